This is an optimization exercise on Yosys and OpenROAD, whose aim is small area, not a production implementation. At most, simulation tests tie the RTL to the original design; equivalence was not proved. Order is by start time. A run may have started before the one above it ended, and the first run may already hold edits. Some runs may be left out. An edit can pass the tests and still lose a function that they never use. Function not checked in runs 8 and 12: the RTL went through the layout flow alone. Power is estimated from default activity; no workload was simulated. No driver is modelled on the clock port, so clocking that relies on it looks cheaper here than on a real chip.

$ cat flow/config.mk
export PLATFORM = sky130hd
export DESIGN_NAME = fifo
export DESIGN_NICKNAME = fifo
export VERILOG_FILES = /design/flow/design.v
export SDC_FILE = /design/flow/constraint.sdc
export NUM_CORES = 4
export LEC_CHECK = 0
export CAP_MARGIN = 20
export CORE_MARGIN = 2
export CORE_UTILIZATION = 50
export PLACE_DENSITY = 0.6
export SLEW_MARGIN = 20
$ cat flow/constraint.sdc
create_clock -name core_clock -period 7.0 [get_ports {clk_i}]
set_input_delay 1.4000 -clock core_clock [delete_from_list [all_inputs] [get_ports {clk_i}]]
set_output_delay 1.4000 -clock core_clock [all_outputs]
set_load 0.01 [all_outputs]
$ cat flow/design.v
module fifo #(
    parameter XLEN = 32,
    parameter FIFO_SIZE = 32
) (
    input                           clk_i,
    input                           rst_ni,
    input                           flush_en_i,
    input                           push_en_i,
    input           [XLEN-1:0]      data_i,
    input                           pop_en_i,
    output  logic   [XLEN-1:0]      data_o,
    output  logic                   full_o,
    output  logic                   empty_o
);
    logic [1:0][15:0] fifo_buffer_q[FIFO_SIZE];
    logic [1:0] valid_q[FIFO_SIZE];
    logic [1:0][15:0] fifo_buffer_d[FIFO_SIZE];
    logic [1:0] valid_d[FIFO_SIZE];
    logic [XLEN-1:0] data_q;
    logic [XLEN-1:0] data_d;
    logic [$clog2(FIFO_SIZE)-1:0] write_ptr;
    logic [$clog2(FIFO_SIZE)-1:0] read_ptr;
    always_ff @(posedge clk_i or negedge rst_ni) begin
        if (~rst_ni) begin
            write_ptr <= '0;
        end else begin
            if (flush_en_i) begin
                write_ptr <= '0;
            end else begin
                case ({push_en_i, pop_en_i})
                    2'b01: begin
                        write_ptr <= write_ptr;
                    end
                    2'b10: begin
                        if (!full_o) begin
                            if (write_ptr == FIFO_SIZE - 1) begin
                                write_ptr <= '0;  
                            end else begin
                                write_ptr <= write_ptr + 1;
                            end
                        end
                    end
                    2'b11: begin
                        if (!empty_o) begin
                            if (write_ptr == FIFO_SIZE - 1) begin
                                write_ptr <= '0;  
                            end else begin
                                write_ptr <= write_ptr + 1;
                            end
                        end
                    end
                    default: begin
                        write_ptr <= write_ptr;
                    end
                endcase
            end
        end
    end
    always_ff @(posedge clk_i or negedge rst_ni) begin
        if (~rst_ni) begin
            read_ptr <= '0;
        end else begin
            if (flush_en_i) begin
                read_ptr <= '0;
            end else begin
                case ({push_en_i, pop_en_i})
                    2'b01, 2'b11: begin
                        if (!empty_o) begin
                            if (read_ptr == FIFO_SIZE - 1) begin
                                read_ptr <= '0;  
                            end else begin
                                read_ptr <= read_ptr + 1;
                            end
                        end
                    end
                    2'b10: begin
                        read_ptr <= read_ptr;
                    end
                    default: begin
                        read_ptr <= read_ptr;
                    end
                endcase
            end
        end
    end
    always_ff @(posedge clk_i or negedge rst_ni) begin
        if (~rst_ni) begin
            for (int i = 0; i < FIFO_SIZE; i++) begin
                fifo_buffer_q[i] <= '0;
                valid_q[i] <= '0;
            end
        end else begin
            if (flush_en_i) begin
                for (int i = 0; i < FIFO_SIZE; i++) begin
                    fifo_buffer_q[i] <= '0;
                    valid_q[i] <= '0;
                end
            end else begin
                for (int i = 0; i < FIFO_SIZE; i++) begin
                    fifo_buffer_q[i] <= fifo_buffer_d[i];
                    valid_q[i] <= valid_d[i];
                end
            end
        end
    end
    always @(*) begin
        data_d = '0;  
        for (int i = 0; i < FIFO_SIZE; i++) begin
            fifo_buffer_d[i] = fifo_buffer_q[i];
            valid_d[i] = valid_q[i];
        end
        if (flush_en_i) begin
            for (int i = 0; i < FIFO_SIZE; i++) begin
                fifo_buffer_d[i] = '0;
                valid_d[i] = '0;
            end
        end else begin
            case ({push_en_i, pop_en_i})
                2'b01: begin
                    if (!empty_o) begin
                        data_d = {fifo_buffer_q[read_ptr][1], fifo_buffer_q[read_ptr][0]};
                        valid_d[read_ptr][1] = '0;
                        valid_d[read_ptr][0] = '0;
                    end
                end
                2'b10: begin
                    if (!full_o) begin
                        fifo_buffer_d[write_ptr][1] = data_i[XLEN-1:16];
                        fifo_buffer_d[write_ptr][0] = data_i[15:0];
                        valid_d[write_ptr][1] = 1'b1;
                        valid_d[write_ptr][0] = 1'b1;
                    end
                end
                2'b11: begin
                    if (empty_o) begin
                        data_d = data_i;  
                    end else begin
                        data_d = {fifo_buffer_q[read_ptr][1], fifo_buffer_q[read_ptr][0]};
                        valid_d[read_ptr][1] = '0;
                        valid_d[read_ptr][0] = '0;
                        fifo_buffer_d[write_ptr][1] = data_i[XLEN-1:16];
                        fifo_buffer_d[write_ptr][0] = data_i[15:0];
                        valid_d[write_ptr][1] = 1'b1;
                        valid_d[write_ptr][0] = 1'b1;
                    end
                end
                default: begin
                    for (int i = 0; i < FIFO_SIZE; i++) begin
                        fifo_buffer_d[i] = fifo_buffer_q[i];
                        valid_d[i] = valid_q[i];
                    end
                end
            endcase
        end
    end
    always_ff @(posedge clk_i or negedge rst_ni) begin
        if (~rst_ni) begin
            data_q <= '0;
        end else begin
            data_q <= data_d;
        end
    end
    assign data_o = data_q;
    assign full_o = (valid_q[write_ptr] != 2'b00);  
    assign empty_o = (valid_q[read_ptr] == 2'b00);  
endmodule
$ cat flow/run.sh
#!/bin/bash
# synth_recipe.tcl (not shown) runs the flow's synth.tcl, then flattens the netlist and writes it again
# the make line also repeats each setting of config.mk as NAME=value (left out here)
make -C /OpenROAD-flow-scripts/flow DESIGN_CONFIG=/design/flow/config.mk WORK_HOME=/design/flow/orfs CLKGATE_MAP_FILE= SYNTH_SCRIPT=/design/flow/synth_recipe.tcl finish
==> out/summary.json, run 1 <==
{
  "grt_pass1_wl_mm": 328,
  "cts.hold.buffers_added": 0,
  "std_cell_rows": 115,
  "final_period_minus_worst_setup_slack_ns": 6.17,
  "drc": 0,
  "run_status": "timing/DRC/antenna clean",
  "area_delta_synth_final_pct": 13.2,
  "synthesis.instances": 4078,
  "grt_pass1_vias": 41900,
  "die_width_um": 320,
  "htreeDepth": 3,
  "initial_utilization_pct": 50.5,
  "post_syn_area_um2": 49800,
  "clock_sink_count": 1130,
  "ys_seq_elements": 1130,
  "skew_ns": 0.0416,
  "cts_tree": "yes",
  "antenna_found_initial": 4,
  "setup-tns-final_ns": 0,
  "drt_first_iter_violations": 6982,
  "num_io_pins": 71,
  "synth_largest_area_cell": "dfrtp_1",
  "largest_net_degree_at_the_start_of_global_routing": 201,
  "m1WireLength_mm": 86.7,
  "design.final.nets": 3973,
  "min_period_over_period_pct": 88.2,
  "fin_cells": 5313,
  "max-slew-margin-rel_pct": 17.7,
  "gp_routability_congestion": 0.927,
  "synth_top_cells_by_area": "dfrtp_1 (57%), a22o_1 (22%), a221oi_1 (3.9%)",
  "synth_top_cell_area_share_pct": 56.8,
  "hold_depth": 1,
  "post_cts_resized": 0,
  "slew_violations": 0,
  "tightest_slew_ns": 1.23,
  "syn-num-nets": 4130,
  "buffer_ports.inserted": 70,
  "postRouteAntennaNets": 0,
  "synth_cell_types": 89,
  "static-leakage-power_nw": 25.6,
  "worst_hold_start": "valid_q[28][1]",
  "peak_clock_frequency_supported_by_timing_ghz": 0.162,
  "ctsLongestPathBuffers": 3,
  "via_count": 42900,
  "grtUsageTotal_pct": 45.2,
  "die-height_um": 320,
  "critical_path.max_fanout": 20,
  "finalSetupViolCount": 0,
  "fraction_of_the_yosys_area_taken_by_sequential_cells_pct": 56.8,
  "detail_route.wirelength_mm": 233,
  "die_area_um2": 102000,
  "cts_made_buffers": 117,
  "routed_wire_length_per_instance_um": 43.9,
  "hold_class": "flip-flop to flip-flop",
  "clock_transition_at_the_registers_of_the_reported_paths_ns": 0.06,
  "rr_worst_depth": 13,
  "dp_hpwl_mm": 123,
  "core_area_um2": 98600,
  "count_of_flip_flops_with_a_built_in_enable_after_synthesis": 0,
  "highest_layer": "met5",
  "worstSetupPathType": "flip-flop to output port",
  "min_to": "valid_q[28][1]",
  "proportion_of_layout_cells_with_a_drive_suffix_above_1_pct": 13.3,
  "async_reset_ff_share_pct": 100,
  "drt_pre_antenna_iters": 9,
  "max_capacitance_violation_count": 0,
  "postCtsSetupRepairBufs": 0,
  "timing.reg2reg.setup_slack_ns": 0.98,
  "met2RoutedLength_mm": 95.9,
  "worstReg2RegEnd": "fifo_buffer_q[30][30]",
  "synthesis.area_per_instance_um2": 12.2,
  "timing.critical_path.required_ns": 5.60,
  "dr_wl_met3_mm": 33.8,
  "critPathLaunchType": "flip-flop",
  "setup_repair_after_global_routing_missed_its_margin": "false",
  "root_cell_of_the_clock_tree": "clkbuf_16",
  "gr_overflow_total": 0,
  "routed_via_density": 8.07,
  "rr_startpoint": "write_ptr[0]",
  "fin_hold_ws_ns": 0.484,
  "most_instantiated_flip_flop_cell_in_the_synthesis_netlist": "dfrtp_1",
  "dpl.cell_count": 5087,
  "finalHoldViolCount": 0,
  "critical_path_arrival_ns": 4.77,
  "insertion_delay_ns": 0.76,
  "kind_of_end_point_of_the_critical_path": "output port",
  "yosysWarningCount": 5,
  "power_density_nw_per_um2": 411,
  "vdd_ir_drop_max_v": 0.000312
}
cell families after synthesis:
family / Yosys count / synth area share [%]
AO/OA/AOI/OAI: 1856 / 32.0
adder cells (fa/ha/maj): 15 / 0.377
buffers and inverters: 562 / 5.10
flip-flops: 1130 / 56.8
multiplexers: 15 / 0.337
AND/OR/NAND/NOR: 500 / 5.45
placed cells by master (no fill, tap or decap), types with 68 or more instances in the layout:
cell type,count
nand2_1,112
buf_4,158
dfrtp_1,1127
nand4_1,68
clkdlybuf4s50_1,68
o21ai_0,91
clkbuf_16,118
a221oi_1,224
nor2_1,78
a22o_1,1250
area by class of cell:
type | count | area, um^2
diodes | 2 | 5.00
clock buffers | 158 | 3400
clock inverters | 64 | 835
fillers | 7983 | 42200
inverters | 29 | 111
multi-input cells | 2386 | 19600
flip-flops and latches | 1130 | 28300
well taps | 1287 | 1610
repair buffers | 257 | 2530
how the worst max path moves through the flow:
stage | end | startpoint
3_3_place_gp | fifo_buffer_q[12][6] | write_ptr[0]
5_1_grt | full_o | write_ptr[0]
4_1_cts | empty_o | read_ptr[0]
2_1_floorplan | empty_o | read_ptr[0]
6_report | empty_o | read_ptr[0]
3_5_place_dp | fifo_buffer_q[30][20] | write_ptr[0]
critical path: stages (launching register included):
cell             delay [ns]
dfrtp_1                0.44
ha_1                   0.52
and3_1                 0.36
ha_2                   0.49
o21ai_0                0.34
o211a_1                0.24
o2111ai_1              0.11
or4_4                  0.61
o2bb2ai_2              0.30
clkdlybuf4s50_1        0.60
synth_stat cells, types with 11 or more instances:
library cell	count
dfrtp_1	1130
nand4_1	68
a221oi_1	224
nand2_1	112
nor2b_1	13
and2_0	33
a211o_1	32
a32o_1	38
clkbuf_1	296
buf_2	127
nor2_1	102
nand3_1	21
buf_1	41
buf_4	66
o21ai_0	92
a21oi_4	21
a222oi_1	32
inv_1	27
and3_1	11
a21oi_1	47
nor3_1	34
nand2b_1	11
a22o_1	1250
ha_1	15
metrics by stage:
stage	util, %	power, W	setup WS, ns	cell area, um^2
3_3_place_gp	52.7	0.0156	1.21	51900
6_report	57.2	0.0232	0.828	56400
3_5_place_dp	52.8	0.0159	1.21	52100
4_1_cts	57.1	0.0226	0.961	56300
5_1_grt	57.2	0.0234	0.781	56400
2_1_floorplan	-	0.0118	2.92	49800
where the power goes:
part           total (W)  switching [W]  internal (W)
clock network    0.00686        0.00286       0.00400
logic            0.00791        0.00595       0.00196
registers        0.00838       0.000758       0.00762
state kept, by name (all words and copies together) (netlist names):
signal,flops
fifo_buffer_q,1024
read_ptr,5
write_ptr,5
data_q,32
valid_q,64
metal layers:
layer,global-route usage (%),vias to the layer above
met2,62.9,3878
met4,26.4,8
met3,17.3,1025
met1,59.9,22100
li1,-,15900
met5,1.89,-
==> run 2: changes to the inputs <==
==> flow/design.v (replaced) <==
module fifo #(
    parameter XLEN = 32,
    parameter FIFO_SIZE = 32
) (
    input                           clk_i,
    input                           rst_ni,
    input                           flush_en_i,
    input                           push_en_i,
    input           [XLEN-1:0]      data_i,
    input                           pop_en_i,
    output  logic   [XLEN-1:0]      data_o,
    output  logic                   full_o,
    output  logic                   empty_o
);
    localparam AW = $clog2(FIFO_SIZE);
    logic [XLEN-1:0] mem_q [FIFO_SIZE];
    logic [AW:0] wptr_q, rptr_q;
    logic [XLEN-1:0] data_q;
    logic ptr_eq;
    assign ptr_eq  = (wptr_q[AW-1:0] == rptr_q[AW-1:0]);
    assign empty_o = ptr_eq & (wptr_q[AW] == rptr_q[AW]);
    assign full_o  = ptr_eq & (wptr_q[AW] != rptr_q[AW]);
    logic do_pop, do_push, fwd;
    assign do_pop  = ~flush_en_i & pop_en_i & ~empty_o;
    assign do_push = ~flush_en_i & push_en_i & (pop_en_i ? ~empty_o : ~full_o);
    assign fwd     = ~flush_en_i & push_en_i & pop_en_i & empty_o;
    always_ff @(posedge clk_i or negedge rst_ni) begin
        if (~rst_ni) begin
            wptr_q <= '0;
            rptr_q <= '0;
        end else if (flush_en_i) begin
            wptr_q <= '0;
            rptr_q <= '0;
        end else begin
            if (do_push) wptr_q <= wptr_q + 1'b1;
            if (do_pop)  rptr_q <= rptr_q + 1'b1;
        end
    end
    always_ff @(posedge clk_i) begin
        for (int i = 0; i < FIFO_SIZE; i++) begin
            if (do_push && (wptr_q[AW-1:0] == i)) mem_q[i] <= data_i;
        end
    end
    logic [FIFO_SIZE:0] rsel;
    always_comb begin
        for (int i = 0; i < FIFO_SIZE; i++) rsel[i] = do_pop && (rptr_q[AW-1:0] == i);
        rsel[FIFO_SIZE] = fwd;
    end
    logic [XLEN-1:0] data_d;
    for (genvar b = 0; b < XLEN; b++) begin : g_rd
        logic [FIFO_SIZE:0] col;
        logic [10:0] grp_n;
        for (genvar i = 0; i < FIFO_SIZE; i++) begin : g_col
            assign col[i] = mem_q[i][b];
        end
        assign col[FIFO_SIZE] = data_i[b];
        for (genvar k = 0; k < 11; k++) begin : g_grp
            fifo_aoi222 u_aoi (
                .a1(rsel[3*k]),   .a2(col[3*k]),
                .b1(rsel[3*k+1]), .b2(col[3*k+1]),
                .c1(rsel[3*k+2]), .c2(col[3*k+2]),
                .y(grp_n[k])
            );
        end
        logic [2:0] part;
        fifo_nand4 u_n0 (.a(grp_n[0]), .b(grp_n[1]), .c(grp_n[2]),  .d(grp_n[3]), .y(part[0]));
        fifo_nand4 u_n1 (.a(grp_n[4]), .b(grp_n[5]), .c(grp_n[6]),  .d(grp_n[7]), .y(part[1]));
        fifo_nand3 u_n2 (.a(grp_n[8]), .b(grp_n[9]), .c(grp_n[10]), .y(part[2]));
        fifo_or3   u_or (.a(part[0]), .b(part[1]), .c(part[2]), .y(data_d[b]));
    end
    always_ff @(posedge clk_i or negedge rst_ni) begin
        if (~rst_ni) data_q <= '0;
        else         data_q <= data_d;
    end
    assign data_o = data_q;
endmodule
module fifo_aoi222 (
    input  logic a1, a2, b1, b2, c1, c2,
    output logic y
);
    assign y = ~((a1 & a2) | (b1 & b2) | (c1 & c2));
endmodule
module fifo_nand4 (
    input  logic a, b, c, d,
    output logic y
);
    assign y = ~(a & b & c & d);
endmodule
module fifo_nand3 (
    input  logic a, b, c,
    output logic y
);
    assign y = ~(a & b & c);
endmodule
module fifo_or3 (
    input  logic a, b, c,
    output logic y
);
    assign y = a | b | c;
endmodule
--- a/flow/config.mk
+++ b/flow/config.mk
@@ -7,6 +7,8 @@
 export LEC_CHECK = 0
 export CAP_MARGIN = 20
 export CORE_MARGIN = 2
-export CORE_UTILIZATION = 50
-export PLACE_DENSITY = 0.6
+export CORE_UTILIZATION = 60
+export PLACE_DENSITY = 0.7
 export SLEW_MARGIN = 20
+export SYNTH_HIERARCHICAL = 1
+export SYNTH_MINIMUM_KEEP_SIZE = 0
==> out/summary.json, run 2 <==
{
  "largest_net_degree_at_the_start_of_global_routing": {"value": 45, "change": "-78%"},
  "root_cell_of_the_clock_tree": "clkbuf_16",
  "critical_path.max_fanout": {"value": 32, "change": "+60%"},
  "detail_route.wirelength": {"value": 94.8, "unit": "mm", "change": "-59%"},
  "finalHoldViolCount": {"value": 0, "change": "unchanged"},
  "area_delta_synth_final_pct": 16.2,
  "ctsLongestPathBuffers": {"value": 3, "change": "unchanged"},
  "synth_largest_area_cell": "edfxtp_1",
  "antenna_found_initial": {"value": 2, "change": "-2"},
  "skew": {"value": 0.0280, "unit": "ns", "change": "-0.0136 ns"},
  "kind_of_end_point_of_the_critical_path": "flip-flop",
  "routed_via_density": {"value": 7.27, "change": "-9.9%"},
  "max_capacitance_violation_count": {"value": 0, "change": "unchanged"},
  "gr_overflow_total": {"value": 0, "change": "unchanged"},
  "regMostFlops": "mem_q",
  "htreeDepth": {"value": 3, "change": "unchanged"},
  "proportion_of_layout_cells_with_a_drive_suffix_above_1": {"value": 15.5, "unit": "%", "change": "+2.2 points"},
  "rr_startpoint": "rptr_q[2]",
  "final_period_minus_worst_setup_slack": {"value": 4.40, "unit": "ns", "change": "-1.77 ns"},
  "grt_pass1_vias": {"value": 20400, "change": "-51%"},
  "fraction_of_the_yosys_area_taken_by_sequential_cells": {"value": 85.6, "unit": "%", "change": "+29 points"},
  "cts.hold.buffers_added": {"value": 0, "change": "unchanged"},
  "clock_sink_count": {"value": 1068, "change": "-5.5%"},
  "die_width": {"value": 253, "unit": "um", "change": "-21%"},
  "worstSetupPathType": "input port to flip-flop",
  "syn-num-nets": {"value": 1781, "change": "-57%"},
  "fill_cells": {"value": 3701, "change": "-54%"},
  "most_instantiated_flip_flop_cell_in_the_synthesis_netlist": "edfxtp_1",
  "setup_repair_after_global_routing_missed_its_margin": "false",
  "die-height": {"value": 253, "unit": "um", "change": "-21%"},
  "finalSetupViolCount": {"value": 0, "change": "unchanged"},
  "buffer_ports.inserted": {"value": 70, "change": "unchanged"},
  "async_reset_ff_share": {"value": 4.12, "unit": "%", "change": "-96 points"},
  "mostFrequentLayoutCells": "edfxtp_1 (1024), a222oi_1 (352), clkbuf_16 (104)",
  "power_density": {"value": 308, "unit": "nW/um^2", "change": "-25%"},
  "routed_wire_length_per_instance": {"value": 33.2, "unit": "um", "change": "-24%"},
  "synth_top_cell_area_share": {"value": 82.6, "unit": "%", "change": "+26 points"},
  "timing.critical_path.from": "pop_en_i",
  "synthesis.area_per_instance": {"value": 21.5, "unit": "um^2", "change": "+76%"},
  "synth_cell_types": {"value": 39, "change": "-56%"},
  "final_critical_path_setup_slack": {"value": 2.60, "unit": "ns", "change": "+1.77 ns"},
  "tightest_slew": {"value": 1.15, "unit": "ns", "change": "-0.0839 ns"},
  "clock_transition_at_the_registers_of_the_reported_paths": {"value": 0.06, "unit": "ns", "change": "about the same"},
  "largest_register_ffs": {"value": 1024, "change": "unchanged"},
  "detailedPlace.worstSlack": {"value": 1.95, "unit": "ns", "change": "+0.738 ns"},
  "finalPower": {"value": 0.0133, "unit": "W", "change": "-43%"},
  "top_count_cell_post_synth": "edfxtp_1",
  "critPathLaunchType": "input port",
  "cts_made_buffers": {"value": 100, "change": "-15%"},
  "most_common_cell_after_layout_fill_and_taps_aside": "edfxtp_1",
  "slew_violations": {"value": 0, "change": "unchanged"},
  "min_period_over_period": {"value": 62.9, "unit": "%", "change": "-25 points"},
  "hold_class": "flip-flop to flip-flop",
  "gp_routability_congestion": {"value": 0.905, "change": "-2.4%"},
  "drc": {"value": 0, "change": "unchanged"},
  "peak_clock_frequency_supported_by_timing": {"value": 0.227, "unit": "GHz", "change": "+40%"},
  "grtUsageTotal": {"value": 29.9, "unit": "%", "change": "-15 points"},
  "design.final.nets": {"value": 2029, "change": "-49%"},
  "num_io_pins": {"value": 71, "change": "unchanged"},
  "number_of_inserted_diodes": {"value": 0, "change": "-2"},
  "synth_top_cells_by_area": "edfxtp_1 (83%), a222oi_1 (9.5%), dfrtp_1 (3.0%)",
  "post_syn_area": {"value": 37200, "unit": "um^2", "change": "-25%"},
  "postRouteAntennaNets": {"value": 0, "change": "unchanged"},
  "synthesis.instances": {"value": 1732, "change": "-58%"},
  "count_of_flip_flops_with_a_built_in_enable_after_synthesis": {"value": 1024, "change": "+1024"},
  "critical_path_arrival": {"value": 4.92, "unit": "ns", "change": "+0.15 ns"},
  "setup-tns-final": {"value": 0, "unit": "ns", "change": "unchanged"},
  "die_area": {"value": 64000, "unit": "um^2", "change": "-37%"},
  "timing.critical_path.required": {"value": 7.52, "unit": "ns", "change": "+1.92 ns"},
  "post_cts_resized": {"value": 0, "change": "unchanged"},
  "std_cell_rows": {"value": 91, "change": "-21%"},
  "drt_first_iter_violations": {"value": 4272, "change": "-39%"},
  "vdd_ir_drop_max": {"value": 0.000293, "unit": "V", "change": "-6.0%"},
  "drt_pre_antenna_iters": {"value": 8, "change": "-1"},
  "postCtsSetupRepairBufs": {"value": 0, "change": "unchanged"},
  "insertion_delay": {"value": 0.66, "unit": "ns", "change": "-0.10 ns"},
  "final-seq-area": {"value": 31900, "unit": "um^2", "change": "+13%"},
  "core_area": {"value": 61500, "unit": "um^2", "change": "-38%"},
  "fin_hold_ws": {"value": 0.563, "unit": "ns", "change": "+0.0784 ns"},
  "reg.largest.list": "mem_q: 1024 flops, data_q: 32 flops",
  "initial_utilization": {"value": 60.5, "unit": "%", "change": "+10 points"},
  "static-leakage-power": {"value": 13.7, "unit": "nW", "change": "-46%"},
  "worst_hold_start": "mem_q[28][13]",
  "multi_input_area": {"value": 5620, "unit": "um^2", "change": "-71%"},
  "grt_pass1_wl": {"value": 137, "unit": "mm", "change": "-58%"},
  "ys_seq_elements": {"value": 1068, "change": "-5.5%"},
  "max-slew-margin-rel": {"value": 23.3, "unit": "%", "change": "+5.6 points"},
  "yosysWarningCount": {"value": 8, "change": "+3"},
  "dp_hpwl": {"value": 51.1, "unit": "mm", "change": "-59%"},
  "run_status": "timing/DRC/antenna clean",
  "cts_tree": "yes",
  "via_count": {"value": 20800, "change": "-52%"},
  "netlist_top_cells_count": "edfxtp_1 (1024), a222oi_1 (352), nand4_1 (65), dfrtp_1 (44), or3_1 (35)"
}
run 2: critical path, stage by stage:
cell and delay [ns]:
clkdlybuf4s50_1 0.49, a21bo_1 0.38, or2_2 0.83, nor3_2 0.11, buf_4 0.34, a222oi_1 0.47, nand4_1 0.40, or3_1 0.47
run 2: Yosys stat by module, one instance, submodules excluded:
module | cell area (um^2) | flip-flops and latches
fifo_or3 | 6.26 | 0
fifo | 32900 | 1068
fifo_nand4 | 6.26 | 0
fifo_nand3 | 5.00 | 0
fifo_aoi222 | 10.0 | 0
run 2: logic make-up after synthesis:
logic type	count (synthesis)	synth area share (%)
buf+inv	28	0.373
mux	2	0.0538
simple gates	245	3.61
fa+ha+maj	12	0.403
xor+xnor	11	0.279
flops	1068	85.6
compound gates	366	9.70
run 2: cell type report:
cell class                      instances  area share (%)
Clock buffer                          129            6.37
Clock inverter                         59            1.37
Inverter                               10          0.0868
Multi-Input combinational cell        636            13.0
Sequential cell                      1068            73.7
Tap cell                              790            2.29
Timing Repair Buffer                  164            3.23
run 2: power by group:
group | internal, W | total, W | switching (W)
Clock | 0.00319 | 0.00545 | 0.00226
Sequential | 0.00710 | 0.00717 | 0.0000690
Combinational | 0.000235 | 0.000686 | 0.000451
Total | 0.0105 | 0.0133 | 0.00278
run 2: through the flow:
stage,utilization (%),cell area [um^2],cells
floorplan,-,37200,1732
global placement,64.9,39900,2668
detailed placement,64.9,39900,2668
CTS,70.3,43200,2856
global route,70.3,43200,2856
finish,70.3,43200,2856
run 2: layer usage:
metal | part of all wire [%] | vias to the layer above | wire [um] | track usage, %
met5 | 0.025 | - | 24 | 0
met4 | 4.1 | 4 | 3900 | 12.9
met3 | 12 | 200 | 11200 | 5.23
met2 | 48 | 1497 | 45300 | 47.2
met1 | 36 | 10500 | 34500 | 42.0
li1 | - | 8524 | - | -
run 2: path summary, 6_finish.rpt:
kind,slack [ns],to,depth (start not counted)
worst max-delay path,2.60,data_q[25],8
worst min-delay path,0.56,data_q[13],3
worst max register to register,2.72,data_q[25],9
worst min register to register,0.56,data_q[13],3
max in group asynchronous,5.50,data_q[6],2
min in group asynchronous,0.92,wptr_q[2],2
==> run 3: changes to the inputs <==
--- a/flow/config.mk
+++ b/flow/config.mk
@@ -7,8 +7,10 @@
 export LEC_CHECK = 0
 export CAP_MARGIN = 20
 export CORE_MARGIN = 2
-export CORE_UTILIZATION = 60
-export PLACE_DENSITY = 0.7
+export CORE_UTILIZATION = 72
+export CTS_CLUSTER_DIAMETER = 100
+export CTS_CLUSTER_SIZE = 25
+export PLACE_DENSITY = 0.8
 export SLEW_MARGIN = 20
 export SYNTH_HIERARCHICAL = 1
 export SYNTH_MINIMUM_KEEP_SIZE = 0
==> out/summary.json, run 3 <==
{
  "die_area": {"value": 53500, "unit": "um^2", "change": "-16%"},
  "regMostFlops": "mem_q",
  "root_cell_of_the_clock_tree": "clkbuf_16",
  "synth_top_cells_by_area": "edfxtp_1 (83%), a222oi_1 (9.5%), dfrtp_1 (3.0%)",
  "routed_wire_length_per_instance": {"value": 36.4, "unit": "um", "change": "+9.5%"},
  "synth_cell_types": {"value": 39, "change": "unchanged"},
  "buffer_ports.inserted": {"value": 70, "change": "unchanged"},
  "hold_class": "flip-flop to flip-flop",
  "detail_route.wirelength": {"value": 96.3, "unit": "mm", "change": "+1.6%"},
  "design.final.nets": {"value": 1981, "change": "-2.4%"},
  "core_area": {"value": 51200, "unit": "um^2", "change": "-17%"},
  "max-slew-margin-rel": {"value": 21.5, "unit": "%", "change": "-1.8 points"},
  "most_instantiated_flip_flop_cell_in_the_synthesis_netlist": "edfxtp_1",
  "count_of_flip_flops_with_a_built_in_enable_after_synthesis": {"value": 1024, "change": "unchanged"},
  "final_period_minus_worst_setup_slack": {"value": 4.91, "unit": "ns", "change": "+0.510 ns"},
  "min_period_over_period": {"value": 70.1, "unit": "%", "change": "+7.3 points"},
  "timing.critical_path.from": "flush_en_i",
  "fill_cells": {"value": 2375, "change": "-36%"},
  "setup-tns-final": {"value": 0, "unit": "ns", "change": "unchanged"},
  "syn-num-nets": {"value": 1781, "change": "unchanged"},
  "vdd_ir_drop_max": {"value": 0.000198, "unit": "V", "change": "-32%"},
  "critical-path-max-stage-delay": {"value": 1.18, "unit": "ns", "change": "+0.35 ns"},
  "grt_pass1_vias": {"value": 20900, "change": "+2.4%"},
  "critical_path.max_fanout": {"value": 32, "change": "unchanged"},
  "postCtsSetupRepairBufs": {"value": 0, "change": "unchanged"},
  "largest_family_of_logic_cells_by_synthesized_area": "compound AO/OA/AOI/OAI gates",
  "yosys-mux-area-fraction": {"value": 0.0538, "unit": "%", "change": "unchanged"},
  "timing.critical_path.required": {"value": 7.54, "unit": "ns", "change": "+0.02 ns"},
  "static-leakage-power": {"value": 12.9, "unit": "nW", "change": "-6.4%"},
  "gp_routability_congestion": {"value": 0.902, "change": "-0.38%"},
  "design_area": {"value": 41500, "unit": "um^2", "change": "-4.1%"},
  "cp_top_family": "simple AND/OR/NAND/NOR gates",
  "antenna_found_initial": {"value": 1, "change": "-1"},
  "worst-path-stages": {"value": 6, "change": "-2"},
  "via_count": {"value": 21200, "change": "+2.1%"},
  "critical_path_arrival": {"value": 5.45, "unit": "ns", "change": "+0.53 ns"},
  "worstPathCellList": "clkdlybuf4s50_1, or2_2, nor2_4, a222oi_1, nand4_1, or3_1",
  "post_cts_resized": {"value": 0, "change": "unchanged"},
  "synthesis.area_per_instance": {"value": 21.5, "unit": "um^2", "change": "unchanged"},
  "drt_pre_antenna_iters": {"value": 12, "change": "+4"},
  "most_common_cell_after_layout_fill_and_taps_aside": "edfxtp_1",
  "detailedPlace.worstSlack": {"value": 1.53, "unit": "ns", "change": "-0.421 ns"},
  "netlist_top_cells_count": "edfxtp_1 (1024), a222oi_1 (352), nand4_1 (65), dfrtp_1 (44), or3_1 (35)",
  "area_delta_synth_final_pct": 11.4,
  "async_reset_ff_share": {"value": 4.12, "unit": "%", "change": "unchanged"},
  "die_width": {"value": 231, "unit": "um", "change": "-8.6%"},
  "largest_net_degree_at_the_start_of_global_routing": {"value": 45, "change": "unchanged"},
  "number_of_inserted_diodes": {"value": 0, "change": "unchanged"},
  "cts_made_buffers": {"value": 48, "change": "-52%"},
  "synth_top_cell_area_share": {"value": 82.6, "unit": "%", "change": "unchanged"},
  "crit_path_end": "data_q[26]",
  "fraction_of_the_yosys_area_taken_by_sequential_cells": {"value": 85.6, "unit": "%", "change": "unchanged"},
  "synth-simple-area-share": {"value": 3.61, "unit": "%", "change": "unchanged"},
  "synth_largest_area_cell": "edfxtp_1",
  "final_critical_path_setup_slack": {"value": 2.09, "unit": "ns", "change": "-0.510 ns"},
  "postRouteAntennaNets": {"value": 0, "change": "unchanged"},
  "proportion_of_layout_cells_with_a_drive_suffix_above_1": {"value": 11.3, "unit": "%", "change": "-4.2 points"},
  "rr_worst_depth": {"value": 8, "change": "-1"},
  "skew": {"value": 0.0260, "unit": "ns", "change": "-0.00202 ns"},
  "routed_via_density": {"value": 8.00, "change": "+10%"},
  "largest_register_ffs": {"value": 1024, "change": "unchanged"},
  "synth_adder_area_share": {"value": 0.403, "unit": "%", "change": "unchanged"},
  "finalSetupViolCount": {"value": 0, "change": "unchanged"},
  "synth-xor-area-share": {"value": 0.279, "unit": "%", "change": "unchanged"},
  "mostFrequentLayoutCells": "edfxtp_1 (1024), a222oi_1 (352), buf_4 (82)",
  "dp_hpwl": {"value": 53.8, "unit": "mm", "change": "+5.4%"},
  "cts_tree": "yes",
  "gr_overflow_total": {"value": 0, "change": "unchanged"},
  "post_syn_area": {"value": 37200, "unit": "um^2", "change": "unchanged"},
  "run_status": "timing/DRC/antenna clean",
  "path_buf_inv": {"value": 1, "change": "-1"},
  "cts.hold.buffers_added": {"value": 0, "change": "unchanged"},
  "std_cell_rows": {"value": 83, "change": "-8.8%"},
  "slew_violations": {"value": 0, "change": "unchanged"},
  "num_io_pins": {"value": 71, "change": "unchanged"},
  "clock_transition_at_the_registers_of_the_reported_paths": {"value": 0.11, "unit": "ns", "change": "+0.05 ns"},
  "ys_seq_elements": {"value": 1068, "change": "unchanged"},
  "initial_utilization": {"value": 72.7, "unit": "%", "change": "+12 points"},
  "synth_compound_gate_area_share": {"value": 9.70, "unit": "%", "change": "unchanged"},
  "drc": {"value": 0, "change": "unchanged"},
  "finalHoldViolCount": {"value": 0, "change": "unchanged"},
  "kind_of_end_point_of_the_critical_path": "flip-flop",
  "grt_pass1_wl": {"value": 138, "unit": "mm", "change": "+0.65%"},
  "htreeDepth": {"value": 2, "change": "-1"},
  "tightest_slew": {"value": 1.17, "unit": "ns", "change": "+0.0264 ns"},
  "ctsLongestPathBuffers": {"value": 3, "change": "unchanged"},
  "clock_sink_count": {"value": 1068, "change": "unchanged"},
  "crit_path_top_delay_cell": "clkdlybuf4s50_1",
  "reg.largest.list": "mem_q: 1024 flops, data_q: 32 flops",
  "worstSetupPathType": "input port to flip-flop",
  "insertion_delay": {"value": 0.64, "unit": "ns", "change": "-0.02 ns"},
  "worstReg2RegEnd": "data_q[26]",
  "synthesis.instances": {"value": 1732, "change": "unchanged"},
  "timing.reg2reg.setup_slack": {"value": 2.70, "unit": "ns", "change": "-0.02 ns"},
  "die-height": {"value": 231, "unit": "um", "change": "-8.6%"},
  "detailed_place.area": {"value": 39900, "unit": "um^2", "change": "unchanged"},
  "drt_first_iter_violations": {"value": 5211, "change": "+22%"},
  "rr_startpoint": "rptr_q[2]",
  "critPathLaunchType": "input port",
  "yosysWarningCount": {"value": 8, "change": "unchanged"},
  "max_capacitance_violation_count": {"value": 0, "change": "unchanged"},
  "top_count_cell_post_synth": "edfxtp_1",
  "peak_clock_frequency_supported_by_timing": {"value": 0.204, "unit": "GHz", "change": "-10%"},
  "setup_repair_after_global_routing_missed_its_margin": "false",
  "grtUsageTotal": {"value": 36.3, "unit": "%", "change": "+6.4 points"},
  "power_density": {"value": 266, "unit": "nW/um^2", "change": "-13%"}
}
[run 3: layout make-up]
class                   count  area (um^2)  area share, %
repair buffers            168         1720           4.16
well taps                 680          851           2.05
inverters                  10         37.5         0.0905
clock buffers              84         1360           3.27
flip-flops and latches   1068        31900           76.8
multi-input cells         636         5610           13.5
clock inverters             3         26.3         0.0634
[run 3: per-module statistics from Yosys (local to each module, per instance)]
| module | cell area, um^2 | cells inside |
|---|---|---|
| fifo_nand3 | 5.00 | 1 |
| fifo_or3 | 6.26 | 1 |
| fifo | 32900 | 1252 |
| fifo_nand4 | 6.26 | 1 |
| fifo_aoi222 | 10.0 | 1 |
[run 3: where the power goes]
group | total [W] | leakage [nW] | switching [W] | internal, W
registers | 0.00716 | 9.81 | 0.0000732 | 0.00709
clock network | 0.00318 | 0.659 | 0.00184 | 0.00134
logic | 0.000696 | 2.40 | 0.000455 | 0.000242
total | 0.0110 | 12.9 | 0.00237 | 0.00867
[run 3: routing by layer]
layer  wire, um  track usage [%]  vias to the layer above
met5          7                0                        -
met4       5030             18.2                        2
met3      13900             6.71                      285
met2      47300             58.2                     2075
met1      30100             49.1                    10500
li1           -                -                     8366
[run 3: cells by family after synthesis]
kind of cell             count (synthesis)
AO/OA/AOI/OAI                          366
XOR/XNOR                                11
adder cells (fa/ha/maj)                 12
buffers and inverters                   28
flip-flops                            1068
multiplexers                             2
AND/OR/NAND/NOR                        245
[run 3: worst register-to-register path: stages (launching register included)]
cell and delay, ns:
dfrtp_1 0.54, xor2_1 0.24, nor3b_1 0.34, a21bo_1 0.33, or2_2 0.82, nor2_4 0.41
a222oi_1 0.60, nand4_1 0.45, or3_1 0.48
[run 3: worst min-delay path by stage]
stage | startpoint | to | slack (ns) | cells after the start
2_1_floorplan | mem_q[28][0] | data_q[0] | 0.52 | 3
3_3_place_gp | mem_q[28][21] | data_q[21] | 0.53 | 3
3_5_place_dp | mem_q[28][25] | data_q[25] | 0.55 | 3
4_1_cts | mem_q[28][25] | data_q[25] | 0.57 | 3
5_1_grt | mem_q[25][12] | data_q[12] | 0.62 | 3
6_report | mem_q[4][26] | data_q[26] | 0.57 | 3
[run 3: per-stage QoR]
step	hold WS [ns]	total power, W	cells	utilization (%)
floorplan	0.523	0.00753	1732	-
global placement	0.531	0.00794	2546	77.5
detailed placement	0.551	0.00797	2555	77.9
CTS	0.573	0.0110	2642	80.6
global route	0.616	0.0113	2649	81.0
finish	0.566	0.0110	2649	81.0
==> run 4: changes to the inputs <==
--- a/flow/config.mk
+++ b/flow/config.mk
@@ -7,10 +7,10 @@
 export LEC_CHECK = 0
 export CAP_MARGIN = 20
 export CORE_MARGIN = 2
-export CORE_UTILIZATION = 72
+export CORE_UTILIZATION = 60
 export CTS_CLUSTER_DIAMETER = 100
 export CTS_CLUSTER_SIZE = 25
-export PLACE_DENSITY = 0.8
+export PLACE_DENSITY = 0.7
 export SLEW_MARGIN = 20
 export SYNTH_HIERARCHICAL = 1
 export SYNTH_MINIMUM_KEEP_SIZE = 0
==> out/summary.json, run 4 <==
{
  "setup_repair_after_global_routing_missed_its_margin": "false",
  "syn-num-nets": {"value": 1781, "change": "unchanged"},
  "async_reset_ff_share": {"value": 4.12, "unit": "%", "change": "unchanged"},
  "synthesis.area_per_instance": {"value": 21.5, "unit": "um^2", "change": "unchanged"},
  "postRouteAntennaNets": {"value": 0, "change": "unchanged"},
  "proportion_of_layout_cells_with_a_drive_suffix_above_1": {"value": 11.2, "unit": "%", "change": "-0.15 points"},
  "peak_clock_frequency_supported_by_timing": {"value": 0.224, "unit": "GHz", "change": "+10%"},
  "drt_first_iter_violations": {"value": 4075, "change": "-22%"},
  "drc": {"value": 0, "change": "unchanged"},
  "setup-tns-final": {"value": 0, "unit": "ns", "change": "unchanged"},
  "final_period_minus_worst_setup_slack": {"value": 4.46, "unit": "ns", "change": "-0.447 ns"},
  "kind_of_end_point_of_the_critical_path": "flip-flop",
  "timing.critical_path.required": {"value": 7.51, "unit": "ns", "change": "-0.03 ns"},
  "htreeDepth": {"value": 2, "change": "unchanged"},
  "synth_largest_area_cell": "edfxtp_1",
  "cts_made_buffers": {"value": 48, "change": "unchanged"},
  "critPathLaunchType": "input port",
  "largest_net_degree_at_the_start_of_global_routing": {"value": 45, "change": "unchanged"},
  "yosysWarningCount": {"value": 8, "change": "unchanged"},
  "initial_utilization": {"value": 60.5, "unit": "%", "change": "-12 points"},
  "detailedPlace.worstSlack": {"value": 1.95, "unit": "ns", "change": "+0.421 ns"},
  "skew": {"value": 0.0158, "unit": "ns", "change": "-0.0102 ns"},
  "routed_wire_length_per_instance": {"value": 33.5, "unit": "um", "change": "-7.9%"},
  "design_area": {"value": 41300, "unit": "um^2", "change": "-0.37%"},
  "buffer_ports.inserted": {"value": 70, "change": "unchanged"},
  "clock_transition_at_the_registers_of_the_reported_paths": {"value": 0.09, "unit": "ns", "change": "-0.02 ns"},
  "num_io_pins": {"value": 71, "change": "unchanged"},
  "max_capacitance_violation_count": {"value": 0, "change": "unchanged"},
  "critical_path_arrival": {"value": 4.97, "unit": "ns", "change": "-0.48 ns"},
  "post_cts_resized": {"value": 0, "change": "unchanged"},
  "synth_top_cells_by_area": "edfxtp_1 (83%), a222oi_1 (9.5%), dfrtp_1 (3.0%)",
  "fraction_of_the_yosys_area_taken_by_sequential_cells": {"value": 85.6, "unit": "%", "change": "unchanged"},
  "final_critical_path_setup_slack": {"value": 2.54, "unit": "ns", "change": "+0.447 ns"},
  "grt_pass1_vias": {"value": 19700, "change": "-5.8%"},
  "via_count": {"value": 20300, "change": "-4.2%"},
  "drt_pre_antenna_iters": {"value": 7, "change": "-5"},
  "power_density": {"value": 267, "unit": "nW/um^2", "change": "+0.17%"},
  "detail_route.wirelength": {"value": 92.4, "unit": "mm", "change": "-4.1%"},
  "crit_path_top_delay_cell": "or2_2",
  "clock_sink_count": {"value": 1068, "change": "unchanged"},
  "reg.largest.list": "mem_q: 1024 flops, data_q: 32 flops",
  "finish.utilization": {"value": 67.2, "unit": "%", "change": "-14 points"},
  "largest_register_ffs": {"value": 1024, "change": "unchanged"},
  "gr_overflow_total": {"value": 0, "change": "unchanged"},
  "area_delta_synth_final_pct": 11.0,
  "synth_cell_types": {"value": 39, "change": "unchanged"},
  "count_of_flip_flops_with_a_built_in_enable_after_synthesis": {"value": 1024, "change": "unchanged"},
  "slew_violations": {"value": 0, "change": "unchanged"},
  "netlist_top_cells_count": "edfxtp_1 (1024), a222oi_1 (352), nand4_1 (65), dfrtp_1 (44), or3_1 (35)",
  "tightest_slew": {"value": 1.21, "unit": "ns", "change": "+0.0327 ns"},
  "finalHoldViolCount": {"value": 0, "change": "unchanged"},
  "routed_via_density": {"value": 7.36, "change": "-8.1%"},
  "ctsLongestPathBuffers": {"value": 3, "change": "unchanged"},
  "cp_top_family": "simple AND/OR/NAND/NOR gates",
  "design.final.nets": {"value": 1978, "change": "-0.15%"},
  "die_area": {"value": 64000, "unit": "um^2", "change": "+20%"},
  "critical-path-max-stage-delay": {"value": 0.83, "unit": "ns", "change": "-0.35 ns"},
  "worstPathCellList": "clkdlybuf4s50_1, a21bo_1, or2_2, nor3_2, buf_4, a222oi_1, nand4_1, or3_1",
  "most_instantiated_flip_flop_cell_in_the_synthesis_netlist": "edfxtp_1",
  "vdd_ir_drop_max": {"value": 0.000201, "unit": "V", "change": "+1.1%"},
  "regMostFlops": "mem_q",
  "mostFrequentLayoutCells": "edfxtp_1 (1024), a222oi_1 (352), buf_4 (94)",
  "min_period_over_period": {"value": 63.8, "unit": "%", "change": "-6.4 points"},
  "timing.reg2reg.setup_slack": {"value": 2.69, "unit": "ns", "change": "about the same"},
  "antenna_found_initial": {"value": 0, "change": "-1"},
  "max-slew-margin-rel": {"value": 19.4, "unit": "%", "change": "-2.1 points"},
  "hold_class": "flip-flop to flip-flop",
  "synthesis.instances": {"value": 1732, "change": "unchanged"},
  "critical_path.max_fanout": {"value": 32, "change": "unchanged"},
  "detailed_place.area": {"value": 39900, "unit": "um^2", "change": "unchanged"},
  "std_cell_rows": {"value": 91, "change": "+9.6%"},
  "grt_pass1_wl": {"value": 134, "unit": "mm", "change": "-3.3%"},
  "grtUsageTotal": {"value": 29.1, "unit": "%", "change": "-7.2 points"},
  "path_buf_inv": {"value": 2, "change": "+1"},
  "gp_routability_congestion": {"value": 0.905, "change": "+0.38%"},
  "fill_cells": {"value": 3961, "change": "+67%"},
  "die-height": {"value": 253, "unit": "um", "change": "+9.4%"},
  "insertion_delay": {"value": 0.63, "unit": "ns", "change": "about the same"},
  "post_syn_area": {"value": 37200, "unit": "um^2", "change": "unchanged"},
  "postCtsSetupRepairBufs": {"value": 0, "change": "unchanged"},
  "top_count_cell_post_synth": "edfxtp_1",
  "worstSetupPathType": "input port to flip-flop",
  "ys_seq_elements": {"value": 1068, "change": "unchanged"},
  "synth_top_cell_area_share": {"value": 82.6, "unit": "%", "change": "unchanged"},
  "die_width": {"value": 253, "unit": "um", "change": "+9.4%"},
  "core_area": {"value": 61500, "unit": "um^2", "change": "+20%"},
  "cts.hold.buffers_added": {"value": 0, "change": "unchanged"},
  "finalSetupViolCount": {"value": 0, "change": "unchanged"},
  "dp_hpwl": {"value": 51.1, "unit": "mm", "change": "-5.1%"},
  "run_status": "timing/DRC/antenna clean",
  "root_cell_of_the_clock_tree": "clkbuf_16",
  "most_common_cell_after_layout_fill_and_taps_aside": "edfxtp_1",
  "cts_tree": "yes",
  "static-leakage-power": {"value": 12.8, "unit": "nW", "change": "-0.79%"}
}
run 4: cell counts after synthesis:
Identical to the previous run, type by type.
run 4: cell type report:
cell class / instances / area [um^2] / share of cell area, %
diodes: 1 / 2.50 / 0.00606
clock buffers: 87 / 1370 / 3.31
clock inverters: 3 / 25.0 / 0.0606
inverters: 10 / 37.5 / 0.0909
multi-input cells: 636 / 5620 / 13.6
flip-flops and latches: 1068 / 31900 / 77.1
well taps: 790 / 988 / 2.39
repair buffers: 165 / 1420 / 3.43
run 4: logic make-up after synthesis:
| logic type | count (synthesis) | synth area share (%) |
|---|---|---|
| AND/OR/NAND/NOR | 245 | 3.61 |
| adder cells (fa/ha/maj) | 12 | 0.403 |
| flip-flops | 1068 | 85.6 |
| XOR/XNOR | 11 | 0.279 |
| buffers and inverters | 28 | 0.373 |
| AO/OA/AOI/OAI | 366 | 9.70 |
| multiplexers | 2 | 0.0538 |
run 4: worst register-to-register path, cell delays in order, from the launching register on:
cell and delay, ns:
dfrtp_1 0.55, xor2_1 0.24, nor3b_1 0.38, a21bo_1 0.33, or2_2 0.83, nor3_2 0.11, buf_4 0.35, a222oi_1 0.50
nand4_1 0.41, or3_1 0.50
run 4: final timing paths:
kind                            depth (start not counted)          start          to
worst max register to register                          9      rptr_q[2]   data_q[9]
worst max-delay path                                    8       pop_en_i   data_q[9]
max in group asynchronous                               2         rst_ni  data_q[19]
min in group asynchronous                               2         rst_ni   wptr_q[2]
worst min-delay path                                    3  mem_q[28][13]  data_q[13]
worst min register to register                          3  mem_q[28][13]  data_q[13]
run 4: routing by layer:
layer / routed length (um) / up-vias / GRT usage (%)
met5: 0 / - / 0
met4: 3390 / 0 / 10.3
met3: 11500 / 153 / 4.77
met2: 44200 / 1508 / 46.4
met1: 33300 / 10300 / 41.5
li1: - / 8356 / -
run 4: stage by stage:
stage	cells	hold WS (ns)	total power, W
floorplan	1732	0.523	0.00753
global placement	2668	0.548	0.00795
detailed placement	2668	0.551	0.00798
CTS	2758	0.565	0.0110
global route	2759	0.617	0.0113
finish	2760	0.566	0.0110
run 4: where the power goes:
part           switching (W)  internal, W
sequential         0.0000674      0.00709
clock                0.00183      0.00134
combinational       0.000449     0.000235
total                0.00235      0.00867
run 4: modules after synthesis (local to each module, per instance):
module	area [um^2]	flops+latches	copies in the design	cells inside
fifo_nand3	5.00	0	32	1
fifo	32900	1068	1	1252
fifo_aoi222	10.0	0	352	1
fifo_nand4	6.26	0	64	1
fifo_or3	6.26	0	32	1
==> run 5: changes to the inputs <==
==> flow/flow/run.sh (new file) <==
#!/bin/bash
set -e
export BUFFER_PORTS_ARGS="-buffer_cell sky130_fd_sc_hd__buf_1"
export CTS_ARGS="-sink_clustering_enable -repair_clock_nets -sink_clustering_size 25 -sink_clustering_max_diameter 100 -dont_use_dummy_load"
bash standard.sh > flow.log 2>&1
==> flow/standard.sh (new file) <==
#!/bin/bash
# synth_recipe.tcl (not shown) runs the flow's synth.tcl, then flattens the netlist and writes it again
# the make line also repeats each setting of config.mk as NAME=value (left out here)
make -C /OpenROAD-flow-scripts/flow DESIGN_CONFIG=/design/flow/config.mk WORK_HOME=/design/flow/orfs CLKGATE_MAP_FILE= SYNTH_SCRIPT=/design/flow/synth_recipe.tcl "${@:-finish}"
--- a/flow/config.mk
+++ b/flow/config.mk
@@ -5,12 +5,12 @@
 export SDC_FILE = /design/flow/constraint.sdc
 export NUM_CORES = 4
 export LEC_CHECK = 0
-export CAP_MARGIN = 20
+export CAP_MARGIN = 5
 export CORE_MARGIN = 2
 export CORE_UTILIZATION = 60
 export CTS_CLUSTER_DIAMETER = 100
 export CTS_CLUSTER_SIZE = 25
 export PLACE_DENSITY = 0.7
-export SLEW_MARGIN = 20
+export SLEW_MARGIN = 5
 export SYNTH_HIERARCHICAL = 1
 export SYNTH_MINIMUM_KEEP_SIZE = 0
removed: flow/run.sh
==> out/summary.json, run 5 <==
{
  "largest_register_ffs": {"value": 1024, "change": "unchanged"},
  "peak_clock_frequency_supported_by_timing": {"value": 0.236, "unit": "GHz", "change": "+5.2%"},
  "ctsLongestPathBuffers": {"value": 3, "change": "unchanged"},
  "antenna_found_initial": {"value": 1, "change": "+1"},
  "ys_seq_elements": {"value": 1068, "change": "unchanged"},
  "tightest_slew": {"value": 1.27, "unit": "ns", "change": "+0.0615 ns"},
  "worstSetupPathType": "flip-flop to flip-flop",
  "kind_of_end_point_of_the_critical_path": "flip-flop",
  "grt_pass1_vias": {"value": 18800, "change": "-4.8%"},
  "yosysWarningCount": {"value": 8, "change": "unchanged"},
  "clock_sink_count": {"value": 1068, "change": "unchanged"},
  "detail_route.wirelength": {"value": 91.9, "unit": "mm", "change": "-0.56%"},
  "finalHoldViolCount": {"value": 0, "change": "unchanged"},
  "power_density": {"value": 266, "unit": "nW/um^2", "change": "-0.36%"},
  "most_common_cell_after_layout_fill_and_taps_aside": "edfxtp_1",
  "setup_repair_after_global_routing_missed_its_margin": "false",
  "count_of_flip_flops_with_a_built_in_enable_after_synthesis": {"value": 1024, "change": "unchanged"},
  "postRouteAntennaNets": {"value": 0, "change": "unchanged"},
  "clock_transition_at_the_registers_of_the_reported_paths": {"value": 0.10, "unit": "ns", "change": "about the same"},
  "htreeDepth": {"value": 2, "change": "unchanged"},
  "worstReg2RegEnd": "data_q[18]",
  "netlist_top_cells_count": "edfxtp_1 (1024), a222oi_1 (352), nand4_1 (65), dfrtp_1 (44), or3_1 (35)",
  "hold_class": "flip-flop to flip-flop",
  "finalSetupViolCount": {"value": 0, "change": "unchanged"},
  "slew_violations": {"value": 0, "change": "unchanged"},
  "core_area": {"value": 61500, "unit": "um^2", "change": "unchanged"},
  "cts_made_buffers": {"value": 48, "change": "unchanged"},
  "proportion_of_layout_cells_with_a_drive_suffix_above_1": {"value": 10.5, "unit": "%", "change": "-0.71 points"},
  "regMostFlops": "mem_q",
  "max_capacitance_violation_count": {"value": 0, "change": "unchanged"},
  "final_critical_path_setup_slack": {"value": 2.76, "unit": "ns", "change": "+0.221 ns"},
  "mostFrequentLayoutCells": "edfxtp_1 (1024), a222oi_1 (352), buf_4 (80)",
  "die_width": {"value": 253, "unit": "um", "change": "unchanged"},
  "post_cts_resized": {"value": 0, "change": "unchanged"},
  "die-height": {"value": 253, "unit": "um", "change": "unchanged"},
  "largest_net_degree_at_the_start_of_global_routing": {"value": 45, "change": "unchanged"},
  "drc": {"value": 0, "change": "unchanged"},
  "fraction_of_the_yosys_area_taken_by_sequential_cells": {"value": 85.6, "unit": "%", "change": "unchanged"},
  "fin_hold_ws": {"value": 0.573, "unit": "ns", "change": "+0.00704 ns"},
  "die_area": {"value": 64000, "unit": "um^2", "change": "unchanged"},
  "critical_path.max_fanout": {"value": 32, "change": "unchanged"},
  "rr_worst_depth": {"value": 9, "change": "unchanged"},
  "grt_pass1_wl": {"value": 133, "unit": "mm", "change": "-0.57%"},
  "design.final.nets": {"value": 1963, "change": "-0.76%"},
  "min_to": "data_q[12]",
  "synth_cell_types": {"value": 39, "change": "unchanged"},
  "routed_via_density": {"value": 7.42, "change": "+0.87%"},
  "synth_top_cell_area_share": {"value": 82.6, "unit": "%", "change": "unchanged"},
  "std_cell_rows": {"value": 91, "change": "unchanged"},
  "gp_routability_congestion": {"value": 0.867, "change": "-4.2%"},
  "dp_hpwl": {"value": 51.8, "unit": "mm", "change": "+1.4%"},
  "synthesis.instances": {"value": 1732, "change": "unchanged"},
  "cts.hold.buffers_added": {"value": 0, "change": "unchanged"},
  "final_period_minus_worst_setup_slack": {"value": 4.24, "unit": "ns", "change": "-0.221 ns"},
  "routed_wire_length_per_instance": {"value": 34.0, "unit": "um", "change": "+1.5%"},
  "top_count_cell_post_synth": "edfxtp_1",
  "grtUsageTotal": {"value": 29.0, "unit": "%", "change": "-0.098 points"},
  "min_period_over_period": {"value": 60.6, "unit": "%", "change": "-3.2 points"},
  "buffer_ports.inserted": {"value": 70, "change": "unchanged"},
  "run_status": "timing/DRC/antenna clean",
  "static-leakage-power": {"value": 12.4, "unit": "nW", "change": "-2.6%"},
  "critPathLaunchType": "flip-flop",
  "insertion_delay": {"value": 0.64, "unit": "ns", "change": "about the same"},
  "synth_largest_area_cell": "edfxtp_1",
  "post_syn_area": {"value": 37200, "unit": "um^2", "change": "unchanged"},
  "timing.critical_path.required": {"value": 7.49, "unit": "ns", "change": "-0.02 ns"},
  "timing.reg2reg.setup_slack": {"value": 2.76, "unit": "ns", "change": "+0.07 ns"},
  "drt_pre_antenna_iters": {"value": 9, "change": "+2"},
  "skew": {"value": 0.0403, "unit": "ns", "change": "+0.0245 ns"},
  "synth_top_cells_by_area": "edfxtp_1 (83%), a222oi_1 (9.5%), dfrtp_1 (3.0%)",
  "root_cell_of_the_clock_tree": "clkbuf_16",
  "detailedPlace.worstSlack": {"value": 2.39, "unit": "ns", "change": "+0.434 ns"},
  "gr_overflow_total": {"value": 0, "change": "unchanged"},
  "synthesis.area_per_instance": {"value": 21.5, "unit": "um^2", "change": "unchanged"},
  "async_reset_ff_share": {"value": 4.12, "unit": "%", "change": "unchanged"},
  "cts_tree": "yes",
  "via_count": {"value": 20100, "change": "-1.2%"},
  "rr_startpoint": "rptr_q[2]",
  "timing.critical_path.from": "rptr_q[2]",
  "initial_utilization": {"value": 60.5, "unit": "%", "change": "unchanged"},
  "reg.largest.list": "mem_q: 1024 flops, data_q: 32 flops",
  "postCtsSetupRepairBufs": {"value": 0, "change": "unchanged"},
  "num_io_pins": {"value": 71, "change": "unchanged"},
  "setup-tns-final": {"value": 0, "unit": "ns", "change": "unchanged"},
  "max-slew-margin-rel": {"value": 15.3, "unit": "%", "change": "-4.1 points"},
  "worst_hold_start": "mem_q[31][12]",
  "hold_depth": {"value": 3, "change": "unchanged"},
  "area_delta_synth_final_pct": 8.98,
  "critical_path_arrival": {"value": 4.74, "unit": "ns", "change": "-0.23 ns"},
  "syn-num-nets": {"value": 1781, "change": "unchanged"},
  "most_instantiated_flip_flop_cell_in_the_synthesis_netlist": "edfxtp_1",
  "drt_first_iter_violations": {"value": 4234, "change": "+3.9%"},
  "vdd_ir_drop_max": {"value": 0.000190, "unit": "V", "change": "-5.4%"}
}
-- run 5: cell count changes in the layout (fill, tap and decap cells not counted), sizes merged --
cell	delta
clkdlybuf4s50	-68
buf	+52
clkbuf	-38
inv	-2
clkinvlp	-1
-- run 5: routing by layer --
| layer | track usage [%] | wire length [um] | up-vias | share of wire (%) |
|---|---|---|---|---|
| met1 | 43.3 | 35100 | 10200 | 38 |
| met4 | 7.39 | 2440 | 0 | 2.7 |
| met3 | 3.96 | 10400 | 114 | 11 |
| li1 | - | - | 8279 | - |
| met2 | 46.1 | 43900 | 1420 | 48 |
| met5 | 0 | 0 | - | 0 |
-- run 5: worst max-delay path, stage by stage (launching register included) --
cell and delay (ns):
dfrtp_1 0.53, xor2_1 0.23, nor3b_1 0.37, a21bo_1 0.28, or2_2 0.81, nor3_2 0.10
buf_4 0.31, a222oi_1 0.58, nand4_1 0.37, or3_1 0.48
-- run 5: cell type report --
| class | count | area, um^2 |
|---|---|---|
| inverters | 10 | 37.5 |
| diodes | 1 | 2.50 |
| multi-input cells | 636 | 5610 |
| flip-flops and latches | 1068 | 31900 |
| fillers | 3945 | 20900 |
| well taps | 790 | 988 |
| repair buffers | 150 | 865 |
| clock buffers | 48 | 1200 |
-- run 5: cells by family after synthesis --
family                   after synthesis  share of synthesized area, %
AO/OA/AOI/OAI                        366                          9.70
XOR/XNOR                              11                         0.279
adder cells (fa/ha/maj)               12                         0.403
buffers and inverters                 28                         0.373
flip-flops                          1068                          85.6
multiplexers                           2                        0.0538
AND/OR/NAND/NOR                      245                          3.61
-- run 5: worst max path at each step --
| stage | endpoint | slack, ns |
|---|---|---|
| CTS | data_q[30] | 2.83 |
| detailed placement | data_q[18] | 2.39 |
| floorplan | mem_q[13][0] | 1.31 |
| global route | data_q[18] | 2.54 |
| global placement | data_q[30] | 2.45 |
| finish | data_q[18] | 2.76 |
-- run 5: modules after synthesis (local to each module, per instance) --
module,cells,copies in the design,flops+latches
fifo,1252,1,1068
fifo_nand3,1,32,0
fifo_nand4,1,64,0
fifo_or3,1,32,0
fifo_aoi222,1,352,0
-- run 5: where the power goes --
part           total [W]  switching [W]  internal [W]  leakage [nW]
clock network    0.00300        0.00177       0.00123         0.592
registers        0.00716      0.0000753       0.00709          9.81
logic           0.000612       0.000454      0.000158          2.04
-- run 5: through the flow --
| stage | util [%] | power (W) | area, um^2 | cells |
|---|---|---|---|---|
| finish | 66.0 | 0.0108 | 40600 | 2703 |
| global route | 66.0 | 0.0110 | 40600 | 2702 |
| CTS | 66.0 | 0.0108 | 40600 | 2702 |
| detailed placement | 64.0 | 0.00792 | 39400 | 2654 |
| global placement | 64.0 | 0.00790 | 39400 | 2654 |
| floorplan | - | 0.00753 | 37200 | 1732 |
==> run 6: changes to the inputs <==
--- a/flow/design.v
+++ b/flow/design.v
@@ -36,15 +36,29 @@
             if (do_pop)  rptr_q <= rptr_q + 1'b1;
         end
     end
+    logic [3:0] wlo_n, rlo_n;
+    logic [7:0] whi_n, rhi_n;
+    always_comb begin
+        for (int j = 0; j < 4; j++) begin
+            wlo_n[j] = ~(do_push && (wptr_q[1:0] == j));
+            rlo_n[j] = ~(do_pop  && (rptr_q[1:0] == j));
+        end
+        for (int k = 0; k < 8; k++) begin
+            whi_n[k] = ~(wptr_q[AW-1:2] == k);
+            rhi_n[k] = ~(rptr_q[AW-1:2] == k);
+        end
+    end
+    logic [FIFO_SIZE-1:0] wsel;
+    logic [FIFO_SIZE:0] rsel;
+    for (genvar i = 0; i < FIFO_SIZE; i++) begin : g_dec
+        fifo_nor2 u_wdec (.a(wlo_n[i%4]), .b(whi_n[i/4]), .y(wsel[i]));
+        fifo_nor2 u_rdec (.a(rlo_n[i%4]), .b(rhi_n[i/4]), .y(rsel[i]));
+    end
+    assign rsel[FIFO_SIZE] = fwd;
     always_ff @(posedge clk_i) begin
         for (int i = 0; i < FIFO_SIZE; i++) begin
-            if (do_push && (wptr_q[AW-1:0] == i)) mem_q[i] <= data_i;
+            if (wsel[i]) mem_q[i] <= data_i;
         end
-    end
-    logic [FIFO_SIZE:0] rsel;
-    always_comb begin
-        for (int i = 0; i < FIFO_SIZE; i++) rsel[i] = do_pop && (rptr_q[AW-1:0] == i);
-        rsel[FIFO_SIZE] = fwd;
     end
     logic [XLEN-1:0] data_d;
     for (genvar b = 0; b < XLEN; b++) begin : g_rd
@@ -98,3 +112,9 @@
 );
     assign y = a | b | c;
 endmodule
+module fifo_nor2 (
+    input  logic a, b,
+    output logic y
+);
+    assign y = ~(a | b);
+endmodule
==> out/summary.json, run 6 <==
{
  "critical-path-max-stage-delay": {"value": 0.79, "unit": "ns", "change": "-0.02 ns"},
  "die_width": {"value": 253, "unit": "um", "change": "-0.11%"},
  "async_reset_ff_share": {"value": 4.12, "unit": "%", "change": "unchanged"},
  "fraction_of_the_yosys_area_taken_by_sequential_cells": {"value": 85.8, "unit": "%", "change": "+0.19 points"},
  "timing.critical_path.from": "rptr_q[3]",
  "skew": {"value": 0.0333, "unit": "ns", "change": "-0.00702 ns"},
  "drt_first_iter_violations": {"value": 4931, "change": "+16%"},
  "min_period_over_period": {"value": 64.9, "unit": "%", "change": "+4.3 points"},
  "detail_route.wirelength": {"value": 102, "unit": "mm", "change": "+11%"},
  "via_count": {"value": 20600, "change": "+2.7%"},
  "max_capacitance_violation_count": {"value": 0, "change": "unchanged"},
  "yosysWarningCount": {"value": 8, "change": "unchanged"},
  "std_cell_rows": {"value": 91, "change": "unchanged"},
  "finalHoldViolCount": {"value": 0, "change": "unchanged"},
  "largest_register_ffs": {"value": 1024, "change": "unchanged"},
  "dpl.cell_count": {"value": 2617, "change": "-1.4%"},
  "dp_hpwl": {"value": 63.6, "unit": "mm", "change": "+23%"},
  "design_area": {"value": 40300, "unit": "um^2", "change": "-0.52%"},
  "reg.largest.list": "mem_q: 1024 flops, data_q: 32 flops",
  "fin_hold_ws": {"value": 0.592, "unit": "ns", "change": "+0.0188 ns"},
  "rr_startpoint": "rptr_q[3]",
  "static-leakage-power": {"value": 12.3, "unit": "nW", "change": "-1.2%"},
  "fin_cells": {"value": 2669, "change": "-1.3%"},
  "max-slew-margin-rel": {"value": 24.3, "unit": "%", "change": "+9.1 points"},
  "initial_utilization": {"value": 60.4, "unit": "%", "change": "-0.14 points"},
  "routed_via_density": {"value": 7.72, "change": "+4.1%"},
  "timing.reg2reg.setup_slack": {"value": 2.46, "unit": "ns", "change": "-0.30 ns"},
  "regMostFlops": "mem_q",
  "cts.hold.buffers_added": {"value": 0, "change": "unchanged"},
  "finalSetupViolCount": {"value": 0, "change": "unchanged"},
  "synthesis.instances": {"value": 1717, "change": "-0.87%"},
  "num_io_pins": {"value": 71, "change": "unchanged"},
  "root_cell_of_the_clock_tree": "clkbuf_16",
  "slew_violations": {"value": 0, "change": "unchanged"},
  "drt_pre_antenna_iters": {"value": 10, "change": "+1"},
  "gp_routability_congestion": {"value": 0.899, "change": "+3.7%"},
  "critical_path_arrival": {"value": 5.05, "unit": "ns", "change": "+0.31 ns"},
  "design.final.nets": {"value": 1922, "change": "-2.1%"},
  "peak_clock_frequency_supported_by_timing": {"value": 0.220, "unit": "GHz", "change": "-6.6%"},
  "gr_overflow_total": {"value": 0, "change": "unchanged"},
  "postCtsSetupRepairBufs": {"value": 0, "change": "unchanged"},
  "post_cts_resized": {"value": 0, "change": "unchanged"},
  "cts_made_buffers": {"value": 48, "change": "unchanged"},
  "ctsLongestPathBuffers": {"value": 3, "change": "unchanged"},
  "routed_wire_length_per_instance": {"value": 38.2, "unit": "um", "change": "+12%"},
  "final_period_minus_worst_setup_slack": {"value": 4.54, "unit": "ns", "change": "+0.302 ns"},
  "critical_path.max_fanout": {"value": 32, "change": "unchanged"},
  "synth_largest_area_cell": "edfxtp_1",
  "synth_top_cells_by_area": "edfxtp_1 (83%), a222oi_1 (9.5%), dfrtp_1 (3.0%)",
  "mostFrequentLayoutCells": "edfxtp_1 (1024), a222oi_1 (352), nand4_1 (68)",
  "post_syn_area": {"value": 37100, "unit": "um^2", "change": "-0.23%"},
  "netlist_top_cells_count": "edfxtp_1 (1024), a222oi_1 (352), nor2_1 (79), nand4_1 (68), dfrtp_1 (44)",
  "grtUsageTotal": {"value": 32.0, "unit": "%", "change": "+3.0 points"},
  "setup-tns-final": {"value": 0, "unit": "ns", "change": "unchanged"},
  "die_area": {"value": 63900, "unit": "um^2", "change": "-0.22%"},
  "worst_hold_start": "mem_q[16][13]",
  "top_count_cell_post_synth": "edfxtp_1",
  "timing.critical_path.required": {"value": 7.51, "unit": "ns", "change": "+0.02 ns"},
  "tightest_slew": {"value": 1.13, "unit": "ns", "change": "-0.136 ns"},
  "clock_sink_count": {"value": 1068, "change": "unchanged"},
  "synth_cell_types": {"value": 32, "change": "-18%"},
  "setup_repair_after_global_routing_missed_its_margin": "false",
  "detailed_place.area": {"value": 39100, "unit": "um^2", "change": "-0.56%"},
  "power_density": {"value": 267, "unit": "nW/um^2", "change": "+0.49%"},
  "synthesis.area_per_instance": {"value": 21.6, "unit": "um^2", "change": "+0.65%"},
  "vdd_ir_drop_max": {"value": 0.000258, "unit": "V", "change": "+36%"},
  "worstPathCellList": "xor2_1, nor3_1, a21boi_2, nor2b_1, nand2_1, nor2_4, a222oi_1, nand4_1, or3_1",
  "antenna_found_initial": {"value": 12, "change": "+11"},
  "buffer_ports.inserted": {"value": 70, "change": "unchanged"},
  "htreeDepth": {"value": 2, "change": "unchanged"},
  "critPathLaunchType": "flip-flop",
  "core_area": {"value": 61500, "unit": "um^2", "change": "unchanged"},
  "count_of_flip_flops_with_a_built_in_enable_after_synthesis": {"value": 1024, "change": "unchanged"},
  "area_delta_synth_final_pct": 8.65,
  "synth_top_cell_area_share": {"value": 82.8, "unit": "%", "change": "+0.19 points"},
  "largest_net_degree_at_the_start_of_global_routing": {"value": 45, "change": "unchanged"},
  "cts_tree": "yes",
  "finalPower": {"value": 0.0108, "unit": "W", "change": "about the same"},
  "ys_seq_elements": {"value": 1068, "change": "unchanged"},
  "drc": {"value": 0, "change": "unchanged"},
  "die-height": {"value": 253, "unit": "um", "change": "-0.11%"},
  "hold_class": "flip-flop to flip-flop",
  "crit_path_top_delay_cell": "a222oi_1",
  "worstSetupPathType": "flip-flop to flip-flop",
  "insertion_delay": {"value": 0.63, "unit": "ns", "change": "about the same"},
  "most_instantiated_flip_flop_cell_in_the_synthesis_netlist": "edfxtp_1",
  "proportion_of_layout_cells_with_a_drive_suffix_above_1": {"value": 9.44, "unit": "%", "change": "-1.0 points"},
  "grt_pass1_wl": {"value": 141, "unit": "mm", "change": "+6.3%"},
  "most_common_cell_after_layout_fill_and_taps_aside": "edfxtp_1",
  "syn-num-nets": {"value": 1762, "change": "-1.1%"},
  "run_status": "timing/DRC/antenna clean",
  "postRouteAntennaNets": {"value": 0, "change": "unchanged"},
  "grt_pass1_vias": {"value": 18800, "change": "+0.17%"},
  "kind_of_end_point_of_the_critical_path": "flip-flop",
  "clock_transition_at_the_registers_of_the_reported_paths": {"value": 0.09, "unit": "ns", "change": "about the same"}
}
run 6: cell count changes in the layout (fill, tap and decap cells not counted), moves of 7 or more:
cell	before	now
buf_4	80	48
nand2_1	20	12
nor2_1	8	15
nor2_2	1	11
nor2_4	25	53
nor3_2	31	1
run 6: critical path, delay by kind of cell, from the launching register on:
family	cells	cell delay, ns
compound gates	2	0.97
flops	1	0.65
simple gates	6	2.60
xor+xnor	1	0.20
run 6: Yosys stat by module (local to each module, per instance):
| module | cells inside | times used | flops+latches | cell area [um^2] |
|---|---|---|---|---|
| fifo_nand4 | 1 | 64 | 0 | 6.26 |
| fifo_or3 | 1 | 32 | 0 | 6.26 |
| fifo_nor2 | 1 | 64 | 0 | 3.75 |
| fifo_aoi222 | 1 | 352 | 0 | 10.0 |
| fifo_nand3 | 1 | 32 | 0 | 5.00 |
| fifo | 1173 | 1 | 1068 | 32600 |
run 6: final timing paths:
check,cells after the start,to
worst min-delay path,3,data_q[13]
worst max register to register,9,data_q[12]
min in group asynchronous,2,data_q[30]
worst min register to register,3,data_q[13]
worst max-delay path,9,data_q[12]
max in group asynchronous,2,data_q[29]
run 6: report_power, final:
group          internal [W]  leakage [nW]  switching [W]
sequential          0.00708          9.81       0.000106
combinational      0.000139          1.88       0.000441
clock               0.00123         0.592        0.00177
run 6: metrics by stage:
step / setup slack [ns] / util, %
2_1_floorplan: 2.87 / -
3_3_place_gp: 2.24 / 63.7
3_5_place_dp: 2.24 / 63.7
4_1_cts: 2.56 / 65.6
5_1_grt: 2.21 / 65.6
6_report: 2.46 / 65.6
run 6: area by class of cell:
class / count / area (um^2)
sequential: 1068 / 31900
fill: 3939 / 21100
multi-input combinational: 637 / 5650
clock buffer: 48 / 1200
tap: 790 / 988
timing repair buffer: 118 / 627
inverter: 4 / 15.0
antenna: 4 / 10.0
run 6: kinds of logic after synthesis:
family	count (synthesis)	share of synthesized area (%)
AND/OR/NAND/NOR	252	3.65
flip-flops	1068	85.8
multiplexers	6	0.195
AO/OA/AOI/OAI	358	9.60
adder cells (fa/ha/maj)	8	0.270
buffers and inverters	12	0.145
XOR/XNOR	13	0.364
run 6: metal layers:
| layer | global-route usage [%] | vias to the layer above | share of wire, % |
|---|---|---|---|
| met2 | 44.5 | 1780 | 43 |
| met4 | 8.20 | 6 | 3.1 |
| met5 | 0 | - | 0.037 |
| li1 | - | 8165 | - |
| met3 | 10.3 | 155 | 17 |
| met1 | 49.6 | 10500 | 37 |
==> run 7: changes to the inputs <==
==> flow/flow/run.sh (replaced) <==
#!/bin/bash
set -e
export BUFFER_PORTS_ARGS="-buffer_cell sky130_fd_sc_hd__buf_1"
export CTS_ARGS="-sink_clustering_enable -repair_clock_nets -sink_clustering_size 29 -sink_clustering_max_diameter 100 -dont_use_dummy_load"
bash standard.sh > flow.log 2>&1
==> out/summary.json, run 7 <==
{
  "run_status": "timing/DRC/antenna clean",
  "worstPathCellList": "xor2_1, nor3_1, a21boi_2, nor2b_1, nand2_1, nor2_4, a222oi_1, nand4_1, or3_1",
  "cts_made_buffers": {"value": 42, "change": "-13%"},
  "drc": {"value": 0, "change": "unchanged"},
  "worst-path-stages": {"value": 9, "change": "unchanged"},
  "routed_wire_length_per_instance": {"value": 38.4, "unit": "um", "change": "+0.42%"},
  "dp_hpwl": {"value": 63.6, "unit": "mm", "change": "unchanged"},
  "std_cell_rows": {"value": 91, "change": "unchanged"},
  "synth_largest_area_cell": "edfxtp_1",
  "post_cts_resized": {"value": 0, "change": "unchanged"},
  "drt_pre_antenna_iters": {"value": 13, "change": "+3"},
  "antenna_found_initial": {"value": 10, "change": "-2"},
  "core_area": {"value": 61500, "unit": "um^2", "change": "unchanged"},
  "initial_utilization": {"value": 60.4, "unit": "%", "change": "unchanged"},
  "via_count": {"value": 20700, "change": "+0.19%"},
  "setup_repair_after_global_routing_missed_its_margin": "false",
  "hold_depth": {"value": 3, "change": "unchanged"},
  "synth-xor-area-share": {"value": 0.364, "unit": "%", "change": "unchanged"},
  "drt_first_iter_violations": {"value": 5119, "change": "+3.8%"},
  "static-leakage-power": {"value": 12.2, "unit": "nW", "change": "-0.60%"},
  "fin_hold_ws": {"value": 0.598, "unit": "ns", "change": "+0.00663 ns"},
  "netlist_top_cells_count": "edfxtp_1 (1024), a222oi_1 (352), nor2_1 (79), nand4_1 (68), dfrtp_1 (44)",
  "gr_overflow_total": {"value": 0, "change": "unchanged"},
  "power_density": {"value": 264, "unit": "nW/um^2", "change": "-1.3%"},
  "ctsLongestPathBuffers": {"value": 3, "change": "unchanged"},
  "path_buf_inv": {"value": 0, "change": "unchanged"},
  "insertion_delay": {"value": 0.62, "unit": "ns", "change": "about the same"},
  "area_delta_synth_final_pct": 8.24,
  "critPathLaunchType": "flip-flop",
  "critical_path_arrival": {"value": 5.16, "unit": "ns", "change": "+0.11 ns"},
  "vdd_ir_drop_max": {"value": 0.000216, "unit": "V", "change": "-16%"},
  "root_cell_of_the_clock_tree": "clkbuf_16",
  "finalSetupViolCount": {"value": 0, "change": "unchanged"},
  "routed_via_density": {"value": 7.76, "change": "+0.46%"},
  "most_instantiated_flip_flop_cell_in_the_synthesis_netlist": "edfxtp_1",
  "slew_violations": {"value": 0, "change": "unchanged"},
  "postCtsSetupRepairBufs": {"value": 0, "change": "unchanged"},
  "worstSetupPathType": "flip-flop to flip-flop",
  "synth_cell_types": {"value": 32, "change": "unchanged"},
  "yosys-mux-area-fraction": {"value": 0.195, "unit": "%", "change": "unchanged"},
  "skew": {"value": 0.0208, "unit": "ns", "change": "-0.0125 ns"},
  "die_width": {"value": 253, "unit": "um", "change": "unchanged"},
  "top_count_cell_post_synth": "edfxtp_1",
  "finalHoldViolCount": {"value": 0, "change": "unchanged"},
  "kind_of_end_point_of_the_critical_path": "flip-flop",
  "finalPower": {"value": 0.0106, "unit": "W", "change": "-1.6%"},
  "max-slew-margin-rel": {"value": 21.9, "unit": "%", "change": "-2.5 points"},
  "largest_net_degree_at_the_start_of_global_routing": {"value": 45, "change": "unchanged"},
  "setup-tns-final": {"value": 0, "unit": "ns", "change": "unchanged"},
  "timing.critical_path.required": {"value": 7.50, "unit": "ns", "change": "about the same"},
  "peak_clock_frequency_supported_by_timing": {"value": 0.215, "unit": "GHz", "change": "-2.4%"},
  "grt_pass1_vias": {"value": 18700, "change": "-0.72%"},
  "grt_pass1_wl": {"value": 141, "unit": "mm", "change": "+0.21%"},
  "detail_route.wirelength": {"value": 102, "unit": "mm", "change": "+0.16%"},
  "design.final.nets": {"value": 1916, "change": "-0.31%"},
  "hold_class": "flip-flop to flip-flop",
  "tightest_slew": {"value": 1.17, "unit": "ns", "change": "+0.0396 ns"},
  "num_io_pins": {"value": 71, "change": "unchanged"},
  "htreeDepth": {"value": 2, "change": "unchanged"},
  "async_reset_ff_share": {"value": 4.12, "unit": "%", "change": "unchanged"},
  "largest_family_of_logic_cells_by_synthesized_area": "compound AO/OA/AOI/OAI gates",
  "largest_register_ffs": {"value": 1024, "change": "unchanged"},
  "crit_path_top_delay_cell": "a222oi_1",
  "cts_tree": "yes",
  "post_syn_area": {"value": 37100, "unit": "um^2", "change": "unchanged"},
  "die_area": {"value": 63900, "unit": "um^2", "change": "unchanged"},
  "max_capacitance_violation_count": {"value": 0, "change": "unchanged"},
  "die-height": {"value": 253, "unit": "um", "change": "unchanged"},
  "cp_top_family": "simple AND/OR/NAND/NOR gates",
  "synth_top_cells_by_area": "edfxtp_1 (83%), a222oi_1 (9.5%), dfrtp_1 (3.0%)",
  "mostFrequentLayoutCells": "edfxtp_1 (1024), a222oi_1 (352), nand4_1 (68)",
  "proportion_of_layout_cells_with_a_drive_suffix_above_1": {"value": 9.15, "unit": "%", "change": "-0.29 points"},
  "synth_top_cell_area_share": {"value": 82.8, "unit": "%", "change": "unchanged"},
  "synth-simple-area-share": {"value": 3.65, "unit": "%", "change": "unchanged"},
  "synth_adder_area_share": {"value": 0.270, "unit": "%", "change": "unchanged"},
  "final_period_minus_worst_setup_slack": {"value": 4.66, "unit": "ns", "change": "+0.112 ns"},
  "synthesis.area_per_instance": {"value": 21.6, "unit": "um^2", "change": "unchanged"},
  "ys_seq_elements": {"value": 1068, "change": "unchanged"},
  "critical_path.max_fanout": {"value": 32, "change": "unchanged"},
  "rr_worst_depth": {"value": 9, "change": "unchanged"},
  "clock_transition_at_the_registers_of_the_reported_paths": {"value": 0.11, "unit": "ns", "change": "+0.02 ns"},
  "min_period_over_period": {"value": 66.5, "unit": "%", "change": "+1.6 points"},
  "yosysWarningCount": {"value": 8, "change": "unchanged"},
  "syn-num-nets": {"value": 1762, "change": "unchanged"},
  "buffer_ports.inserted": {"value": 70, "change": "unchanged"},
  "clock_sink_count": {"value": 1068, "change": "unchanged"},
  "fraction_of_the_yosys_area_taken_by_sequential_cells": {"value": 85.8, "unit": "%", "change": "unchanged"},
  "count_of_flip_flops_with_a_built_in_enable_after_synthesis": {"value": 1024, "change": "unchanged"},
  "reg.largest.list": "mem_q: 1024 flops, data_q: 32 flops",
  "regMostFlops": "mem_q",
  "grtUsageTotal": {"value": 32.1, "unit": "%", "change": "+0.057 points"},
  "gp_routability_congestion": {"value": 0.899, "change": "unchanged"},
  "cts.hold.buffers_added": {"value": 0, "change": "unchanged"},
  "synthesis.instances": {"value": 1717, "change": "unchanged"},
  "synth_compound_gate_area_share": {"value": 9.60, "unit": "%", "change": "unchanged"},
  "critical-path-max-stage-delay": {"value": 0.75, "unit": "ns", "change": "-0.04 ns"},
  "postRouteAntennaNets": {"value": 0, "change": "unchanged"},
  "most_common_cell_after_layout_fill_and_taps_aside": "edfxtp_1"
}
[run 7: cell types whose count changed in the layout (fill, tap and decap cells not counted), sizes merged]
cell	change
clkbuf	-6
diode	-1
[run 7: where the power goes]
group | internal, W | switching [W]
clock | 0.00109 | 0.00174
combinational | 0.000140 | 0.000442
sequential | 0.00708 | 0.000106
total | 0.00831 | 0.00229
[run 7: routing by layer]
layer	vias up	GRT usage, %	share of wire (%)
li1	8155	-	-
met4	6	7.76	2.8
met1	10600	50.6	37
met3	129	9.10	17
met5	-	0	0.031
met2	1769	44.8	43
[run 7: final timing paths]
| kind | from | to | slack, ns |
|---|---|---|---|
| setup / recovery | rptr_q[3] | data_q[8] | 2.34 |
| hold / removal | mem_q[16][13] | data_q[13] | 0.60 |
| setup reg to reg | rptr_q[3] | data_q[8] | 2.34 |
| hold reg to reg | mem_q[16][13] | data_q[13] | 0.60 |
| max in group asynchronous | rst_ni | data_q[2] | 5.56 |
| min in group asynchronous | rst_ni | data_q[30] | 0.91 |
[run 7: worst reg2reg max path, cell delays in order (launching register included)]
cell,delay [ns]
dfrtp_1,0.66
xor2_1,0.20
nor3_1,0.45
a21boi_2,0.18
nor2b_1,0.21
nand2_1,0.65
nor2_4,0.32
a222oi_1,0.77
nand4_1,0.60
or3_1,0.52
[run 7: through the flow]
step / cell area [um^2] / worst slack, ns / instances / util [%]
6_report: 40200 / 2.34 / 2662 / 65.4
5_1_grt: 40200 / 2.24 / 2659 / 65.4
4_1_cts: 40200 / 2.57 / 2659 / 65.4
3_5_place_dp: 39100 / 2.24 / 2617 / 63.7
3_3_place_gp: 39100 / 2.24 / 2617 / 63.7
2_1_floorplan: 37100 / 2.87 / 1717 / -
[run 7: layout make-up]
cell class                 count  area (um^2)
inverter                       4         15.0
multi-input combinational    637         5650
clock buffer                  42         1050
fill                        3957        21300
tap                          790          988
timing repair buffer         118          627
antenna                        3         7.51
sequential                  1068        31900
[run 7: cell families (layout without fill, tap and decap cells)]
logic type | count (synthesis) | count (layout)
flops | 1068 | 1068
compound gates | 358 | 358
simple gates | 252 | 252
xor+xnor | 13 | 13
buf+inv | 12 | 164
fa+ha+maj | 8 | 8
mux | 6 | 6
other cells | 0 | 3
[run 7: modules after synthesis (local to each module, per instance)]
module	cells inside	cell area, um^2
fifo	1173	32600
fifo_aoi222	1	10.0
fifo_nand3	1	5.00
fifo_nand4	1	6.26
fifo_nor2	1	3.75
fifo_or3	1	6.26
==> run 8: changes to the inputs <==
==> flow/design.v (replaced) <==
module fifo #(
    parameter XLEN = 32,
    parameter FIFO_SIZE = 32
) (
    input                           clk_i,
    input                           rst_ni,
    input                           flush_en_i,
    input                           push_en_i,
    input           [XLEN-1:0]      data_i,
    input                           pop_en_i,
    output  logic   [XLEN-1:0]      data_o,
    output  logic                   full_o,
    output  logic                   empty_o
);
    localparam AW = 5;
    logic [XLEN-1:0] mem_q [32];
    logic [AW:0] wptr_q, rptr_q;
    logic [AW:0] wptr_d, rptr_d;
    logic [XLEN-1:0] data_q;
    logic [AW-1:0] ptr_same;
    for (genvar i = 0; i < AW; i++) begin : g_cmp
        fifo_xnor2 u_x (.a(wptr_q[i]), .b(rptr_q[i]), .y(ptr_same[i]));
    end
    logic eq_a_n, eq_b_n, eq5, wrap_diff;
    fifo_nand3 u_eqa (.a(ptr_same[0]), .b(ptr_same[1]), .c(ptr_same[2]), .y(eq_a_n));
    fifo_nand2 u_eqb (.a(ptr_same[3]), .b(ptr_same[4]), .y(eq_b_n));
    fifo_nor2  u_eq  (.a(eq_a_n), .b(eq_b_n), .y(eq5));
    fifo_xor2  u_wd  (.a(wptr_q[AW]), .b(rptr_q[AW]), .y(wrap_diff));
    fifo_nor3  u_emp (.a(eq_a_n), .b(eq_b_n), .c(wrap_diff), .y(empty_o));
    fifo_and2  u_ful (.a(wrap_diff), .b(eq5), .y(full_o));
    logic nflush, pop_nf_n, push_nf, room_n, do_pop, do_push, fwd;
    fifo_inv   u_nf   (.a(flush_en_i), .y(nflush));
    fifo_nand2 u_pnf  (.a(pop_en_i), .b(nflush), .y(pop_nf_n));
    fifo_nor2  u_dpop (.a(empty_o), .b(pop_nf_n), .y(do_pop));         
    fifo_and2  u_unf  (.a(push_en_i), .b(nflush), .y(push_nf));        
    fifo_and3  u_fwd  (.a(push_nf), .b(pop_en_i), .c(empty_o), .y(fwd));
    fifo_mux2i u_room (.a0(full_o), .a1(empty_o), .s(pop_en_i), .y(room_n));  
    fifo_and2  u_dpsh (.a(push_nf), .b(room_n), .y(do_push));
    logic [AW:0] wcarry, rcarry, wsum, rsum;
    assign wcarry[0] = do_push;
    assign rcarry[0] = do_pop;
    for (genvar i = 0; i < AW; i++) begin : g_inc
        fifo_ha u_wha (.a(wptr_q[i]), .b(wcarry[i]), .s(wsum[i]), .c(wcarry[i+1]));
        fifo_ha u_rha (.a(rptr_q[i]), .b(rcarry[i]), .s(rsum[i]), .c(rcarry[i+1]));
    end
    fifo_xor2 u_wtop (.a(wptr_q[AW]), .b(wcarry[AW]), .y(wsum[AW]));
    fifo_xor2 u_rtop (.a(rptr_q[AW]), .b(rcarry[AW]), .y(rsum[AW]));
    for (genvar i = 0; i <= AW; i++) begin : g_clr
        fifo_and2 u_wclr (.a(wsum[i]), .b(nflush), .y(wptr_d[i]));
        fifo_and2 u_rclr (.a(rsum[i]), .b(nflush), .y(rptr_d[i]));
    end
    always_ff @(posedge clk_i or negedge rst_ni) begin
        if (~rst_ni) begin
            wptr_q <= '0;
            rptr_q <= '0;
        end else begin
            wptr_q <= wptr_d;
            rptr_q <= rptr_d;
        end
    end
    logic [AW-1:0] wptr_n, rptr_n;
    for (genvar i = 0; i < AW; i++) begin : g_inv
        fifo_inv u_wi (.a(wptr_q[i]), .y(wptr_n[i]));
        fifo_inv u_ri (.a(rptr_q[i]), .y(rptr_n[i]));
    end
    logic [3:0] wlo_n, rlo_n;
    logic [7:0] whi_n, rhi_n;
    for (genvar j = 0; j < 4; j++) begin : g_lo
        fifo_nand3 u_w (.a(do_push),
                        .b(j[0] ? wptr_q[0] : wptr_n[0]),
                        .c(j[1] ? wptr_q[1] : wptr_n[1]), .y(wlo_n[j]));
        fifo_nand3 u_r (.a(do_pop),
                        .b(j[0] ? rptr_q[0] : rptr_n[0]),
                        .c(j[1] ? rptr_q[1] : rptr_n[1]), .y(rlo_n[j]));
    end
    for (genvar k = 0; k < 8; k++) begin : g_hi
        fifo_nand3 u_w (.a(k[0] ? wptr_q[2] : wptr_n[2]),
                        .b(k[1] ? wptr_q[3] : wptr_n[3]),
                        .c(k[2] ? wptr_q[4] : wptr_n[4]), .y(whi_n[k]));
        fifo_nand3 u_r (.a(k[0] ? rptr_q[2] : rptr_n[2]),
                        .b(k[1] ? rptr_q[3] : rptr_n[3]),
                        .c(k[2] ? rptr_q[4] : rptr_n[4]), .y(rhi_n[k]));
    end
    logic [31:0] wsel;
    logic [32:0] rsel;
    for (genvar i = 0; i < 32; i++) begin : g_dec
        fifo_nor2 u_wdec (.a(wlo_n[i%4]), .b(whi_n[i/4]), .y(wsel[i]));
        fifo_nor2 u_rdec (.a(rlo_n[i%4]), .b(rhi_n[i/4]), .y(rsel[i]));
    end
    assign rsel[32] = fwd;
    always_ff @(posedge clk_i) begin
        for (int i = 0; i < 32; i++) begin
            if (wsel[i]) mem_q[i] <= data_i;
        end
    end
    logic [XLEN-1:0] data_d;
    for (genvar b = 0; b < XLEN; b++) begin : g_rd
        logic [32:0] col;
        logic [10:0] grp_n;
        for (genvar i = 0; i < 32; i++) begin : g_col
            assign col[i] = mem_q[i][b];
        end
        assign col[32] = data_i[b];
        for (genvar k = 0; k < 11; k++) begin : g_grp
            fifo_aoi222 u_aoi (
                .a1(rsel[3*k]),   .a2(col[3*k]),
                .b1(rsel[3*k+1]), .b2(col[3*k+1]),
                .c1(rsel[3*k+2]), .c2(col[3*k+2]),
                .y(grp_n[k])
            );
        end
        logic [2:0] part;
        fifo_nand4 u_n0 (.a(grp_n[0]), .b(grp_n[1]), .c(grp_n[2]),  .d(grp_n[3]), .y(part[0]));
        fifo_nand4 u_n1 (.a(grp_n[4]), .b(grp_n[5]), .c(grp_n[6]),  .d(grp_n[7]), .y(part[1]));
        fifo_nand3 u_n2 (.a(grp_n[8]), .b(grp_n[9]), .c(grp_n[10]), .y(part[2]));
        fifo_or3   u_or (.a(part[0]), .b(part[1]), .c(part[2]), .y(data_d[b]));
    end
    always_ff @(posedge clk_i or negedge rst_ni) begin
        if (~rst_ni) data_q <= '0;
        else         data_q <= data_d;
    end
    assign data_o = data_q;
endmodule
module fifo_inv (input logic a, output logic y);
    assign y = ~a;
endmodule
module fifo_and2 (input logic a, b, output logic y);
    assign y = a & b;
endmodule
module fifo_and3 (input logic a, b, c, output logic y);
    assign y = a & b & c;
endmodule
module fifo_nand2 (input logic a, b, output logic y);
    assign y = ~(a & b);
endmodule
module fifo_nand3 (input logic a, b, c, output logic y);
    assign y = ~(a & b & c);
endmodule
module fifo_nand4 (input logic a, b, c, d, output logic y);
    assign y = ~(a & b & c & d);
endmodule
module fifo_nor2 (input logic a, b, output logic y);
    assign y = ~(a | b);
endmodule
module fifo_nor3 (input logic a, b, c, output logic y);
    assign y = ~(a | b | c);
endmodule
module fifo_or3 (input logic a, b, c, output logic y);
    assign y = a | b | c;
endmodule
module fifo_xor2 (input logic a, b, output logic y);
    assign y = a ^ b;
endmodule
module fifo_xnor2 (input logic a, b, output logic y);
    assign y = ~(a ^ b);
endmodule
module fifo_mux2i (input logic a0, a1, s, output logic y);
    assign y = ~(s ? a1 : a0);
endmodule
module fifo_ha (input logic a, b, output logic s, c);
    assign s = a ^ b;
    assign c = a & b;
endmodule
module fifo_aoi222 (
    input  logic a1, a2, b1, b2, c1, c2,
    output logic y
);
    assign y = ~((a1 & a2) | (b1 & b2) | (c1 & c2));
endmodule
==> out/summary.json, run 8 <==
{
  "kind_of_end_point_of_the_critical_path": "flip-flop",
  "gr_overflow_total": {"value": 0, "change": "unchanged"},
  "worst_hold_start": "mem_q[25][7]",
  "gp_routability_congestion": {"value": 0.905, "change": "+0.60%"},
  "largest_register_ffs": {"value": 1024, "change": "unchanged"},
  "buffer_ports.inserted": {"value": 70, "change": "unchanged"},
  "most_common_cell_after_layout_fill_and_taps_aside": "edfxtp_1",
  "skew": {"value": 0.0392, "unit": "ns", "change": "+0.0184 ns"},
  "critPathLaunchType": "input port",
  "cts.hold.buffers_added": {"value": 0, "change": "unchanged"},
  "mostFrequentLayoutCells": "edfxtp_1 (1024), a222oi_1 (352), buf_4 (84)",
  "drt_pre_antenna_iters": {"value": 9, "change": "-4"},
  "die_area": {"value": 63500, "unit": "um^2", "change": "-0.70%"},
  "max_capacitance_violation_count": {"value": 0, "change": "unchanged"},
  "timing.critical_path.required": {"value": 7.53, "unit": "ns", "change": "+0.03 ns"},
  "die-height": {"value": 252, "unit": "um", "change": "-0.35%"},
  "regMostFlops": "mem_q",
  "syn-num-nets": {"value": 1735, "change": "-1.5%"},
  "most_instantiated_flip_flop_cell_in_the_synthesis_netlist": "edfxtp_1",
  "htreeDepth": {"value": 2, "change": "unchanged"},
  "fraction_of_the_yosys_area_taken_by_sequential_cells": {"value": 86.4, "unit": "%", "change": "+0.61 points"},
  "setup_repair_after_global_routing_missed_its_margin": "false",
  "crit_path_top_delay_cell": "nor2_4",
  "yosysWarningCount": {"value": 8, "change": "unchanged"},
  "root_cell_of_the_clock_tree": "clkbuf_16",
  "proportion_of_layout_cells_with_a_drive_suffix_above_1": {"value": 10.2, "unit": "%", "change": "+1.0 points"},
  "p_int": {"value": 0.00814, "unit": "W", "change": "-2.0%"},
  "cts_tree": "yes",
  "tightest_slew": {"value": 1.27, "unit": "ns", "change": "+0.0970 ns"},
  "cts_made_buffers": {"value": 42, "change": "unchanged"},
  "final_period_minus_worst_setup_slack": {"value": 4.26, "unit": "ns", "change": "-0.391 ns"},
  "count_of_flip_flops_with_a_built_in_enable_after_synthesis": {"value": 1024, "change": "unchanged"},
  "power_frac_seq": {"value": 70.0, "unit": "%", "change": "+2.2 points"},
  "switching_share": {"value": 18.9, "unit": "%", "change": "-2.7 points"},
  "power_density": {"value": 250, "unit": "nW/um^2", "change": "-5.3%"},
  "worstPathCellList": "buf_1, inv_1, nand2_1, nor2_1, nand3_1, nor2_4, a222oi_1, nand4_1, or3_1",
  "clock_network_fraction_of_design_power": {"value": 28.0, "unit": "%", "change": "+1.3 points"},
  "postRouteAntennaNets": {"value": 0, "change": "unchanged"},
  "grtUsageTotal": {"value": 28.8, "unit": "%", "change": "-3.3 points"},
  "max-slew-margin-rel": {"value": 15.2, "unit": "%", "change": "-6.7 points"},
  "routed_via_density": {"value": 7.43, "change": "-4.3%"},
  "reg.largest.list": "mem_q: 1024 flops, data_q: 32 flops",
  "ctsLongestPathBuffers": {"value": 3, "change": "unchanged"},
  "routed_wire_length_per_instance": {"value": 34.2, "unit": "um", "change": "-11%"},
  "worstSetupPathType": "input port to flip-flop",
  "antenna_found_initial": {"value": 0, "change": "-10"},
  "largest_net_degree_at_the_start_of_global_routing": {"value": 45, "change": "unchanged"},
  "min_to": "data_q[7]",
  "via_count": {"value": 19800, "change": "-4.1%"},
  "ys_seq_elements": {"value": 1068, "change": "unchanged"},
  "insertion_delay": {"value": 0.62, "unit": "ns", "change": "about the same"},
  "met2RoutedLength": {"value": 43.2, "unit": "mm", "change": "-1.3%"},
  "drc": {"value": 0, "change": "unchanged"},
  "post_cts_resized": {"value": 0, "change": "unchanged"},
  "dp_hpwl": {"value": 50.8, "unit": "mm", "change": "-20%"},
  "dr_wl_met3": {"value": 10.9, "unit": "mm", "change": "-39%"},
  "synth_largest_area_cell": "edfxtp_1",
  "setup-tns-final": {"value": 0, "unit": "ns", "change": "unchanged"},
  "die_width": {"value": 252, "unit": "um", "change": "-0.35%"},
  "num_io_pins": {"value": 71, "change": "unchanged"},
  "m1WireLength": {"value": 33.4, "unit": "mm", "change": "-11%"},
  "net-switching-power": {"value": 0.00190, "unit": "W", "change": "-17%"},
  "std_cell_rows": {"value": 90, "change": "-1.1%"},
  "top_count_cell_post_synth": "edfxtp_1",
  "clock_transition_at_the_registers_of_the_reported_paths": {"value": 0.10, "unit": "ns", "change": "about the same"},
  "critical-path-max-stage-delay": {"value": 1.17, "unit": "ns", "change": "+0.42 ns"},
  "slew_violations": {"value": 0, "change": "unchanged"},
  "hold_class": "flip-flop to flip-flop",
  "synthesis.area_per_instance": {"value": 21.8, "unit": "um^2", "change": "+1.0%"},
  "fill_cells": {"value": 3938, "change": "-0.48%"},
  "postCtsSetupRepairBufs": {"value": 0, "change": "unchanged"},
  "timing.reg2reg.setup_slack": {"value": 3.12, "unit": "ns", "change": "+0.78 ns"},
  "drt_first_iter_violations": {"value": 4104, "change": "-20%"},
  "cp_top_family": "simple AND/OR/NAND/NOR gates",
  "static-leakage-power": {"value": 12.4, "unit": "nW", "change": "+1.3%"},
  "finalHoldViolCount": {"value": 0, "change": "unchanged"},
  "critical_path.max_fanout": {"value": 32, "change": "unchanged"},
  "async_reset_ff_share": {"value": 4.12, "unit": "%", "change": "unchanged"},
  "rr_startpoint": "wptr_q[2]",
  "run_status": "timing/DRC/antenna clean",
  "critical_path_arrival": {"value": 4.80, "unit": "ns", "change": "-0.36 ns"},
  "synth_cell_types": {"value": 16, "change": "-50%"},
  "grt_pass1_vias": {"value": 18800, "change": "+0.40%"},
  "synth_top_cell_area_share": {"value": 83.4, "unit": "%", "change": "+0.59 points"},
  "rr_worst_depth": {"value": 9, "change": "unchanged"},
  "min_period_over_period": {"value": 60.9, "unit": "%", "change": "-5.6 points"},
  "area_delta_synth_final_pct": 9.08,
  "clock_sink_count": {"value": 1068, "change": "unchanged"},
  "post_syn_area": {"value": 36900, "unit": "um^2", "change": "-0.70%"},
  "hold_depth": {"value": 3, "change": "unchanged"},
  "peak_clock_frequency_supported_by_timing": {"value": 0.234, "unit": "GHz", "change": "+9.2%"},
  "synthesis.instances": {"value": 1688, "change": "-1.7%"},
  "core_area": {"value": 60600, "unit": "um^2", "change": "-1.5%"},
  "fin_hold_ws": {"value": 0.566, "unit": "ns", "change": "-0.0320 ns"},
  "grt_pass1_wl": {"value": 130, "unit": "mm", "change": "-8.1%"},
  "highest_layer": "met4",
  "vdd_ir_drop_max": {"value": 0.000280, "unit": "V", "change": "+30%"},
  "synth_top_cells_by_area": "edfxtp_1 (83%), a222oi_1 (9.6%), dfrtp_1 (3.0%)",
  "p_comb_share": {"value": 2.0, "unit": "%", "change": "-3.5 points"},
  "netlist_top_cells_count": "edfxtp_1 (1024), a222oi_1 (352), nor2_1 (66), nand4_1 (64), nand3_1 (57)",
  "finalSetupViolCount": {"value": 0, "change": "unchanged"},
  "design.final.nets": {"value": 1933, "change": "+0.89%"},
  "initial_utilization": {"value": 60.9, "unit": "%", "change": "+0.47 points"},
  "detail_route.wirelength": {"value": 91.2, "unit": "mm", "change": "-11%"},
  "worstReg2RegEnd": "data_q[3]",
  "path_buf_inv": {"value": 2, "change": "+2"}
}
==> run 8: cell types whose count changed after synthesis, moves of 4 or more <==
cell      change
nor2b_1       -6
nand3_1      +22
inv_1         +7
nand3b_1      -6
nand2_1      -10
nor2_1       -13
and2_1       +14
nand4_1       -4
or3b_2        -4
a21oi_1       -4
clkbuf_1      -6
==> run 8: per-stage QoR <==
stage	util, %	instance area [um^2]	instances	setup slack [ns]	total power, W
2_1_floorplan	-	36900	1688	3.07	0.00721
3_3_place_gp	64.6	39200	2624	2.32	0.00736
3_5_place_dp	64.6	39200	2624	2.26	0.00737
4_1_cts	66.4	40200	2666	2.92	0.0101
5_1_grt	66.4	40200	2666	2.68	0.0103
6_report	66.4	40200	2667	2.74	0.0100
==> run 8: layout make-up <==
cell class	count	area, um^2	share of cell area (%)
repair buffers	154	895	2.22
inverters	11	41.3	0.103
multi-input cells	609	5400	13.4
well taps	782	978	2.43
clock buffers	42	1050	2.61
flip-flops and latches	1068	31900	79.2
diodes	1	2.50	0.00622
==> run 8: tightest hold or removal path, delay by kind of cell, from the launching register on <==
family	cells	cell delay (ns)
flip-flops	1	0.33
AO/OA/AOI/OAI	1	0.06
AND/OR/NAND/NOR	2	0.16
==> run 8: kinds of logic (layout without fill, tap and decap cells) <==
family / Yosys count / count (layout) / synth area share, %
flops: 1068 / 1068 / 86.4
compound gates: 352 / 352 / 9.56
simple gates: 238 / 238 / 3.39
buf+inv: 11 / 207 / 0.112
fa+ha+maj: 10 / 10 / 0.339
xor+xnor: 8 / 8 / 0.190
mux: 1 / 1 / 0.0271
other cells: 0 / 1 / 0
==> run 8: worst max-delay path by stage <==
stage | from | endpoint | slack [ns] | depth (start not counted)
2_1_floorplan | flush_en_i | mem_q[11][0] | 3.07 | 5
5_1_grt | flush_en_i | data_q[3] | 2.68 | 9
4_1_cts | flush_en_i | data_q[28] | 2.92 | 9
3_5_place_dp | flush_en_i | data_q[28] | 2.26 | 9
3_3_place_gp | flush_en_i | data_q[16] | 2.32 | 9
6_report | flush_en_i | data_q[3] | 2.74 | 9
==> run 8: per-layer routing <==
layer / vias up / global-route usage [%]
met5: - / 0
met4: 0 / 11.3
met3: 144 / 4.57
met2: 1384 / 45.4
met1: 10100 / 41.1
li1: 8145 / -
==> run 8: per-module statistics from Yosys (local to each module, per instance) <==
module	cell area (um^2)	flip-flops and latches	times used	cells
fifo_and2	6.26	0	15	1
fifo_and3	6.26	0	1	1
fifo_ha	12.5	0	10	1
fifo_xor2	8.76	0	3	1
fifo_or3	6.26	0	32	1
fifo_inv	3.75	0	11	1
fifo_mux2i	10.0	0	1	1
fifo_xnor2	8.76	0	5	1
fifo	31900	1068	1	1068
fifo_nand4	6.26	0	64	1
fifo_nor2	3.75	0	66	1
fifo_aoi222	10.0	0	352	1
fifo_nand3	5.00	0	57	1
fifo_nor3	10.0	0	1	1
fifo_nand2	3.75	0	2	1
==> run 8: power by group through the flow <==
stage	clock network [W]	logic [W]	registers, W
final	0.00281	0.000200	0.00703
after detailed placement	0	0.000200	0.00717
after global routing	0.00303	0.000215	0.00703
after CTS	0.00284	0.000200	0.00702
after global placement	0	0.000190	0.00717
after floorplan	0	0.0000375	0.00717
==> run 9: changes to the inputs <==
--- a/flow/design.v
+++ b/flow/design.v
@@ -63,29 +63,29 @@
         fifo_inv u_wi (.a(wptr_q[i]), .y(wptr_n[i]));
         fifo_inv u_ri (.a(rptr_q[i]), .y(rptr_n[i]));
     end
-    logic [3:0] wlo_n, rlo_n;
-    logic [7:0] whi_n, rhi_n;
+    logic [3:0] wlo, rlo;
+    logic [7:0] whi, rhi;
     for (genvar j = 0; j < 4; j++) begin : g_lo
-        fifo_nand3 u_w (.a(do_push),
-                        .b(j[0] ? wptr_q[0] : wptr_n[0]),
-                        .c(j[1] ? wptr_q[1] : wptr_n[1]), .y(wlo_n[j]));
-        fifo_nand3 u_r (.a(do_pop),
-                        .b(j[0] ? rptr_q[0] : rptr_n[0]),
-                        .c(j[1] ? rptr_q[1] : rptr_n[1]), .y(rlo_n[j]));
+        fifo_and3 u_w (.a(do_push),
+                       .b(j[0] ? wptr_q[0] : wptr_n[0]),
+                       .c(j[1] ? wptr_q[1] : wptr_n[1]), .y(wlo[j]));
+        fifo_and3 u_r (.a(do_pop),
+                       .b(j[0] ? rptr_q[0] : rptr_n[0]),
+                       .c(j[1] ? rptr_q[1] : rptr_n[1]), .y(rlo[j]));
     end
     for (genvar k = 0; k < 8; k++) begin : g_hi
-        fifo_nand3 u_w (.a(k[0] ? wptr_q[2] : wptr_n[2]),
-                        .b(k[1] ? wptr_q[3] : wptr_n[3]),
-                        .c(k[2] ? wptr_q[4] : wptr_n[4]), .y(whi_n[k]));
-        fifo_nand3 u_r (.a(k[0] ? rptr_q[2] : rptr_n[2]),
-                        .b(k[1] ? rptr_q[3] : rptr_n[3]),
-                        .c(k[2] ? rptr_q[4] : rptr_n[4]), .y(rhi_n[k]));
+        fifo_and3 u_w (.a(k[0] ? wptr_q[2] : wptr_n[2]),
+                       .b(k[1] ? wptr_q[3] : wptr_n[3]),
+                       .c(k[2] ? wptr_q[4] : wptr_n[4]), .y(whi[k]));
+        fifo_and3 u_r (.a(k[0] ? rptr_q[2] : rptr_n[2]),
+                       .b(k[1] ? rptr_q[3] : rptr_n[3]),
+                       .c(k[2] ? rptr_q[4] : rptr_n[4]), .y(rhi[k]));
     end
     logic [31:0] wsel;
     logic [32:0] rsel;
     for (genvar i = 0; i < 32; i++) begin : g_dec
-        fifo_nor2 u_wdec (.a(wlo_n[i%4]), .b(whi_n[i/4]), .y(wsel[i]));
-        fifo_nor2 u_rdec (.a(rlo_n[i%4]), .b(rhi_n[i/4]), .y(rsel[i]));
+        fifo_and2 u_wdec (.a(wlo[i%4]), .b(whi[i/4]), .y(wsel[i]));
+        fifo_and2 u_rdec (.a(rlo[i%4]), .b(rhi[i/4]), .y(rsel[i]));
     end
     assign rsel[32] = fwd;
     always_ff @(posedge clk_i) begin
==> out/summary.json, run 9 <==
{
  "rr_worst_depth": {"value": 10, "change": "+1"},
  "multi_input_area": {"value": 5210, "unit": "um^2", "change": "-3.5%"},
  "clock_transition_at_the_registers_of_the_reported_paths": {"value": 0.10, "unit": "ns", "change": "about the same"},
  "final-seq-area": {"value": 31900, "unit": "um^2", "change": "unchanged"},
  "antenna_found_initial": {"value": 2, "change": "+2"},
  "async_reset_ff_share": {"value": 4.12, "unit": "%", "change": "unchanged"},
  "postCtsSetupRepairBufs": {"value": 0, "change": "unchanged"},
  "met2_usage": {"value": 45.6, "unit": "%", "change": "+0.14 points"},
  "design_area": {"value": 39900, "unit": "um^2", "change": "-0.78%"},
  "syn-num-nets": {"value": 1735, "change": "unchanged"},
  "design.final.nets": {"value": 1915, "change": "-0.93%"},
  "setup-tns-final": {"value": 0, "unit": "ns", "change": "unchanged"},
  "routed_wire_length_per_instance": {"value": 33.2, "unit": "um", "change": "-2.9%"},
  "critPathLaunchType": "flip-flop",
  "post_cts_resized": {"value": 0, "change": "unchanged"},
  "timing.critical_path.from": "rptr_q[2]",
  "routed_via_density": {"value": 7.33, "change": "-1.3%"},
  "synth_top_cells_by_area": "edfxtp_1 (83%), a222oi_1 (9.5%), dfrtp_1 (3.0%)",
  "worstSetupPathType": "flip-flop to flip-flop",
  "synth_cell_types": {"value": 16, "change": "unchanged"},
  "synth_largest_area_cell": "edfxtp_1",
  "top_count_cell_post_synth": "edfxtp_1",
  "cts.hold.buffers_added": {"value": 0, "change": "unchanged"},
  "die-height": {"value": 253, "unit": "um", "change": "+0.25%"},
  "grt_pass1_wl": {"value": 128, "unit": "mm", "change": "-1.7%"},
  "grt_pass1_vias": {"value": 19200, "change": "+2.5%"},
  "finalPower": {"value": 0.0100, "unit": "W", "change": "-0.13%"},
  "worstReg2RegEnd": "data_q[5]",
  "num_io_pins": {"value": 71, "change": "unchanged"},
  "std_cell_rows": {"value": 91, "change": "+1.1%"},
  "power_density": {"value": 251, "unit": "nW/um^2", "change": "+0.66%"},
  "fill_cells": {"value": 4031, "change": "+2.4%"},
  "final_period_minus_worst_setup_slack": {"value": 3.55, "unit": "ns", "change": "-0.712 ns"},
  "detail_route.wirelength": {"value": 88.2, "unit": "mm", "change": "-3.3%"},
  "fin_cells": {"value": 2657, "change": "-0.37%"},
  "ys_seq_elements": {"value": 1068, "change": "unchanged"},
  "rr_startpoint": "rptr_q[2]",
  "synth_top_cell_area_share": {"value": 83.0, "unit": "%", "change": "-0.43 points"},
  "yosysWarningCount": {"value": 8, "change": "unchanged"},
  "root_cell_of_the_clock_tree": "clkbuf_16",
  "skew": {"value": 0.0215, "unit": "ns", "change": "-0.0177 ns"},
  "run_status": "timing/DRC/antenna clean",
  "drt_pre_antenna_iters": {"value": 12, "change": "+3"},
  "netlist_top_cells_count": "edfxtp_1 (1024), a222oi_1 (352), and2_1 (79), nand4_1 (64), dfrtp_1 (44)",
  "synthesis.area_per_instance": {"value": 22.0, "unit": "um^2", "change": "+0.52%"},
  "slew_violations": {"value": 0, "change": "unchanged"},
  "htreeDepth": {"value": 2, "change": "unchanged"},
  "drc": {"value": 0, "change": "unchanged"},
  "critical-path-max-stage-delay": {"value": 0.51, "unit": "ns", "change": "-0.66 ns"},
  "mostFrequentLayoutCells": "edfxtp_1 (1024), a222oi_1 (352), buf_1 (69)",
  "cts_made_buffers": {"value": 42, "change": "unchanged"},
  "path_buf_inv": {"value": 1, "change": "-1"},
  "finalSetupViolCount": {"value": 0, "change": "unchanged"},
  "grtUsageTotal": {"value": 27.9, "unit": "%", "change": "-0.89 points"},
  "ctsLongestPathBuffers": {"value": 3, "change": "unchanged"},
  "timing.reg2reg.setup_slack": {"value": 3.45, "unit": "ns", "change": "+0.33 ns"},
  "postRouteAntennaNets": {"value": 0, "change": "unchanged"},
  "dp_hpwl": {"value": 47.6, "unit": "mm", "change": "-6.4%"},
  "gr_overflow_total": {"value": 0, "change": "unchanged"},
  "synthesis.instances": {"value": 1688, "change": "unchanged"},
  "crit_path_top_delay_cell": "a222oi_1",
  "die_area": {"value": 63800, "unit": "um^2", "change": "+0.51%"},
  "critical_path.max_fanout": {"value": 32, "change": "unchanged"},
  "detailed_place.area": {"value": 38800, "unit": "um^2", "change": "-0.81%"},
  "insertion_delay": {"value": 0.61, "unit": "ns", "change": "about the same"},
  "regMostFlops": "mem_q",
  "hold_class": "flip-flop to flip-flop",
  "largest_net_degree_at_the_start_of_global_routing": {"value": 45, "change": "unchanged"},
  "vdd_ir_drop_max": {"value": 0.000202, "unit": "V", "change": "-28%"},
  "fraction_of_the_yosys_area_taken_by_sequential_cells": {"value": 85.9, "unit": "%", "change": "-0.44 points"},
  "peak_clock_frequency_supported_by_timing": {"value": 0.282, "unit": "GHz", "change": "+20%"},
  "area_delta_synth_final_pct": 7.67,
  "static-leakage-power": {"value": 12.5, "unit": "nW", "change": "+1.4%"},
  "via_count": {"value": 19500, "change": "-1.7%"},
  "max_capacitance_violation_count": {"value": 0, "change": "unchanged"},
  "crit_path_end": "data_q[5]",
  "gp_routability_congestion": {"value": 0.822, "change": "-9.2%"},
  "max-slew-margin-rel": {"value": 23.9, "unit": "%", "change": "+8.7 points"},
  "worstPathCellList": "xnor2_1, nand3_1, nor3_2, nor2_1, and3_1, and2_1, buf_4, a222oi_1, nand4_1, or3_1",
  "finalHoldViolCount": {"value": 0, "change": "unchanged"},
  "proportion_of_layout_cells_with_a_drive_suffix_above_1": {"value": 7.61, "unit": "%", "change": "-2.6 points"},
  "gr-usage-met3": {"value": 4.42, "unit": "%", "change": "-0.15 points"},
  "global_route.peak_usage_layer": "met2",
  "core_area": {"value": 61400, "unit": "um^2", "change": "+1.3%"},
  "most_common_cell_after_layout_fill_and_taps_aside": "edfxtp_1",
  "tightest_slew": {"value": 1.14, "unit": "ns", "change": "-0.127 ns"},
  "most_instantiated_flip_flop_cell_in_the_synthesis_netlist": "edfxtp_1",
  "cp_top_family": "simple AND/OR/NAND/NOR gates",
  "reg.largest.list": "mem_q: 1024 flops, data_q: 32 flops",
  "count_of_flip_flops_with_a_built_in_enable_after_synthesis": {"value": 1024, "change": "unchanged"},
  "timing.critical_path.required": {"value": 7.49, "unit": "ns", "change": "-0.04 ns"},
  "grt_use_met1": {"value": 39.5, "unit": "%", "change": "-1.7 points"},
  "clock_sink_count": {"value": 1068, "change": "unchanged"},
  "dpl.cell_count": {"value": 2614, "change": "-0.38%"},
  "cts_tree": "yes",
  "min_period_over_period": {"value": 50.7, "unit": "%", "change": "-10 points"},
  "initial_utilization": {"value": 60.4, "unit": "%", "change": "-0.47 points"},
  "kind_of_end_point_of_the_critical_path": "flip-flop",
  "buffer_ports.inserted": {"value": 70, "change": "unchanged"},
  "largest_register_ffs": {"value": 1024, "change": "unchanged"},
  "die_width": {"value": 253, "unit": "um", "change": "+0.25%"},
  "setup_repair_after_global_routing_missed_its_margin": "false",
  "finish.utilization": {"value": 65.0, "unit": "%", "change": "-1.4 points"},
  "critical_path_arrival": {"value": 4.04, "unit": "ns", "change": "-0.76 ns"},
  "worst-path-stages": {"value": 10, "change": "+1"},
  "post_syn_area": {"value": 37100, "unit": "um^2", "change": "+0.52%"},
  "drt_first_iter_violations": {"value": 4012, "change": "-2.2%"}
}
run 9: cell count changes after synthesis, sizes merged:
cell	previous run	this run
and2	15	79
nor2	66	2
and3	1	25
nand3	57	33
run 9: cells by family (layout without fill, tap and decap cells):
logic type                 count (synthesis)  in the layout  synth area share [%]
DFF                                     1068           1068                  85.9
AOI/OAI and AO/OA                        352            352                  9.51
and+or+nand+nor                          238            238                  3.89
buffers and inverters                     11            189                 0.111
adders and majority gates                 10             10                 0.338
xor gates and xnor gates                   8              8                 0.189
muxes                                      1              1                0.0270
other                                      0              1                     0
run 9: routing by layer:
layer,part of all wire [%],up-vias,wire [um]
met5,0.010,-,9
met4,3.0,2,2640
met3,11,136,9400
met2,49,1253,43200
met1,37,9986,32900
li1,-,8101,-
run 9: through the flow:
| step | hold WS, ns | setup slack (ns) |
|---|---|---|
| final | 0.556 | 3.45 |
| after detailed placement | 0.552 | 2.93 |
| after global routing | 0.575 | 3.25 |
| after CTS | 0.560 | 3.50 |
| after floorplan | 0.523 | 3.69 |
| after global placement | 0.545 | 3.01 |
run 9: final cells by class:
type / count / area share, %
clock buffers: 42 / 2.63
well taps: 790 / 2.48
multi-input cells: 609 / 13.1
inverters: 11 / 0.103
flip-flops and latches: 1068 / 79.8
repair buffers: 136 / 1.90
diodes: 1 / 0.00627
run 9: how the worst min path moves through the flow:
stage,start,endpoint,cells after the start
floorplan,mem_q[28][0],data_q[0],3
finish,mem_q[28][19],data_q[19],3
CTS,mem_q[28][19],data_q[19],3
detailed placement,mem_q[28][19],data_q[19],3
global route,mem_q[28][19],data_q[19],3
global placement,mem_q[28][18],data_q[18],3
run 9: power breakdown:
part	leakage, nW	internal [W]	switching [W]
clock	0.518	0.00109	0.00172
sequential	9.81	0.00701	0.0000123
combinational	2.21	0.0000419	0.000155
total	12.5	0.00814	0.00188
run 9: worst reg2reg max path, stage by stage (launching register included):
cell and delay [ns]:
dfrtp_1 0.48, xnor2_1 0.20, nand3_1 0.15, nor3_2 0.29, nor2_1 0.15, and3_1 0.29, and2_1 0.20, buf_4 0.29
a222oi_1 0.52, nand4_1 0.39, or3_1 0.47
run 9: per-module statistics from Yosys, one instance, submodules excluded:
module | flops+latches | times used | area, um^2
fifo | 1068 | 1 | 31900
fifo_and2 | 0 | 79 | 6.26
fifo_and3 | 0 | 25 | 6.26
fifo_aoi222 | 0 | 352 | 10.0
fifo_ha | 0 | 10 | 12.5
fifo_inv | 0 | 11 | 3.75
fifo_mux2i | 0 | 1 | 10.0
fifo_nand2 | 0 | 2 | 3.75
fifo_nand3 | 0 | 33 | 5.00
fifo_nand4 | 0 | 64 | 6.26
fifo_nor2 | 0 | 2 | 3.75
fifo_nor3 | 0 | 1 | 10.0
fifo_or3 | 0 | 32 | 6.26
fifo_xnor2 | 0 | 5 | 8.76
fifo_xor2 | 0 | 3 | 8.76
==> run 10: changes to the inputs <==
==> flow/flow/run.sh (replaced) <==
#!/bin/bash
set -e
here=$(pwd)
export BUFFER_PORTS_ARGS="-inputs -buffer_cell sky130_fd_sc_hd__buf_4"
export POST_GLOBAL_PLACE_TCL="$here/flow/post_global_place.tcl"
export CTS_ARGS="-sink_clustering_enable -repair_clock_nets -sink_clustering_size 17 -sink_clustering_max_diameter 100 -dont_use_dummy_load -buf_list sky130_fd_sc_hd__clkbuf_8"
bash standard.sh > flow.log 2>&1
==> flow/flow/post_global_place.tcl (new file) <==
# Output ports get their buffers here, after global placement, with the
# smallest buffer: they only drive the pin. The input ports are buffered
# before placement (BUFFER_PORTS_ARGS in run.sh).
buffer_ports -outputs -buffer_cell sky130_fd_sc_hd__buf_1
==> out/summary.json, run 10 <==
{
  "run_status": "timing/DRC/antenna clean",
  "die-height": {"value": 253, "unit": "um", "change": "unchanged"},
  "max_capacitance_violation_count": {"value": 0, "change": "unchanged"},
  "final-seq-area": {"value": 31900, "unit": "um^2", "change": "unchanged"},
  "most_instantiated_flip_flop_cell_in_the_synthesis_netlist": "edfxtp_1",
  "synth_top_cells_by_area": "edfxtp_1 (83%), a222oi_1 (9.5%), dfrtp_1 (3.0%)",
  "clock_sink_count": {"value": 1068, "change": "unchanged"},
  "detail_route.wirelength": {"value": 90.5, "unit": "mm", "change": "+2.6%"},
  "setup_repair_after_global_routing_missed_its_margin": "false",
  "post_syn_area": {"value": 37100, "unit": "um^2", "change": "unchanged"},
  "antenna_found_initial": {"value": 2, "change": "unchanged"},
  "synth_top_cell_area_share": {"value": 83.0, "unit": "%", "change": "unchanged"},
  "clock_transition_at_the_registers_of_the_reported_paths": {"value": 0.11, "unit": "ns", "change": "about the same"},
  "netlist_top_cells_count": "edfxtp_1 (1024), a222oi_1 (352), and2_1 (79), nand4_1 (64), dfrtp_1 (44)",
  "drt_pre_antenna_iters": {"value": 9, "change": "-3"},
  "via_count": {"value": 19700, "change": "+0.89%"},
  "fraction_of_the_yosys_area_taken_by_sequential_cells": {"value": 85.9, "unit": "%", "change": "unchanged"},
  "static-leakage-power": {"value": 12.5, "unit": "nW", "change": "-0.29%"},
  "routed_wire_length_per_instance": {"value": 34.1, "unit": "um", "change": "+2.7%"},
  "synth_cell_types": {"value": 16, "change": "unchanged"},
  "setup-tns-final": {"value": 0, "unit": "ns", "change": "unchanged"},
  "ys_seq_elements": {"value": 1068, "change": "unchanged"},
  "area_delta_synth_final_pct": 7.19,
  "initial_utilization": {"value": 60.4, "unit": "%", "change": "unchanged"},
  "most_common_cell_after_layout_fill_and_taps_aside": "edfxtp_1",
  "buffer_ports.inserted": {"value": 70, "change": "unchanged"},
  "die_area": {"value": 63800, "unit": "um^2", "change": "unchanged"},
  "routed_via_density": {"value": 7.40, "change": "+1.0%"},
  "post_cts_resized": {"value": 0, "change": "unchanged"},
  "fin_hold_ws": {"value": 0.560, "unit": "ns", "change": "+0.00386 ns"},
  "num_io_pins": {"value": 71, "change": "unchanged"},
  "critical_path_arrival": {"value": 4.08, "unit": "ns", "change": "+0.04 ns"},
  "worstReg2RegEnd": "data_q[17]",
  "mostFrequentLayoutCells": "edfxtp_1 (1024), a222oi_1 (352), clkbuf_8 (72)",
  "grt_pass1_wl": {"value": 130, "unit": "mm", "change": "+1.5%"},
  "ctsLongestPathBuffers": {"value": 3, "change": "unchanged"},
  "peak_clock_frequency_supported_by_timing": {"value": 0.284, "unit": "GHz", "change": "+0.85%"},
  "synthesis.area_per_instance": {"value": 22.0, "unit": "um^2", "change": "unchanged"},
  "cts_tree": "yes",
  "async_reset_ff_share": {"value": 4.12, "unit": "%", "change": "unchanged"},
  "critPathLaunchType": "flip-flop",
  "cts.hold.buffers_added": {"value": 0, "change": "unchanged"},
  "timing.reg2reg.setup_slack": {"value": 3.48, "unit": "ns", "change": "+0.03 ns"},
  "critical_path.max_fanout": {"value": 32, "change": "unchanged"},
  "gr_overflow_total": {"value": 0, "change": "unchanged"},
  "root_cell_of_the_clock_tree": "clkbuf_8",
  "core_area": {"value": 61400, "unit": "um^2", "change": "unchanged"},
  "proportion_of_layout_cells_with_a_drive_suffix_above_1": {"value": 9.34, "unit": "%", "change": "+1.7 points"},
  "final_period_minus_worst_setup_slack": {"value": 3.52, "unit": "ns", "change": "-0.0298 ns"},
  "htreeDepth": {"value": 3, "change": "+1"},
  "synth_largest_area_cell": "edfxtp_1",
  "rr_startpoint": "rptr_q[3]",
  "design.final.nets": {"value": 1911, "change": "-0.21%"},
  "finalHoldViolCount": {"value": 0, "change": "unchanged"},
  "reg.largest.list": "mem_q: 1024 flops, data_q: 32 flops",
  "largest_net_degree_at_the_start_of_global_routing": {"value": 45, "change": "unchanged"},
  "skew": {"value": 0.0311, "unit": "ns", "change": "+0.00967 ns"},
  "fill_cells": {"value": 3977, "change": "-1.3%"},
  "timing.critical_path.from": "rptr_q[3]",
  "worstSetupPathType": "flip-flop to flip-flop",
  "postRouteAntennaNets": {"value": 0, "change": "unchanged"},
  "grt_pass1_vias": {"value": 19100, "change": "-0.46%"},
  "postCtsSetupRepairBufs": {"value": 0, "change": "unchanged"},
  "largest_register_ffs": {"value": 1024, "change": "unchanged"},
  "tightest_slew": {"value": 1.15, "unit": "ns", "change": "+0.00366 ns"},
  "cts_made_buffers": {"value": 72, "change": "+71%"},
  "min_period_over_period": {"value": 50.3, "unit": "%", "change": "-0.43 points"},
  "timing.critical_path.required": {"value": 7.56, "unit": "ns", "change": "+0.07 ns"},
  "power_density": {"value": 249, "unit": "nW/um^2", "change": "-0.77%"},
  "multi_input_area": {"value": 5210, "unit": "um^2", "change": "about the same"},
  "top_count_cell_post_synth": "edfxtp_1",
  "max-slew-margin-rel": {"value": 23.6, "unit": "%", "change": "-0.24 points"},
  "drc": {"value": 0, "change": "unchanged"},
  "die_width": {"value": 253, "unit": "um", "change": "unchanged"},
  "insertion_delay": {"value": 0.69, "unit": "ns", "change": "+0.08 ns"},
  "vdd_ir_drop_max": {"value": 0.000142, "unit": "V", "change": "-30%"},
  "std_cell_rows": {"value": 91, "change": "unchanged"},
  "regMostFlops": "mem_q",
  "dp_hpwl": {"value": 48.0, "unit": "mm", "change": "+0.91%"},
  "slew_violations": {"value": 0, "change": "unchanged"},
  "drt_first_iter_violations": {"value": 3846, "change": "-4.1%"},
  "synthesis.instances": {"value": 1688, "change": "unchanged"},
  "yosysWarningCount": {"value": 8, "change": "unchanged"},
  "rr_worst_depth": {"value": 10, "change": "unchanged"},
  "finalSetupViolCount": {"value": 0, "change": "unchanged"},
  "grtUsageTotal": {"value": 28.5, "unit": "%", "change": "+0.66 points"},
  "hold_class": "flip-flop to flip-flop",
  "count_of_flip_flops_with_a_built_in_enable_after_synthesis": {"value": 1024, "change": "unchanged"},
  "kind_of_end_point_of_the_critical_path": "flip-flop",
  "crit_path_end": "data_q[17]",
  "syn-num-nets": {"value": 1735, "change": "unchanged"}
}
-- run 10: cell counts after synthesis --
Identical to the previous run, type by type.
-- run 10: report_power, final --
part           total, W  internal (W)  switching, W
Sequential      0.00703       0.00701     0.0000152
Combinational  0.000189     0.0000382      0.000151
Clock           0.00269      0.000930       0.00176
Total           0.00990       0.00798       0.00192
-- run 10: cell families (layout without fill, tap and decap cells) --
group,Yosys count,count (layout),share of synthesized area (%)
compound gates,352,352,9.51
xor+xnor,8,8,0.189
fa+ha+maj,10,10,0.338
buf+inv,11,185,0.111
flops,1068,1068,85.9
mux,1,1,0.0270
other cells,0,2,0
simple gates,238,238,3.89
-- run 10: worst max-delay path: stages, from the launching register on --
cell and delay, ns:
dfrtp_1 0.49, xnor2_1 0.20, nand2_1 0.10, nor3_2 0.29, nor2_1 0.15, and3_1 0.28, and2_1 0.19, buf_4 0.29
a222oi_1 0.56, nand4_1 0.38, or3_1 0.44
-- run 10: how the worst min path moves through the flow --
stage,from,endpoint,slack (ns),depth (start not counted)
floorplan,mem_q[28][0],data_q[0],0.52,3
global placement,mem_q[28][25],data_q[25],0.54,3
detailed placement,mem_q[28][31],data_q[31],0.54,3
CTS,mem_q[31][21],data_q[21],0.56,3
global route,mem_q[28][31],data_q[31],0.59,3
finish,mem_q[28][31],data_q[31],0.56,3
-- run 10: modules after synthesis, one instance, submodules excluded, a selection --
| module | cell area [um^2] | flops+latches | times used | cells |
|---|---|---|---|---|
| fifo_inv | 3.75 | 0 | 11 | 1 |
| fifo_xor2 | 8.76 | 0 | 3 | 1 |
| fifo_nand2 | 3.75 | 0 | 2 | 1 |
| fifo_nor3 | 10.0 | 0 | 1 | 1 |
| fifo_aoi222 | 10.0 | 0 | 352 | 1 |
| fifo_mux2i | 10.0 | 0 | 1 | 1 |
| fifo_xnor2 | 8.76 | 0 | 5 | 1 |
| fifo_or3 | 6.26 | 0 | 32 | 1 |
| fifo_and3 | 6.26 | 0 | 25 | 1 |
| fifo_nand3 | 5.00 | 0 | 33 | 1 |
| fifo_and2 | 6.26 | 0 | 79 | 1 |
| fifo_nand4 | 6.26 | 0 | 64 | 1 |
| fifo_ha | 12.5 | 0 | 10 | 1 |
-- run 10: routing by layer --
layer,wire [um],vias up,part of all wire [%],global-route usage [%]
met4,2740,0,3.0,9.65
met1,34000,10100,38,41.1
li1,-,8080,-,-
met2,43000,1332,48,45.0
met3,10700,141,12,4.96
met5,0,-,0,0
-- run 10: through the flow --
step	power, W	instance area (um^2)	util (%)	cells	setup slack, ns
final	0.00990	39700	64.7	2654	3.48
after global routing	0.0102	39700	64.7	2653	3.24
after CTS	0.00994	39700	64.7	2652	3.54
after detailed placement	0.00736	38700	63.1	2580	2.95
after global placement	0.00734	38600	62.9	2546	2.96
after floorplan	0.00721	37100	-	1688	3.69
-- run 10: cell type report --
cell class | count | share of cell area [%]
multi-input cells | 609 | 13.1
flip-flops and latches | 1068 | 80.2
clock buffers | 72 | 2.49
well taps | 790 | 2.49
inverters | 11 | 0.104
repair buffers | 102 | 1.61
diodes | 2 | 0.0126
==> run 11: changes to the inputs <==
--- a/flow/config.mk
+++ b/flow/config.mk
@@ -7,10 +7,10 @@
 export LEC_CHECK = 0
 export CAP_MARGIN = 5
 export CORE_MARGIN = 2
-export CORE_UTILIZATION = 60
+export CORE_UTILIZATION = 70
 export CTS_CLUSTER_DIAMETER = 100
 export CTS_CLUSTER_SIZE = 25
-export PLACE_DENSITY = 0.7
+export PLACE_DENSITY = 0.8
 export SLEW_MARGIN = 5
 export SYNTH_HIERARCHICAL = 1
 export SYNTH_MINIMUM_KEEP_SIZE = 0
==> out/summary.json, run 11 <==
{
  "largest_net_degree_at_the_start_of_global_routing": {"value": 45, "change": "unchanged"},
  "insertion_delay": {"value": 0.69, "unit": "ns", "change": "about the same"},
  "timing.critical_path.from": "rptr_q[4]",
  "gr_overflow_total": {"value": 0, "change": "unchanged"},
  "skew": {"value": 0.0442, "unit": "ns", "change": "+0.0131 ns"},
  "finalPower": {"value": 0.00987, "unit": "W", "change": "-0.35%"},
  "post_cts_resized": {"value": 0, "change": "unchanged"},
  "power_density": {"value": 249, "unit": "nW/um^2", "change": "about the same"},
  "peak_clock_frequency_supported_by_timing": {"value": 0.282, "unit": "GHz", "change": "-0.76%"},
  "ctsLongestPathBuffers": {"value": 3, "change": "unchanged"},
  "p_comb_share": {"value": 1.9, "unit": "%", "change": "about the same"},
  "design.final.nets": {"value": 1914, "change": "+0.16%"},
  "rr_startpoint": "rptr_q[4]",
  "min_period_over_period": {"value": 50.7, "unit": "%", "change": "+0.38 points"},
  "dp_hpwl": {"value": 48.2, "unit": "mm", "change": "+0.31%"},
  "yosysWarningCount": {"value": 8, "change": "unchanged"},
  "drc": {"value": 0, "change": "unchanged"},
  "regMostFlops": "mem_q",
  "worstSetupPathType": "flip-flop to flip-flop",
  "clock_transition_at_the_registers_of_the_reported_paths": {"value": 0.10, "unit": "ns", "change": "about the same"},
  "cts_made_buffers": {"value": 72, "change": "unchanged"},
  "drt_pre_antenna_iters": {"value": 8, "change": "-1"},
  "mostFrequentLayoutCells": "edfxtp_1 (1024), a222oi_1 (352), clkbuf_8 (72)",
  "die_width": {"value": 234, "unit": "um", "change": "-7.3%"},
  "postCtsSetupRepairBufs": {"value": 0, "change": "unchanged"},
  "buffer_ports.inserted": {"value": 70, "change": "unchanged"},
  "die-height": {"value": 234, "unit": "um", "change": "-7.3%"},
  "detail_route.wirelength": {"value": 88.6, "unit": "mm", "change": "-2.1%"},
  "critical_path.max_fanout": {"value": 32, "change": "unchanged"},
  "grtUsageTotal": {"value": 33.3, "unit": "%", "change": "+4.8 points"},
  "worst_hold_start": "mem_q[28][28]",
  "multi_input_area": {"value": 5210, "unit": "um^2", "change": "about the same"},
  "finalSetupViolCount": {"value": 0, "change": "unchanged"},
  "tightest_slew": {"value": 1.16, "unit": "ns", "change": "+0.0181 ns"},
  "async_reset_ff_share": {"value": 4.12, "unit": "%", "change": "unchanged"},
  "grt_pass1_wl": {"value": 128, "unit": "mm", "change": "-1.1%"},
  "static-leakage-power": {"value": 12.5, "unit": "nW", "change": "+0.13%"},
  "critical_path_arrival": {"value": 4.09, "unit": "ns", "change": "about the same"},
  "synth_cell_types": {"value": 16, "change": "unchanged"},
  "hold_class": "flip-flop to flip-flop",
  "via_count": {"value": 19900, "change": "+1.2%"},
  "power_frac_seq": {"value": 71.2, "unit": "%", "change": "+0.2 points"},
  "std_cell_rows": {"value": 84, "change": "-7.7%"},
  "final_period_minus_worst_setup_slack": {"value": 3.55, "unit": "ns", "change": "+0.0269 ns"},
  "cts_tree": "yes",
  "timing.critical_path.required": {"value": 7.54, "unit": "ns", "change": "-0.02 ns"},
  "fraction_of_the_yosys_area_taken_by_sequential_cells": {"value": 85.9, "unit": "%", "change": "unchanged"},
  "clock_sink_count": {"value": 1068, "change": "unchanged"},
  "top_count_cell_post_synth": "edfxtp_1",
  "most_instantiated_flip_flop_cell_in_the_synthesis_netlist": "edfxtp_1",
  "die_area": {"value": 54800, "unit": "um^2", "change": "-14%"},
  "synth_largest_area_cell": "edfxtp_1",
  "post_syn_area": {"value": 37100, "unit": "um^2", "change": "unchanged"},
  "setup_repair_after_global_routing_missed_its_margin": "false",
  "area_delta_synth_final_pct": 6.90,
  "routed_wire_length_per_instance": {"value": 34.7, "unit": "um", "change": "+1.7%"},
  "cts.hold.buffers_added": {"value": 0, "change": "unchanged"},
  "routed_via_density": {"value": 7.78, "change": "+5.1%"},
  "postRouteAntennaNets": {"value": 0, "change": "unchanged"},
  "num_io_pins": {"value": 71, "change": "unchanged"},
  "max_capacitance_violation_count": {"value": 0, "change": "unchanged"},
  "htreeDepth": {"value": 3, "change": "unchanged"},
  "net-switching-power": {"value": 0.00189, "unit": "W", "change": "-1.8%"},
  "proportion_of_layout_cells_with_a_drive_suffix_above_1": {"value": 9.44, "unit": "%", "change": "+0.092 points"},
  "final-seq-area": {"value": 31900, "unit": "um^2", "change": "unchanged"},
  "clock_network_fraction_of_design_power": {"value": 26.9, "unit": "%", "change": "-0.2 points"},
  "grt_pass1_vias": {"value": 19900, "change": "+4.0%"},
  "synthesis.area_per_instance": {"value": 22.0, "unit": "um^2", "change": "unchanged"},
  "drt_first_iter_violations": {"value": 4278, "change": "+11%"},
  "setup-tns-final": {"value": 0, "unit": "ns", "change": "unchanged"},
  "core_area": {"value": 52400, "unit": "um^2", "change": "-15%"},
  "initial_utilization": {"value": 70.7, "unit": "%", "change": "+10 points"},
  "synth_top_cells_by_area": "edfxtp_1 (83%), a222oi_1 (9.5%), dfrtp_1 (3.0%)",
  "synthesis.instances": {"value": 1688, "change": "unchanged"},
  "count_of_flip_flops_with_a_built_in_enable_after_synthesis": {"value": 1024, "change": "unchanged"},
  "largest_register_ffs": {"value": 1024, "change": "unchanged"},
  "synth_top_cell_area_share": {"value": 83.0, "unit": "%", "change": "unchanged"},
  "fill_cells": {"value": 2798, "change": "-30%"},
  "max-slew-margin-rel": {"value": 22.4, "unit": "%", "change": "-1.2 points"},
  "antenna_found_initial": {"value": 1, "change": "-1"},
  "vdd_ir_drop_max": {"value": 0.000160, "unit": "V", "change": "+13%"},
  "ys_seq_elements": {"value": 1068, "change": "unchanged"},
  "slew_violations": {"value": 0, "change": "unchanged"},
  "switching_share": {"value": 19.1, "unit": "%", "change": "-0.28 points"},
  "most_common_cell_after_layout_fill_and_taps_aside": "edfxtp_1",
  "reg.largest.list": "mem_q: 1024 flops, data_q: 32 flops",
  "critPathLaunchType": "flip-flop",
  "root_cell_of_the_clock_tree": "clkbuf_8",
  "kind_of_end_point_of_the_critical_path": "flip-flop",
  "netlist_top_cells_count": "edfxtp_1 (1024), a222oi_1 (352), and2_1 (79), nand4_1 (64), dfrtp_1 (44)",
  "syn-num-nets": {"value": 1735, "change": "unchanged"},
  "run_status": "timing/DRC/antenna clean",
  "p_int": {"value": 0.00798, "unit": "W", "change": "about the same"},
  "finalHoldViolCount": {"value": 0, "change": "unchanged"}
}
-- run 11: area by class of cell --
cell class	count	area share, %
clock buffers	72	2.50
repair buffers	105	1.67
diodes	2	0.0126
flip-flops and latches	1068	80.4
inverters	11	0.104
well taps	688	2.17
multi-input cells	609	13.2
-- run 11: modules after synthesis (local to each module, per instance) --
module / area (um^2) / copies in the design / cells / flops+latches
fifo: 31900 / 1 / 1068 / 1068
fifo_mux2i: 10.0 / 1 / 1 / 0
fifo_nor2: 3.75 / 2 / 1 / 0
fifo_xor2: 8.76 / 3 / 1 / 0
fifo_nand3: 5.00 / 33 / 1 / 0
fifo_and3: 6.26 / 25 / 1 / 0
fifo_nor3: 10.0 / 1 / 1 / 0
fifo_nand2: 3.75 / 2 / 1 / 0
fifo_xnor2: 8.76 / 5 / 1 / 0
fifo_aoi222: 10.0 / 352 / 1 / 0
fifo_inv: 3.75 / 11 / 1 / 0
fifo_ha: 12.5 / 10 / 1 / 0
fifo_or3: 6.26 / 32 / 1 / 0
fifo_nand4: 6.26 / 64 / 1 / 0
fifo_and2: 6.26 / 79 / 1 / 0
-- run 11: per-layer routing --
metal | track usage, % | part of all wire [%] | vias up | wire (um)
li1 | - | - | 8088 | -
met1 | 46.9 | 34 | 9837 | 30100
met2 | 51.1 | 47 | 1709 | 41700
met3 | 6.29 | 14 | 245 | 12000
met4 | 17.1 | 5.5 | 0 | 4860
met5 | 0 | 0 | - | 0
-- run 11: path summary, 6_finish.rpt --
| kind | end | slack (ns) | depth (start not counted) |
|---|---|---|---|
| max | data_q[2] | 3.45 | 10 |
| max in group asynchronous | data_q[30] | 5.71 | 1 |
| min | data_q[28] | 0.58 | 3 |
| min reg2reg | data_q[28] | 0.58 | 3 |
| max reg2reg | data_q[2] | 3.45 | 10 |
| min in group asynchronous | rptr_q[4] | 0.77 | 1 |
-- run 11: cells by family after synthesis --
logic type / count (synthesis) / synth area share [%]
flip-flops: 1068 / 85.9
adder cells (fa/ha/maj): 10 / 0.338
multiplexers: 1 / 0.0270
AND/OR/NAND/NOR: 238 / 3.89
XOR/XNOR: 8 / 0.189
buffers and inverters: 11 / 0.111
AO/OA/AOI/OAI: 352 / 9.51
-- run 11: power by group through the flow --
stage          logic [W]  registers, W  clock network [W]
3_5_place_dp    0.000186       0.00717                  0
4_1_cts         0.000186       0.00702            0.00268
3_3_place_gp    0.000163       0.00718                  0
2_1_floorplan  0.0000370       0.00717                  0
6_report        0.000189       0.00702            0.00265
5_1_grt         0.000202       0.00703            0.00288
-- run 11: worst max-delay path: stages, from the launching register on --
cell and delay, ns:
dfrtp_1 0.50, xnor2_1 0.20, nand2_1 0.11, nor3_2 0.28, nor2_1 0.15, and3_1 0.29, and2_1 0.19, buf_4 0.30
a222oi_1 0.46, nand4_1 0.44, or3_1 0.50
-- run 11: stage by stage --
stage	std cells	area, um^2	setup WS [ns]	hold WS [ns]	util (%)
CTS	2553	39600	3.54	0.582	75.5
finish	2555	39600	3.45	0.580	75.5
global placement	2447	38500	2.99	0.548	73.4
detailed placement	2481	38600	2.99	0.554	73.6
floorplan	1688	37100	3.69	0.523	-
global route	2554	39600	3.33	0.605	75.5
==> run 12: changes to the inputs <==
--- a/flow/design.v
+++ b/flow/design.v
@@ -85,7 +85,9 @@
     logic [32:0] rsel;
     for (genvar i = 0; i < 32; i++) begin : g_dec
         fifo_and2 u_wdec (.a(wlo[i%4]), .b(whi[i/4]), .y(wsel[i]));
-        fifo_and2 u_rdec (.a(rlo[i%4]), .b(rhi[i/4]), .y(rsel[i]));
+        logic rsel_n;
+        fifo_nand2 u_rdec (.a(rlo[i%4]), .b(rhi[i/4]), .y(rsel_n));
+        fifo_inv   u_rdrv (.a(rsel_n), .y(rsel[i]));
     end
     assign rsel[32] = fwd;
     always_ff @(posedge clk_i) begin
--- a/flow/config.mk
+++ b/flow/config.mk
@@ -7,10 +7,10 @@
 export LEC_CHECK = 0
 export CAP_MARGIN = 5
 export CORE_MARGIN = 2
-export CORE_UTILIZATION = 70
+export CORE_UTILIZATION = 60
 export CTS_CLUSTER_DIAMETER = 100
 export CTS_CLUSTER_SIZE = 25
-export PLACE_DENSITY = 0.8
+export PLACE_DENSITY = 0.7
 export SLEW_MARGIN = 5
 export SYNTH_HIERARCHICAL = 1
 export SYNTH_MINIMUM_KEEP_SIZE = 0
==> out/summary.json, run 12 <==
{
  "setup_repair_after_global_routing_missed_its_margin": "false",
  "num_io_pins": {"value": 71, "change": "unchanged"},
  "finalSetupViolCount": {"value": 0, "change": "unchanged"},
  "synth_top_cell_area_share": {"value": 82.9, "unit": "%", "change": "-0.090 points"},
  "power_frac_seq": {"value": 71.0, "unit": "%", "change": "-0.2 points"},
  "via_count": {"value": 19700, "change": "-1.2%"},
  "ys_seq_elements": {"value": 1068, "change": "unchanged"},
  "count_of_flip_flops_with_a_built_in_enable_after_synthesis": {"value": 1024, "change": "unchanged"},
  "drt_pre_antenna_iters": {"value": 8, "change": "unchanged"},
  "largest_net_degree_at_the_start_of_global_routing": {"value": 45, "change": "unchanged"},
  "drt_first_iter_violations": {"value": 3695, "change": "-14%"},
  "die_area": {"value": 63800, "unit": "um^2", "change": "+16%"},
  "async_reset_ff_share": {"value": 4.12, "unit": "%", "change": "unchanged"},
  "cts_made_buffers": {"value": 72, "change": "unchanged"},
  "postCtsSetupRepairBufs": {"value": 0, "change": "unchanged"},
  "fill_cells": {"value": 3956, "change": "+41%"},
  "buffer_ports.inserted": {"value": 70, "change": "unchanged"},
  "synth_largest_area_cell": "edfxtp_1",
  "net-switching-power": {"value": 0.00191, "unit": "W", "change": "+1.3%"},
  "gr_overflow_total": {"value": 0, "change": "unchanged"},
  "static-leakage-power": {"value": 12.7, "unit": "nW", "change": "+1.8%"},
  "drc": {"value": 0, "change": "unchanged"},
  "power_density": {"value": 249, "unit": "nW/um^2", "change": "-0.10%"},
  "switching_share": {"value": 19.3, "unit": "%", "change": "+0.20 points"},
  "largest_register_ffs": {"value": 1024, "change": "unchanged"},
  "syn-num-nets": {"value": 1767, "change": "+1.8%"},
  "synth_cell_types": {"value": 16, "change": "unchanged"},
  "antenna_found_initial": {"value": 2, "change": "+1"},
  "synthesis.area_per_instance": {"value": 21.6, "unit": "um^2", "change": "-1.8%"},
  "clock_network_fraction_of_design_power": {"value": 27.1, "unit": "%", "change": "+0.2 points"},
  "p_int": {"value": 0.00798, "unit": "W", "change": "about the same"},
  "post_syn_area": {"value": 37100, "unit": "um^2", "change": "+0.11%"},
  "rr_worst_depth": {"value": 11, "change": "+1"},
  "synth_top_cells_by_area": "edfxtp_1 (83%), a222oi_1 (9.5%), dfrtp_1 (3.0%)",
  "p_comb_share": {"value": 1.9, "unit": "%", "change": "about the same"},
  "dp_hpwl": {"value": 46.7, "unit": "mm", "change": "-3.0%"},
  "hold_class": "flip-flop to flip-flop",
  "critical_path.max_fanout": {"value": 32, "change": "unchanged"},
  "mostFrequentLayoutCells": "edfxtp_1 (1024), a222oi_1 (352), clkbuf_8 (72)",
  "detail_route.wirelength": {"value": 88.7, "unit": "mm", "change": "+0.11%"},
  "yosysWarningCount": {"value": 8, "change": "unchanged"},
  "final-seq-area": {"value": 31900, "unit": "um^2", "change": "unchanged"},
  "grt_pass1_vias": {"value": 19100, "change": "-3.8%"},
  "regMostFlops": "mem_q",
  "skew": {"value": 0.0469, "unit": "ns", "change": "+0.00272 ns"},
  "synth_compound_gate_area_share": {"value": 9.50, "unit": "%", "change": "-0.010 points"},
  "insertion_delay": {"value": 0.69, "unit": "ns", "change": "about the same"},
  "fin_hold_ws": {"value": 0.543, "unit": "ns", "change": "-0.0372 ns"},
  "synthesis.instances": {"value": 1720, "change": "+1.9%"},
  "proportion_of_layout_cells_with_a_drive_suffix_above_1": {"value": 9.19, "unit": "%", "change": "-0.25 points"},
  "final_period_minus_worst_setup_slack": {"value": 3.42, "unit": "ns", "change": "-0.133 ns"},
  "reg.largest.list": "mem_q: 1024 flops, data_q: 32 flops",
  "synth-simple-area-share": {"value": 3.67, "unit": "%", "change": "-0.22 points"},
  "post_cts_resized": {"value": 0, "change": "unchanged"},
  "clock_sink_count": {"value": 1068, "change": "unchanged"},
  "die_width": {"value": 253, "unit": "um", "change": "+7.9%"},
  "kind_of_end_point_of_the_critical_path": "flip-flop",
  "cts_tree": "yes",
  "number_of_inserted_diodes": {"value": 0, "change": "-2"},
  "finish.utilization": {"value": 64.8, "unit": "%", "change": "-11 points"},
  "timing.critical_path.required": {"value": 7.54, "unit": "ns", "change": "about the same"},
  "std_cell_rows": {"value": 91, "change": "+8.3%"},
  "routed_via_density": {"value": 7.32, "change": "-5.9%"},
  "die-height": {"value": 253, "unit": "um", "change": "+7.9%"},
  "initial_utilization": {"value": 60.5, "unit": "%", "change": "-10 points"},
  "slew_violations": {"value": 0, "change": "unchanged"},
  "max-slew-margin-rel": {"value": 23.2, "unit": "%", "change": "+0.78 points"},
  "root_cell_of_the_clock_tree": "clkbuf_8",
  "run_status": "timing/DRC/antenna clean",
  "setup-tns-final": {"value": 0, "unit": "ns", "change": "unchanged"},
  "grtUsageTotal": {"value": 27.9, "unit": "%", "change": "-5.4 points"},
  "postRouteAntennaNets": {"value": 0, "change": "unchanged"},
  "area_delta_synth_final_pct": 7.17,
  "grt_pass1_wl": {"value": 127, "unit": "mm", "change": "-0.90%"},
  "critical_path_arrival": {"value": 3.96, "unit": "ns", "change": "-0.13 ns"},
  "top_count_cell_post_synth": "edfxtp_1",
  "cts.hold.buffers_added": {"value": 0, "change": "unchanged"},
  "tightest_slew": {"value": 1.15, "unit": "ns", "change": "-0.0116 ns"},
  "synth_adder_area_share": {"value": 0.337, "unit": "%", "change": "-0.00036 points"},
  "rr_startpoint": "rptr_q[2]",
  "timing.reg2reg.setup_slack": {"value": 3.58, "unit": "ns", "change": "+0.13 ns"},
  "ctsLongestPathBuffers": {"value": 3, "change": "unchanged"},
  "htreeDepth": {"value": 3, "change": "unchanged"},
  "max_capacitance_violation_count": {"value": 0, "change": "unchanged"},
  "min_to": "data_q[3]",
  "synth-xor-area-share": {"value": 0.189, "unit": "%", "change": "-0.00020 points"},
  "clock_transition_at_the_registers_of_the_reported_paths": {"value": 0.10, "unit": "ns", "change": "about the same"},
  "critPathLaunchType": "flip-flop",
  "vdd_ir_drop_max": {"value": 0.000119, "unit": "V", "change": "-26%"},
  "peak_clock_frequency_supported_by_timing": {"value": 0.293, "unit": "GHz", "change": "+3.9%"},
  "finalHoldViolCount": {"value": 0, "change": "unchanged"},
  "core_area": {"value": 61400, "unit": "um^2", "change": "+17%"},
  "most_common_cell_after_layout_fill_and_taps_aside": "edfxtp_1",
  "largest_family_of_logic_cells_by_synthesized_area": "compound AO/OA/AOI/OAI gates",
  "worstReg2RegEnd": "data_q[13]",
  "worstSetupPathType": "flip-flop to flip-flop",
  "worst_hold_start": "mem_q[28][3]",
  "multi_input_area": {"value": 5130, "unit": "um^2", "change": "-1.5%"},
  "yosys-mux-area-fraction": {"value": 0.0270, "unit": "%", "change": "-0.000029 points"},
  "fraction_of_the_yosys_area_taken_by_sequential_cells": {"value": 85.8, "unit": "%", "change": "-0.093 points"},
  "hold_depth": {"value": 3, "change": "unchanged"},
  "most_instantiated_flip_flop_cell_in_the_synthesis_netlist": "edfxtp_1",
  "design.final.nets": {"value": 1943, "change": "+1.5%"},
  "min_period_over_period": {"value": 48.8, "unit": "%", "change": "-1.9 points"},
  "routed_wire_length_per_instance": {"value": 33.1, "unit": "um", "change": "-4.7%"},
  "netlist_top_cells_count": "edfxtp_1 (1024), a222oi_1 (352), nand4_1 (64), and2_1 (47), dfrtp_1 (44)"
}
==> run 12: changes by cell type in the layout (fill, tap and decap cells not counted), sizes merged <==
cell,change
and2,-32
inv,+32
nand2,+32
buf,-3
diode,-2
==> run 12: area by class of cell <==
cell class / count / share of cell area [%]
clock buffer: 72 / 2.49
inverter: 43 / 0.406
multi-input combinational: 609 / 12.9
sequential: 1068 / 80.1
tap: 790 / 2.49
timing repair buffer: 102 / 1.60
==> run 12: worst max-delay path by stage <==
stage | cells past startpoint | to | start
3_3_place_gp | 11 | data_q[0] | flush_en_i
3_5_place_dp | 11 | data_q[13] | flush_en_i
2_1_floorplan | 5 | mem_q[10][0] | flush_en_i
5_1_grt | 11 | data_q[31] | rptr_q[2]
4_1_cts | 4 | empty_o | rptr_q[2]
6_report | 11 | data_q[13] | rptr_q[2]
==> run 12: critical path, cell delays in order, from the launching register on <==
cell and delay (ns):
dfrtp_1 0.47, xnor2_1 0.19, nand3_1 0.13, nor3_2 0.26, nor2_1 0.13, and3_1 0.32, nand2_1 0.13, inv_1 0.04
buf_4 0.27, a222oi_1 0.54, nand4_1 0.34, or3_1 0.43
==> run 12: cell families after synthesis <==
logic type | after synthesis
compound gates | 352
xor+xnor | 8
fa+ha+maj | 10
buf+inv | 43
flops | 1068
mux | 1
simple gates | 238
==> run 12: modules after synthesis (local to each module, per instance) <==
| module | area, um^2 | cells inside | flip-flops and latches | copies in the design |
|---|---|---|---|---|
| fifo_aoi222 | 10.0 | 1 | 0 | 352 |
| fifo_xor2 | 8.76 | 1 | 0 | 3 |
| fifo_nor2 | 3.75 | 1 | 0 | 2 |
| fifo_inv | 3.75 | 1 | 0 | 43 |
| fifo_nand4 | 6.26 | 1 | 0 | 64 |
| fifo_nor3 | 10.0 | 1 | 0 | 1 |
| fifo_or3 | 6.26 | 1 | 0 | 32 |
| fifo_nand3 | 5.00 | 1 | 0 | 33 |
| fifo_and3 | 6.26 | 1 | 0 | 25 |
| fifo_and2 | 6.26 | 1 | 0 | 47 |
| fifo_xnor2 | 8.76 | 1 | 0 | 5 |
| fifo_nand2 | 3.75 | 1 | 0 | 34 |
| fifo_ha | 12.5 | 1 | 0 | 10 |
| fifo_mux2i | 10.0 | 1 | 0 | 1 |
| fifo | 31900 | 1068 | 1068 | 1 |
==> run 12: layer usage <==
metal  wire, um  part of all wire (%)  up-vias  GRT usage [%]
met5         15                 0.017        -              0
met4       2680                   3.0        2           9.62
met3      10800                    12      144           4.64
met2      42600                    48     1392           44.3
met1      32700                    37     9963           40.1
li1           -                     -     8149              -
==> run 12: per-stage QoR <==
| step | setup WS, ns | total power [W] | cell area (um^2) | instances |
|---|---|---|---|---|
| 3_3_place_gp | 3.04 | 0.00734 | 38600 | 2578 |
| 5_1_grt | 3.45 | 0.0102 | 39800 | 2684 |
| 3_5_place_dp | 3.02 | 0.00736 | 38800 | 2612 |
| 2_1_floorplan | 3.69 | 0.00721 | 37100 | 1720 |
| 6_report | 3.58 | 0.00989 | 39800 | 2684 |
| 4_1_cts | 3.64 | 0.00994 | 39800 | 2684 |
==> run 12: power groups by stage <==
stage / logic, W / registers, W / clock network [W]
3_3_place_gp: 0.000163 / 0.00718 / 0
5_1_grt: 0.000201 / 0.00703 / 0.00293
4_1_cts: 0.000187 / 0.00702 / 0.00273
6_report: 0.000185 / 0.00703 / 0.00268
2_1_floorplan: 0.0000371 / 0.00717 / 0
3_5_place_dp: 0.000187 / 0.00717 / 0
==> run 13: changes to the inputs <==
--- a/flow/design.v
+++ b/flow/design.v
@@ -85,9 +85,7 @@
     logic [32:0] rsel;
     for (genvar i = 0; i < 32; i++) begin : g_dec
         fifo_and2 u_wdec (.a(wlo[i%4]), .b(whi[i/4]), .y(wsel[i]));
-        logic rsel_n;
-        fifo_nand2 u_rdec (.a(rlo[i%4]), .b(rhi[i/4]), .y(rsel_n));
-        fifo_inv   u_rdrv (.a(rsel_n), .y(rsel[i]));
+        fifo_and2 u_rdec (.a(rlo[i%4]), .b(rhi[i/4]), .y(rsel[i]));
     end
     assign rsel[32] = fwd;
     always_ff @(posedge clk_i) begin
==> flow/flow/run.sh (replaced) <==
#!/bin/bash
set -e
here=$(pwd)
export BUFFER_PORTS_ARGS="-inputs -buffer_cell sky130_fd_sc_hd__buf_2"
export POST_GLOBAL_PLACE_TCL="$here/flow/post_global_place.tcl"
export CTS_ARGS="-sink_clustering_enable -repair_clock_nets -sink_clustering_size 17 -sink_clustering_max_diameter 100 -dont_use_dummy_load -buf_list sky130_fd_sc_hd__clkbuf_8"
bash standard.sh > flow.log 2>&1
==> flow/flow/post_global_place.tcl (replaced) <==
# Runs at the end of global placement (POST_GLOBAL_PLACE_TCL).
#
# 1. The timing-driven repair puts a buffer behind each read select line
#    (the u_rdec AND2 outputs, each driving 32 AOI inputs). A 4x AND2 drives
#    such a line alone well within the slew limit, for less area, so the
#    buffer is removed and the AND2 upsized.
set bufs {}
set drvs {}
foreach c [get_cells -filter "ref_name == sky130_fd_sc_hd__buf_4"] {
  set net [get_nets -of_objects [get_pins -of_objects $c -filter "direction == input"]]
  if {![string match "*u_rdec.y" [get_full_name $net]]} { continue }
  if {[llength [get_pins -of_objects $net]] != 2} { continue }
  set d [get_cells -of_objects [get_pins -of_objects $net -filter "direction == output"]]
  if {[lsearch -exact {sky130_fd_sc_hd__and2_0 sky130_fd_sc_hd__and2_1 sky130_fd_sc_hd__and2_2} [get_property $d ref_name]] < 0} { continue }
  lappend bufs $c
  lappend drvs $d
}
puts "post_global_place: unbuffering [llength $bufs] read select lines"
if {[llength $bufs] > 0} {
  remove_buffers {*}$bufs
  foreach d $drvs { replace_cell $d sky130_fd_sc_hd__and2_4 }
}

# 2. Output ports get their buffers here, with the smallest buffer: they only
#    drive the pin. The input ports are buffered before placement
#    (BUFFER_PORTS_ARGS in run.sh).
buffer_ports -outputs -buffer_cell sky130_fd_sc_hd__buf_1
==> out/summary.json, run 13 <==
{
  "run_status": "timing/DRC/antenna clean",
  "design.final.nets": {"value": 1882, "change": "-3.1%"},
  "synthesis.area_per_instance": {"value": 22.0, "unit": "um^2", "change": "+1.8%"},
  "cts_made_buffers": {"value": 72, "change": "unchanged"},
  "die_width": {"value": 253, "unit": "um", "change": "about the same"},
  "netlist_top_cells_count": "edfxtp_1 (1024), a222oi_1 (352), and2_1 (79), nand4_1 (64), dfrtp_1 (44)",
  "gr-usage-met3": {"value": 5.52, "unit": "%", "change": "+0.88 points"},
  "synthesis.instances": {"value": 1688, "change": "-1.9%"},
  "fraction_of_the_yosys_area_taken_by_sequential_cells": {"value": 85.9, "unit": "%", "change": "+0.093 points"},
  "setup-tns-final": {"value": 0, "unit": "ns", "change": "unchanged"},
  "detailedPlace.worstSlack": {"value": 2.84, "unit": "ns", "change": "-0.185 ns"},
  "global_route.peak_usage_layer": "met2",
  "setup_repair_after_global_routing_missed_its_margin": "false",
  "grt_use_met1": {"value": 39.3, "unit": "%", "change": "-0.80 points"},
  "root_cell_of_the_clock_tree": "clkbuf_8",
  "clock_transition_at_the_registers_of_the_reported_paths": {"value": 0.10, "unit": "ns", "change": "about the same"},
  "final_critical_path_setup_slack": {"value": 3.48, "unit": "ns", "change": "-0.106 ns"},
  "core_area": {"value": 61400, "unit": "um^2", "change": "unchanged"},
  "skew": {"value": 0.0291, "unit": "ns", "change": "-0.0178 ns"},
  "num_io_pins": {"value": 71, "change": "unchanged"},
  "die-height": {"value": 253, "unit": "um", "change": "about the same"},
  "cts_tree": "yes",
  "worstPathCellList": "xnor2_1, nand3_1, nor3_2, nor2_1, and3_1, and2_2, a222oi_1, nand4_1, or3_1",
  "largest_register_ffs": {"value": 1024, "change": "unchanged"},
  "critPathLaunchType": "flip-flop",
  "ctsLongestPathBuffers": {"value": 3, "change": "unchanged"},
  "critical-path-max-stage-delay": {"value": 0.56, "unit": "ns", "change": "+0.02 ns"},
  "reg.largest.list": "mem_q: 1024 flops, data_q: 32 flops",
  "initial_utilization": {"value": 60.4, "unit": "%", "change": "-0.065 points"},
  "critical_path_arrival": {"value": 4.10, "unit": "ns", "change": "+0.14 ns"},
  "finalHoldViolCount": {"value": 0, "change": "unchanged"},
  "critical_path.max_fanout": {"value": 32, "change": "unchanged"},
  "drt_pre_antenna_iters": {"value": 10, "change": "+2"},
  "hold_class": "flip-flop to flip-flop",
  "final_period_minus_worst_setup_slack": {"value": 3.52, "unit": "ns", "change": "+0.106 ns"},
  "max-slew-margin-rel": {"value": 24.9, "unit": "%", "change": "+1.7 points"},
  "yosysWarningCount": {"value": 8, "change": "unchanged"},
  "tightest_slew": {"value": 1.13, "unit": "ns", "change": "-0.0253 ns"},
  "routed_wire_length_per_instance": {"value": 33.5, "unit": "um", "change": "+1.4%"},
  "most_common_cell_after_layout_fill_and_taps_aside": "edfxtp_1",
  "timing.critical_path.required": {"value": 7.58, "unit": "ns", "change": "+0.04 ns"},
  "synth_top_cells_by_area": "edfxtp_1 (83%), a222oi_1 (9.5%), dfrtp_1 (3.0%)",
  "postCtsSetupRepairBufs": {"value": 0, "change": "unchanged"},
  "drt_first_iter_violations": {"value": 3939, "change": "+6.6%"},
  "drc": {"value": 0, "change": "unchanged"},
  "htreeDepth": {"value": 3, "change": "unchanged"},
  "fin_hold_ws": {"value": 0.558, "unit": "ns", "change": "+0.0148 ns"},
  "synth_largest_area_cell": "edfxtp_1",
  "synth_top_cell_area_share": {"value": 83.0, "unit": "%", "change": "+0.090 points"},
  "via_count": {"value": 19600, "change": "-0.48%"},
  "mostFrequentLayoutCells": "edfxtp_1 (1024), a222oi_1 (352), clkbuf_8 (72)",
  "grtUsageTotal": {"value": 27.6, "unit": "%", "change": "-0.28 points"},
  "power_density": {"value": 250, "unit": "nW/um^2", "change": "+0.63%"},
  "most_instantiated_flip_flop_cell_in_the_synthesis_netlist": "edfxtp_1",
  "post_cts_resized": {"value": 0, "change": "unchanged"},
  "min_period_over_period": {"value": 50.3, "unit": "%", "change": "+1.5 points"},
  "post_syn_area": {"value": 37100, "unit": "um^2", "change": "-0.11%"},
  "routed_via_density": {"value": 7.45, "change": "+1.8%"},
  "worstSetupPathType": "flip-flop to flip-flop",
  "synth_cell_types": {"value": 16, "change": "unchanged"},
  "crit_path_top_delay_cell": "a222oi_1",
  "hold_depth": {"value": 3, "change": "unchanged"},
  "syn-num-nets": {"value": 1735, "change": "-1.8%"},
  "insertion_delay": {"value": 0.68, "unit": "ns", "change": "about the same"},
  "die_area": {"value": 63800, "unit": "um^2", "change": "-0.11%"},
  "antenna_found_initial": {"value": 0, "change": "-2"},
  "postRouteAntennaNets": {"value": 0, "change": "unchanged"},
  "top_count_cell_post_synth": "edfxtp_1",
  "slew_violations": {"value": 0, "change": "unchanged"},
  "buffer_ports.inserted": {"value": 70, "change": "unchanged"},
  "grt_pass1_wl": {"value": 127, "unit": "mm", "change": "-0.40%"},
  "dp_hpwl": {"value": 46.1, "unit": "mm", "change": "-1.4%"},
  "async_reset_ff_share": {"value": 4.12, "unit": "%", "change": "unchanged"},
  "std_cell_rows": {"value": 91, "change": "unchanged"},
  "detailed_place.area": {"value": 38500, "unit": "um^2", "change": "-0.70%"},
  "ys_seq_elements": {"value": 1068, "change": "unchanged"},
  "regMostFlops": "mem_q",
  "static-leakage-power": {"value": 12.4, "unit": "nW", "change": "-3.1%"},
  "largest_net_degree_at_the_start_of_global_routing": {"value": 45, "change": "unchanged"},
  "rr_worst_depth": {"value": 9, "change": "-2"},
  "peak_clock_frequency_supported_by_timing": {"value": 0.284, "unit": "GHz", "change": "-3.0%"},
  "max_capacitance_violation_count": {"value": 0, "change": "unchanged"},
  "finalSetupViolCount": {"value": 0, "change": "unchanged"},
  "proportion_of_layout_cells_with_a_drive_suffix_above_1": {"value": 9.60, "unit": "%", "change": "+0.41 points"},
  "gr_overflow_total": {"value": 0, "change": "unchanged"},
  "design_area": {"value": 39500, "unit": "um^2", "change": "-0.68%"},
  "detail_route.wirelength": {"value": 88.0, "unit": "mm", "change": "-0.86%"},
  "cts.hold.buffers_added": {"value": 0, "change": "unchanged"},
  "clock_sink_count": {"value": 1068, "change": "unchanged"},
  "met2_usage": {"value": 43.9, "unit": "%", "change": "-0.32 points"},
  "kind_of_end_point_of_the_critical_path": "flip-flop",
  "grt_pass1_vias": {"value": 19200, "change": "+0.23%"},
  "count_of_flip_flops_with_a_built_in_enable_after_synthesis": {"value": 1024, "change": "unchanged"},
  "area_delta_synth_final_pct": 6.56,
  "vdd_ir_drop_max": {"value": 0.000156, "unit": "V", "change": "+31%"}
}
## run 13: changes by cell type after synthesis
cell	before	now
and2_1	47	79
inv_1	43	11
nand2_1	34	2
## run 13: logic make-up after synthesis
| logic type | count (synthesis) | synth area share, % |
|---|---|---|
| compound gates | 352 | 9.51 |
| xor+xnor | 8 | 0.189 |
| fa+ha+maj | 10 | 0.338 |
| buf+inv | 11 | 0.111 |
| flops | 1068 | 85.9 |
| mux | 1 | 0.0270 |
| simple gates | 238 | 3.89 |
## run 13: layer usage
metal / wire [um] / vias to the layer above / share of wire [%]
met4: 2220 / 0 / 2.5
met3: 9530 / 137 / 11
met2: 42600 / 1306 / 48
met5: 0 / - / 0
li1: - / 8028 / -
met1: 33600 / 10100 / 38
## run 13: worst max-delay path: cells and delay by family (launching register included)
family	cells	cell delay, ns
simple gates	7	2.15
compound gates	1	0.56
flops	1	0.47
xor+xnor	1	0.19
## run 13: cell type report
| cell class | instances | area (um^2) |
|---|---|---|
| repair buffers | 73 | 330 |
| clock buffers | 72 | 991 |
| flip-flops and latches | 1068 | 31900 |
| diodes | 1 | 2.50 |
| fillers | 3953 | 21900 |
| multi-input cells | 609 | 5290 |
| inverters | 11 | 41.3 |
| well taps | 790 | 988 |
## run 13: modules after synthesis, one instance, submodules excluded
module / cells inside / flops+latches / times used
fifo_nand2: 1 / 0 / 2
fifo_and2: 1 / 0 / 79
fifo_mux2i: 1 / 0 / 1
fifo: 1068 / 1068 / 1
fifo_xnor2: 1 / 0 / 5
fifo_nor2: 1 / 0 / 2
fifo_inv: 1 / 0 / 11
fifo_or3: 1 / 0 / 32
fifo_nor3: 1 / 0 / 1
fifo_nand4: 1 / 0 / 64
fifo_xor2: 1 / 0 / 3
fifo_aoi222: 1 / 0 / 352
fifo_ha: 1 / 0 / 10
fifo_and3: 1 / 0 / 25
fifo_nand3: 1 / 0 / 33
## run 13: worst paths after layout
| kind | slack [ns] | startpoint | endpoint |
|---|---|---|---|
| worst max-delay path | 3.48 | rptr_q[2] | data_q[24] |
| min in group asynchronous | 0.83 | rst_ni | data_q[7] |
| worst max register to register | 3.48 | rptr_q[2] | data_q[24] |
| max in group asynchronous | 5.67 | rst_ni | data_q[27] |
| worst min register to register | 0.56 | mem_q[28][18] | data_q[18] |
| worst min-delay path | 0.56 | mem_q[28][18] | data_q[18] |
## run 13: metrics by stage
stage	utilization, %	std cells	power, W
global route	64.3	2623	0.0101
CTS	64.3	2623	0.00992
global placement	62.8	2547	0.00734
floorplan	-	1688	0.00721
detailed placement	62.7	2551	0.00735
finish	64.3	2624	0.00989
## run 13: where the power goes
part           internal (W)  leakage [nW]  total, W  switching [W]
Combinational     0.0000324          2.03  0.000179       0.000147
Sequential          0.00701          9.81   0.00703      0.0000138
Clock              0.000929         0.518   0.00268        0.00175
Total               0.00797          12.4   0.00989        0.00191

[separate check: timing with driven ports]
No port has a modelled driver above. Below, the same layouts with a new extraction and two added sets of constraints.
Step 1, drivers: a clkbuf_16 drives clk_i and a buf_2 each remaining input, both assumed.
Step 2 also shifts input and output timing later by t, the mid clock arrival at the registers, as if the neighbouring blocks saw the same clock.
Slacks: ideal ports / drivers / drivers and shift; pairs: ideal ports / drivers.
run | t, ns | slack for setup (ns) | worst register clock-pin slew, ns
run 1 | 0.809 | 0.828 / 0.755 / 0.975 | 0.07 / 0.07
run 2 | 0.710 | 2.599 / 2.636 / 1.926 | 0.07 / 0.07
run 3 | 0.690 | 2.090 / 2.120 / 1.430 | 0.11 / 0.11
run 4 | 0.682 | 2.537 / 2.573 / 1.891 | 0.10 / 0.10
run 5 | 0.678 | 2.758 / 2.758 / 2.316 | 0.10 / 0.10
run 6 | 0.674 | 2.456 / 2.456 / 2.157 | 0.10 / 0.10
run 7 | 0.667 | 2.344 / 2.344 / 2.044 | 0.11 / 0.11
run 8 | 0.663 | 2.735 / 2.775 / 2.112 | 0.11 / 0.11
run 9 | 0.672 | 3.448 / 3.448 / 2.891 | 0.11 / 0.11
run 10 | 0.736 | 3.477 / 3.477 / 2.914 | 0.11 / 0.11
run 11 | 0.727 | 3.451 / 3.451 / 2.879 | 0.11 / 0.11
run 12 | 0.724 | 3.584 / 3.584 / 2.952 | 0.11 / 0.11
run 13 | 0.726 | 3.479 / 3.479 / 2.836 | 0.11 / 0.11
After both steps setup and hold are still met in every run listed. The setup slack of run 2, which loses most, moves by +0.037 ns with the drivers and by -0.673 ns with both steps.
